This design comes from an exercise in tuning for a short achievable clock period and few clock cycles per item on the open sky130 flow, not from production work. Function was checked by simulation only, so behaviour that the tests miss may differ from the original. The runs stand in the order in which they began. Some may have run side by side, so a run need not build on the results above it, and the first need not be the original design. Some runs may be left out. An edit can pass the tests and still lose a function that they never use.

==> design.v <==
`timescale 1ps / 1fs
module sysc_verilog_top
(
    input  wire                   clk,
    input  wire                   rst_n,
    input  wire [8-1:0]    s_axi_awid,
    input  wire [8-1:0]  s_axi_awaddr,
    input  wire [7:0]             s_axi_awlen,
    input  wire [2:0]             s_axi_awsize,
    input  wire [1:0]             s_axi_awburst,
    input  wire                   s_axi_awlock,
    input  wire [3:0]             s_axi_awcache,
    input  wire [2:0]             s_axi_awprot,
    input  wire                   s_axi_awvalid,
    output wire                   s_axi_awready,
    input  wire [32-1:0]  s_axi_wdata,
    input  wire [4-1:0]  s_axi_wstrb,
    input  wire                   s_axi_wlast,
    input  wire                   s_axi_wvalid,
    output wire                   s_axi_wready,
    output wire [8-1:0]    s_axi_bid,
    output wire [1:0]             s_axi_bresp,
    output wire                   s_axi_bvalid,
    input  wire                   s_axi_bready,
    input  wire [8-1:0]    s_axi_arid,
    input  wire [8-1:0]  s_axi_araddr,
    input  wire [7:0]             s_axi_arlen,
    input  wire [2:0]             s_axi_arsize,
    input  wire [1:0]             s_axi_arburst,
    input  wire                   s_axi_arlock,
    input  wire [3:0]             s_axi_arcache,
    input  wire [2:0]             s_axi_arprot,
    input  wire                   s_axi_arvalid,
    output wire                   s_axi_arready,
    output wire [8-1:0]    s_axi_rid,
    output wire [32-1:0]  s_axi_rdata,
    output wire [1:0]             s_axi_rresp,
    output wire                   s_axi_rlast,
    output wire                   s_axi_rvalid,
    input  wire                   s_axi_rready
);
parameter VALID_ADDR_WIDTH = 8 - $clog2(4);
parameter WORD_WIDTH = 4;
parameter WORD_SIZE = 32/WORD_WIDTH;
localparam [0:0]
    READ_STATE_IDLE = 1'd0,
    READ_STATE_BURST = 1'd1;
reg [0:0] read_state_reg, read_state_next;
localparam [1:0]
    WRITE_STATE_IDLE = 2'd0,
    WRITE_STATE_BURST = 2'd1,
    WRITE_STATE_RESP = 2'd2;
reg [1:0] write_state_reg, write_state_next;
reg mem_wr_en;
reg mem_rd_en;
reg [8-1:0] read_id_reg, read_id_next;
reg [8-1:0] read_addr_reg, read_addr_next;
reg [7:0] read_count_reg, read_count_next;
reg [2:0] read_size_reg, read_size_next;
reg [1:0] read_burst_reg, read_burst_next;
reg [8-1:0] write_id_reg, write_id_next;
reg [8-1:0] write_addr_reg, write_addr_next;
reg [7:0] write_count_reg, write_count_next;
reg [2:0] write_size_reg, write_size_next;
reg [1:0] write_burst_reg, write_burst_next;
reg s_axi_awready_reg, s_axi_awready_next;
reg s_axi_wready_reg, s_axi_wready_next;
reg [8-1:0] s_axi_bid_reg, s_axi_bid_next;
reg s_axi_bvalid_reg, s_axi_bvalid_next;
reg s_axi_arready_reg, s_axi_arready_next;
reg [8-1:0] s_axi_rid_reg, s_axi_rid_next;
reg [32-1:0] s_axi_rdata_reg, s_axi_rdata_next;
reg s_axi_rlast_reg, s_axi_rlast_next;
reg s_axi_rvalid_reg, s_axi_rvalid_next;
reg [8-1:0] s_axi_rid_pipe_reg;
reg [32-1:0] s_axi_rdata_pipe_reg;
reg s_axi_rlast_pipe_reg;
reg s_axi_rvalid_pipe_reg;
reg [32-1:0] mem[(2**VALID_ADDR_WIDTH)-1:0];
wire [VALID_ADDR_WIDTH-1:0] s_axi_awaddr_valid = s_axi_awaddr >> (8 - VALID_ADDR_WIDTH);
wire [VALID_ADDR_WIDTH-1:0] s_axi_araddr_valid = s_axi_araddr >> (8 - VALID_ADDR_WIDTH);
wire [VALID_ADDR_WIDTH-1:0] read_addr_valid = read_addr_reg >> (8 - VALID_ADDR_WIDTH);
wire [VALID_ADDR_WIDTH-1:0] write_addr_valid = write_addr_reg >> (8 - VALID_ADDR_WIDTH);
assign s_axi_awready = s_axi_awready_reg;
assign s_axi_wready = s_axi_wready_reg;
assign s_axi_bid = s_axi_bid_reg;
assign s_axi_bresp = 2'b00;
assign s_axi_bvalid = s_axi_bvalid_reg;
assign s_axi_arready = s_axi_arready_reg;
assign s_axi_rid = 0 ? s_axi_rid_pipe_reg : s_axi_rid_reg;
assign s_axi_rdata = 0 ? s_axi_rdata_pipe_reg : s_axi_rdata_reg;
assign s_axi_rresp = 2'b00;
assign s_axi_rlast = 0 ? s_axi_rlast_pipe_reg : s_axi_rlast_reg;
assign s_axi_rvalid = 0 ? s_axi_rvalid_pipe_reg : s_axi_rvalid_reg;
integer i, j;
always @* begin
    write_state_next = WRITE_STATE_IDLE;
    mem_wr_en = 1'b0;
    write_id_next = write_id_reg;
    write_addr_next = write_addr_reg;
    write_count_next = write_count_reg;
    write_size_next = write_size_reg;
    write_burst_next = write_burst_reg;
    s_axi_awready_next = 1'b0;
    s_axi_wready_next = 1'b0;
    s_axi_bid_next = s_axi_bid_reg;
    s_axi_bvalid_next = s_axi_bvalid_reg && !s_axi_bready;
    case (write_state_reg)
        WRITE_STATE_IDLE: begin
            s_axi_awready_next = 1'b1;
            if (s_axi_awready && s_axi_awvalid) begin
                write_id_next = s_axi_awid;
                write_addr_next = s_axi_awaddr;
                write_count_next = s_axi_awlen;
                write_size_next = s_axi_awsize < $clog2(4) ? s_axi_awsize : $clog2(4);
                write_burst_next = s_axi_awburst;
                s_axi_awready_next = 1'b0;
                s_axi_wready_next = 1'b1;
                write_state_next = WRITE_STATE_BURST;
            end else begin
                write_state_next = WRITE_STATE_IDLE;
            end
        end
        WRITE_STATE_BURST: begin
            s_axi_wready_next = 1'b1;
            if (s_axi_wready && s_axi_wvalid) begin
                mem_wr_en = 1'b1;
                if (write_burst_reg != 2'b00) begin
                    write_addr_next = write_addr_reg + (1 << write_size_reg);
                end
                write_count_next = write_count_reg - 1;
                if (write_count_reg > 0) begin
                    write_state_next = WRITE_STATE_BURST;
                end else begin
                    s_axi_wready_next = 1'b0;
                    if (s_axi_bready || !s_axi_bvalid) begin
                        s_axi_bid_next = write_id_reg;
                        s_axi_bvalid_next = 1'b1;
                        s_axi_awready_next = 1'b1;
                        write_state_next = WRITE_STATE_IDLE;
                    end else begin
                        write_state_next = WRITE_STATE_RESP;
                    end
                end
            end else begin
                write_state_next = WRITE_STATE_BURST;
            end
        end
        WRITE_STATE_RESP: begin
            if (s_axi_bready || !s_axi_bvalid) begin
                s_axi_bid_next = write_id_reg;
                s_axi_bvalid_next = 1'b1;
                s_axi_awready_next = 1'b1;
                write_state_next = WRITE_STATE_IDLE;
            end else begin
                write_state_next = WRITE_STATE_RESP;
            end
        end
    endcase
end
always @(posedge clk) begin
    write_state_reg <= write_state_next;
    write_id_reg <= write_id_next;
    write_addr_reg <= write_addr_next;
    write_count_reg <= write_count_next;
    write_size_reg <= write_size_next;
    write_burst_reg <= write_burst_next;
    s_axi_awready_reg <= s_axi_awready_next;
    s_axi_wready_reg <= s_axi_wready_next;
    s_axi_bid_reg <= s_axi_bid_next;
    s_axi_bvalid_reg <= s_axi_bvalid_next;
    for (i = 0; i < WORD_WIDTH; i = i + 1) begin
        if (mem_wr_en & s_axi_wstrb[i]) begin
            mem[write_addr_valid][WORD_SIZE*i +: WORD_SIZE] <= s_axi_wdata[WORD_SIZE*i +: WORD_SIZE];
        end
    end
    if (!rst_n) begin
        write_state_reg <= WRITE_STATE_IDLE;
        s_axi_awready_reg <= 1'b0;
        s_axi_wready_reg <= 1'b0;
        s_axi_bvalid_reg <= 1'b0;
    end
end
always @* begin
    read_state_next = READ_STATE_IDLE;
    mem_rd_en = 1'b0;
    s_axi_rid_next = s_axi_rid_reg;
    s_axi_rlast_next = s_axi_rlast_reg;
    s_axi_rvalid_next = s_axi_rvalid_reg && !(s_axi_rready || (0 && !s_axi_rvalid_pipe_reg));
    read_id_next = read_id_reg;
    read_addr_next = read_addr_reg;
    read_count_next = read_count_reg;
    read_size_next = read_size_reg;
    read_burst_next = read_burst_reg;
    s_axi_arready_next = 1'b0;
    case (read_state_reg)
        READ_STATE_IDLE: begin
            s_axi_arready_next = 1'b1;
            if (s_axi_arready && s_axi_arvalid) begin
                read_id_next = s_axi_arid;
                read_addr_next = s_axi_araddr;
                read_count_next = s_axi_arlen;
                read_size_next = s_axi_arsize < $clog2(4) ? s_axi_arsize : $clog2(4);
                read_burst_next = s_axi_arburst;
                s_axi_arready_next = 1'b0;
                read_state_next = READ_STATE_BURST;
            end else begin
                read_state_next = READ_STATE_IDLE;
            end
        end
        READ_STATE_BURST: begin
            if (s_axi_rready || (0 && !s_axi_rvalid_pipe_reg) || !s_axi_rvalid_reg) begin
                mem_rd_en = 1'b1;
                s_axi_rvalid_next = 1'b1;
                s_axi_rid_next = read_id_reg;
                s_axi_rlast_next = read_count_reg == 0;
                if (read_burst_reg != 2'b00) begin
                    read_addr_next = read_addr_reg + (1 << read_size_reg);
                end
                read_count_next = read_count_reg - 1;
                if (read_count_reg > 0) begin
                    read_state_next = READ_STATE_BURST;
                end else begin
                    s_axi_arready_next = 1'b1;
                    read_state_next = READ_STATE_IDLE;
                end
            end else begin
                read_state_next = READ_STATE_BURST;
            end
        end
    endcase
end
always @(posedge clk) begin
    read_state_reg <= read_state_next;
    read_id_reg <= read_id_next;
    read_addr_reg <= read_addr_next;
    read_count_reg <= read_count_next;
    read_size_reg <= read_size_next;
    read_burst_reg <= read_burst_next;
    s_axi_arready_reg <= s_axi_arready_next;
    s_axi_rid_reg <= s_axi_rid_next;
    s_axi_rlast_reg <= s_axi_rlast_next;
    s_axi_rvalid_reg <= s_axi_rvalid_next;
    if (mem_rd_en) begin
        s_axi_rdata_reg <= mem[read_addr_valid];
    end
    if (!s_axi_rvalid_pipe_reg || s_axi_rready) begin
        s_axi_rid_pipe_reg <= s_axi_rid_reg;
        s_axi_rdata_pipe_reg <= s_axi_rdata_reg;
        s_axi_rlast_pipe_reg <= s_axi_rlast_reg;
        s_axi_rvalid_pipe_reg <= s_axi_rvalid_reg;
    end
    if (!rst_n) begin
        read_state_reg <= READ_STATE_IDLE;
        s_axi_arready_reg <= 1'b0;
        s_axi_rvalid_reg <= 1'b0;
        s_axi_rvalid_pipe_reg <= 1'b0;
    end
end
endmodule
==> run.sh <==
#!/bin/bash
# synth_recipe.tcl (not shown) runs the flow's synth.tcl, then flattens the netlist and writes it again
# the make line also repeats each setting of config.mk as NAME=value (left out here)
make -C /OpenROAD-flow-scripts/flow DESIGN_CONFIG=/design/flow/config.mk WORK_HOME=/design/flow/orfs CLKGATE_MAP_FILE= SYNTH_SCRIPT=/design/flow/synth_recipe.tcl finish
==> config.mk <==
export PLATFORM = sky130hd
export DESIGN_NAME = sysc_verilog_top
export DESIGN_NICKNAME = sysc_verilog_top
export VERILOG_FILES = /design/flow/design.v
export SDC_FILE = /design/flow/constraint.sdc
export NUM_CORES = 4
export LEC_CHECK = 0
export CAP_MARGIN = 20
export CORE_MARGIN = 2
export CORE_UTILIZATION = 40
export SLEW_MARGIN = 20
==> constraint.sdc <==
create_clock -name core_clock -period 4.5 [get_ports {clk}]
set_input_delay 0.9000 -clock core_clock [delete_from_list [all_inputs] [get_ports {clk}]]
set_output_delay 0.9000 -clock core_clock [all_outputs]
set_load 0.01 [all_outputs]
==> reports/results.ini, run 1 <==
[outcome]
outcome = timing/DRC/antenna clean

[synth]
synth-compound-area-share_pct = 3.02
synth-main-ff-cell = sky130_fd_sc_hd__edfxtp_1
synth_top_family_by_area = multiplexers
synth-edff-count = 2155
yosys_warnings = 1
number_of_register_bits_inferred_by_synthesis = 2163
post_synth_mux_area_share_pct = 14.7
synth_xor_area_share_pct = 0.209
avg_inst_size_synth_um2 = 21.2
post_synth_inst_count = 3949
synth_fa_ha_area_share_pct = 0.376
synthesized_area_um2 = 83900
synth_seq_area_share_pct = 77.3
synth_cell_type_count = 61
synth-async-reset-ratio_pct = 0
synth-simple-area-share_pct = 2.70

[clocking]
clock-root-buffer = sky130_fd_sc_hd__clkbuf_16
cts_post_setup_buffers_inserted = 0
worst_skew_pair.late_latency_ns = 0.88
cts_tree = built
cts-resized-gates = 0
h_tree_levels = 4
clockBufferDepth = 3
numCtsBuffers = 207
holdBufCountCts = 0
cts.sink_count = 2163
clk_pin_slew_worst_paths_ns = 0.06

[worst_setup_path]
rrSetupSlack_ns = 0.77
worst_setup_path_startpoint = write_addr_reg[2]$_DFFE_PP_
timing.reg2reg.worst_path_depth = 3
cp.arrival_ns = 4.23
worstPathRequired_ns = 5.00
timing.critical_path.from_type = register
reg2reg_to = mem[17][26]$_DFFE_PP_
crit_type = register to register
rr_startpoint = write_addr_reg[2]$_DFFE_PP_
critPathCaptureType = register
crit_path_max_fanout = 9
critical_path.endpoint = mem[17][26]$_DFFE_PP_

[layout]
num-fill-cells = 17400
area_taken_by_multi_input_logic_gates_um2 = 17700
final_core_util_pct = 46.4
number_of_nets_in_the_final_layout = 4565
largest_register_ff_count = 2048
area_growth_pct = 15.5
finish.instance_area_um2 = 96900
post_route_cells_drive_above_1_share_pct = 26.0
seq_area_um2 = 64900
stdcell_count = 7414

[place]
dp.final_hpwl_um = 145000
numPortBuffers = 154
placement.cell_area_um2 = 90400
numPlacedInstances = 7019
globalplace.congestion = 0.825

[detailed_routing]
drcViolationCount = 0
routed_wirelength_um = 227000
drtPass1Iterations = 14
drt-initial-drc-count = 5557
vias = 42200
postRouteAntennaNets = 0
vias_per_cell = 5.69
routed_wire_length_per_instance_um = 30.7

[floorplan]
fp.dieH_um = 462
die-width_um = 462
io_pins = 176
core_um2 = 209000
initial_utilization_pct = 40.1
floorplan.rows = 168
floorplan.die_area_um2 = 213000

[sta]
finClkSkew_ns = 0.0540
hold_viol_final = 0
min_period_over_period_pct = 82.9
worst_slew_margin_pct = 19.1
final_setup_violations = 0
finalCriticalPeriod_ns = 3.73
timing.setup.tns_ns = 0
worst_pin_slew_ns = 1.21
rsz_0062_raised_after_global_routing = no
fmax_mhz = 268
timing.final.max_slew_violations = 0

[global_routing]
groute.usage.overall_pct = 21.3
grt_pass1_vias = 42400
grt_max_degree = 92
gr-total-overflow = 0
grt_first_pass_wirelength_um = 319000
grt_antenna_before_repair = 26

[hold_path]
min-delay-path-class = input port to register
worstHoldStart = s_axi_wdata[18]

[run]
max_cap_violations = 0

==> synthesized netlist by cell type, drive strengths merged, types with 3 or more instances <==
cell    number  area (um2)
mux2        12         135
edfxtp    2155       64700
dfxtp        8         160
nor3        21         110
a31oi        4        25.0
a21o         4        30.0
nand2b      11        68.8
o221ai      39         342
nand2      106         398
nor2       313        1180
o21ai       47         235
mux4       512       11500
nand4b       3        26.3
or2          6        37.5
and3        12        75.1
inv         27         101
mux2i       70         701
buf        123         843
nor2b       16         100
and3b        7        61.3
ha          22         275
clkbuf     103         387
o22ai       34         213
a21boi       4        30.0
xor2         5        43.8
nor3b       10        75.1
a211oi       9        67.6
nand3        6        30.0
xnor2       15         131
a221oi      60         563
a22o        34         298
o211a        8        80.1
nor4         5        31.3
a21oi      111         556
and2         4        25.0
==> worst min path at each step <==
stage               cells after the start                         end
detailed placement                      0  s_axi_bid_reg[4]$_DFFE_PP_
CTS                                     1       mem[60][18]$_DFFE_PP_
floorplan                               0  s_axi_bid_reg[0]$_DFFE_PP_
global placement                        0  s_axi_bid_reg[7]$_DFFE_PP_
finish                                  1       mem[60][18]$_DFFE_PP_
global route                            1       mem[60][18]$_DFFE_PP_
==> cell families after synthesis <==
kind of cell	after synthesis
flip-flops	2163
AND/OR/NAND/NOR	526
other	1
AO/OA/AOI/OAI	366
adder cells (fa/ha/maj)	24
XOR/XNOR	20
multiplexers	594
buffers and inverters	255
==> critical path, cell delays in order, from the launching register on <==
cell and delay, ns:
sky130_fd_sc_hd__edfxtp_1 0.68, sky130_fd_sc_hd__nor3b_1 0.90, sky130_fd_sc_hd__nand2_1 0.86, sky130_fd_sc_hd__nor2_1 0.89
==> layout by cell type, fill, tap and decap left out, types with 21 or more instances in the layout <==
cell type,n
sky130_fd_sc_hd__buf_12,21
sky130_fd_sc_hd__edfxtp_1,2155
sky130_fd_sc_hd__clkdlybuf4s50_1,122
sky130_fd_sc_hd__o22ai_1,34
sky130_fd_sc_hd__a21oi_1,111
sky130_fd_sc_hd__ha_1,22
sky130_fd_sc_hd__clkinv_2,38
sky130_fd_sc_hd__a22o_1,34
sky130_fd_sc_hd__o21ai_0,27
sky130_fd_sc_hd__o221ai_1,39
sky130_fd_sc_hd__nor2_1,311
sky130_fd_sc_hd__a221oi_1,54
sky130_fd_sc_hd__mux2i_1,70
sky130_fd_sc_hd__nand2_1,102
sky130_fd_sc_hd__inv_1,26
sky130_fd_sc_hd__buf_2,24
sky130_fd_sc_hd__clkinv_1,48
sky130_fd_sc_hd__clkbuf_1,54
sky130_fd_sc_hd__buf_4,318
sky130_fd_sc_hd__mux4_2,512
sky130_fd_sc_hd__clkbuf_16,209
==> cell type report <==
type                    count  share of cell area, %
multi-input cells        1536                   18.3
clock buffers             263                   5.61
repair buffers            486                   4.30
inverters                  29                  0.112
flip-flops and latches   2163                   67.0
well taps                2805                   3.62
clock inverters           120                   1.07
diodes                     12                 0.0310
==> stage by stage <==
| step | hold slack (ns) | setup WS (ns) |
|---|---|---|
| after floorplan | 0.400 | 2.02 |
| after global routing | 0.238 | 0.633 |
| final | 0.263 | 0.771 |
| after global placement | 0.401 | 0.963 |
| after CTS | 0.234 | 0.996 |
| after detailed placement | 0.406 | 0.970 |
==> layer usage <==
| layer | GRT usage, % | routed length (um) | vias up |
|---|---|---|---|
| met1 | 28.3 | 90400 | 22600 |
| met5 | 0.475 | 285 | - |
| li1 | - | - | 17400 |
| met2 | 33.9 | 109000 | 1773 |
| met3 | 5.29 | 19000 | 410 |
| met4 | 8.14 | 8340 | 22 |
Testbench counts, summed over its fixed seeds: cycles 5,661, items 8,352.
Power of run 1 is not shown: the default activity estimate is doubtful for this run.
==> run 2: changes to the inputs <==
==> design.v (replaced) <==
`timescale 1ps / 1fs
module sysc_verilog_top
(
    input  wire                   clk,
    input  wire                   rst_n,
    input  wire [7:0]             s_axi_awid,
    input  wire [7:0]             s_axi_awaddr,
    input  wire [7:0]             s_axi_awlen,
    input  wire [2:0]             s_axi_awsize,
    input  wire [1:0]             s_axi_awburst,
    input  wire                   s_axi_awlock,
    input  wire [3:0]             s_axi_awcache,
    input  wire [2:0]             s_axi_awprot,
    input  wire                   s_axi_awvalid,
    output wire                   s_axi_awready,
    input  wire [31:0]            s_axi_wdata,
    input  wire [3:0]             s_axi_wstrb,
    input  wire                   s_axi_wlast,
    input  wire                   s_axi_wvalid,
    output wire                   s_axi_wready,
    output wire [7:0]             s_axi_bid,
    output wire [1:0]             s_axi_bresp,
    output wire                   s_axi_bvalid,
    input  wire                   s_axi_bready,
    input  wire [7:0]             s_axi_arid,
    input  wire [7:0]             s_axi_araddr,
    input  wire [7:0]             s_axi_arlen,
    input  wire [2:0]             s_axi_arsize,
    input  wire [1:0]             s_axi_arburst,
    input  wire                   s_axi_arlock,
    input  wire [3:0]             s_axi_arcache,
    input  wire [2:0]             s_axi_arprot,
    input  wire                   s_axi_arvalid,
    output wire                   s_axi_arready,
    output wire [7:0]             s_axi_rid,
    output wire [31:0]            s_axi_rdata,
    output wire [1:0]             s_axi_rresp,
    output wire                   s_axi_rlast,
    output wire                   s_axi_rvalid,
    input  wire                   s_axi_rready
);
integer i;
function [2:0] step_of(input [2:0] size, input [1:0] burst);
    if (burst == 2'b00)
        step_of = 3'd0;
    else if (size == 3'd0)
        step_of = 3'd1;
    else if (size == 3'd1)
        step_of = 3'd2;
    else
        step_of = 3'd4;
endfunction
reg [31:0] mem [0:63];
reg [7:0] awf_id   [0:3];
reg [7:0] awf_addr [0:3];
reg [7:0] awf_len  [0:3];
reg [2:0] awf_step [0:3];
reg [1:0] awf_wp, awf_rp;
reg [2:0] awf_cnt;
reg       awready_reg;
reg       cw_valid;
reg [7:0] cw_id;
reg [7:0] cw_addr;
reg [7:0] cw_cnt;
reg [2:0] cw_step;
reg [31:0] wf_data [0:3];
reg [3:0]  wf_strb [0:3];
reg [1:0]  wf_wp, wf_rp;
reg [2:0]  wf_cnt;
reg        wready_reg;
reg        wb_valid;
reg [5:0]  wb_word;
reg [31:0] wb_data;
reg [3:0]  wb_strb;
reg       bq_valid [0:3];
reg [7:0] bq_id    [0:3];
wire aw_hs  = s_axi_awvalid & awready_reg;
wire w_hs   = s_axi_wvalid & wready_reg;
wire b_pop  = bq_valid[0] & s_axi_bready;
wire cw_last = (cw_cnt == 8'd0);
wire w_fire  = cw_valid & (wf_cnt != 3'd0) & (!cw_last | !bq_valid[3]);
wire cw_free = !cw_valid | (w_fire & cw_last);
wire awf_empty = (awf_cnt == 3'd0);
wire awf_pop  = cw_free & !awf_empty;
wire awf_push = aw_hs & !(cw_free & awf_empty);
wire b_push   = w_fire & cw_last;
wire [2:0] awf_cnt_next = awf_cnt + {2'b0, awf_push} - {2'b0, awf_pop};
wire [2:0] wf_cnt_next  = wf_cnt + {2'b0, w_hs} - {2'b0, w_fire};
always @(posedge clk) begin
    if (awf_push) begin
        awf_id[awf_wp]   <= s_axi_awid;
        awf_addr[awf_wp] <= s_axi_awaddr;
        awf_len[awf_wp]  <= s_axi_awlen;
        awf_step[awf_wp] <= step_of(s_axi_awsize, s_axi_awburst);
        awf_wp <= awf_wp + 2'd1;
    end
    if (awf_pop)
        awf_rp <= awf_rp + 2'd1;
    awf_cnt <= awf_cnt_next;
    awready_reg <= (awf_cnt_next != 3'd4);
    if (cw_free) begin
        if (!awf_empty) begin
            cw_valid <= 1'b1;
            cw_id    <= awf_id[awf_rp];
            cw_addr  <= awf_addr[awf_rp];
            cw_cnt   <= awf_len[awf_rp];
            cw_step  <= awf_step[awf_rp];
        end else if (aw_hs) begin
            cw_valid <= 1'b1;
            cw_id    <= s_axi_awid;
            cw_addr  <= s_axi_awaddr;
            cw_cnt   <= s_axi_awlen;
            cw_step  <= step_of(s_axi_awsize, s_axi_awburst);
        end else begin
            cw_valid <= 1'b0;
        end
    end else if (w_fire) begin
        cw_addr <= cw_addr + {5'd0, cw_step};
        cw_cnt  <= cw_cnt - 8'd1;
    end
    if (w_hs) begin
        wf_data[wf_wp] <= s_axi_wdata;
        wf_strb[wf_wp] <= s_axi_wstrb;
        wf_wp <= wf_wp + 2'd1;
    end
    if (w_fire)
        wf_rp <= wf_rp + 2'd1;
    wf_cnt <= wf_cnt_next;
    wready_reg <= (wf_cnt_next != 3'd4);
    wb_valid <= w_fire;
    wb_word  <= cw_addr[7:2];
    wb_data  <= wf_data[wf_rp];
    wb_strb  <= wf_strb[wf_rp];
    for (i = 0; i < 4; i = i + 1) begin
        if (b_push && (b_pop ? ((i == 3 || !bq_valid[i+1]) && (i == 0 || bq_valid[i]))
                             : (!bq_valid[i] && (i == 0 || bq_valid[i-1])))) begin
            bq_valid[i] <= 1'b1;
            bq_id[i]    <= cw_id;
        end else if (b_pop) begin
            bq_valid[i] <= (i == 3) ? 1'b0 : bq_valid[i+1];
            bq_id[i]    <= (i == 3) ? bq_id[i] : bq_id[i+1];
        end
    end
    if (!rst_n) begin
        awf_wp <= 2'd0;
        awf_rp <= 2'd0;
        awf_cnt <= 3'd0;
        awready_reg <= 1'b0;
        cw_valid <= 1'b0;
        wf_wp <= 2'd0;
        wf_rp <= 2'd0;
        wf_cnt <= 3'd0;
        wready_reg <= 1'b0;
        wb_valid <= 1'b0;
        for (i = 0; i < 4; i = i + 1)
            bq_valid[i] <= 1'b0;
    end
end
always @(posedge clk) begin
    for (i = 0; i < 64; i = i + 1) begin
        if (wb_valid && wb_word == i[5:0]) begin
            if (wb_strb[0]) mem[i][7:0]   <= wb_data[7:0];
            if (wb_strb[1]) mem[i][15:8]  <= wb_data[15:8];
            if (wb_strb[2]) mem[i][23:16] <= wb_data[23:16];
            if (wb_strb[3]) mem[i][31:24] <= wb_data[31:24];
        end
    end
end
assign s_axi_awready = awready_reg;
assign s_axi_wready  = wready_reg;
assign s_axi_bvalid  = bq_valid[0];
assign s_axi_bid     = bq_id[0];
assign s_axi_bresp   = 2'b00;
reg [7:0] arf_id   [0:3];
reg [7:0] arf_addr [0:3];
reg [7:0] arf_len  [0:3];
reg [2:0] arf_step [0:3];
reg [1:0] arf_wp, arf_rp;
reg [2:0] arf_cnt;
reg       arready_reg;
reg       cr_valid;
reg [7:0] cr_id;
reg [7:0] cr_addr;
reg [7:0] cr_cnt;
reg [2:0] cr_step;
reg        s1_valid;
reg [2:0]  s1_sel;
reg [7:0]  s1_id;
reg        s1_last;
reg [31:0] s1_data [0:7];
reg        rq_valid [0:3];
reg [7:0]  rq_id    [0:3];
reg [31:0] rq_data  [0:3];
reg        rq_last  [0:3];
reg [2:0]  r_inflight;    
wire ar_hs = s_axi_arvalid & arready_reg;
wire r_pop = rq_valid[0] & s_axi_rready;
wire cr_last = (cr_cnt == 8'd0);
wire r_fire  = cr_valid & (r_inflight != 3'd4);
wire cr_free = !cr_valid | (r_fire & cr_last);
wire arf_empty = (arf_cnt == 3'd0);
wire arf_pop  = cr_free & !arf_empty;
wire arf_push = ar_hs & !(cr_free & arf_empty);
wire [2:0] arf_cnt_next = arf_cnt + {2'b0, arf_push} - {2'b0, arf_pop};
wire [31:0] s2_data = s1_data[s1_sel];
always @(posedge clk) begin
    if (arf_push) begin
        arf_id[arf_wp]   <= s_axi_arid;
        arf_addr[arf_wp] <= s_axi_araddr;
        arf_len[arf_wp]  <= s_axi_arlen;
        arf_step[arf_wp] <= step_of(s_axi_arsize, s_axi_arburst);
        arf_wp <= arf_wp + 2'd1;
    end
    if (arf_pop)
        arf_rp <= arf_rp + 2'd1;
    arf_cnt <= arf_cnt_next;
    arready_reg <= (arf_cnt_next != 3'd4);
    if (cr_free) begin
        if (!arf_empty) begin
            cr_valid <= 1'b1;
            cr_id    <= arf_id[arf_rp];
            cr_addr  <= arf_addr[arf_rp];
            cr_cnt   <= arf_len[arf_rp];
            cr_step  <= arf_step[arf_rp];
        end else if (ar_hs) begin
            cr_valid <= 1'b1;
            cr_id    <= s_axi_arid;
            cr_addr  <= s_axi_araddr;
            cr_cnt   <= s_axi_arlen;
            cr_step  <= step_of(s_axi_arsize, s_axi_arburst);
        end else begin
            cr_valid <= 1'b0;
        end
    end else if (r_fire) begin
        cr_addr <= cr_addr + {5'd0, cr_step};
        cr_cnt  <= cr_cnt - 8'd1;
    end
    s1_valid <= r_fire;
    s1_sel   <= cr_addr[7:5];
    s1_id    <= cr_id;
    s1_last  <= cr_last;
    for (i = 0; i < 8; i = i + 1)
        s1_data[i] <= mem[{i[2:0], cr_addr[4:2]}];
    r_inflight <= r_inflight + {2'b0, r_fire} - {2'b0, r_pop};
    for (i = 0; i < 4; i = i + 1) begin
        if (s1_valid && (r_pop ? ((i == 3 || !rq_valid[i+1]) && (i == 0 || rq_valid[i]))
                               : (!rq_valid[i] && (i == 0 || rq_valid[i-1])))) begin
            rq_valid[i] <= 1'b1;
            rq_id[i]    <= s1_id;
            rq_data[i]  <= s2_data;
            rq_last[i]  <= s1_last;
        end else if (r_pop) begin
            rq_valid[i] <= (i == 3) ? 1'b0 : rq_valid[i+1];
            rq_id[i]    <= (i == 3) ? rq_id[i]   : rq_id[i+1];
            rq_data[i]  <= (i == 3) ? rq_data[i] : rq_data[i+1];
            rq_last[i]  <= (i == 3) ? rq_last[i] : rq_last[i+1];
        end
    end
    if (!rst_n) begin
        arf_wp <= 2'd0;
        arf_rp <= 2'd0;
        arf_cnt <= 3'd0;
        arready_reg <= 1'b0;
        cr_valid <= 1'b0;
        s1_valid <= 1'b0;
        r_inflight <= 3'd0;
        for (i = 0; i < 4; i = i + 1)
            rq_valid[i] <= 1'b0;
    end
end
assign s_axi_arready = arready_reg;
assign s_axi_rvalid  = rq_valid[0];
assign s_axi_rid     = rq_id[0];
assign s_axi_rdata   = rq_data[0];
assign s_axi_rlast   = rq_last[0];
assign s_axi_rresp   = 2'b00;
endmodule
==> run 2 against run 1 <==
Against the previous run: still clean; non-clock buffer count is 107 lower; flip-flop and latch count is 848 higher; setup slack better by 0.19 ns; final area is 35% higher; critical endpoint is now awready_reg$_SDFF_PN0_; maximum frequency is 5.3% higher; wire length is 41% higher.
==> reports/results.ini, run 2 <==
[detailed_routing]
postRouteAntennaNets = 0  ; unchanged
vias_per_cell = 5.68  ; was 5.69
routed_wirelength_um = 320000  ; was 227000 um
drtPass1Iterations = 6  ; was 14
drcViolationCount = 0  ; unchanged
routed_wire_length_per_instance_um = 28.9  ; was 30.7 um
vias = 63000  ; was 42200
drt-initial-drc-count = 7329  ; was 5557

[worst_setup_path]
critical_path_depth = 13  ; was 3
worstPathRequired_ns = 5.33  ; was 5.00 ns
critical_path.n_buffers_inverters = 4  ; was 0
critical-path-max-stage-delay_ns = 0.50  ; was 0.90 ns
timing.critical_path.slowest_stage_cell = sky130_fd_sc_hd__or3b_2  ; was sky130_fd_sc_hd__nor3b_1
crit_path_cell_trace = inv_1, ha_1, or3b_2, o41ai_2, buf_4, a21oi_1, inv_1, ha_1, inv_1, ha_1, fa_1, nor3_1, nor2_1  ; was nor3b_1, nand2_1, nor2_1
timing.critical_path.from_type = register  ; unchanged
rrSetupSlack_ns = 0.96  ; was 0.77 ns
crit_path_max_fanout = 22  ; was 9
timing.reg2reg.worst_path_depth = 13  ; was 3
critPathTopFamily = adder cells  ; was simple AND/OR/NAND/NOR gates
crit_type = register to register  ; unchanged
cp.arrival_ns = 4.37  ; was 4.23 ns
critPathCaptureType = register  ; unchanged

[place]
globalplace.congestion = 0.891  ; was 0.825
numPlacedInstances = 10500  ; was 7019
numPortBuffers = 154  ; unchanged
dp.final_hpwl_um = 195000  ; was 145000 um
post_place_worst_slack_ns = 0.852  ; was 0.970 ns

[global_routing]
grt_max_degree = 117  ; was 92
gr-total-overflow = 0  ; unchanged
grt_pass1_vias = 61900  ; was 42400
grt_first_pass_wirelength_um = 453000  ; was 319000 um
groute.usage.overall_pct = 21.8  ; was 21.3%
grt_antenna_before_repair = 34  ; was 26

[clocking]
cts_post_setup_buffers_inserted = 0  ; unchanged
numCtsBuffers = 325  ; was 207
worst_skew_pair.late_latency_ns = 0.95  ; was 0.88 ns
cts-resized-gates = 0  ; unchanged
clock-root-buffer = sky130_fd_sc_hd__clkbuf_16  ; unchanged
cts_tree = built  ; unchanged
cts.sink_count = 3011  ; was 2163
h_tree_levels = 5  ; was 4
clk_pin_slew_worst_paths_ns = 0.06  ; about the same
holdBufCountCts = 0  ; unchanged
clockBufferDepth = 4  ; was 3

[floorplan]
fp.dieH_um = 538  ; was 462 um
core_um2 = 283000  ; was 209000 um2
initial_utilization_pct = 40.3  ; was 40.1%
io_pins = 176  ; unchanged
floorplan.die_area_um2 = 289000  ; was 213000 um2
floorplan.rows = 195  ; was 168
die-width_um = 538  ; was 462 um

[synth]
synth-edff-count = 2658  ; was 2155
synth-simple-area-share_pct = 5.56  ; was 2.70%
synth_seq_area_share_pct = 76.3  ; was 77.3%
yosys_warnings = 9  ; was 1
number_of_register_bits_inferred_by_synthesis = 3011  ; was 2163
synth_xor_area_share_pct = 0.238  ; was 0.209%
post_synth_inst_count = 6758  ; was 3949
synth_cell_type_count = 70  ; was 61
synth.largest_area_cell = sky130_fd_sc_hd__edfxtp_1  ; unchanged
avg_inst_size_synth_um2 = 16.8  ; was 21.2 um2
ys_top_cells_by_count = sky130_fd_sc_hd__edfxtp_1 (2658), sky130_fd_sc_hd__nor2_1 (502), sky130_fd_sc_hd__dfxtp_1 (353), sky130_fd_sc_hd__clkbuf_1 (315), sky130_fd_sc_hd__and2_1 (278)  ; was sky130_fd_sc_hd__edfxtp_1 (2155), sky130_fd_sc_hd__mux4_2 (512), sky130_fd_sc_hd__nor2_1 (312), sky130_fd_sc_hd__a21oi_1 (111), sky130_fd_sc_hd__nand2_1 (106)
synth_most_common_cell = sky130_fd_sc_hd__edfxtp_1  ; unchanged
synth-async-reset-ratio_pct = 0  ; unchanged
synth-compound-area-share_pct = 7.55  ; was 3.02%
synth-main-ff-cell = sky130_fd_sc_hd__edfxtp_1  ; unchanged
synth_fa_ha_area_share_pct = 0.435  ; was 0.376%
synthesized_area_um2 = 114000  ; was 83900 um2
post_synth_mux_area_share_pct = 7.79  ; was 14.7%
post-synth-top-area-fraction_pct = 70.1  ; was 77.2%
synth_top_family_by_area = multiplexers  ; unchanged
synth_top_cells_by_area = sky130_fd_sc_hd__edfxtp_1 (70%), sky130_fd_sc_hd__dfxtp_1 (6.2%), sky130_fd_sc_hd__mux4_2 (4.2%)  ; was sky130_fd_sc_hd__edfxtp_1 (77%), sky130_fd_sc_hd__mux4_2 (14%), sky130_fd_sc_hd__nor2_1 (1.4%)

[layout]
area_growth_pct = 15.2  ; was 15.5%
post_route_cells_drive_above_1_share_pct = 15.8  ; was 26.0%
num-fill-cells = 23800  ; was 17400
stdcell_count = 11100  ; was 7414
largest-register = mem
final_core_util_pct = 46.4  ; about the same
layout.cells.most_common_list = sky130_fd_sc_hd__edfxtp_1 (2658), sky130_fd_sc_hd__nor2_1 (475), sky130_fd_sc_hd__clkbuf_16 (332), sky130_fd_sc_hd__dfxtp_1 (308), sky130_fd_sc_hd__mux2i_1 (275)  ; was sky130_fd_sc_hd__edfxtp_1 (2155), sky130_fd_sc_hd__mux4_2 (512), sky130_fd_sc_hd__buf_4 (318), sky130_fd_sc_hd__nor2_1 (311), sky130_fd_sc_hd__clkbuf_16 (209)
largest_register_ff_count = 2048  ; unchanged
layout_commonest_cell = sky130_fd_sc_hd__edfxtp_1  ; unchanged
number_of_nets_in_the_final_layout = 7211  ; was 4565

[run]
max_cap_violations = 0  ; unchanged

[hold_path]
min-delay-path-class = register to register  ; was input port to register
min_delay_path_depth = 0  ; was 1

[sta]
post-route-worst-setup-slack_ns = 0.960  ; was 0.771 ns
worst_pin_slew_ns = 1.34  ; was 1.21 ns
final_setup_violations = 0  ; unchanged
timing.final.max_slew_violations = 0  ; unchanged
rsz_0062_raised_after_global_routing = no  ; unchanged
hold_viol_final = 0  ; unchanged
fmax_mhz = 282  ; was 268 MHz
worst_slew_margin_pct = 10.6  ; was 19.1%
timing.setup.tns_ns = 0  ; unchanged
min_period_over_period_pct = 78.7  ; was 82.9%
finClkSkew_ns = 0.0598  ; was 0.0540 ns
finalCriticalPeriod_ns = 3.54  ; was 3.73 ns

[outcome]
outcome = timing/DRC/antenna clean  ; unchanged

run 2: cell types whose count changed in the layout (fill, tap and decap cells not counted), moves of 190 or more:
cell / previous run / this run
sky130_fd_sc_hd__a221oi_1: 54 / 259
sky130_fd_sc_hd__and2_1: 3 / 274
sky130_fd_sc_hd__dfxtp_1: 8 / 308
sky130_fd_sc_hd__edfxtp_1: 2155 / 2658
sky130_fd_sc_hd__inv_1: 26 / 216
sky130_fd_sc_hd__mux2i_1: 70 / 275
sky130_fd_sc_hd__mux4_2: 512 / 213
run 2: routing by layer:
metal / part of all wire, % / routed length (um) / vias to the layer above / GRT usage [%]
met4: 4.4 / 14100 / 20 / 9.04
met1: 40 / 128000 / 32500 / 29.4
met5: 0.073 / 234 / - / 0
li1: - / - / 26900 / -
met3: 9.1 / 29000 / 656 / 5.08
met2: 46 / 149000 / 2973 / 34.2
run 2: worst register-to-register path, delay by kind of cell (launching register included):
kind | cells | cell delay, ns
AO/OA/AOI/OAI | 2 | 0.54
buffers and inverters | 4 | 0.65
adder cells (fa/ha/maj) | 4 | 1.03
flip-flops | 1 | 0.44
AND/OR/NAND/NOR | 3 | 0.77
run 2: final timing paths:
check | start | endpoint
setup reg to reg | cw_cnt[0]$_DFFE_PP_ | awready_reg$_SDFF_PN0_
hold / removal | cr_id[1]$_DFFE_PP_ | s1_id[1]$_DFF_P_
setup / recovery | cw_cnt[0]$_DFFE_PP_ | awready_reg$_SDFF_PN0_
hold reg to reg | cr_id[1]$_DFFE_PP_ | s1_id[1]$_DFF_P_
run 2: metrics by stage:
stage               hold WS (ns)  area (um2)
floorplan                  0.323      114000
global route               0.359      131000
finish                     0.349      131000
global placement           0.324      121000
CTS                        0.356      131000
detailed placement         0.344      121000
run 2: cell families (layout without fill, tap and decap cells):
group	after synthesis	count (layout)
AO/OA/AOI/OAI	1142	1142
XOR/XNOR	31	31
adder cells (fa/ha/maj)	36	36
buffers and inverters	628	1178
flip-flops	3011	3011
multiplexers	605	605
other	1	41
AND/OR/NAND/NOR	1304	1304
run 2: cell type report:
| class | count | area, um2 | share of cell area (%) |
|---|---|---|---|
| Clock inverter | 134 | 1160 | 0.887 |
| Multi-Input combinational cell | 3122 | 24800 | 18.9 |
| Inverter | 218 | 823 | 0.627 |
| Tap cell | 3743 | 4680 | 3.57 |
| Timing Repair Buffer | 379 | 3560 | 2.72 |
| Antenna cell | 37 | 92.6 | 0.0706 |
| Clock buffer | 447 | 9120 | 6.95 |
| Sequential cell | 3011 | 87000 | 66.3 |
Testbench counts for the RTL of run 2, summed over its fixed seeds: cycles 4,393, items 8,352.
Power of run 2 is not shown: the default activity estimate is doubtful for this run.
==> run 3: changes to the inputs <==
==> design.v (replaced) <==
`timescale 1ps / 1fs
module sysc_verilog_top
(
    input  wire                   clk,
    input  wire                   rst_n,
    input  wire [7:0]             s_axi_awid,
    input  wire [7:0]             s_axi_awaddr,
    input  wire [7:0]             s_axi_awlen,
    input  wire [2:0]             s_axi_awsize,
    input  wire [1:0]             s_axi_awburst,
    input  wire                   s_axi_awlock,
    input  wire [3:0]             s_axi_awcache,
    input  wire [2:0]             s_axi_awprot,
    input  wire                   s_axi_awvalid,
    output wire                   s_axi_awready,
    input  wire [31:0]            s_axi_wdata,
    input  wire [3:0]             s_axi_wstrb,
    input  wire                   s_axi_wlast,
    input  wire                   s_axi_wvalid,
    output wire                   s_axi_wready,
    output wire [7:0]             s_axi_bid,
    output wire [1:0]             s_axi_bresp,
    output wire                   s_axi_bvalid,
    input  wire                   s_axi_bready,
    input  wire [7:0]             s_axi_arid,
    input  wire [7:0]             s_axi_araddr,
    input  wire [7:0]             s_axi_arlen,
    input  wire [2:0]             s_axi_arsize,
    input  wire [1:0]             s_axi_arburst,
    input  wire                   s_axi_arlock,
    input  wire [3:0]             s_axi_arcache,
    input  wire [2:0]             s_axi_arprot,
    input  wire                   s_axi_arvalid,
    output wire                   s_axi_arready,
    output wire [7:0]             s_axi_rid,
    output wire [31:0]            s_axi_rdata,
    output wire [1:0]             s_axi_rresp,
    output wire                   s_axi_rlast,
    output wire                   s_axi_rvalid,
    input  wire                   s_axi_rready
);
integer i, j;
function [2:0] step_of(input [2:0] size, input [1:0] burst);
    if (burst == 2'b00)
        step_of = 3'd0;
    else if (size == 3'd0)
        step_of = 3'd1;
    else if (size == 3'd1)
        step_of = 3'd2;
    else
        step_of = 3'd4;
endfunction
function put_here(input [3:0] occ, input pop, input integer k);
    if (pop)
        put_here = (k == 3 || !occ[k+1]) && (k == 0 || occ[k]);
    else
        put_here = !occ[k] && (k == 0 || occ[k-1]);
endfunction
function [3:0] occ_next(input [3:0] occ, input push, input pop);
    reg [3:0] o;
    begin
        o = pop ? {1'b0, occ[3:1]} : occ;
        occ_next = push ? {o[2:0], 1'b1} : o;
    end
endfunction
reg [31:0] mem [0:63];
reg [7:0] awq_id   [0:3];
reg [7:0] awq_addr [0:3];
reg [7:0] awq_len  [0:3];
reg [2:0] awq_step [0:3];
reg       awq_one  [0:3];    
reg [3:0] awq_occ;
reg       awready_reg;
reg       cw_valid;
reg [7:0] cw_id;
reg [7:0] cw_addr;
reg [7:0] cw_cnt;            
reg       cw_last;           
reg [2:0] cw_step;
reg [7:0] cw_hi;             
reg [7:0] cw_lo;             
reg [31:0] wq_data [0:3];
reg [3:0]  wq_strb [0:3];
reg [3:0]  wq_occ;
reg        wready_reg;
reg [3:0]  wb_en [0:63];
reg [31:0] wb_data;
reg [7:0] bq_id [0:3];
reg [3:0] bq_occ;
reg [7:0] bo_id;
reg       bo_valid;
wire aw_hs = s_axi_awvalid & awready_reg;
wire w_hs  = s_axi_wvalid & wready_reg;
wire b_pop = bq_occ[0] & s_axi_bready;
wire w_fire  = cw_valid & wq_occ[0] & (!cw_last | !bq_occ[3]);
wire cw_free = !cw_valid | (w_fire & cw_last);
wire awq_pop  = cw_free & awq_occ[0];
wire awq_push = aw_hs & !(cw_free & !awq_occ[0]);
wire b_push   = w_fire & cw_last;
wire [3:0] awq_occ_n = occ_next(awq_occ, awq_push, awq_pop);
wire [3:0] wq_occ_n  = occ_next(wq_occ, w_hs, w_fire);
wire [3:0] bq_occ_n  = occ_next(bq_occ, b_push, b_pop);
reg [7:0] cw_addr_n;
always @* begin
    if (cw_free)
        cw_addr_n = awq_occ[0] ? awq_addr[0] : s_axi_awaddr;
    else
        cw_addr_n = cw_addr + {5'd0, cw_step};
end
always @(posedge clk) begin
    for (i = 0; i < 4; i = i + 1) begin
        if (awq_push && put_here(awq_occ, awq_pop, i)) begin
            awq_id[i]   <= s_axi_awid;
            awq_addr[i] <= s_axi_awaddr;
            awq_len[i]  <= s_axi_awlen;
            awq_step[i] <= step_of(s_axi_awsize, s_axi_awburst);
            awq_one[i]  <= (s_axi_awlen == 8'd0);
        end else if (awq_pop && i < 3) begin
            awq_id[i]   <= awq_id[i+1];
            awq_addr[i] <= awq_addr[i+1];
            awq_len[i]  <= awq_len[i+1];
            awq_step[i] <= awq_step[i+1];
            awq_one[i]  <= awq_one[i+1];
        end
    end
    awq_occ <= awq_occ_n;
    awready_reg <= !awq_occ_n[3];
    if (cw_free) begin
        if (awq_occ[0]) begin
            cw_valid <= 1'b1;
            cw_id    <= awq_id[0];
            cw_addr  <= cw_addr_n;
            cw_hi    <= 8'd1 << cw_addr_n[7:5];
            cw_lo    <= 8'd1 << cw_addr_n[4:2];
            cw_cnt   <= awq_len[0];
            cw_last  <= awq_one[0];
            cw_step  <= awq_step[0];
        end else if (aw_hs) begin
            cw_valid <= 1'b1;
            cw_id    <= s_axi_awid;
            cw_addr  <= cw_addr_n;
            cw_hi    <= 8'd1 << cw_addr_n[7:5];
            cw_lo    <= 8'd1 << cw_addr_n[4:2];
            cw_cnt   <= s_axi_awlen;
            cw_last  <= (s_axi_awlen == 8'd0);
            cw_step  <= step_of(s_axi_awsize, s_axi_awburst);
        end else begin
            cw_valid <= 1'b0;
        end
    end else if (w_fire) begin
        cw_addr <= cw_addr_n;
        cw_hi   <= 8'd1 << cw_addr_n[7:5];
        cw_lo   <= 8'd1 << cw_addr_n[4:2];
        cw_cnt  <= cw_cnt - 8'd1;
        cw_last <= (cw_cnt == 8'd1);
    end
    for (i = 0; i < 4; i = i + 1) begin
        if (w_hs && put_here(wq_occ, w_fire, i)) begin
            wq_data[i] <= s_axi_wdata;
            wq_strb[i] <= s_axi_wstrb;
        end else if (w_fire && i < 3) begin
            wq_data[i] <= wq_data[i+1];
            wq_strb[i] <= wq_strb[i+1];
        end
    end
    wq_occ <= wq_occ_n;
    wready_reg <= !wq_occ_n[3];
    for (i = 0; i < 64; i = i + 1)
        wb_en[i] <= (w_fire && cw_hi[i/8] && cw_lo[i%8]) ? wq_strb[0] : 4'b0000;
    wb_data <= wq_data[0];
    for (i = 0; i < 4; i = i + 1) begin
        if (b_push && put_here(bq_occ, b_pop, i))
            bq_id[i] <= cw_id;
        else if (b_pop && i < 3)
            bq_id[i] <= bq_id[i+1];
    end
    bq_occ <= bq_occ_n;
    bo_valid <= bq_occ_n[0];
    if (b_push && put_here(bq_occ, b_pop, 0))
        bo_id <= cw_id;
    else if (b_pop)
        bo_id <= bq_id[1];
    else
        bo_id <= bq_id[0];
    if (!rst_n) begin
        awq_occ <= 4'b0000;
        awready_reg <= 1'b0;
        cw_valid <= 1'b0;
        wq_occ <= 4'b0000;
        wready_reg <= 1'b0;
        for (i = 0; i < 64; i = i + 1)
            wb_en[i] <= 4'b0000;
        bq_occ <= 4'b0000;
        bo_valid <= 1'b0;
    end
end
always @(posedge clk) begin
    for (i = 0; i < 64; i = i + 1)
        for (j = 0; j < 4; j = j + 1)
            if (wb_en[i][j])
                mem[i][8*j +: 8] <= wb_data[8*j +: 8];
end
assign s_axi_awready = awready_reg;
assign s_axi_wready  = wready_reg;
assign s_axi_bvalid  = bo_valid;
assign s_axi_bid     = bo_id;
assign s_axi_bresp   = 2'b00;
reg [7:0] arq_id   [0:3];
reg [7:0] arq_addr [0:3];
reg [7:0] arq_len  [0:3];
reg [2:0] arq_step [0:3];
reg       arq_one  [0:3];
reg [3:0] arq_occ;
reg       arready_reg;
reg       cr_valid;
reg [7:0] cr_id;
reg [7:0] cr_addr;
reg [7:0] cr_cnt;
reg       cr_last;
reg [2:0] cr_step;
reg [7:0] cr_lo;             
reg        s1_valid;
reg [7:0]  s1_sel;          
reg [7:0]  s1_id;
reg        s1_last;
reg [31:0] s1_data [0:7];
reg [7:0]  rq_id   [0:3];
reg [31:0] rq_data [0:3];
reg        rq_last [0:3];
reg [3:0]  rq_occ;
reg [7:0]  ro_id;
reg [31:0] ro_data;
reg        ro_last;
reg        ro_valid;
reg [3:0]  r_cred;           
wire ar_hs = s_axi_arvalid & arready_reg;
wire r_pop = rq_occ[0] & s_axi_rready;
wire r_fire  = cr_valid & !r_cred[3];
wire cr_free = !cr_valid | (r_fire & cr_last);
wire arq_pop  = cr_free & arq_occ[0];
wire arq_push = ar_hs & !(cr_free & !arq_occ[0]);
wire [3:0] arq_occ_n = occ_next(arq_occ, arq_push, arq_pop);
wire [3:0] rq_occ_n = occ_next(rq_occ, s1_valid, r_pop);
reg [7:0] cr_addr_n;
always @* begin
    if (cr_free)
        cr_addr_n = arq_occ[0] ? arq_addr[0] : s_axi_araddr;
    else
        cr_addr_n = cr_addr + {5'd0, cr_step};
end
reg [31:0] s1_mux [0:7];
reg [31:0] s2_data;
always @* begin
    for (i = 0; i < 8; i = i + 1) begin
        s1_mux[i] = 32'd0;
        for (j = 0; j < 8; j = j + 1)
            s1_mux[i] = s1_mux[i] | (mem[8*i + j] & {32{cr_lo[j]}});
    end
    s2_data = 32'd0;
    for (j = 0; j < 8; j = j + 1)
        s2_data = s2_data | (s1_data[j] & {32{s1_sel[j]}});
end
always @(posedge clk) begin
    for (i = 0; i < 4; i = i + 1) begin
        if (arq_push && put_here(arq_occ, arq_pop, i)) begin
            arq_id[i]   <= s_axi_arid;
            arq_addr[i] <= s_axi_araddr;
            arq_len[i]  <= s_axi_arlen;
            arq_step[i] <= step_of(s_axi_arsize, s_axi_arburst);
            arq_one[i]  <= (s_axi_arlen == 8'd0);
        end else if (arq_pop && i < 3) begin
            arq_id[i]   <= arq_id[i+1];
            arq_addr[i] <= arq_addr[i+1];
            arq_len[i]  <= arq_len[i+1];
            arq_step[i] <= arq_step[i+1];
            arq_one[i]  <= arq_one[i+1];
        end
    end
    arq_occ <= arq_occ_n;
    arready_reg <= !arq_occ_n[3];
    if (cr_free) begin
        if (arq_occ[0]) begin
            cr_valid <= 1'b1;
            cr_id    <= arq_id[0];
            cr_addr  <= cr_addr_n;
            cr_lo    <= 8'd1 << cr_addr_n[4:2];
            cr_cnt   <= arq_len[0];
            cr_last  <= arq_one[0];
            cr_step  <= arq_step[0];
        end else if (ar_hs) begin
            cr_valid <= 1'b1;
            cr_id    <= s_axi_arid;
            cr_addr  <= cr_addr_n;
            cr_lo    <= 8'd1 << cr_addr_n[4:2];
            cr_cnt   <= s_axi_arlen;
            cr_last  <= (s_axi_arlen == 8'd0);
            cr_step  <= step_of(s_axi_arsize, s_axi_arburst);
        end else begin
            cr_valid <= 1'b0;
        end
    end else if (r_fire) begin
        cr_addr <= cr_addr_n;
        cr_lo   <= 8'd1 << cr_addr_n[4:2];
        cr_cnt  <= cr_cnt - 8'd1;
        cr_last <= (cr_cnt == 8'd1);
    end
    s1_valid <= r_fire;
    s1_sel   <= 8'd1 << cr_addr[7:5];
    s1_id    <= cr_id;
    s1_last  <= cr_last;
    for (i = 0; i < 8; i = i + 1)
        s1_data[i] <= s1_mux[i];
    r_cred <= occ_next(r_cred, r_fire, r_pop);
    for (i = 0; i < 4; i = i + 1) begin
        if (s1_valid && put_here(rq_occ, r_pop, i)) begin
            rq_id[i]   <= s1_id;
            rq_data[i] <= s2_data;
            rq_last[i] <= s1_last;
        end else if (r_pop && i < 3) begin
            rq_id[i]   <= rq_id[i+1];
            rq_data[i] <= rq_data[i+1];
            rq_last[i] <= rq_last[i+1];
        end
    end
    rq_occ <= rq_occ_n;
    ro_valid <= rq_occ_n[0];
    if (s1_valid && put_here(rq_occ, r_pop, 0)) begin
        ro_id   <= s1_id;
        ro_data <= s2_data;
        ro_last <= s1_last;
    end else if (r_pop) begin
        ro_id   <= rq_id[1];
        ro_data <= rq_data[1];
        ro_last <= rq_last[1];
    end else begin
        ro_id   <= rq_id[0];
        ro_data <= rq_data[0];
        ro_last <= rq_last[0];
    end
    if (!rst_n) begin
        arq_occ <= 4'b0000;
        arready_reg <= 1'b0;
        cr_valid <= 1'b0;
        s1_valid <= 1'b0;
        r_cred <= 4'b0000;
        rq_occ <= 4'b0000;
        ro_valid <= 1'b0;
    end
end
assign s_axi_arready = arready_reg;
assign s_axi_rvalid  = ro_valid;
assign s_axi_rid     = ro_id;
assign s_axi_rdata   = ro_data;
assign s_axi_rlast   = ro_last;
assign s_axi_rresp   = 2'b00;
endmodule
--- a/config.mk
+++ b/config.mk
@@ -5,7 +5,9 @@
 export SDC_FILE = /design/flow/constraint.sdc
 export NUM_CORES = 4
 export LEC_CHECK = 0
+export ABC_CLOCK_PERIOD_IN_PS = 2000
 export CAP_MARGIN = 20
 export CORE_MARGIN = 2
 export CORE_UTILIZATION = 40
+export SETUP_SLACK_MARGIN = 2.5
 export SLEW_MARGIN = 20
==> run 3 against run 2 <==
Against the previous run: sequential share of layout area is 0.86 points higher; setup slack better by 1.2 ns; highest routed layer is now met4; die area is 0.53% higher; still clean on timing, DRC and antenna.
==> reports/results.ini, run 3 <==
[outcome]
outcome = timing/DRC/antenna clean  ; unchanged

[synth]
synth_cell_type_count = 66  ; was 70
ys_top_cells_by_count = sky130_fd_sc_hd__edfxtp_1 (2692), sky130_fd_sc_hd__a22oi_1 (1155), sky130_fd_sc_hd__dfxtp_1 (591), sky130_fd_sc_hd__clkbuf_1 (345), sky130_fd_sc_hd__mux2_2 (333)  ; was sky130_fd_sc_hd__edfxtp_1 (2658), sky130_fd_sc_hd__nor2_1 (502), sky130_fd_sc_hd__dfxtp_1 (353), sky130_fd_sc_hd__clkbuf_1 (315), sky130_fd_sc_hd__and2_1 (278)
post-synth-top-area-fraction_pct = 70.6  ; was 70.1%
yosys_warnings = 33  ; was 9
synthesized_area_um2 = 114000  ; about the same
synth_most_common_cell = sky130_fd_sc_hd__edfxtp_1  ; unchanged
synth.largest_area_cell = sky130_fd_sc_hd__edfxtp_1  ; unchanged
post_synth_inst_count = 6423  ; was 6758
synth-main-ff-cell = sky130_fd_sc_hd__edfxtp_1  ; unchanged
synth_top_cells_by_area = sky130_fd_sc_hd__edfxtp_1 (71%), sky130_fd_sc_hd__dfxtp_1 (10%), sky130_fd_sc_hd__a22oi_1 (7.6%)  ; was sky130_fd_sc_hd__edfxtp_1 (70%), sky130_fd_sc_hd__dfxtp_1 (6.2%), sky130_fd_sc_hd__mux4_2 (4.2%)
synth-async-reset-ratio_pct = 0  ; unchanged
synth_seq_area_share_pct = 81.0  ; was 76.3%
number_of_register_bits_inferred_by_synthesis = 3283  ; was 3011
synth-edff-count = 2692  ; was 2658
avg_inst_size_synth_um2 = 17.8  ; was 16.8 um2

[floorplan]
io_pins = 176  ; unchanged
fp.dieH_um = 539  ; was 538 um
floorplan.die_area_um2 = 290000  ; was 289000 um2
core_um2 = 285000  ; was 283000 um2
die-width_um = 539  ; was 538 um
initial_utilization_pct = 40.2  ; was 40.3%
floorplan.rows = 196  ; was 195

[worst_setup_path]
critPathTopFamily = buffers and inverters  ; was adder cells
timing.reg2reg.worst_path_depth = 10  ; was 13
crit_path_max_fanout = 6  ; was 22
critPathCaptureType = register  ; unchanged
worstPathRequired_ns = 5.10  ; was 5.33 ns
reg2reg_to = wq_data[1][14]$_DFFE_PP_  ; was awready_reg$_SDFF_PN0_
timing.critical_path.from_type = register  ; unchanged
critical-path-max-stage-delay_ns = 0.37  ; was 0.50 ns
cp.arrival_ns = 2.94  ; was 4.37 ns
crit_path_cell_trace = buf_6, buf_4, a21o_4, nor3b_4, o21bai_4, buf_12, buf_12, buf_12, buf_16, mux2_4  ; was inv_1, ha_1, or3b_2, o41ai_2, buf_4, a21oi_1, inv_1, ha_1, inv_1, ha_1, fa_1, nor3_1, nor2_1
crit_type = register to register  ; unchanged
critical_path.n_buffers_inverters = 6  ; was 4
worst_setup_path_startpoint = cw_last$_DFFE_PP_  ; was cw_cnt[0]$_DFFE_PP_
rr_startpoint = cw_last$_DFFE_PP_  ; was cw_cnt[0]$_DFFE_PP_
worst_path_most_repeated_cell = sky130_fd_sc_hd__buf_12
timing.critical_path.slowest_stage_cell = sky130_fd_sc_hd__edfxtp_1  ; was sky130_fd_sc_hd__or3b_2
rrSetupSlack_ns = 2.16  ; was 0.96 ns

[layout]
layout_commonest_cell = sky130_fd_sc_hd__edfxtp_1  ; unchanged
post_route_cells_drive_above_1_share_pct = 23.1  ; was 15.8%
largest_register_ff_count = 2048  ; unchanged
largest-register = mem  ; unchanged
number_of_nets_in_the_final_layout = 7062  ; was 7211
stdcell_count = 11000  ; was 11100
area_growth_pct = 20.8  ; was 15.2%
layout.cells.most_common_list = sky130_fd_sc_hd__edfxtp_1 (2692), sky130_fd_sc_hd__a22oi_1 (1093), sky130_fd_sc_hd__dfxtp_1 (538), sky130_fd_sc_hd__clkbuf_16 (364), sky130_fd_sc_hd__mux2_4 (313)  ; was sky130_fd_sc_hd__edfxtp_1 (2658), sky130_fd_sc_hd__nor2_1 (475), sky130_fd_sc_hd__clkbuf_16 (332), sky130_fd_sc_hd__dfxtp_1 (308), sky130_fd_sc_hd__mux2i_1 (275)

[clocking]
cts.sink_count = 3283  ; was 3011
holdBufCountCts = 0  ; unchanged
cts_tree = built  ; unchanged
h_tree_levels = 5  ; unchanged
clock-root-buffer = sky130_fd_sc_hd__clkbuf_16  ; unchanged
clk_pin_slew_worst_paths_ns = 0.07  ; was 0.06 ns
worst_skew_pair.late_latency_ns = 0.88  ; was 0.95 ns
clockBufferDepth = 4  ; unchanged
numCtsBuffers = 325  ; unchanged

[global_routing]
grt_pass1_vias = 61400  ; was 61900
grt_antenna_before_repair = 19  ; was 34
gr-total-overflow = 0  ; unchanged
grt_first_pass_wirelength_um = 428000  ; was 453000 um
groute.usage.overall_pct = 19.8  ; was 21.8%
grt_max_degree = 129  ; was 117

[place]
globalplace.congestion = 0.797  ; was 0.891
numPortBuffers = 154  ; unchanged
dp.final_hpwl_um = 158000  ; was 195000 um
numPlacedInstances = 10100  ; was 10500

[detailed_routing]
vias = 62200  ; was 63000
drtPass1Iterations = 5  ; was 6
vias_per_cell = 5.67  ; was 5.68
routed_wirelength_um = 302000  ; was 320000 um
drcViolationCount = 0  ; unchanged
drt-initial-drc-count = 6589  ; was 7329
routed_wire_length_per_instance_um = 27.6  ; was 28.9 um
postRouteAntennaNets = 0  ; unchanged

[sta]
worst_pin_slew_ns = 1.12  ; was 1.34 ns
final_setup_violations = 0  ; unchanged
rsz_0062_raised_after_global_routing = yes  ; was no
fmax_mhz = 428  ; was 282 MHz
finClkSkew_ns = 0.0726  ; was 0.0598 ns
finalCriticalPeriod_ns = 2.34  ; was 3.54 ns
min_period_over_period_pct = 52.0  ; was 78.7%
holdWs_ns = 0.337  ; was 0.349 ns
hold_viol_final = 0  ; unchanged
worst_slew_margin_pct = 25.0  ; was 10.6%
timing.setup.tns_ns = 0  ; unchanged
timing.final.max_slew_violations = 0  ; unchanged

[hold_path]
min_delay_worst_endpoint = wb_data[9]$_DFF_P_  ; was s1_id[1]$_DFF_P_
min-delay-path-class = register to register  ; unchanged
worstHoldStart = wq_data[0][9]$_DFFE_PP_  ; was cr_id[1]$_DFFE_PP_
min_delay_path_depth = 0  ; unchanged

[run]
max_cap_violations = 0  ; unchanged

[run 3: per-stage QoR]
stage / instance area (um2) / worst slack (ns) / utilization [%]
after floorplan: 116000 / 2.11 / -
after global routing: 138000 / 2.10 / 48.5
after CTS: 136000 / 2.10 / 47.6
after global placement: 122000 / 1.01 / 42.6
after detailed placement: 122000 / 1.01 / 42.7
final: 138000 / 2.16 / 48.5
[run 3: logic make-up (layout without fill, tap and decap cells)]
group / count (synthesis) / in the layout / share of synthesized area [%]
simple gates: 861 / 887 / 4.39
fa+ha+maj: 12 / 12 / 0.144
mux: 389 / 389 / 3.91
flops: 3283 / 3283 / 81.0
other cells: 1 / 15 / 0.00328
compound gates: 1371 / 1379 / 8.68
buf+inv: 474 / 1214 / 1.68
xor+xnor: 32 / 32 / 0.245
[run 3: per-layer routing]
layer | global-route usage, % | up-vias | share of wire, %
met3 | 2.90 | 429 | 6.6
li1 | - | 27000 | -
met4 | 6.56 | 0 | 3.4
met2 | 33.4 | 2283 | 49
met5 | 0 | - | 0
met1 | 26.4 | 32500 | 41
[run 3: timing repair]
action                     4_1_cts  5_1_grt
setup buffers                  135       94
gates resized for setup        599      268
setup endpoints to repair     1556     1007
pin swaps                       65       95
gates cloned                    52       35
[run 3: worst max-delay path by stage]
stage                                    end  cells after the start
floorplan           arq_addr[0][0]$_DFFE_PP_                      7
global placement    rq_data[2][14]$_DFFE_PP_                      7
detailed placement  rq_data[2][20]$_DFFE_PP_                      7
CTS                           s_axi_rdata[9]                      1
global route         awq_len[1][7]$_DFFE_PP_                     11
finish              wq_data[1][14]$_DFFE_PP_                     10
[run 3: area by class of cell]
| class | instances | area, um2 |
|---|---|---|
| Antenna cell | 11 | 27.5 |
| Clock buffer | 475 | 9530 |
| Clock inverter | 120 | 1050 |
| Fill cell | 23300 | 147000 |
| Inverter | 64 | 250 |
| Multi-Input combinational cell | 2703 | 23100 |
| Sequential cell | 3283 | 92800 |
| Tap cell | 3762 | 4710 |
| Timing Repair Buffer | 555 | 6840 |
Testbench counts for the RTL of run 3, summed over its fixed seeds: cycles 4,393, items 8,352.
Power of run 3 is not shown: the default activity estimate is doubtful for this run.
==> run 4: changes to the inputs <==
==> design.v (replaced) <==
`timescale 1ps / 1fs
module sysc_verilog_top
(
    input  wire                   clk,
    input  wire                   rst_n,
    input  wire [7:0]             s_axi_awid,
    input  wire [7:0]             s_axi_awaddr,
    input  wire [7:0]             s_axi_awlen,
    input  wire [2:0]             s_axi_awsize,
    input  wire [1:0]             s_axi_awburst,
    input  wire                   s_axi_awlock,
    input  wire [3:0]             s_axi_awcache,
    input  wire [2:0]             s_axi_awprot,
    input  wire                   s_axi_awvalid,
    output wire                   s_axi_awready,
    input  wire [31:0]            s_axi_wdata,
    input  wire [3:0]             s_axi_wstrb,
    input  wire                   s_axi_wlast,
    input  wire                   s_axi_wvalid,
    output wire                   s_axi_wready,
    output wire [7:0]             s_axi_bid,
    output wire [1:0]             s_axi_bresp,
    output wire                   s_axi_bvalid,
    input  wire                   s_axi_bready,
    input  wire [7:0]             s_axi_arid,
    input  wire [7:0]             s_axi_araddr,
    input  wire [7:0]             s_axi_arlen,
    input  wire [2:0]             s_axi_arsize,
    input  wire [1:0]             s_axi_arburst,
    input  wire                   s_axi_arlock,
    input  wire [3:0]             s_axi_arcache,
    input  wire [2:0]             s_axi_arprot,
    input  wire                   s_axi_arvalid,
    output wire                   s_axi_arready,
    output wire [7:0]             s_axi_rid,
    output wire [31:0]            s_axi_rdata,
    output wire [1:0]             s_axi_rresp,
    output wire                   s_axi_rlast,
    output wire                   s_axi_rvalid,
    input  wire                   s_axi_rready
);
integer i, j;
function [2:0] step_of(input [2:0] size, input [1:0] burst);
    if (burst == 2'b00)
        step_of = 3'd0;
    else if (size == 3'd0)
        step_of = 3'd1;
    else if (size == 3'd1)
        step_of = 3'd2;
    else
        step_of = 3'd4;
endfunction
function [3:0] occ_next(input [3:0] occ, input push, input pop);
    reg [3:0] o;
    begin
        o = pop ? {1'b0, occ[3:1]} : occ;
        occ_next = push ? {o[2:0], 1'b1} : o;
    end
endfunction
function [3:0] rot(input [3:0] p, input adv);
    rot = adv ? {p[2:0], p[3]} : p;
endfunction
reg [31:0] mem [0:63];
reg [27:0] awq [0:3];
reg [3:0]  awq_wp, awq_rp, awq_occ;
reg        awready_reg;
reg       cw_valid;
reg [7:0] cw_id;
reg [7:0] cw_addr;
reg [7:0] cw_cnt;            
reg       cw_last;           
reg [2:0] cw_step;
reg [7:0] cw_hi;             
reg [7:0] cw_lo;             
reg [35:0] wq [0:3];
reg [3:0]  wq_wp, wq_rp, wq_occ;
reg        wready_reg;
reg [3:0]  wb_en [0:63];
reg [31:0] wb_data;
reg [7:0] bq [0:3];
reg [3:0] bq_wp, bq_rp, bq_occ;
reg [7:0] bo_id;
reg       bo_valid;
wire aw_hs = s_axi_awvalid & awready_reg;
wire w_hs  = s_axi_wvalid & wready_reg;
wire b_pop = bo_valid & s_axi_bready;
wire w_fire  = cw_valid & wq_occ[0] & (!cw_last | !bq_occ[3]);
wire cw_free = !cw_valid | (w_fire & cw_last);
wire awq_pop  = cw_free & awq_occ[0];
wire awq_push = aw_hs & !(cw_free & !awq_occ[0]);
wire b_push   = w_fire & cw_last;
wire [3:0] awq_occ_n = occ_next(awq_occ, awq_push, awq_pop);
wire [3:0] wq_occ_n  = occ_next(wq_occ, w_hs, w_fire);
wire [3:0] bq_occ_n  = occ_next(bq_occ, b_push, b_pop);
wire [3:0] bq_rp_n   = rot(bq_rp, b_pop);
reg [27:0] awq_head;
reg [35:0] wq_head;
reg [7:0]  bq_next;          
always @* begin
    awq_head = 28'd0;
    wq_head  = 36'd0;
    bq_next  = 8'd0;
    for (i = 0; i < 4; i = i + 1) begin
        awq_head = awq_head | (awq[i] & {28{awq_rp[i]}});
        wq_head  = wq_head  | (wq[i]  & {36{wq_rp[i]}});
        bq_next  = bq_next  | (bq[i]  & {8{bq_rp_n[i]}});
    end
end
wire [27:0] aw_in = {s_axi_awlen == 8'd0, step_of(s_axi_awsize, s_axi_awburst),
                     s_axi_awlen, s_axi_awaddr, s_axi_awid};
reg [7:0] cw_addr_n;
always @* begin
    if (cw_free)
        cw_addr_n = awq_occ[0] ? awq_head[15:8] : s_axi_awaddr;
    else
        cw_addr_n = cw_addr + {5'd0, cw_step};
end
always @(posedge clk) begin
    for (i = 0; i < 4; i = i + 1)
        if (awq_push && awq_wp[i])
            awq[i] <= aw_in;
    awq_wp  <= rot(awq_wp, awq_push);
    awq_rp  <= rot(awq_rp, awq_pop);
    awq_occ <= awq_occ_n;
    awready_reg <= !awq_occ_n[3];
    if (cw_free) begin
        if (awq_occ[0] || aw_hs) begin
            cw_valid <= 1'b1;
            {cw_last, cw_step, cw_cnt, cw_id} <= awq_occ[0] ?
                {awq_head[27:16], awq_head[7:0]} : {aw_in[27:16], aw_in[7:0]};
            cw_addr  <= cw_addr_n;
            cw_hi    <= 8'd1 << cw_addr_n[7:5];
            cw_lo    <= 8'd1 << cw_addr_n[4:2];
        end else begin
            cw_valid <= 1'b0;
        end
    end else if (w_fire) begin
        cw_addr <= cw_addr_n;
        cw_hi   <= 8'd1 << cw_addr_n[7:5];
        cw_lo   <= 8'd1 << cw_addr_n[4:2];
        cw_cnt  <= cw_cnt - 8'd1;
        cw_last <= (cw_cnt == 8'd1);
    end
    for (i = 0; i < 4; i = i + 1)
        if (w_hs && wq_wp[i])
            wq[i] <= {s_axi_wstrb, s_axi_wdata};
    wq_wp  <= rot(wq_wp, w_hs);
    wq_rp  <= rot(wq_rp, w_fire);
    wq_occ <= wq_occ_n;
    wready_reg <= !wq_occ_n[3];
    for (i = 0; i < 64; i = i + 1)
        wb_en[i] <= (w_fire && cw_hi[i/8] && cw_lo[i%8]) ? wq_head[35:32] : 4'b0000;
    wb_data <= wq_head[31:0];
    for (i = 0; i < 4; i = i + 1)
        if (b_push && bq_wp[i])
            bq[i] <= cw_id;
    bq_wp  <= rot(bq_wp, b_push);
    bq_rp  <= bq_rp_n;
    bq_occ <= bq_occ_n;
    bo_valid <= bq_occ_n[0];
    bo_id    <= (b_push && !(b_pop ? bq_occ[1] : bq_occ[0])) ? cw_id : bq_next;
    if (!rst_n) begin
        awq_wp <= 4'b0001;
        awq_rp <= 4'b0001;
        awq_occ <= 4'b0000;
        awready_reg <= 1'b0;
        cw_valid <= 1'b0;
        wq_wp <= 4'b0001;
        wq_rp <= 4'b0001;
        wq_occ <= 4'b0000;
        wready_reg <= 1'b0;
        for (i = 0; i < 64; i = i + 1)
            wb_en[i] <= 4'b0000;
        bq_wp <= 4'b0001;
        bq_rp <= 4'b0001;
        bq_occ <= 4'b0000;
        bo_valid <= 1'b0;
    end
end
always @(posedge clk) begin
    for (i = 0; i < 64; i = i + 1)
        for (j = 0; j < 4; j = j + 1)
            if (wb_en[i][j])
                mem[i][8*j +: 8] <= wb_data[8*j +: 8];
end
assign s_axi_awready = awready_reg;
assign s_axi_wready  = wready_reg;
assign s_axi_bvalid  = bo_valid;
assign s_axi_bid     = bo_id;
assign s_axi_bresp   = 2'b00;
reg [27:0] arq [0:3];
reg [3:0]  arq_wp, arq_rp, arq_occ;
reg        arready_reg;
reg       cr_valid;
reg [7:0] cr_id;
reg [7:0] cr_addr;
reg [7:0] cr_cnt;
reg       cr_last;
reg [2:0] cr_step;
reg [7:0] cr_lo;             
reg        s1_valid;
reg [7:0]  s1_sel;           
reg [7:0]  s1_id;
reg        s1_last;
reg [31:0] s1_data [0:7];
reg [40:0] rq [0:3];
reg [3:0]  rq_wp, rq_rp, rq_occ;
reg [40:0] ro;
reg        ro_valid;
reg [3:0]  r_cred;           
wire ar_hs = s_axi_arvalid & arready_reg;
wire r_pop = ro_valid & s_axi_rready;
wire r_fire  = cr_valid & !r_cred[3];
wire cr_free = !cr_valid | (r_fire & cr_last);
wire arq_pop  = cr_free & arq_occ[0];
wire arq_push = ar_hs & !(cr_free & !arq_occ[0]);
wire [3:0] arq_occ_n = occ_next(arq_occ, arq_push, arq_pop);
wire [3:0] rq_occ_n  = occ_next(rq_occ, s1_valid, r_pop);
wire [3:0] rq_rp_n   = rot(rq_rp, r_pop);
wire [27:0] ar_in = {s_axi_arlen == 8'd0, step_of(s_axi_arsize, s_axi_arburst),
                     s_axi_arlen, s_axi_araddr, s_axi_arid};
reg [31:0] s1_mux [0:7];
reg [31:0] s2_data;
reg [27:0] arq_head;
reg [40:0] rq_next;          
always @* begin
    for (i = 0; i < 8; i = i + 1) begin
        s1_mux[i] = 32'd0;
        for (j = 0; j < 8; j = j + 1)
            s1_mux[i] = s1_mux[i] | (mem[8*i + j] & {32{cr_lo[j]}});
    end
    s2_data = 32'd0;
    for (j = 0; j < 8; j = j + 1)
        s2_data = s2_data | (s1_data[j] & {32{s1_sel[j]}});
    arq_head = 28'd0;
    rq_next  = 41'd0;
    for (i = 0; i < 4; i = i + 1) begin
        arq_head = arq_head | (arq[i] & {28{arq_rp[i]}});
        rq_next  = rq_next  | (rq[i]  & {41{rq_rp_n[i]}});
    end
end
reg [7:0] cr_addr_n;
always @* begin
    if (cr_free)
        cr_addr_n = arq_occ[0] ? arq_head[15:8] : s_axi_araddr;
    else
        cr_addr_n = cr_addr + {5'd0, cr_step};
end
always @(posedge clk) begin
    for (i = 0; i < 4; i = i + 1)
        if (arq_push && arq_wp[i])
            arq[i] <= ar_in;
    arq_wp  <= rot(arq_wp, arq_push);
    arq_rp  <= rot(arq_rp, arq_pop);
    arq_occ <= arq_occ_n;
    arready_reg <= !arq_occ_n[3];
    if (cr_free) begin
        if (arq_occ[0] || ar_hs) begin
            cr_valid <= 1'b1;
            {cr_last, cr_step, cr_cnt, cr_id} <= arq_occ[0] ?
                {arq_head[27:16], arq_head[7:0]} : {ar_in[27:16], ar_in[7:0]};
            cr_addr  <= cr_addr_n;
            cr_lo    <= 8'd1 << cr_addr_n[4:2];
        end else begin
            cr_valid <= 1'b0;
        end
    end else if (r_fire) begin
        cr_addr <= cr_addr_n;
        cr_lo   <= 8'd1 << cr_addr_n[4:2];
        cr_cnt  <= cr_cnt - 8'd1;
        cr_last <= (cr_cnt == 8'd1);
    end
    s1_valid <= r_fire;
    s1_sel   <= 8'd1 << cr_addr[7:5];
    s1_id    <= cr_id;
    s1_last  <= cr_last;
    for (i = 0; i < 8; i = i + 1)
        s1_data[i] <= s1_mux[i];
    r_cred <= occ_next(r_cred, r_fire, r_pop);
    for (i = 0; i < 4; i = i + 1)
        if (s1_valid && rq_wp[i])
            rq[i] <= {s1_last, s1_id, s2_data};
    rq_wp  <= rot(rq_wp, s1_valid);
    rq_rp  <= rq_rp_n;
    rq_occ <= rq_occ_n;
    ro_valid <= rq_occ_n[0];
    ro       <= (s1_valid && !(r_pop ? rq_occ[1] : rq_occ[0])) ?
                {s1_last, s1_id, s2_data} : rq_next;
    if (!rst_n) begin
        arq_wp <= 4'b0001;
        arq_rp <= 4'b0001;
        arq_occ <= 4'b0000;
        arready_reg <= 1'b0;
        cr_valid <= 1'b0;
        s1_valid <= 1'b0;
        r_cred <= 4'b0000;
        rq_wp <= 4'b0001;
        rq_rp <= 4'b0001;
        rq_occ <= 4'b0000;
        ro_valid <= 1'b0;
    end
end
assign s_axi_arready = arready_reg;
assign s_axi_rvalid  = ro_valid;
assign s_axi_rid     = ro[39:32];
assign s_axi_rdata   = ro[31:0];
assign s_axi_rlast   = ro[40];
assign s_axi_rresp   = 2'b00;
endmodule
==> run 4 against run 3 <==
Against the previous run: now fails the layout checks on antenna rules; wire length increased by 2.4%; critical path depth decreased by 9; die area decreased by 0.37%; area after synthesis decreased by 0.37%; cell count decreased by 1.3%; setup slack improved by 0.025 ns; non-clock buffer count decreased by 225; utilization decreased by 2.0 points; flip-flop and latch count increased by 89; register-to-register slack improved by 0.23 ns; count of clock-buffer cells in the layout decreased by 4.
==> reports/results.ini, run 4 <==
[place]
numPortBuffers = 154  ; unchanged
placement.cell_area_um2 = 120000  ; was 122000 um2
dp.final_hpwl_um = 175000  ; was 158000 um
post_place_worst_slack_ns = 0.942  ; was 1.01 ns
numPlacedInstances = 10100  ; about the same
globalplace.congestion = 0.824  ; was 0.797

[clocking]
cts.sink_count = 3372  ; was 3283
numCtsBuffers = 337  ; was 325
cts_tree = built  ; unchanged
clock-root-buffer = sky130_fd_sc_hd__clkbuf_16  ; unchanged
clk_pin_slew_worst_paths_ns = 0.06  ; was 0.07 ns
clockBufferDepth = 4  ; unchanged
worst_skew_pair.late_latency_ns = 0.94  ; was 0.88 ns
h_tree_levels = 5  ; unchanged

[worst_setup_path]
crit_path_cell_trace = buf_6  ; was buf_6, buf_4, a21o_4, nor3b_4, o21bai_4, buf_12, buf_12, buf_12, buf_16, mux2_4
critPathTopFamily = flip-flops  ; was buffers and inverters
worstPathRequired_ns = 3.60  ; was 5.10 ns
crit_type = register to primary output  ; was register to register
timing.critical_path.slowest_stage_cell = sky130_fd_sc_hd__dfxtp_4  ; was sky130_fd_sc_hd__edfxtp_1
crit_path_max_fanout = 1  ; was 6
critical_path.n_buffers_inverters = 1  ; was 6
timing.reg2reg.worst_path_depth = 9  ; was 10
timing.critical_path.from_type = register  ; unchanged
rr_startpoint = cw_step[0]$_DFFE_PP_  ; was cw_last$_DFFE_PP_
cp.arrival_ns = 1.41  ; was 2.94 ns
critPathCaptureType = primary output  ; was register
reg2reg_to = cw_hi[7]$_SDFFCE_PN0P_  ; was wq_data[1][14]$_DFFE_PP_
critical-path-max-stage-delay_ns = 0.36  ; was 0.37 ns
rrSetupSlack_ns = 2.39  ; was 2.16 ns

[synth]
ys_top_cells_by_count = sky130_fd_sc_hd__edfxtp_1 (2692), sky130_fd_sc_hd__a22oi_1 (1423), sky130_fd_sc_hd__dfxtp_1 (680), sky130_fd_sc_hd__nor2_1 (389), sky130_fd_sc_hd__clkbuf_1 (307)  ; was sky130_fd_sc_hd__edfxtp_1 (2692), sky130_fd_sc_hd__a22oi_1 (1155), sky130_fd_sc_hd__dfxtp_1 (591), sky130_fd_sc_hd__clkbuf_1 (345), sky130_fd_sc_hd__mux2_2 (333)
avg_inst_size_synth_um2 = 17.6  ; was 17.8 um2
number_of_register_bits_inferred_by_synthesis = 3372  ; was 3283
synth_top_cells_by_area = sky130_fd_sc_hd__edfxtp_1 (71%), sky130_fd_sc_hd__dfxtp_1 (12%), sky130_fd_sc_hd__a22oi_1 (9.4%)  ; was sky130_fd_sc_hd__edfxtp_1 (71%), sky130_fd_sc_hd__dfxtp_1 (10%), sky130_fd_sc_hd__a22oi_1 (7.6%)
yosys_warnings = 10  ; was 33
synth_cell_type_count = 70  ; was 66
post_synth_inst_count = 6493  ; was 6423
synth_seq_area_share_pct = 82.8  ; was 81.0%
post-synth-top-area-fraction_pct = 70.9  ; was 70.6%
synth-main-ff-cell = sky130_fd_sc_hd__edfxtp_1  ; unchanged
synth-async-reset-ratio_pct = 0  ; unchanged
synth.largest_area_cell = sky130_fd_sc_hd__edfxtp_1  ; unchanged
synth-edff-count = 2692  ; unchanged
synth_most_common_cell = sky130_fd_sc_hd__edfxtp_1  ; unchanged
synthesized_area_um2 = 114000  ; about the same

[sta]
post-route-worst-setup-slack_ns = 2.19  ; was 2.16 ns
timing.setup.tns_ns = 0  ; unchanged
hold_viol_final = 0  ; unchanged
rsz_0062_raised_after_global_routing = yes  ; unchanged
final_setup_violations = 0  ; unchanged
finalCriticalPeriod_ns = 2.31  ; was 2.34 ns
worst_pin_slew_ns = 1.05  ; was 1.12 ns
timing.final.max_slew_violations = 0  ; unchanged
min_period_over_period_pct = 51.4  ; was 52.0%
fmax_mhz = 432  ; was 428 MHz
finClkSkew_ns = 0.0662  ; was 0.0726 ns
worst_slew_margin_pct = 29.9  ; was 25.0%

[detailed_routing]
postRouteAntennaNets = 1  ; was 0
drtPass1Iterations = 6  ; was 5
vias = 62500  ; was 62200
vias_per_cell = 5.77  ; was 5.67
routed_wirelength_um = 310000  ; was 302000 um
routed_wire_length_per_instance_um = 28.6  ; was 27.6 um
drcViolationCount = 0  ; unchanged
drt-initial-drc-count = 7422  ; was 6589

[hold_path]
min_delay_path_depth = 0  ; unchanged
min_delay_worst_endpoint = s1_id[6]$_DFF_P_  ; was wb_data[9]$_DFF_P_
min-delay-path-class = register to register  ; unchanged
worstHoldStart = cr_id[6]$_DFFE_PP_  ; was wq_data[0][9]$_DFFE_PP_

[layout]
seq_area_um2 = 94700  ; was 92800 um2
area_growth_pct = 16.2  ; was 20.8%
largest-register = mem  ; unchanged
stdcell_count = 10800  ; was 11000
number_of_nets_in_the_final_layout = 6921  ; was 7062
layout.cells.most_common_list = sky130_fd_sc_hd__edfxtp_1 (2692), sky130_fd_sc_hd__a22oi_1 (1417), sky130_fd_sc_hd__dfxtp_1 (580), sky130_fd_sc_hd__nor2_1 (382), sky130_fd_sc_hd__clkbuf_16 (347)  ; was sky130_fd_sc_hd__edfxtp_1 (2692), sky130_fd_sc_hd__a22oi_1 (1093), sky130_fd_sc_hd__dfxtp_1 (538), sky130_fd_sc_hd__clkbuf_16 (364), sky130_fd_sc_hd__mux2_4 (313)
post_route_cells_drive_above_1_share_pct = 14.5  ; was 23.1%
area_taken_by_multi_input_logic_gates_um2 = 18900  ; was 23100 um2
layout_commonest_cell = sky130_fd_sc_hd__edfxtp_1  ; unchanged
num-fill-cells = 23600  ; was 23300
finish.instance_area_um2 = 132000  ; was 138000 um2
largest_register_ff_count = 2048  ; unchanged

[global_routing]
grt_pass1_vias = 60500  ; was 61400
groute.usage.overall_pct = 20.8  ; was 19.8%
grt_first_pass_wirelength_um = 437000  ; was 428000 um
grt_antenna_before_repair = 18  ; was 19
grt_max_degree = 129  ; unchanged
gr-total-overflow = 0  ; unchanged

[floorplan]
initial_utilization_pct = 40.1  ; was 40.2%
floorplan.die_area_um2 = 289000  ; was 290000 um2
fp.dieH_um = 538  ; was 539 um
io_pins = 176  ; unchanged
die-width_um = 538  ; was 539 um
floorplan.rows = 196  ; unchanged
core_um2 = 284000  ; was 285000 um2

[outcome]
checkFailReasons = antenna rules
outcome = complete, but fails checks  ; was timing/DRC/antenna clean

[run]
max_cap_violations = 0  ; unchanged

run 4: cell types whose count changed after synthesis, moves of 66 or more:
cell	before	now
sky130_fd_sc_hd__a22oi_1	1155	1423
sky130_fd_sc_hd__a31oi_1	6	72
sky130_fd_sc_hd__and3_1	262	17
sky130_fd_sc_hd__dfxtp_1	591	680
sky130_fd_sc_hd__mux2_2	333	8
sky130_fd_sc_hd__nor2_1	39	389
sky130_fd_sc_hd__o21ai_0	113	34
run 4: timing repair:
item / CTS / global route
gates resized for setup: 499 / 77
cloned: 15 / 7
setup endpoints to repair: 827 / 439
hold buffers: 0 / 0
pin swaps: 53 / 22
buffers inserted: 55 / 20
run 4: worst max path at each step:
stage | startpoint | end | slack [ns] | cells past startpoint
after floorplan | s_axi_awvalid | cw_addr[0]$_DFFE_PP_ | 2.34 | 4
after global placement | s_axi_rready | ro[39]$_DFF_P_ | 1.01 | 6
after detailed placement | s_axi_rready | ro[35]$_DFF_P_ | 0.94 | 6
after CTS | bq_occ[0]$_SDFF_PN0_ | s_axi_bvalid | 1.90 | 1
after global routing | ro[10]$_DFF_P_ | s_axi_rdata[10] | 2.13 | 1
final | ro[10]$_DFF_P_ | s_axi_rdata[10] | 2.19 | 1
run 4: kinds of logic (layout without fill, tap and decap cells):
logic type      after synthesis  after routing  share of synthesized area, %
compound gates             1645           1648                          10.7
xor+xnor                     29             29                         0.223
fa+ha+maj                    12             12                         0.145
buf+inv                     422            959                          1.56
flops                      3372           3372                          82.8
mux                          29             32                         0.263
other cells                   1             20                       0.00329
simple gates                983            999                          4.28
run 4: routing by layer:
layer,global-route usage (%),share of wire [%],wire length (um),up-vias
met4,7.02,3.4,10500,12
met3,4.85,9.0,27800,518
met5,0.280,0.074,230,-
met2,32.5,47,145000,2822
met1,28.7,41,126000,32400
li1,-,-,-,26800
run 4: layout make-up:
| class | instances | share of cell area, % |
|---|---|---|
| flip-flops and latches | 3372 | 71.5 |
| multi-input cells | 2724 | 14.2 |
| clock buffers | 471 | 7.16 |
| well taps | 3762 | 3.55 |
| repair buffers | 330 | 2.51 |
| clock inverters | 132 | 0.975 |
| inverters | 26 | 0.0793 |
| diodes | 16 | 0.0302 |
run 4: stage by stage:
stage          hold WS, ns  util (%)
5_1_grt              0.317      46.6
3_5_place_dp         0.327      42.1
6_report             0.328      46.6
3_3_place_gp         0.326      42.1
4_1_cts              0.285      46.3
2_1_floorplan        0.323         -
Testbench counts for the RTL of run 4, summed over its fixed seeds: cycles 4,393, items 8,352.
Power of run 4 is not shown: the default activity estimate is doubtful for this run.
==> run 5: changes to the inputs <==
--- a/config.mk
+++ b/config.mk
@@ -11,3 +11,4 @@
 export CORE_UTILIZATION = 40
 export SETUP_SLACK_MARGIN = 2.5
 export SLEW_MARGIN = 20
+export TNS_END_PERCENT = 100
==> run 5 against run 4 <==
Against the previous run: count of clock-buffer cells in the layout did not move; cell count did not move; critical path type unchanged; first-iteration DRC count did not move; wire length did not move; critical endpoint unchanged; non-clock buffer count did not move; sequential share of layout area did not move; critical path depth did not move; register-to-register slack barely moved; clock skew did not move; final area did not move; the layout still fails its checks (antenna rules); worst hold slack did not move.
==> reports/results.ini, run 5 <==
[outcome]
outcome = complete, but fails checks  ; unchanged
checkFailReasons = antenna rules    ; unchanged

[sta]
rsz_0062_raised_after_global_routing = yes  ; unchanged
worst_pin_slew_ns = 1.05  ; unchanged
timing.final.max_slew_violations = 0  ; unchanged
post-route-worst-setup-slack_ns = 2.19  ; unchanged
holdWs_ns = 0.328  ; unchanged
fmax_mhz = 432  ; unchanged
finalCriticalPeriod_ns = 2.31  ; unchanged
final_setup_violations = 0  ; unchanged
worst_slew_margin_pct = 29.9  ; unchanged
timing.setup.tns_ns = 0  ; unchanged
finClkSkew_ns = 0.0662  ; unchanged
min_period_over_period_pct = 51.4  ; unchanged
hold_viol_final = 0  ; unchanged

[layout]
largest_register_ff_count = 2048  ; unchanged
largest-register = mem  ; unchanged
area_growth_pct = 16.2  ; unchanged
post_route_cells_drive_above_1_share_pct = 14.5  ; unchanged
number_of_nets_in_the_final_layout = 6921  ; unchanged
layout_commonest_cell = sky130_fd_sc_hd__edfxtp_1  ; unchanged
layout.cells.most_common_list = sky130_fd_sc_hd__edfxtp_1 (2692), sky130_fd_sc_hd__a22oi_1 (1417), sky130_fd_sc_hd__dfxtp_1 (580), sky130_fd_sc_hd__nor2_1 (382), sky130_fd_sc_hd__clkbuf_16 (347)  ; unchanged
stdcell_count = 10800  ; unchanged
num-fill-cells = 23600  ; unchanged

[detailed_routing]
drcViolationCount = 0  ; unchanged
drt-initial-drc-count = 7422  ; unchanged
vias_per_cell = 5.77  ; unchanged
drtPass1Iterations = 6  ; unchanged
postRouteAntennaNets = 1  ; unchanged
routed_wire_length_per_instance_um = 28.6  ; unchanged
vias = 62500  ; unchanged
routed_wirelength_um = 310000  ; unchanged

[global_routing]
grt_pass1_vias = 60500  ; unchanged
gr-usage-met2_pct = 32.5  ; unchanged
grt_first_pass_wirelength_um = 437000  ; unchanged
gr-total-overflow = 0  ; unchanged
grt_util_met1_pct = 28.7  ; unchanged
grt_max_degree = 129  ; unchanged
groute.usage.overall_pct = 20.8  ; unchanged
globalRouteMet3Util_pct = 4.85  ; unchanged
grt_antenna_before_repair = 18  ; unchanged
gr-max-usage-layer = met2  ; unchanged

[clocking]
cts.sink_count = 3372  ; unchanged
worst_skew_pair.late_latency_ns = 0.94  ; about the same
numCtsBuffers = 337  ; unchanged
h_tree_levels = 5  ; unchanged
clk_pin_slew_worst_paths_ns = 0.06  ; about the same
clock-root-buffer = sky130_fd_sc_hd__clkbuf_16  ; unchanged
holdBufCountCts = 0  ; unchanged
cts_tree = built  ; unchanged
clockBufferDepth = 4  ; unchanged

[hold_path]
min_delay_worst_endpoint = s1_id[6]$_DFF_P_  ; unchanged
min_delay_path_depth = 0  ; unchanged
worstHoldStart = cr_id[6]$_DFFE_PP_  ; unchanged
min-delay-path-class = register to register  ; unchanged

[worst_setup_path]
cp.arrival_ns = 1.41  ; about the same
timing.critical_path.slowest_stage_cell = sky130_fd_sc_hd__dfxtp_4  ; unchanged
reg2reg_to = cw_hi[7]$_SDFFCE_PN0P_  ; unchanged
crit_path_max_fanout = 1  ; unchanged
timing.reg2reg.worst_path_depth = 9  ; unchanged
critical_path.n_buffers_inverters = 1  ; unchanged
critPathTopFamily = flip-flops  ; unchanged
rr_startpoint = cw_step[0]$_DFFE_PP_  ; unchanged
crit_type = register to primary output  ; unchanged
rrSetupSlack_ns = 2.39  ; about the same
critical-path-max-stage-delay_ns = 0.36  ; about the same
critPathCaptureType = primary output  ; unchanged
worstPathRequired_ns = 3.60  ; about the same
crit_path_cell_trace = buf_6  ; unchanged
timing.critical_path.from_type = register  ; unchanged

[place]
globalplace.congestion = 0.824  ; unchanged
numPortBuffers = 154  ; unchanged
post_place_worst_slack_ns = 0.942  ; unchanged
numPlacedInstances = 10100  ; unchanged
dp.final_hpwl_um = 175000  ; unchanged

[synth]
synth-edff-count = 2692  ; unchanged
post-synth-top-area-fraction_pct = 70.9  ; unchanged
number_of_register_bits_inferred_by_synthesis = 3372  ; unchanged
synthesized_area_um2 = 114000  ; unchanged
synth_seq_area_share_pct = 82.8  ; unchanged
synth_most_common_cell = sky130_fd_sc_hd__edfxtp_1  ; unchanged
synth_cell_type_count = 70  ; unchanged
ys_top_cells_by_count = sky130_fd_sc_hd__edfxtp_1 (2692), sky130_fd_sc_hd__a22oi_1 (1423), sky130_fd_sc_hd__dfxtp_1 (680), sky130_fd_sc_hd__nor2_1 (389), sky130_fd_sc_hd__clkbuf_1 (307)  ; unchanged
synth-main-ff-cell = sky130_fd_sc_hd__edfxtp_1  ; unchanged
yosys_warnings = 10  ; unchanged
post_synth_inst_count = 6493  ; unchanged
avg_inst_size_synth_um2 = 17.6  ; unchanged
synth-async-reset-ratio_pct = 0  ; unchanged
synth.largest_area_cell = sky130_fd_sc_hd__edfxtp_1  ; unchanged
synth_top_cells_by_area = sky130_fd_sc_hd__edfxtp_1 (71%), sky130_fd_sc_hd__dfxtp_1 (12%), sky130_fd_sc_hd__a22oi_1 (9.4%)  ; unchanged

[run]
max_cap_violations = 0  ; unchanged

[floorplan]
fp.dieH_um = 538  ; unchanged
io_pins = 176  ; unchanged
floorplan.die_area_um2 = 289000  ; unchanged
floorplan.rows = 196  ; unchanged
initial_utilization_pct = 40.1  ; unchanged
die-width_um = 538  ; unchanged
core_um2 = 284000  ; unchanged

## run 5: cell counts after synthesis
Identical to the previous run, type by type.
## run 5: layout make-up
cell class	count	area, um2	area share (%)
Sequential cell	3372	94700	71.5
Tap cell	3762	4710	3.55
Clock buffer	471	9490	7.16
Multi-Input combinational cell	2724	18900	14.2
Inverter	26	105	0.0793
Antenna cell	16	40.0	0.0302
Clock inverter	132	1290	0.975
Timing Repair Buffer	330	3330	2.51
## run 5: kinds of logic after synthesis
group                    after synthesis  synth area share [%]
AND/OR/NAND/NOR                      983                  4.28
adder cells (fa/ha/maj)               12                 0.145
other                                  1               0.00329
XOR/XNOR                              29                 0.223
AO/OA/AOI/OAI                       1645                  10.7
multiplexers                          29                 0.263
buffers and inverters                422                  1.56
flip-flops                          3372                  82.8
## run 5: repair_timing
item | 4_1_cts | 5_1_grt
pin swaps | 53 | 22
cloned | 15 | 7
setup buffers | 55 | 20
gates resized for setup | 499 | 77
setup endpoints to repair | 827 | 439
## run 5: routing by layer
| layer | up-vias | part of all wire (%) |
|---|---|---|
| met5 | - | 0.074 |
| met4 | 12 | 3.4 |
| met3 | 518 | 9.0 |
| met2 | 2822 | 47 |
| met1 | 32400 | 41 |
| li1 | 26800 | - |
## run 5: worst max path at each step
stage,start,depth (start not counted),slack (ns),to
6_report,ro[10]$_DFF_P_,1,2.19,s_axi_rdata[10]
5_1_grt,ro[10]$_DFF_P_,1,2.13,s_axi_rdata[10]
4_1_cts,bq_occ[0]$_SDFF_PN0_,1,1.90,s_axi_bvalid
3_5_place_dp,s_axi_rready,6,0.94,ro[35]$_DFF_P_
3_3_place_gp,s_axi_rready,6,1.01,ro[39]$_DFF_P_
2_1_floorplan,s_axi_awvalid,4,2.34,cw_addr[0]$_DFFE_PP_
## run 5: stage by stage
step           util [%]  instance area, um2
6_report           46.6              132000
5_1_grt            46.6              132000
4_1_cts            46.3              132000
3_5_place_dp       42.1              120000
3_3_place_gp       42.1              120000
2_1_floorplan         -              114000
Power of run 5 is not shown: the default activity estimate is doubtful for this run.
==> run 6: changes to the inputs <==
--- a/config.mk
+++ b/config.mk
@@ -8,7 +8,6 @@
 export ABC_CLOCK_PERIOD_IN_PS = 2000
 export CAP_MARGIN = 20
 export CORE_MARGIN = 2
-export CORE_UTILIZATION = 40
+export CORE_UTILIZATION = 45
 export SETUP_SLACK_MARGIN = 2.5
 export SLEW_MARGIN = 20
-export TNS_END_PERCENT = 100
==> run 6 against run 5 <==
Against the previous run: now clean on timing, DRC and antenna; wire length decreased by 2.1%; critical path depth unchanged; count of clock-buffer cells in the layout did not move; clock skew fell by 0.0049 ns; synthesized cell count unchanged; non-clock buffer count rose by 13; first-iteration DRC count shrank 2.7%; flip-flop and latch count unchanged; critical endpoint is now s_axi_awready.
==> reports/results.ini, run 6 <==
[outcome]
outcome = timing/DRC/antenna clean  ; was complete, but fails checks

[sta]
min_period_over_period_pct = 51.0  ; was 51.4%
hold_viol_final = 0  ; unchanged
final_setup_violations = 0  ; unchanged
timing.final.max_slew_violations = 0  ; unchanged
fmax_mhz = 436  ; was 432 MHz
worst_pin_slew_ns = 1.01  ; was 1.05 ns
timing.setup.tns_ns = 0  ; unchanged
rsz_0062_raised_after_global_routing = yes  ; unchanged
finalCriticalPeriod_ns = 2.30  ; was 2.31 ns
worst_slew_margin_pct = 32.3  ; was 29.9%
finClkSkew_ns = 0.0613  ; was 0.0662 ns

[clocking]
cts.sink_count = 3372  ; unchanged
worst_skew_pair.late_latency_ns = 0.95  ; was 0.94 ns
h_tree_levels = 5  ; unchanged
clockBufferDepth = 4  ; unchanged
clk_pin_slew_worst_paths_ns = 0.06  ; about the same
numCtsBuffers = 339  ; was 337
cts_tree = built  ; unchanged
holdBufCountCts = 0  ; unchanged
clock-root-buffer = sky130_fd_sc_hd__clkbuf_16  ; unchanged

[layout]
largest-register = mem  ; unchanged
stdcell_count = 10400  ; was 10800
post_route_cells_drive_above_1_share_pct = 14.8  ; was 14.5%
area_growth_pct = 15.9  ; was 16.2%
num-fill-cells = 19900  ; was 23600
layout_commonest_cell = sky130_fd_sc_hd__edfxtp_1  ; unchanged
layout.cells.most_common_list = sky130_fd_sc_hd__edfxtp_1 (2692), sky130_fd_sc_hd__a22oi_1 (1417), sky130_fd_sc_hd__dfxtp_1 (581), sky130_fd_sc_hd__nor2_1 (382), sky130_fd_sc_hd__clkbuf_16 (356)  ; was sky130_fd_sc_hd__edfxtp_1 (2692), sky130_fd_sc_hd__a22oi_1 (1417), sky130_fd_sc_hd__dfxtp_1 (580), sky130_fd_sc_hd__nor2_1 (382), sky130_fd_sc_hd__clkbuf_16 (347)
number_of_nets_in_the_final_layout = 6926  ; was 6921
largest_register_ff_count = 2048  ; unchanged
final_core_util_pct = 52.5  ; was 46.6%

[synth]
synth.largest_area_cell = sky130_fd_sc_hd__edfxtp_1  ; unchanged
synthesized_area_um2 = 114000  ; unchanged
synth_most_common_cell = sky130_fd_sc_hd__edfxtp_1  ; unchanged
post_synth_inst_count = 6493  ; unchanged
synth_top_cells_by_area = sky130_fd_sc_hd__edfxtp_1 (71%), sky130_fd_sc_hd__dfxtp_1 (12%), sky130_fd_sc_hd__a22oi_1 (9.4%)  ; unchanged
avg_inst_size_synth_um2 = 17.6  ; unchanged
synth_seq_area_share_pct = 82.8  ; unchanged
post-synth-top-area-fraction_pct = 70.9  ; unchanged
number_of_register_bits_inferred_by_synthesis = 3372  ; unchanged
synth-async-reset-ratio_pct = 0  ; unchanged
synth_cell_type_count = 70  ; unchanged
yosys_warnings = 10  ; unchanged
synth-edff-count = 2692  ; unchanged
ys_top_cells_by_count = sky130_fd_sc_hd__edfxtp_1 (2692), sky130_fd_sc_hd__a22oi_1 (1423), sky130_fd_sc_hd__dfxtp_1 (680), sky130_fd_sc_hd__nor2_1 (389), sky130_fd_sc_hd__clkbuf_1 (307)  ; unchanged
synth-main-ff-cell = sky130_fd_sc_hd__edfxtp_1  ; unchanged

[floorplan]
io_pins = 176  ; unchanged
floorplan.die_area_um2 = 257000  ; was 289000 um2
fp.dieH_um = 507  ; was 538 um
die-width_um = 507  ; was 538 um
floorplan.rows = 184  ; was 196
core_um2 = 252000  ; was 284000 um2
initial_utilization_pct = 45.3  ; was 40.1%

[run]
max_cap_violations = 0  ; unchanged

[worst_setup_path]
timing.critical_path.from_type = register  ; unchanged
timing.critical_path.slowest_stage_cell = sky130_fd_sc_hd__dfxtp_4  ; unchanged
worstPathRequired_ns = 3.60  ; about the same
cp.arrival_ns = 1.40  ; was 1.41 ns
crit_path_cell_trace = buf_6  ; unchanged
crit_type = register to primary output  ; unchanged
critical-path-max-stage-delay_ns = 0.35  ; was 0.36 ns
critPathTopFamily = flip-flops  ; unchanged
critical_path.n_buffers_inverters = 1  ; unchanged
critPathCaptureType = primary output  ; unchanged
rrSetupSlack_ns = 2.33  ; was 2.39 ns
crit_path_max_fanout = 2  ; was 1

[detailed_routing]
drt-initial-drc-count = 7222  ; was 7422
routed_wirelength_um = 303000  ; was 310000 um
routed_wire_length_per_instance_um = 29.1  ; was 28.6 um
vias = 62400  ; was 62500
vias_per_cell = 5.99  ; was 5.77
drtPass1Iterations = 6  ; unchanged
drcViolationCount = 0  ; unchanged
postRouteAntennaNets = 0  ; was 1

[global_routing]
grt_antenna_before_repair = 20  ; was 18
grt_pass1_vias = 60600  ; was 60500
gr-total-overflow = 0  ; unchanged
grt_first_pass_wirelength_um = 430000  ; was 437000 um
grt_max_degree = 119  ; was 129
groute.usage.overall_pct = 23.0  ; was 20.8%

[place]
numPlacedInstances = 9706  ; was 10100
numPortBuffers = 154  ; unchanged
globalplace.congestion = 0.855  ; was 0.824
dp.final_hpwl_um = 171000  ; was 175000 um

[hold_path]
min-delay-path-class = register to register  ; unchanged

[run 6: cell counts after synthesis]
No cell type changed its count.
[run 6: layout make-up]
class	instances	area, um2	area share [%]
Antenna cell	5	12.5	0.00946
Sequential cell	3372	94700	71.6
Inverter	26	100	0.0757
Clock inverter	136	1380	1.04
Multi-Input combinational cell	2714	18600	14.1
Clock buffer	471	9700	7.34
Timing Repair Buffer	343	3530	2.67
Tap cell	3348	4190	3.17
[run 6: kinds of logic (layout without fill, tap and decap cells)]
kind of cell,after synthesis,count (layout),share of synthesized area (%)
AO/OA/AOI/OAI,1645,1647,10.7
XOR/XNOR,29,29,0.223
adder cells (fa/ha/maj),12,12,0.145
buffers and inverters,422,976,1.56
flip-flops,3372,3372,82.8
multiplexers,29,29,0.263
other,1,9,0.00329
AND/OR/NAND/NOR,983,993,4.28
[run 6: path summary, 6_finish.rpt]
path	from	to	cells after the start
max reg2reg	cw_step[0]$_DFFE_PP_	cw_hi[6]$_SDFFCE_PN0P_	9
min reg2reg	cr_id[3]$_DFFE_PP_	s1_id[3]$_DFF_P_	0
max	awready_reg$_SDFF_PN0_	s_axi_awready	1
min	cr_id[3]$_DFFE_PP_	s1_id[3]$_DFF_P_	0
[run 6: per-layer routing]
metal / GRT usage, % / wire [um] / part of all wire (%)
met5: 0 / 277 / 0.091
met1: 31.6 / 123000 / 41
met3: 5.43 / 27900 / 9.2
met4: 7.28 / 9510 / 3.1
met2: 36.3 / 142000 / 47
[run 6: metrics by stage]
stage | area [um2] | worst slack (ns) | hold WS [ns]
3_3_place_gp | 119000 | 1.15 | 0.324
2_1_floorplan | 114000 | 2.34 | 0.323
5_1_grt | 132000 | 2.14 | 0.345
6_report | 132000 | 2.20 | 0.340
3_5_place_dp | 119000 | 1.12 | 0.327
4_1_cts | 132000 | 2.02 | 0.342
[run 6: repair_timing]
item                       in CTS  in global routing
gates cloned                   11                  2
setup endpoints to repair     883                241
resized for setup             448                 81
pin swaps                      51                 18
setup buffers                  76                  8
Power of run 6 is not shown: the default activity estimate is doubtful for this run.
==> run 7: changes to the inputs <==
--- a/design.v
+++ b/design.v
@@ -40,6 +40,10 @@
     input  wire                   s_axi_rready
 );
 integer i, j;
+localparam AQD = 2;          
+localparam WQD = 2;          
+localparam BQD = 2;          
+localparam RQD = 4;          
 function [2:0] step_of(input [2:0] size, input [1:0] burst);
     if (burst == 2'b00)
         step_of = 3'd0;
@@ -57,11 +61,11 @@
         occ_next = push ? {o[2:0], 1'b1} : o;
     end
 endfunction
-function [3:0] rot(input [3:0] p, input adv);
-    rot = adv ? {p[2:0], p[3]} : p;
+function [3:0] rot(input [3:0] p, input adv, input integer n);
+    rot = !adv ? p : (n == 2) ? {2'b00, p[0], p[1]} : {p[2:0], p[3]};
 endfunction
 reg [31:0] mem [0:63];
-reg [27:0] awq [0:3];
+reg [27:0] awq [0:AQD-1];
 reg [3:0]  awq_wp, awq_rp, awq_occ;
 reg        awready_reg;
 reg       cw_valid;
@@ -72,19 +76,20 @@
 reg [2:0] cw_step;
 reg [7:0] cw_hi;             
 reg [7:0] cw_lo;             
-reg [35:0] wq [0:3];
+reg [35:0] wq [0:WQD-1];
 reg [3:0]  wq_wp, wq_rp, wq_occ;
 reg        wready_reg;
-reg [3:0]  wb_en [0:63];
+reg [63:0] wb_row;
+reg [3:0]  wb_strb;
 reg [31:0] wb_data;
-reg [7:0] bq [0:3];
+reg [7:0] bq [0:BQD-1];
 reg [3:0] bq_wp, bq_rp, bq_occ;
 reg [7:0] bo_id;
 reg       bo_valid;
 wire aw_hs = s_axi_awvalid & awready_reg;
 wire w_hs  = s_axi_wvalid & wready_reg;
 wire b_pop = bo_valid & s_axi_bready;
-wire w_fire  = cw_valid & wq_occ[0] & (!cw_last | !bq_occ[3]);
+wire w_fire  = cw_valid & wq_occ[0] & (!cw_last | !bq_occ[BQD-1]);
 wire cw_free = !cw_valid | (w_fire & cw_last);
 wire awq_pop  = cw_free & awq_occ[0];
 wire awq_push = aw_hs & !(cw_free & !awq_occ[0]);
@@ -92,7 +97,7 @@
 wire [3:0] awq_occ_n = occ_next(awq_occ, awq_push, awq_pop);
 wire [3:0] wq_occ_n  = occ_next(wq_occ, w_hs, w_fire);
 wire [3:0] bq_occ_n  = occ_next(bq_occ, b_push, b_pop);
-wire [3:0] bq_rp_n   = rot(bq_rp, b_pop);
+wire [3:0] bq_rp_n   = rot(bq_rp, b_pop, BQD);
 reg [27:0] awq_head;
 reg [35:0] wq_head;
 reg [7:0]  bq_next;          
@@ -100,11 +105,12 @@
     awq_head = 28'd0;
     wq_head  = 36'd0;
     bq_next  = 8'd0;
-    for (i = 0; i < 4; i = i + 1) begin
+    for (i = 0; i < AQD; i = i + 1)
         awq_head = awq_head | (awq[i] & {28{awq_rp[i]}});
+    for (i = 0; i < WQD; i = i + 1)
         wq_head  = wq_head  | (wq[i]  & {36{wq_rp[i]}});
+    for (i = 0; i < BQD; i = i + 1)
         bq_next  = bq_next  | (bq[i]  & {8{bq_rp_n[i]}});
-    end
 end
 wire [27:0] aw_in = {s_axi_awlen == 8'd0, step_of(s_axi_awsize, s_axi_awburst),
                      s_axi_awlen, s_axi_awaddr, s_axi_awid};
@@ -115,14 +121,17 @@
     else
         cw_addr_n = cw_addr + {5'd0, cw_step};
 end
+wire cw_carry = cw_step[2] | (cw_step[1] & cw_addr[1]) | (cw_step[0] & cw_addr[1] & cw_addr[0]);
+wire [7:0] cw_lo_inc = cw_carry ? {cw_lo[6:0], cw_lo[7]} : cw_lo;
+wire [7:0] cw_hi_inc = (cw_carry & cw_lo[7]) ? {cw_hi[6:0], cw_hi[7]} : cw_hi;
 always @(posedge clk) begin
-    for (i = 0; i < 4; i = i + 1)
+    for (i = 0; i < AQD; i = i + 1)
         if (awq_push && awq_wp[i])
             awq[i] <= aw_in;
-    awq_wp  <= rot(awq_wp, awq_push);
-    awq_rp  <= rot(awq_rp, awq_pop);
+    awq_wp  <= rot(awq_wp, awq_push, AQD);
+    awq_rp  <= rot(awq_rp, awq_pop, AQD);
     awq_occ <= awq_occ_n;
-    awready_reg <= !awq_occ_n[3];
+    awready_reg <= !awq_occ_n[AQD-1];
     if (cw_free) begin
         if (awq_occ[0] || aw_hs) begin
             cw_valid <= 1'b1;
@@ -136,25 +145,26 @@
         end
     end else if (w_fire) begin
         cw_addr <= cw_addr_n;
-        cw_hi   <= 8'd1 << cw_addr_n[7:5];
-        cw_lo   <= 8'd1 << cw_addr_n[4:2];
+        cw_hi   <= cw_hi_inc;
+        cw_lo   <= cw_lo_inc;
         cw_cnt  <= cw_cnt - 8'd1;
         cw_last <= (cw_cnt == 8'd1);
     end
-    for (i = 0; i < 4; i = i + 1)
+    for (i = 0; i < WQD; i = i + 1)
         if (w_hs && wq_wp[i])
             wq[i] <= {s_axi_wstrb, s_axi_wdata};
-    wq_wp  <= rot(wq_wp, w_hs);
-    wq_rp  <= rot(wq_rp, w_fire);
+    wq_wp  <= rot(wq_wp, w_hs, WQD);
+    wq_rp  <= rot(wq_rp, w_fire, WQD);
     wq_occ <= wq_occ_n;
-    wready_reg <= !wq_occ_n[3];
+    wready_reg <= !wq_occ_n[WQD-1];
     for (i = 0; i < 64; i = i + 1)
-        wb_en[i] <= (w_fire && cw_hi[i/8] && cw_lo[i%8]) ? wq_head[35:32] : 4'b0000;
+        wb_row[i] <= w_fire && cw_hi[i/8] && cw_lo[i%8];
+    wb_strb <= wq_head[35:32];
     wb_data <= wq_head[31:0];
-    for (i = 0; i < 4; i = i + 1)
+    for (i = 0; i < BQD; i = i + 1)
         if (b_push && bq_wp[i])
             bq[i] <= cw_id;
-    bq_wp  <= rot(bq_wp, b_push);
+    bq_wp  <= rot(bq_wp, b_push, BQD);
     bq_rp  <= bq_rp_n;
     bq_occ <= bq_occ_n;
     bo_valid <= bq_occ_n[0];
@@ -169,8 +179,7 @@
         wq_rp <= 4'b0001;
         wq_occ <= 4'b0000;
         wready_reg <= 1'b0;
-        for (i = 0; i < 64; i = i + 1)
-            wb_en[i] <= 4'b0000;
+        wb_row <= 64'd0;
         bq_wp <= 4'b0001;
         bq_rp <= 4'b0001;
         bq_occ <= 4'b0000;
@@ -180,7 +189,7 @@
 always @(posedge clk) begin
     for (i = 0; i < 64; i = i + 1)
         for (j = 0; j < 4; j = j + 1)
-            if (wb_en[i][j])
+            if (wb_row[i] && wb_strb[j])
                 mem[i][8*j +: 8] <= wb_data[8*j +: 8];
 end
 assign s_axi_awready = awready_reg;
@@ -188,7 +197,7 @@
 assign s_axi_bvalid  = bo_valid;
 assign s_axi_bid     = bo_id;
 assign s_axi_bresp   = 2'b00;
-reg [27:0] arq [0:3];
+reg [27:0] arq [0:AQD-1];
 reg [3:0]  arq_wp, arq_rp, arq_occ;
 reg        arready_reg;
 reg       cr_valid;
@@ -197,47 +206,47 @@
 reg [7:0] cr_cnt;
 reg       cr_last;
 reg [2:0] cr_step;
-reg [7:0] cr_lo;             
+reg [15:0] cr_lo;            
 reg        s1_valid;
-reg [7:0]  s1_sel;           
+reg [3:0]  s1_sel;           
 reg [7:0]  s1_id;
 reg        s1_last;
-reg [31:0] s1_data [0:7];
-reg [40:0] rq [0:3];
+reg [31:0] s1_data [0:3];
+reg [40:0] rq [0:RQD-1];
 reg [3:0]  rq_wp, rq_rp, rq_occ;
 reg [40:0] ro;
 reg        ro_valid;
 reg [3:0]  r_cred;           
 wire ar_hs = s_axi_arvalid & arready_reg;
 wire r_pop = ro_valid & s_axi_rready;
-wire r_fire  = cr_valid & !r_cred[3];
+wire r_fire  = cr_valid & !r_cred[RQD-1];
 wire cr_free = !cr_valid | (r_fire & cr_last);
 wire arq_pop  = cr_free & arq_occ[0];
 wire arq_push = ar_hs & !(cr_free & !arq_occ[0]);
 wire [3:0] arq_occ_n = occ_next(arq_occ, arq_push, arq_pop);
 wire [3:0] rq_occ_n  = occ_next(rq_occ, s1_valid, r_pop);
-wire [3:0] rq_rp_n   = rot(rq_rp, r_pop);
+wire [3:0] rq_rp_n   = rot(rq_rp, r_pop, RQD);
 wire [27:0] ar_in = {s_axi_arlen == 8'd0, step_of(s_axi_arsize, s_axi_arburst),
                      s_axi_arlen, s_axi_araddr, s_axi_arid};
-reg [31:0] s1_mux [0:7];
+reg [31:0] s1_mux [0:3];
 reg [31:0] s2_data;
 reg [27:0] arq_head;
 reg [40:0] rq_next;          
 always @* begin
-    for (i = 0; i < 8; i = i + 1) begin
+    for (i = 0; i < 4; i = i + 1) begin
         s1_mux[i] = 32'd0;
-        for (j = 0; j < 8; j = j + 1)
-            s1_mux[i] = s1_mux[i] | (mem[8*i + j] & {32{cr_lo[j]}});
+        for (j = 0; j < 16; j = j + 1)
+            s1_mux[i] = s1_mux[i] | (mem[16*i + j] & {32{cr_lo[j]}});
     end
     s2_data = 32'd0;
-    for (j = 0; j < 8; j = j + 1)
+    for (j = 0; j < 4; j = j + 1)
         s2_data = s2_data | (s1_data[j] & {32{s1_sel[j]}});
     arq_head = 28'd0;
     rq_next  = 41'd0;
-    for (i = 0; i < 4; i = i + 1) begin
+    for (i = 0; i < AQD; i = i + 1)
         arq_head = arq_head | (arq[i] & {28{arq_rp[i]}});
+    for (i = 0; i < RQD; i = i + 1)
         rq_next  = rq_next  | (rq[i]  & {41{rq_rp_n[i]}});
-    end
 end
 reg [7:0] cr_addr_n;
 always @* begin
@@ -246,41 +255,43 @@
     else
         cr_addr_n = cr_addr + {5'd0, cr_step};
 end
+wire cr_carry = cr_step[2] | (cr_step[1] & cr_addr[1]) | (cr_step[0] & cr_addr[1] & cr_addr[0]);
+wire [15:0] cr_lo_inc = cr_carry ? {cr_lo[14:0], cr_lo[15]} : cr_lo;
 always @(posedge clk) begin
-    for (i = 0; i < 4; i = i + 1)
+    for (i = 0; i < AQD; i = i + 1)
         if (arq_push && arq_wp[i])
             arq[i] <= ar_in;
-    arq_wp  <= rot(arq_wp, arq_push);
-    arq_rp  <= rot(arq_rp, arq_pop);
+    arq_wp  <= rot(arq_wp, arq_push, AQD);
+    arq_rp  <= rot(arq_rp, arq_pop, AQD);
     arq_occ <= arq_occ_n;
-    arready_reg <= !arq_occ_n[3];
+    arready_reg <= !arq_occ_n[AQD-1];
     if (cr_free) begin
         if (arq_occ[0] || ar_hs) begin
             cr_valid <= 1'b1;
             {cr_last, cr_step, cr_cnt, cr_id} <= arq_occ[0] ?
                 {arq_head[27:16], arq_head[7:0]} : {ar_in[27:16], ar_in[7:0]};
             cr_addr  <= cr_addr_n;
-            cr_lo    <= 8'd1 << cr_addr_n[4:2];
+            cr_lo    <= 16'd1 << cr_addr_n[5:2];
         end else begin
             cr_valid <= 1'b0;
         end
     end else if (r_fire) begin
         cr_addr <= cr_addr_n;
-        cr_lo   <= 8'd1 << cr_addr_n[4:2];
+        cr_lo   <= cr_lo_inc;
         cr_cnt  <= cr_cnt - 8'd1;
         cr_last <= (cr_cnt == 8'd1);
     end
     s1_valid <= r_fire;
-    s1_sel   <= 8'd1 << cr_addr[7:5];
+    s1_sel   <= 4'd1 << cr_addr[7:6];
     s1_id    <= cr_id;
     s1_last  <= cr_last;
-    for (i = 0; i < 8; i = i + 1)
+    for (i = 0; i < 4; i = i + 1)
         s1_data[i] <= s1_mux[i];
     r_cred <= occ_next(r_cred, r_fire, r_pop);
-    for (i = 0; i < 4; i = i + 1)
+    for (i = 0; i < RQD; i = i + 1)
         if (s1_valid && rq_wp[i])
             rq[i] <= {s1_last, s1_id, s2_data};
-    rq_wp  <= rot(rq_wp, s1_valid);
+    rq_wp  <= rot(rq_wp, s1_valid, RQD);
     rq_rp  <= rq_rp_n;
     rq_occ <= rq_occ_n;
     ro_valid <= rq_occ_n[0];
--- a/config.mk
+++ b/config.mk
@@ -8,6 +8,6 @@
 export ABC_CLOCK_PERIOD_IN_PS = 2000
 export CAP_MARGIN = 20
 export CORE_MARGIN = 2
-export CORE_UTILIZATION = 45
+export CORE_UTILIZATION = 55
 export SETUP_SLACK_MARGIN = 2.5
 export SLEW_MARGIN = 20
==> run 7 against run 6 <==
Against the previous run: flip-flop and latch count is 534 lower; wire length is 4.6% lower; area after synthesis is 12% lower; critical path depth stayed put; via count is 10% lower; largest cell class unchanged; non-clock buffer count is 53 lower; worst hold slack worse by 0.0025 ns; die area is 28% lower; register-to-register slack better by 0.13 ns; count of clock-buffer cells in the layout is 33 lower; highest routed layer unchanged; first-iteration DRC count is 3.2% lower; cell count is 19% lower; still clean on timing, DRC and antenna.
==> reports/results.ini, run 7 <==
[synth]
synth-async-reset-ratio_pct = 0  ; unchanged
post-synth-top-area-fraction_pct = 74.5  ; was 70.9%
post_synth_inst_count = 5571  ; was 6493
synth-edff-count = 2494  ; was 2692
synth_most_common_cell = sky130_fd_sc_hd__edfxtp_1  ; unchanged
ys_top_cells_by_count = sky130_fd_sc_hd__edfxtp_1 (2494), sky130_fd_sc_hd__a22o_1 (564), sky130_fd_sc_hd__a221oi_1 (528), sky130_fd_sc_hd__dfxtp_1 (344), sky130_fd_sc_hd__and2_1 (276)  ; was sky130_fd_sc_hd__edfxtp_1 (2692), sky130_fd_sc_hd__a22oi_1 (1423), sky130_fd_sc_hd__dfxtp_1 (680), sky130_fd_sc_hd__nor2_1 (389), sky130_fd_sc_hd__clkbuf_1 (307)
synth_top_cells_by_area = sky130_fd_sc_hd__edfxtp_1 (75%), sky130_fd_sc_hd__dfxtp_1 (6.9%), sky130_fd_sc_hd__a22o_1 (4.9%)  ; was sky130_fd_sc_hd__edfxtp_1 (71%), sky130_fd_sc_hd__dfxtp_1 (12%), sky130_fd_sc_hd__a22oi_1 (9.4%)
synth-main-ff-cell = sky130_fd_sc_hd__edfxtp_1  ; unchanged
synth_seq_area_share_pct = 81.4  ; was 82.8%
synth.largest_area_cell = sky130_fd_sc_hd__edfxtp_1  ; unchanged
synthesized_area_um2 = 100000  ; was 114000 um2
number_of_register_bits_inferred_by_synthesis = 2838  ; was 3372
synth_cell_type_count = 69  ; was 70
yosys_warnings = 9  ; was 10
avg_inst_size_synth_um2 = 18.0  ; was 17.6 um2

[clocking]
clk_pin_slew_worst_paths_ns = 0.06  ; about the same
holdBufCountCts = 0  ; unchanged
h_tree_levels = 5  ; unchanged
worst_skew_pair.late_latency_ns = 0.93  ; was 0.95 ns
clock-root-buffer = sky130_fd_sc_hd__clkbuf_16  ; unchanged
cts.sink_count = 2838  ; was 3372
clockBufferDepth = 4  ; unchanged
cts_tree = built  ; unchanged
numCtsBuffers = 297  ; was 339

[sta]
finalCriticalPeriod_ns = 2.28  ; was 2.30 ns
rsz_0062_raised_after_global_routing = yes  ; unchanged
timing.setup.tns_ns = 0  ; unchanged
fmax_mhz = 438  ; was 436 MHz
worst_slew_margin_pct = 27.2  ; was 32.3%
finClkSkew_ns = 0.0481  ; was 0.0613 ns
worst_pin_slew_ns = 1.09  ; was 1.01 ns
hold_viol_final = 0  ; unchanged
timing.final.max_slew_violations = 0  ; unchanged
min_period_over_period_pct = 50.8  ; was 51.0%
final_setup_violations = 0  ; unchanged

[layout]
number_of_nets_in_the_final_layout = 5943  ; was 6926
layout_commonest_cell = sky130_fd_sc_hd__edfxtp_1  ; unchanged
area_growth_pct = 14.3  ; was 15.9%
largest-register = mem  ; unchanged
largest_register_ff_count = 2048  ; unchanged
layout.cells.most_common_list = sky130_fd_sc_hd__edfxtp_1 (2494), sky130_fd_sc_hd__a22o_1 (564), sky130_fd_sc_hd__a221oi_1 (501), sky130_fd_sc_hd__clkbuf_16 (302), sky130_fd_sc_hd__and2_1 (268)  ; was sky130_fd_sc_hd__edfxtp_1 (2692), sky130_fd_sc_hd__a22oi_1 (1417), sky130_fd_sc_hd__dfxtp_1 (581), sky130_fd_sc_hd__nor2_1 (382), sky130_fd_sc_hd__clkbuf_16 (356)
finish.instance_area_um2 = 115000  ; was 132000 um2
post_route_cells_drive_above_1_share_pct = 12.5  ; was 14.8%

[global_routing]
groute.usage.overall_pct = 30.7  ; was 23.0%
grt_antenna_before_repair = 22  ; was 20
grt_max_degree = 101  ; was 119
grt_first_pass_wirelength_um = 402000  ; was 430000 um
gr-total-overflow = 0  ; unchanged
grt_pass1_vias = 54000  ; was 60600

[run]
max_cap_violations = 0  ; unchanged

[worst_setup_path]
timing.critical_path.from_type = register  ; unchanged
critPathCaptureType = primary output  ; unchanged
crit_type = register to primary output  ; unchanged
critical-path-max-stage-delay_ns = 0.36  ; was 0.35 ns
rr_startpoint = cr_lo[11]$_DFFE_PP_  ; was cw_step[0]$_DFFE_PP_
timing.reg2reg.worst_path_depth = 4  ; was 9
timing.critical_path.slowest_stage_cell = sky130_fd_sc_hd__dfxtp_2  ; was sky130_fd_sc_hd__dfxtp_4
critPathTopFamily = flip-flops  ; unchanged
worstPathRequired_ns = 3.60  ; about the same
reg2reg_to = s1_data[1][21]$_DFF_P_  ; was cw_hi[6]$_SDFFCE_PN0P_
critical_path.n_buffers_inverters = 1  ; unchanged
crit_path_cell_trace = buf_6  ; unchanged
cp.arrival_ns = 1.38  ; was 1.40 ns
rrSetupSlack_ns = 2.46  ; was 2.33 ns
crit_path_max_fanout = 1  ; was 2

[place]
dp.final_hpwl_um = 163000  ; was 171000 um
globalplace.congestion = 0.822  ; was 0.855
placement.cell_area_um2 = 105000  ; was 119000 um2
numPortBuffers = 154  ; unchanged

[hold_path]
min_delay_worst_endpoint = s1_id[4]$_DFF_P_  ; was s1_id[3]$_DFF_P_
min_delay_path_depth = 0  ; unchanged
worstHoldStart = cr_id[4]$_DFFE_PP_  ; was cr_id[3]$_DFFE_PP_
min-delay-path-class = register to register  ; unchanged

[detailed_routing]
postRouteAntennaNets = 0  ; unchanged
drtPass1Iterations = 6  ; unchanged
drt-initial-drc-count = 6993  ; was 7222
vias_per_cell = 6.67  ; was 5.99
drcViolationCount = 0  ; unchanged
vias = 56200  ; was 62400
routed_wire_length_per_instance_um = 34.3  ; was 29.1 um
routed_wirelength_um = 289000  ; was 303000 um

[floorplan]
io_pins = 176  ; unchanged
core_um2 = 181000  ; was 252000 um2
floorplan.die_area_um2 = 186000  ; was 257000 um2
initial_utilization_pct = 55.5  ; was 45.3%
floorplan.rows = 156  ; was 184
die-width_um = 431  ; was 507 um
fp.dieH_um = 431  ; was 507 um

[outcome]
outcome = timing/DRC/antenna clean  ; unchanged

run 7: changes by cell type after synthesis, sizes merged, moves of 23 or more:
cell	change
a221oi	+523
and2	+236
a21oi	+28
nand3	-25
clkbuf	-31
dfxtp	-336
o211ai	-23
nor2	-200
a31oi	-26
edfxtp	-198
a22o	+560
nand4	-160
a22oi	-1232
run 7: cell families after synthesis:
family	synth area share, %
mux	0.176
other cells	0.00373
simple gates	4.27
xor+xnor	0.174
fa+ha+maj	0.152
compound gates	12.3
buf+inv	1.50
flops	81.4
run 7: final cells by class:
cell class / instances / area [um2]
Antenna cell: 26 / 65.1
Inverter: 21 / 86.3
Timing Repair inverter: 2 / 12.5
Clock buffer: 438 / 8440
Multi-Input combinational cell: 2364 / 17700
Tap cell: 2370 / 2970
Timing Repair Buffer: 290 / 3050
Clock inverter: 76 / 641
Sequential cell: 2838 / 81900
Fill cell: 12800 / 66300
run 7: repair_timing:
item	in CTS	in global routing
pin swaps	2	5
gates resized for setup	349	55
endpoints found under the setup margin	989	296
cloned	4	5
buffers inserted	22	7
run 7: routing by layer:
layer	vias to the layer above	share of wire (%)	wire (um)	GRT usage, %
met5	-	0.063	181	0.625
met1	29400	40	115000	42.4
met2	2794	47	135000	47.6
met3	483	9.8	28300	7.44
li1	23500	-	-	-
met4	6	3.8	10900	11.4
run 7: how the worst max path moves through the flow:
stage / from / to / slack, ns / cells after the start
after detailed placement: s_axi_rready / ro[19]$_DFF_P_ / 1.51 / 5
after floorplan: s_axi_arvalid / cr_lo[0]$_DFFE_PP_ / 2.15 / 4
final: ro[12]$_DFF_P_ / s_axi_rdata[12] / 2.22 / 1
after global placement: s_axi_rready / ro[24]$_DFF_P_ / 1.55 / 5
after global routing: ro[15]$_DFF_P_ / s_axi_rdata[15] / 2.17 / 1
after CTS: ro[6]$_DFF_P_ / s_axi_rdata[6] / 2.16 / 1
run 7: per-stage QoR:
stage	worst slack (ns)	utilization, %	hold WS, ns	std cells
6_report	2.22	63.4	0.337	8425
5_1_grt	2.17	63.4	0.342	8404
3_3_place_gp	1.55	57.9	0.325	7846
4_1_cts	2.16	63.1	0.341	8387
3_5_place_dp	1.51	57.9	0.329	7847
2_1_floorplan	2.15	-	0.323	5574
Testbench counts for the RTL of run 7, summed over its fixed seeds: cycles 4,393, items 8,352.
Power of run 7 is not shown: the default activity estimate is doubtful for this run.
==> run 8: changes to the inputs <==
--- a/config.mk
+++ b/config.mk
@@ -8,6 +8,8 @@
 export ABC_CLOCK_PERIOD_IN_PS = 2000
 export CAP_MARGIN = 20
 export CORE_MARGIN = 2
-export CORE_UTILIZATION = 55
+export CORE_UTILIZATION = 60
+export CTS_CLUSTER_DIAMETER = 90
+export CTS_CLUSTER_SIZE = 25
 export SETUP_SLACK_MARGIN = 2.5
 export SLEW_MARGIN = 20
==> run 8 against run 7 <==
Against the previous run: count of clock-buffer cells in the layout shrank 217; setup slack improved by 0.092 ns; utilization grew 2.4 points; clock skew down 0.013 ns; sequential share of layout area up 3.4 points; maximum frequency grew 4.2%; critical path depth stayed put; critical endpoint is now s_axi_rdata[7]; largest cell class unchanged.
==> reports/results.ini, run 8 <==
[outcome]
outcome = timing/DRC/antenna clean  ; unchanged

[detailed_routing]
postRouteAntennaNets = 0  ; unchanged
met1_length_um = 112000  ; was 115000 um
vias_per_cell = 6.92  ; was 6.67
drcViolationCount = 0  ; unchanged
routed_wirelength_um = 283000  ; was 289000 um
drtPass1Iterations = 5  ; was 6
vias = 55200  ; was 56200
met3_wirelength_um = 27700  ; was 28300 um
routed_wire_length_per_instance_um = 35.5  ; was 34.3 um
top_layer = met5  ; unchanged
drt-initial-drc-count = 7784  ; was 6993
detailroute.wirelength.met2_um = 132000  ; was 135000 um

[layout]
number_of_nets_in_the_final_layout = 5785  ; was 5943
num-fill-cells = 11400  ; was 12800
seq_area_um2 = 81900  ; about the same
final_core_util_pct = 65.8  ; was 63.4%
layout_commonest_cell = sky130_fd_sc_hd__edfxtp_1  ; unchanged
post_route_cells_drive_above_1_share_pct = 9.76  ; was 12.5%
area_growth_pct = 9.18  ; was 14.3%
area_taken_by_multi_input_logic_gates_um2 = 17900  ; was 17700 um2
largest-register = mem  ; unchanged
largest_register_ff_count = 2048  ; unchanged
layout.cells.most_common_list = sky130_fd_sc_hd__edfxtp_1 (2494), sky130_fd_sc_hd__a22o_1 (564), sky130_fd_sc_hd__a221oi_1 (471), sky130_fd_sc_hd__and2_1 (268), sky130_fd_sc_hd__dfxtp_1 (255)  ; was sky130_fd_sc_hd__edfxtp_1 (2494), sky130_fd_sc_hd__a22o_1 (564), sky130_fd_sc_hd__a221oi_1 (501), sky130_fd_sc_hd__clkbuf_16 (302), sky130_fd_sc_hd__and2_1 (268)

[worst_setup_path]
crit_path_cell_trace = buf_6  ; unchanged
timing.critical_path.from_type = register  ; unchanged
critPathTopFamily = flip-flops  ; unchanged
worstPathRequired_ns = 3.60  ; about the same
timing.critical_path.slowest_stage_cell = sky130_fd_sc_hd__dfxtp_4  ; was sky130_fd_sc_hd__dfxtp_2
crit_type = register to primary output  ; unchanged
crit_path_max_fanout = 1  ; unchanged
critPathCaptureType = primary output  ; unchanged
cp.arrival_ns = 1.29  ; was 1.38 ns
critical_path.n_buffers_inverters = 1  ; unchanged
critical-path-max-stage-delay_ns = 0.37  ; was 0.36 ns

[clocking]
cts_tree = built  ; unchanged
holdBufCountCts = 0  ; unchanged
numCtsBuffers = 132  ; was 297
h_tree_levels = 4  ; was 5
clock-root-buffer = sky130_fd_sc_hd__clkbuf_16  ; unchanged
worst_skew_pair.late_latency_ns = 0.81  ; was 0.93 ns
clockBufferDepth = 3  ; was 4
cts.sink_count = 2838  ; unchanged
clk_pin_slew_worst_paths_ns = 0.10  ; was 0.06 ns

[synth]
synth_most_common_cell = sky130_fd_sc_hd__edfxtp_1  ; unchanged
number_of_register_bits_inferred_by_synthesis = 2838  ; unchanged
synth-edff-count = 2494  ; unchanged
post-synth-top-area-fraction_pct = 74.5  ; unchanged
synthesized_area_um2 = 100000  ; unchanged
avg_inst_size_synth_um2 = 18.0  ; unchanged
yosys_warnings = 9  ; unchanged
synth_top_cells_by_area = sky130_fd_sc_hd__edfxtp_1 (75%), sky130_fd_sc_hd__dfxtp_1 (6.9%), sky130_fd_sc_hd__a22o_1 (4.9%)  ; unchanged
ys_top_cells_by_count = sky130_fd_sc_hd__edfxtp_1 (2494), sky130_fd_sc_hd__a22o_1 (564), sky130_fd_sc_hd__a221oi_1 (528), sky130_fd_sc_hd__dfxtp_1 (344), sky130_fd_sc_hd__and2_1 (276)  ; unchanged
synth_seq_area_share_pct = 81.4  ; unchanged
post_synth_inst_count = 5571  ; unchanged
synth-async-reset-ratio_pct = 0  ; unchanged
synth-main-ff-cell = sky130_fd_sc_hd__edfxtp_1  ; unchanged
synth_cell_type_count = 69  ; unchanged
synth.largest_area_cell = sky130_fd_sc_hd__edfxtp_1  ; unchanged

[hold_path]
min-delay-path-class = register to register  ; unchanged

[run]
max_cap_violations = 0  ; unchanged

[sta]
finalCriticalPeriod_ns = 2.19  ; was 2.28 ns
worst_slew_margin_pct = 24.3  ; was 27.2%
finClkSkew_ns = 0.0347  ; was 0.0481 ns
holdWs_ns = 0.348  ; was 0.337 ns
rsz_0062_raised_after_global_routing = yes  ; unchanged
final_setup_violations = 0  ; unchanged
timing.final.max_slew_violations = 0  ; unchanged
hold_viol_final = 0  ; unchanged
worst_pin_slew_ns = 1.14  ; was 1.09 ns
fmax_mhz = 456  ; was 438 MHz
min_period_over_period_pct = 48.7  ; was 50.8%
timing.setup.tns_ns = 0  ; unchanged

[global_routing]
grt_max_degree = 130  ; was 101
grt_antenna_before_repair = 17  ; was 22
gr-total-overflow = 0  ; unchanged
grt_pass1_vias = 51600  ; was 54000
groute.usage.overall_pct = 32.6  ; was 30.7%
grt_first_pass_wirelength_um = 388000  ; was 402000 um

[floorplan]
floorplan.die_area_um2 = 171000  ; was 186000 um2
initial_utilization_pct = 60.3  ; was 55.5%
io_pins = 176  ; unchanged
die-width_um = 413  ; was 431 um
floorplan.rows = 150  ; was 156
core_um2 = 167000  ; was 181000 um2
fp.dieH_um = 413  ; was 431 um

[place]
globalplace.congestion = 0.829  ; was 0.822
numPortBuffers = 154  ; unchanged
dp.final_hpwl_um = 161000  ; was 163000 um

==> run 8: cell types whose count changed in the layout (fill, tap and decap cells not counted), moves of 4 or more <==
cell / previous run / this run
sky130_fd_sc_hd__inv_6: 2 / 6
sky130_fd_sc_hd__clkbuf_8: 41 / 0
sky130_fd_sc_hd__buf_6: 50 / 56
sky130_fd_sc_hd__buf_12: 27 / 19
sky130_fd_sc_hd__clkbuf_1: 97 / 84
sky130_fd_sc_hd__clkinv_2: 29 / 0
sky130_fd_sc_hd__diode_2: 26 / 18
sky130_fd_sc_hd__a221oi_2: 27 / 57
sky130_fd_sc_hd__clkbuf_16: 302 / 140
sky130_fd_sc_hd__clkinv_1: 32 / 1
sky130_fd_sc_hd__buf_4: 93 / 99
sky130_fd_sc_hd__bufinv_16: 11 / 1
sky130_fd_sc_hd__a221oi_1: 501 / 471
==> run 8: logic make-up (layout without fill, tap and decap cells) <==
group           Yosys count  in the layout  share of synthesized area, %
buf+inv                 376            556                          1.50
other cells               1             22                       0.00373
xor+xnor                 20             20                         0.174
compound gates         1501           1502                          12.3
mux                      17             17                         0.176
flops                  2838           2838                          81.4
simple gates            807            810                          4.27
fa+ha+maj                11             11                         0.152
==> run 8: worst paths after layout <==
path | end | slack [ns] | from | depth (start not counted)
worst min-delay path | s1_id[1]$_DFF_P_ | 0.35 | cr_id[1]$_DFFE_PP_ | 0
worst max-delay path | s_axi_rdata[7] | 2.31 | ro[7]$_DFF_P_ | 1
worst min register to register | s1_id[1]$_DFF_P_ | 0.35 | cr_id[1]$_DFFE_PP_ | 0
worst max register to register | ro[5]$_DFF_P_ | 2.47 | s1_sel[0]$_SDFF_PP0_ | 4
==> run 8: area by class of cell <==
cell class                      count  area share [%]
Sequential cell                  2838            74.7
Multi-Input combinational cell   2364            16.3
Clock buffer                      221            3.41
Timing Repair Buffer              297            2.76
Tap cell                         2204            2.51
Clock inverter                     15           0.182
Inverter                           21          0.0787
Antenna cell                       18          0.0411
Timing Repair inverter              2          0.0114
==> run 8: through the flow <==
stage | setup WS, ns | std cells | cell area (um2)
after floorplan | 2.15 | 5574 | 101000
after global placement | 1.56 | 7681 | 105000
after detailed placement | 1.51 | 7681 | 105000
after CTS | 2.26 | 7943 | 109000
after global routing | 2.26 | 7964 | 110000
final | 2.31 | 7980 | 110000
==> run 8: timing repair <==
action                     in CTS  in global routing
setup endpoints to repair    1583                246
gates resized for setup       378                 68
pin swaps                       2                  6
cloned                          5                  6
setup buffers                  21                 13
==> run 8: per-layer routing <==
metal  vias up  global-route usage (%)
li1      23100                       -
met1     28900                    46.9
met2      2773                    50.2
met3       438                    5.88
met4         6                    12.8
met5         -                       0
Power of run 8 is not shown: the default activity estimate is doubtful for this run.
==> run 9: changes to the inputs <==
--- a/config.mk
+++ b/config.mk
@@ -8,7 +8,7 @@
 export ABC_CLOCK_PERIOD_IN_PS = 2000
 export CAP_MARGIN = 20
 export CORE_MARGIN = 2
-export CORE_UTILIZATION = 60
+export CORE_UTILIZATION = 70
 export CTS_CLUSTER_DIAMETER = 90
 export CTS_CLUSTER_SIZE = 25
 export SETUP_SLACK_MARGIN = 2.5
==> run 9 against run 8 <==
Against the previous run: area after synthesis did not move; final area fell by 0.55%; maximum frequency fell by 0.68%; die area fell by 14%; utilization rose by 10 points; highest routed layer unchanged; count of clock-buffer cells in the layout rose by 15; synthesized cell count did not move; largest cell class unchanged; cell count fell by 3.6%; non-clock buffer count rose by 3; via count rose by 1.4%; global-route usage rose by 4.0 points; critical path depth did not move.
==> reports/results.ini, run 9 <==
[clocking]
worst_skew_pair.late_latency_ns = 0.82  ; was 0.81 ns
cts_tree = built  ; unchanged
h_tree_levels = 4  ; unchanged
clk_pin_slew_worst_paths_ns = 0.09  ; was 0.10 ns
holdBufCountCts = 0  ; unchanged
clock-root-buffer = sky130_fd_sc_hd__clkbuf_16  ; unchanged
cts.sink_count = 2838  ; unchanged
clockBufferDepth = 3  ; unchanged
numCtsBuffers = 131  ; was 132

[worst_setup_path]
critPathCaptureType = primary output  ; unchanged
critPathTopFamily = flip-flops  ; unchanged
critical-path-max-stage-delay_ns = 0.38  ; was 0.37 ns
timing.critical_path.slowest_stage_cell = sky130_fd_sc_hd__dfxtp_2  ; was sky130_fd_sc_hd__dfxtp_4
timing.critical_path.from_type = register  ; unchanged
critical_path.n_buffers_inverters = 1  ; unchanged
crit_type = register to primary output  ; unchanged
crit_path_cell_trace = buf_6  ; unchanged
cp.arrival_ns = 1.31  ; was 1.29 ns
worstPathRequired_ns = 3.60  ; about the same
crit_path_max_fanout = 1  ; unchanged

[place]
globalplace.congestion = 0.876  ; was 0.829
dp.final_hpwl_um = 155000  ; was 161000 um
numPortBuffers = 154  ; unchanged
numPlacedInstances = 7385  ; was 7681

[detailed_routing]
drtPass1Iterations = 6  ; was 5
vias = 56000  ; was 55200
routed_wire_length_per_instance_um = 35.2  ; was 35.5 um
routed_wirelength_um = 271000  ; was 283000 um
drcViolationCount = 0  ; unchanged
drt-initial-drc-count = 8485  ; was 7784
postRouteAntennaNets = 0  ; unchanged
vias_per_cell = 7.27  ; was 6.92

[layout]
largest_register_ff_count = 2048  ; unchanged
area_growth_pct = 8.59  ; was 9.18%
layout_commonest_cell = sky130_fd_sc_hd__edfxtp_1  ; unchanged
num-fill-cells = 8166  ; was 11400
largest-register = mem  ; unchanged
layout.cells.most_common_list = sky130_fd_sc_hd__edfxtp_1 (2494), sky130_fd_sc_hd__a22o_1 (564), sky130_fd_sc_hd__a221oi_1 (495), sky130_fd_sc_hd__and2_1 (267), sky130_fd_sc_hd__dfxtp_1 (256)  ; was sky130_fd_sc_hd__edfxtp_1 (2494), sky130_fd_sc_hd__a22o_1 (564), sky130_fd_sc_hd__a221oi_1 (471), sky130_fd_sc_hd__and2_1 (268), sky130_fd_sc_hd__dfxtp_1 (255)
number_of_nets_in_the_final_layout = 5786  ; was 5785
post_route_cells_drive_above_1_share_pct = 9.25  ; was 9.76%
stdcell_count = 7695  ; was 7980

[synth]
synth_seq_area_share_pct = 81.4  ; unchanged
post_synth_inst_count = 5571  ; unchanged
synth.largest_area_cell = sky130_fd_sc_hd__edfxtp_1  ; unchanged
synth_top_cells_by_area = sky130_fd_sc_hd__edfxtp_1 (75%), sky130_fd_sc_hd__dfxtp_1 (6.9%), sky130_fd_sc_hd__a22o_1 (4.9%)  ; unchanged
synth_most_common_cell = sky130_fd_sc_hd__edfxtp_1  ; unchanged
synth_cell_type_count = 69  ; unchanged
synth-async-reset-ratio_pct = 0  ; unchanged
ys_top_cells_by_count = sky130_fd_sc_hd__edfxtp_1 (2494), sky130_fd_sc_hd__a22o_1 (564), sky130_fd_sc_hd__a221oi_1 (528), sky130_fd_sc_hd__dfxtp_1 (344), sky130_fd_sc_hd__and2_1 (276)  ; unchanged
synth-edff-count = 2494  ; unchanged
post-synth-top-area-fraction_pct = 74.5  ; unchanged
synthesized_area_um2 = 100000  ; unchanged
yosys_warnings = 9  ; unchanged
avg_inst_size_synth_um2 = 18.0  ; unchanged
number_of_register_bits_inferred_by_synthesis = 2838  ; unchanged
synth-main-ff-cell = sky130_fd_sc_hd__edfxtp_1  ; unchanged

[sta]
finClkSkew_ns = 0.0303  ; was 0.0347 ns
rsz_0062_raised_after_global_routing = yes  ; unchanged
final_setup_violations = 0  ; unchanged
worst_slew_margin_pct = 33.9  ; was 24.3%
holdWs_ns = 0.349  ; was 0.348 ns
fmax_mhz = 453  ; was 456 MHz
finalCriticalPeriod_ns = 2.21  ; was 2.19 ns
timing.setup.tns_ns = 0  ; unchanged
hold_viol_final = 0  ; unchanged
timing.final.max_slew_violations = 0  ; unchanged
worst_pin_slew_ns = 0.991  ; was 1.14 ns
min_period_over_period_pct = 49.0  ; was 48.7%

[floorplan]
io_pins = 176  ; unchanged
floorplan.rows = 139  ; was 150
initial_utilization_pct = 70.3  ; was 60.3%
fp.dieH_um = 383  ; was 413 um
core_um2 = 143000  ; was 167000 um2
die-width_um = 383  ; was 413 um
floorplan.die_area_um2 = 147000  ; was 171000 um2

[global_routing]
grt_pass1_vias = 52800  ; was 51600
grt_antenna_before_repair = 26  ; was 17
grt_first_pass_wirelength_um = 378000  ; was 388000 um
groute.usage.overall_pct = 36.6  ; was 32.6%
gr-total-overflow = 0  ; unchanged
grt_max_degree = 130  ; unchanged

[hold_path]
min-delay-path-class = register to register  ; unchanged

[outcome]
outcome = timing/DRC/antenna clean  ; unchanged

[run]
max_cap_violations = 0  ; unchanged

[run 9: changes by cell type in the layout (fill, tap and decap cells not counted), sizes merged]
cell           before  now
buf               192  198
bufbuf              2    0
bufinv              2    0
clkbuf            224  238
clkdlybuf4s50      99   98
clkinv              6    2
diode              18   29
dlygate4sd2         1    2
inv                26   20
o21a                8    7
[run 9: worst paths after layout]
path / startpoint / slack, ns / endpoint / cells after the start
setup / recovery: ro[5]$_DFF_P_ / 2.29 / s_axi_rdata[5] / 1
hold / removal: cr_id[1]$_DFFE_PP_ / 0.35 / s1_id[1]$_DFF_P_ / 0
setup reg to reg: cr_lo[15]$_DFFE_PP_ / 2.42 / s1_data[3][17]$_DFF_P_ / 6
hold reg to reg: cr_id[1]$_DFFE_PP_ / 0.35 / s1_id[1]$_DFF_P_ / 0
[run 9: layer usage]
layer | vias up | routed length (um) | share of wire [%] | track usage [%]
li1 | 23100 | - | - | -
met1 | 28700 | 99400 | 37 | 51.3
met2 | 3643 | 125000 | 46 | 55.0
met3 | 596 | 32300 | 12 | 8.99
met4 | 12 | 14700 | 5.4 | 17.8
met5 | - | 126 | 0.046 | 0
[run 9: cell type report]
cell class	count	area [um2]	share of cell area, %
Clock buffer	236	3880	3.56
Inverter	21	86.3	0.0791
Timing Repair Buffer	300	2960	2.71
Antenna cell	29	72.6	0.0665
Timing Repair inverter	2	15.0	0.0138
Clock inverter	3	33.8	0.0310
Sequential cell	2838	81900	75.1
Multi-Input combinational cell	2363	17700	16.3
Tap cell	1903	2380	2.18
[run 9: logic make-up after synthesis]
group | count (synthesis) | synth area share (%)
xor+xnor | 20 | 0.174
other cells | 1 | 0.00373
flops | 2838 | 81.4
mux | 17 | 0.176
buf+inv | 376 | 1.50
simple gates | 807 | 4.27
compound gates | 1501 | 12.3
fa+ha+maj | 11 | 0.152
[run 9: per-stage QoR]
stage	area [um2]	setup slack, ns	utilization, %
after CTS	109000	2.26	76.1
after floorplan	101000	2.15	-
after global placement	104000	1.56	72.9
after global routing	109000	2.26	76.3
final	109000	2.29	76.3
after detailed placement	104000	1.50	72.9
[run 9: what timing repair did]
| action | CTS | global route |
|---|---|---|
| gates cloned | 2 | 5 |
| setup buffers | 30 | 5 |
| endpoints found under the setup margin | 1447 | 267 |
| pin swaps | 5 | 2 |
| resized for setup | 370 | 42 |
Power of run 9 is not shown: the default activity estimate is doubtful for this run.
==> run 10: changes to the inputs <==
--- a/config.mk
+++ b/config.mk
@@ -8,8 +8,8 @@
 export ABC_CLOCK_PERIOD_IN_PS = 2000
 export CAP_MARGIN = 20
 export CORE_MARGIN = 2
-export CORE_UTILIZATION = 70
-export CTS_CLUSTER_DIAMETER = 90
-export CTS_CLUSTER_SIZE = 25
+export CORE_UTILIZATION = 60
+export CTS_CLUSTER_DIAMETER = 100
+export CTS_CLUSTER_SIZE = 28
 export SETUP_SLACK_MARGIN = 2.5
 export SLEW_MARGIN = 20
==> run 10 against run 9 <==
Against the previous run: synthesized cell count stayed put; critical path depth stayed put; area after synthesis stayed put; global-route usage is 4.1 points lower; wire length is 4.4% higher; count of clock-buffer cells in the layout is 28 lower; maximum frequency is 1.3% higher; register-to-register slack better by 0.06 ns; clock skew is 0.0023 ns higher.
==> reports/results.ini, run 10 <==
[outcome]
outcome = timing/DRC/antenna clean  ; unchanged

[synth]
post-synth-top-area-fraction_pct = 74.5  ; unchanged
yosys_warnings = 9  ; unchanged
ys_top_cells_by_count = sky130_fd_sc_hd__edfxtp_1 (2494), sky130_fd_sc_hd__a22o_1 (564), sky130_fd_sc_hd__a221oi_1 (528), sky130_fd_sc_hd__dfxtp_1 (344), sky130_fd_sc_hd__and2_1 (276)  ; unchanged
synth.largest_area_cell = sky130_fd_sc_hd__edfxtp_1  ; unchanged
synth_most_common_cell = sky130_fd_sc_hd__edfxtp_1  ; unchanged
synth-main-ff-cell = sky130_fd_sc_hd__edfxtp_1  ; unchanged
synth_seq_area_share_pct = 81.4  ; unchanged
synth_top_cells_by_area = sky130_fd_sc_hd__edfxtp_1 (75%), sky130_fd_sc_hd__dfxtp_1 (6.9%), sky130_fd_sc_hd__a22o_1 (4.9%)  ; unchanged
number_of_register_bits_inferred_by_synthesis = 2838  ; unchanged
avg_inst_size_synth_um2 = 18.0  ; unchanged
synth-async-reset-ratio_pct = 0  ; unchanged
synth_cell_type_count = 69  ; unchanged
synth-edff-count = 2494  ; unchanged
post_synth_inst_count = 5571  ; unchanged
synthesized_area_um2 = 100000  ; unchanged

[sta]
worst_slew_margin_pct = 28.9  ; was 33.9%
fmax_mhz = 459  ; was 453 MHz
timing.setup.tns_ns = 0  ; unchanged
rsz_0062_raised_after_global_routing = yes  ; unchanged
worst_pin_slew_ns = 1.07  ; was 0.991 ns
hold_viol_final = 0  ; unchanged
holdWs_ns = 0.350  ; was 0.349 ns
final_setup_violations = 0  ; unchanged
timing.final.max_slew_violations = 0  ; unchanged
min_period_over_period_pct = 48.4  ; was 49.0%
finalCriticalPeriod_ns = 2.18  ; was 2.21 ns
finClkSkew_ns = 0.0325  ; was 0.0303 ns

[layout]
layout.cells.most_common_list = sky130_fd_sc_hd__edfxtp_1 (2494), sky130_fd_sc_hd__a22o_1 (564), sky130_fd_sc_hd__a221oi_1 (476), sky130_fd_sc_hd__and2_1 (267), sky130_fd_sc_hd__dfxtp_1 (255)  ; was sky130_fd_sc_hd__edfxtp_1 (2494), sky130_fd_sc_hd__a22o_1 (564), sky130_fd_sc_hd__a221oi_1 (495), sky130_fd_sc_hd__and2_1 (267), sky130_fd_sc_hd__dfxtp_1 (256)
largest-register = mem  ; unchanged
number_of_nets_in_the_final_layout = 5759  ; was 5786
area_growth_pct = 8.50  ; was 8.59%
final_core_util_pct = 65.4  ; was 76.3%
largest_register_ff_count = 2048  ; unchanged
layout_commonest_cell = sky130_fd_sc_hd__edfxtp_1  ; unchanged
num-fill-cells = 11500  ; was 8166
post_route_cells_drive_above_1_share_pct = 9.11  ; was 9.25%

[floorplan]
floorplan.die_area_um2 = 171000  ; was 147000 um2
die-width_um = 413  ; was 383 um
io_pins = 176  ; unchanged
fp.dieH_um = 413  ; was 383 um
floorplan.rows = 150  ; was 139
initial_utilization_pct = 60.3  ; was 70.3%
core_um2 = 167000  ; was 143000 um2

[run]
max_cap_violations = 0  ; unchanged

[global_routing]
grt_antenna_before_repair = 17  ; was 26
groute.usage.overall_pct = 32.5  ; was 36.6%
grt_pass1_vias = 51500  ; was 52800
grt_first_pass_wirelength_um = 388000  ; was 378000 um
grt_max_degree = 130  ; unchanged
gr-total-overflow = 0  ; unchanged

[detailed_routing]
drt-initial-drc-count = 7620  ; was 8485
postRouteAntennaNets = 0  ; unchanged
vias = 55100  ; was 56000
routed_wire_length_per_instance_um = 35.5  ; was 35.2 um
vias_per_cell = 6.92  ; was 7.27
drcViolationCount = 0  ; unchanged
drtPass1Iterations = 6  ; unchanged
routed_wirelength_um = 283000  ; was 271000 um

[place]
globalplace.congestion = 0.829  ; was 0.876
numPortBuffers = 154  ; unchanged
dp.final_hpwl_um = 161000  ; was 155000 um

[clocking]
clk_pin_slew_worst_paths_ns = 0.11  ; was 0.09 ns
h_tree_levels = 3  ; was 4
numCtsBuffers = 111  ; was 131
clockBufferDepth = 3  ; unchanged
cts_tree = built  ; unchanged
clock-root-buffer = sky130_fd_sc_hd__clkbuf_16  ; unchanged
holdBufCountCts = 0  ; unchanged
worst_skew_pair.late_latency_ns = 0.78  ; was 0.82 ns
cts.sink_count = 2838  ; unchanged

[worst_setup_path]
critPathTopFamily = flip-flops  ; unchanged
timing.reg2reg.worst_path_depth = 3  ; was 6
critical_path_depth = 1  ; unchanged
critical_path.n_buffers_inverters = 1  ; unchanged
critical-path-max-stage-delay_ns = 0.38  ; about the same
critPathCaptureType = primary output  ; unchanged
timing.critical_path.slowest_stage_cell = sky130_fd_sc_hd__dfxtp_4  ; was sky130_fd_sc_hd__dfxtp_2
crit_path_cell_trace = buf_6  ; unchanged
crit_path_max_fanout = 1  ; unchanged
worstPathRequired_ns = 3.60  ; about the same
cp.arrival_ns = 1.28  ; was 1.31 ns
timing.critical_path.from_type = register  ; unchanged
crit_type = register to primary output  ; unchanged

[hold_path]
min-delay-path-class = register to register  ; unchanged
min_delay_path_depth = 0  ; unchanged

[run 10: area by class of cell]
class / instances / area (um2) / share of cell area [%]
flip-flops and latches: 2838 / 81900 / 75.2
clock buffers: 208 / 3240 / 2.97
clock inverters: 4 / 42.5 / 0.0390
well taps: 2204 / 2760 / 2.53
inverters: 21 / 86.3 / 0.0792
diodes: 34 / 85.1 / 0.0780
repair buffers: 292 / 2990 / 2.75
repair inverters: 2 / 12.5 / 0.0115
multi-input cells: 2364 / 17900 / 16.4
[run 10: what timing repair did]
item                                    4_1_cts  5_1_grt
pin swaps                                     1        8
setup buffers                                21        8
gates cloned                                  4        7
resized for setup                           377       67
endpoints found under the setup margin     1568      264
[run 10: cell families after synthesis]
logic type	count (synthesis)	synth area share, %
DFF	2838	81.4
AOI/OAI and AO/OA	1501	12.3
and+or+nand+nor	807	4.27
buffers and inverters	376	1.50
xor gates and xnor gates	20	0.174
muxes	17	0.176
adders and majority gates	11	0.152
other	1	0.00373
[run 10: through the flow]
stage	instance area, um2	setup WS [ns]	std cells
after global routing	109000	2.31	7938
after CTS	108000	2.28	7918
after detailed placement	105000	1.51	7681
after floorplan	101000	2.15	5574
final	109000	2.32	7967
after global placement	105000	1.56	7681
[run 10: final timing paths]
check / startpoint / to / slack, ns
max: ro[7]$_DFF_P_ / s_axi_rdata[7] / 2.32
min: cr_id[1]$_DFFE_PP_ / s1_id[1]$_DFF_P_ / 0.35
max reg2reg: cr_lo[9]$_DFFE_PP_ / s1_data[3][14]$_DFF_P_ / 2.48
min reg2reg: cr_id[1]$_DFFE_PP_ / s1_id[1]$_DFF_P_ / 0.35
[run 10: routing by layer]
metal / GRT usage (%) / wire (um)
met1: 47.3 / 112000
met2: 50.3 / 132000
met3: 5.13 / 27200
met4: 12.2 / 11500
met5: 0 / 12
Power of run 10 is not shown: the default activity estimate is doubtful for this run.

## re-timing with driven ports
How much do the figures lean on ideal ports? The routed layouts below were timed once more, with nothing changed but the port constraints.
Step 1 sets driving cells, clkbuf_16 on the clock port and buf_2 on the other inputs (assumed; they add their load-dependent delay and slew).
Step 2 moves the port delays by t, midway between the first and last clock arrival at a register: inputs arrive t later, outputs are due t later. That takes back most of the time a late clock gives input paths.
Slacks: no drivers / after step 1 / after step 2; pairs: no drivers / after step 1.
run	t (ns)	setup slack, ns	worst setup path at the end
run 1	0.944	0.771 / 0.771 / 0.771	register to register
run 2	1.017	0.960 / 0.960 / 0.779	input to register
run 3	0.941	2.161 / 2.074 / 1.478	input to register
run 4	1.018	2.186 / 2.083 / 1.511	input to register
run 5	1.018	2.186 / 2.083 / 1.511	input to register
run 6	1.017	2.204 / 2.102 / 1.663	input to register
run 7	1.002	2.216 / 2.125 / 1.643	input to register
run 8	0.879	2.308 / 2.219 / 1.737	input to register
run 9	0.891	2.293 / 2.207 / 1.713	input to register
run 10	0.858	2.321 / 2.232 / 1.815	input to register
For run 3, which loses most, drivers alone change the setup slack by -0.087 ns; drivers and shift together by -0.683 ns.
